Context: an optimization exercise on an open-source flow, tuned for small area. The choices shown serve that exercise and are no tape-out recipe. At most, simulation tests tie the RTL to the original design; equivalence was not proved. Runs are listed by start time; runs that overlapped did not see each other's results, and the first one shown may already differ from the original design. The series may have gaps, and a smaller design here may also do less where the tests do not look. No functional check of the RTL was part of runs 1, 6 to 8 and 17. No activity file was given, so power comes from the tool's default toggle rates.

`flow/design.v`:
```
`timescale 1ns / 1ps
module full_adder(
    input x,
    input y,
    input c_in,
    output s,
    output c_out
    );
    assign s = x ^ y ^ c_in;
    assign c_out = (x & y) + (c_in & (x ^ y));
endmodule 
`timescale 1ns / 1ps
module adder_subtracter32(
    input [31:0] x,       
    input [31:0] y,       
    input c_in,          
    output reg [31:0] r,      
    output v             
    );
    wire [31:0] s;      
    wire [31:0] c_out;
    wire positive_v, negative_v;
    full_adder add0(
        .x(x[0]),
        .y(y[0] ^ c_in),     
        .c_in(c_in),
        .s(s[0]),
        .c_out(c_out[0]));
    full_adder add1(
        .x(x[1]),
        .y(y[1] ^ c_in),
        .c_in(c_out[0]),
        .s(s[1]),
        .c_out(c_out[1]));
    full_adder add2(
        .x(x[2]),
        .y(y[2] ^ c_in),
        .c_in(c_out[1]),
        .s(s[2]),
        .c_out(c_out[2]));
    full_adder add3(
        .x(x[3]),
        .y(y[3] ^ c_in),
        .c_in(c_out[2]),
        .s(s[3]),
        .c_out(c_out[3]));
    full_adder add4(
        .x(x[4]),
        .y(y[4] ^ c_in),
        .c_in(c_out[3]),
        .s(s[4]),
        .c_out(c_out[4]));
    full_adder add5(
        .x(x[5]),
        .y(y[5] ^ c_in),
        .c_in(c_out[4]),
        .s(s[5]),
        .c_out(c_out[5]));
    full_adder add6(
        .x(x[6]),
        .y(y[6] ^ c_in),
        .c_in(c_out[5]),
        .s(s[6]),
        .c_out(c_out[6]));
    full_adder add7(
        .x(x[7]),
        .y(y[7] ^ c_in),
        .c_in(c_out[6]),
        .s(s[7]),
        .c_out(c_out[7]));
    full_adder add8(
        .x(x[8]),
        .y(y[8] ^ c_in),
        .c_in(c_out[7]),
        .s(s[8]),
        .c_out(c_out[8])); 
    full_adder add9(
        .x(x[9]),
        .y(y[9] ^ c_in),
        .c_in(c_out[8]),
        .s(s[9]),
        .c_out(c_out[9]));
    full_adder add10(
        .x(x[10]),
        .y(y[10] ^ c_in),
        .c_in(c_out[9]),
        .s(s[10]),
        .c_out(c_out[10]));
    full_adder add11(
        .x(x[11]),
        .y(y[11] ^ c_in),
        .c_in(c_out[10]),
        .s(s[11]),
        .c_out(c_out[11]));
    full_adder add12(
        .x(x[12]),
        .y(y[12] ^ c_in),
        .c_in(c_out[11]),
        .s(s[12]),
        .c_out(c_out[12]));
    full_adder add13(
        .x(x[13]),
        .y(y[13] ^ c_in),
        .c_in(c_out[12]),
        .s(s[13]),
        .c_out(c_out[13]));
    full_adder add14(
        .x(x[14]),
        .y(y[14] ^ c_in),
        .c_in(c_out[13]),
        .s(s[14]),
        .c_out(c_out[14]));
    full_adder add15(
        .x(x[15]),
        .y(y[15] ^ c_in),
        .c_in(c_out[14]),
        .s(s[15]),
        .c_out(c_out[15]));
    full_adder add16(
        .x(x[16]),
        .y(y[16] ^ c_in),     
        .c_in(c_out[15]),
        .s(s[16]),
        .c_out(c_out[16]));
    full_adder add17(
        .x(x[17]),
        .y(y[17] ^ c_in),
        .c_in(c_out[16]),
        .s(s[17]),
        .c_out(c_out[17]));
    full_adder add18(
        .x(x[18]),
        .y(y[18] ^ c_in),
        .c_in(c_out[17]),
        .s(s[18]),
        .c_out(c_out[18]));
    full_adder add19(
        .x(x[19]),
        .y(y[19] ^ c_in),
        .c_in(c_out[18]),
        .s(s[19]),
        .c_out(c_out[19]));
    full_adder add20(
        .x(x[20]),
        .y(y[20] ^ c_in),
        .c_in(c_out[19]),
        .s(s[20]),
        .c_out(c_out[20]));
    full_adder add21(
        .x(x[21]),
        .y(y[21] ^ c_in),
        .c_in(c_out[20]),
        .s(s[21]),
        .c_out(c_out[21]));
    full_adder add22(
        .x(x[22]),
        .y(y[22] ^ c_in),
        .c_in(c_out[21]),
        .s(s[22]),
        .c_out(c_out[22]));
    full_adder add23(
        .x(x[23]),
        .y(y[23] ^ c_in),
        .c_in(c_out[22]),
        .s(s[23]),
        .c_out(c_out[23]));
    full_adder add24(
        .x(x[24]),
        .y(y[24] ^ c_in),
        .c_in(c_out[23]),
        .s(s[24]),
        .c_out(c_out[24])); 
    full_adder add25(
        .x(x[25]),
        .y(y[25] ^ c_in),
        .c_in(c_out[24]),
        .s(s[25]),
        .c_out(c_out[25]));
    full_adder add26(
        .x(x[26]),
        .y(y[26] ^ c_in),
        .c_in(c_out[25]),
        .s(s[26]),
        .c_out(c_out[26]));
    full_adder add27(
        .x(x[27]),
        .y(y[27] ^ c_in),
        .c_in(c_out[26]),
        .s(s[27]),
        .c_out(c_out[27]));
    full_adder add28(
        .x(x[28]),
        .y(y[28] ^ c_in),
        .c_in(c_out[27]),
        .s(s[28]),
        .c_out(c_out[28]));
    full_adder add29(
        .x(x[29]),
        .y(y[29] ^ c_in),
        .c_in(c_out[28]),
        .s(s[29]),
        .c_out(c_out[29]));
    full_adder add30(
        .x(x[30]),
        .y(y[30] ^ c_in),
        .c_in(c_out[29]),
        .s(s[30]),
        .c_out(c_out[30]));
    full_adder add31(
        .x(x[31]),
        .y(y[31] ^ c_in),
        .c_in(c_out[30]),
        .s(s[31]),
        .c_out(c_out[31]));
    assign v = c_out[31] ^ c_out[30];  
    assign positive_v = ~x[31] && ((!y[31] && !c_in) || (!y[31] && !c_in)) && v;  
    assign negative_v = x[31] && (y[31] ^ c_in) && v;   
    always @* begin
        if (negative_v) begin  
            r <= 32'h80000000;  
        end 
        else if (positive_v)  begin
            r <= 32'h7FFFFFFF;  
        end
        else begin  
            r <= s;
        end
    end  
endmodule
module mux2 (
	d0,
	d1,
	s,
	y
);
	parameter WIDTH = 32;
	input wire [WIDTH - 1:0] d0;
	input wire [WIDTH - 1:0] d1;
	input wire s;
	output wire [WIDTH - 1:0] y;
	assign y = (s ? d1 : d0);
endmodule
`timescale 1ns / 1ps
module shift_right #(
    parameter SHIFT_NUM = 7,  
    parameter WIDTH = 32
)(
    input signed [WIDTH-1:0] data_in,
    output signed [WIDTH-1:0] data_out
);
wire signed [WIDTH-1:0] bias;
wire [WIDTH-1:0] shift_mask = (1 << SHIFT_NUM) - 1;
assign bias = (data_in < 0) ? shift_mask : 0;
assign data_out = (data_in + bias) >>> SHIFT_NUM;
endmodule
`timescale 1ns / 1ps
module mux2_0 (
    input  wire [31:0] d0,
    input  wire [31:0] d1,
    input  wire        s,
    output wire [31:0] y
);
mux2 #(.WIDTH(32)) inst (
    .d0(d0),
    .d1(d1),
    .s(s),
    .y(y)
);
endmodule
module adder_subtracter32_ip (
    input  wire [31:0] x,
    input  wire [31:0] y,
    input  wire        c_in,
    output wire [31:0] r,
    output wire        v
);
adder_subtracter32 inst (
    .x(x),
    .y(y),
    .c_in(c_in),
    .r(r),
    .v(v)
);
endmodule
module shift_right_fractional_len (
    input  wire [31:0] data_in,
    output wire [31:0] data_out
);
shift_right #(.SHIFT_NUM(8), .WIDTH(32)) inst (
    .data_in(data_in),
    .data_out(data_out)
);
endmodule
module multiplier (
    input  wire        CLK,
    input  wire [31:0] A,
    input  wire [9:0]  B,
    output wire [31:0] P
);
reg [31:0] a_r;
reg [9:0]  b_r;
reg [31:0] p1;
reg [31:0] p2;
reg [31:0] p3;
always @(posedge CLK) begin
    a_r <= A;
    b_r <= B;
    p1  <= $signed(a_r) * $signed(b_r);
    p2  <= p1;
    p3  <= p2;
end
assign P = p3;
endmodule
`timescale 1ns / 1ps
module butterfly_full(
    input clk,
    input rstn,
    input CE,
    input [31:0] x0_re_i,
    input [31:0] x0_im_i,
    input [31:0] x1_re_i,
    input [31:0] x1_im_i,
    input [9:0] w_re_i,
    input [9:0] w_im_i,
    output reg [31:0] X0_re_o,
    output reg [31:0] X0_im_o,
    output reg [31:0] X1_re_o,
    output reg [31:0] X1_im_o
    );
    reg [31:0] x1_re_x_w_re_r;
    reg [31:0] x1_im_x_w_im_r;
    reg [31:0] x1_re_x_w_im_r;
    reg [31:0] x1_im_x_w_re_r;
    wire [31:0] z_re;
    wire [31:0] z_im;
    reg [31:0] z_re_add_r;
    reg [31:0] z_im_add_r;
    wire [31:0] z_re_shifted;
    wire [31:0] z_im_shifted;
    reg [31:0] x0_re_r;
    reg [31:0] x0_im_r;
    reg [31:0] x1_re_r;
    reg [31:0] x1_im_r;
    wire [31:0] x1_re;
    wire [31:0] x1_im;
    wire [31:0] w_re;
    wire [31:0] w_im;
    wire [31:0] X0_re;
    wire [31:0] X0_im;
    wire [31:0] X1_re;
    wire [31:0] X1_im;
    wire [31:0] x1_re_x_w_re_m;
    wire [31:0] x1_im_x_w_im_m;
    wire [31:0] x1_im_x_w_re_m;
    wire [31:0] x1_re_x_w_im_m;
    wire [31:0] x1_re_x_w_re;
    wire [31:0] x1_im_x_w_im;
    wire [31:0] x1_re_x_w_im;
    wire [31:0] x1_im_x_w_re;
wire X0_re_add_v;
wire X0_im_add_v;
wire X1_re_sub_v;
wire X1_im_sub_v;
wire z_re_sub_v;
wire z_im_add_v;
always @(posedge clk or negedge rstn) begin
  if(!rstn) begin
    x0_re_r <= 32'd0;
    x0_im_r <= 32'd0;
    x1_re_r <= 32'd0;
    x1_im_r <= 32'd0;
    x1_re_x_w_re_r <= 32'd0;
    x1_re_x_w_im_r <= 32'd0;
    x1_im_x_w_im_r <= 32'd0;   
    x1_im_x_w_re_r <= 32'd0;
    z_re_add_r <= 32'd0;
    z_im_add_r <= 32'd0;
  end
  else begin
    x0_re_r <= x0_re_i;
    x0_im_r <= x0_im_i;
    x1_re_r <= x1_re_i;
    x1_im_r <= x1_im_i;
    x1_re_x_w_re_r <= x1_re_x_w_re;
    x1_re_x_w_im_r <= x1_re_x_w_im;
    x1_im_x_w_im_r <= x1_im_x_w_im;   
    x1_im_x_w_re_r <= x1_im_x_w_re;
    z_re_add_r <= z_re;
    z_im_add_r <= z_im;
  end
end    
always @(posedge clk or negedge rstn) begin
  if(!rstn) begin
    X0_re_o <= 32'd0;
    X0_im_o <= 32'd0;
    X1_re_o <= 32'd0;
    X1_im_o <= 32'd0;  
  end
  else if(CE) begin
    X0_re_o <= X0_re;
    X0_im_o <= X0_im;
    X1_re_o <= X1_re;
    X1_im_o <= X1_im;
  end
end
adder_subtracter32_ip X0_re_add(
  .x(x0_re_r),      
  .y(z_re_shifted),            
  .c_in(1'b0),                 
  .v(X0_re_add_v), 
  .r(X0_re)         
);
adder_subtracter32_ip X0_im_add(
  .x(x0_im_r),      
  .y(z_im_shifted),         
  .c_in(1'b0),   
  .v(X0_im_add_v), 
  .r(X0_im)        
);
adder_subtracter32_ip X1_re_sub(
  .x(x0_re_r),    
  .y(z_re_shifted),        
  .c_in(1'b1),        
  .v(X1_re_sub_v), 
  .r(X1_re)       
);
adder_subtracter32_ip X1_im_sub(
  .x(x0_im_r),    
  .y(z_im_shifted),             
  .c_in(1'b1),            
  .v(X1_im_sub_v),
  .r(X1_im)       
);
shift_right_fractional_len shift_z_re (
    .data_in(z_re_add_r),
    .data_out(z_re_shifted)
);
shift_right_fractional_len shift_z_im (
    .data_in(z_im_add_r),
    .data_out(z_im_shifted)
);
adder_subtracter32_ip z_re_sub(
  .x(x1_re_x_w_re_r),     
  .y(x1_im_x_w_im_r),
  .c_in(1'b1),   
  .v(z_re_sub_v), 
  .r(z_re)         
);
adder_subtracter32_ip z_im_add(
  .x(x1_re_x_w_im_r),   
  .y(x1_im_x_w_re_r),          
  .c_in(1'b0),    
  .v(z_im_add_v), 
  .r(z_im)       
);
mux2_0 x1_re_mux (  
  .d0(x1_re_r),  
  .d1(~x1_re_r + 1'b1),
  .s(x1_re_r[31]),
  .y(x1_re)
);
mux2_0 x1_im_mux (  
  .d0(x1_im_r),  
  .d1(~x1_im_r + 1'b1),
  .s(x1_im_r[31]),
  .y(x1_im)
);
mux2_0 w_re_mux (  
  .d0(w_re_i),  
  .d1(~w_re_i + 1'b1),
  .s(w_re_i[9]),
  .y(w_re)
);
mux2_0 w_im_mux (  
  .d0(w_im_i),  
  .d1(~w_im_i + 1'b1),
  .s(w_im_i[9]),
  .y(w_im)
);
multiplier x1_re_w_re_mul(
  .CLK(clk),  
  .A(x1_re),     
  .B(w_re),     
  .P(x1_re_x_w_re_m)    
); 
multiplier x1_im_w_im_mul(
  .CLK(clk), 
  .A(x1_im),   
  .B(w_im),       
  .P(x1_im_x_w_im_m)      
);
multiplier x1_re_w_im_mul(
  .CLK(clk), 
  .A(x1_re),    
  .B(w_im),      
  .P(x1_re_x_w_im_m)    
); 
multiplier x1_im_w_re_mul(
  .CLK(clk),  
  .A(x1_im),     
  .B(w_re),     
  .P(x1_im_x_w_re_m)   
);
mux2_0 x1_re_w_re_mux ( 
  .d0(x1_re_x_w_re_m),  
  .d1(~x1_re_x_w_re_m + 1'b1),
  .s(x1_re_r[31] ^ w_re_i[9]),
  .y(x1_re_x_w_re)
);
mux2_0 x1_im_w_im_mux ( 
  .d0(x1_im_x_w_im_m),  
  .d1(~x1_im_x_w_im_m + 1'b1),
  .s(x1_im_r[31] ^ w_im_i[9]),
  .y(x1_im_x_w_im)
);
mux2_0 x1_re_w_im_mux ( 
  .d0(x1_re_x_w_im_m),  
  .d1(~x1_re_x_w_im_m + 1'b1),
  .s(x1_re_r[31] ^ w_im_i[9]),
  .y(x1_re_x_w_im)
);
mux2_0 x1_im_w_re ( 
  .d0(x1_im_x_w_re_m),  
  .d1(~x1_im_x_w_re_m + 1'b1),
  .s(x1_im_r[31] ^ w_re_i[9]),
  .y(x1_im_x_w_re)
);
endmodule
```
`flow/run.sh`:
```
#!/bin/bash
# synth_recipe.tcl (not shown) runs the flow's synth.tcl, then flattens the netlist and writes it again
# the make line also repeats each setting of config.mk as NAME=value (left out here)
make -C /OpenROAD-flow-scripts/flow DESIGN_CONFIG=/design/flow/config.mk WORK_HOME=/design/flow/orfs CLKGATE_MAP_FILE= SYNTH_SCRIPT=/design/flow/synth_recipe.tcl finish
```
`flow/config.mk`:
```
export PLATFORM = sky130hd
export DESIGN_NAME = butterfly_full
export DESIGN_NICKNAME = butterfly_full
export VERILOG_FILES = /design/flow/design.v
export SDC_FILE = /design/flow/constraint.sdc
export NUM_CORES = 4
export LEC_CHECK = 0
export CAP_MARGIN = 20
export CORE_MARGIN = 2
export CORE_UTILIZATION = 40
export PLACE_DENSITY = 0.6
export SLEW_MARGIN = 20
```
`flow/constraint.sdc`:
```
create_clock -name core_clock -period 16.0 [get_ports {clk}]
set_input_delay 3.2000 -clock core_clock [delete_from_list [all_inputs] [get_ports {clk}]]
set_output_delay 3.2000 -clock core_clock [all_outputs]
set_load 0.01 [all_outputs]
```
==> impl_summary.log, run 1 <==
INFO  metric outcome = timing/DRC/antenna clean
INFO  metric clkTransAtPathRegs = 60 ps
INFO  metric final_hold_viol_count = 0
INFO  metric nFillCells = 15319
INFO  metric drt_drc_violations_left = 0
INFO  metric synth.mux.area_fraction = 0.0495%
INFO  metric critical_path_buf_inv_count = 5
INFO  metric die_y = 409 um
INFO  metric tritoncts.num_buffers = 98
INFO  metric synthesis.area_per_instance = 10.5 um^2
INFO  metric antenna_violations_before_repair = 11
INFO  metric synthFlopType = sky130_fd_sc_hd__dfxtp_1
INFO  metric placed_wire_length_estimate = 118000 um
INFO  metric clock_skew = 27.1 ps
INFO  metric syn_nets = 7739
INFO  metric synth_top_family_by_area = adder cells
INFO  metric ctsRootBufferMaster = sky130_fd_sc_hd__clkbuf_16
INFO  metric start_util = 40.3%
INFO  metric util_after_layout = 45.4%
INFO  metric coreArea = 163000 um^2
INFO  metric crit_path_top_cell_by_count = sky130_fd_sc_hd__fa_1
INFO  metric first_pass_grt_wire_length = 252000 um
INFO  metric layout.nets = 7887
INFO  metric timing.critical_path.max_delay_family = adder cells
INFO  metric firstDrtPassIters = 7
INFO  metric die_w = 409 um
INFO  metric route.detailed.wl_per_inst = 17.9 um
INFO  metric clock_insertion_delay_at_the_later_pin_of_the_skew_report = 740 ps
INFO  metric crit_slowest_cell = sky130_fd_sc_hd__dfrtp_2
INFO  metric yosys_synthesis_warning_count = 11
INFO  metric ys_seq_area_share = 31.3%
INFO  metric layout-drive-gt1-share = 4.38%
INFO  metric crit_path_max_incr_delay = 500 ps
INFO  metric clock_tree_from_tritoncts = built
INFO  metric vias_per_cell = 4.94
INFO  metric drtIter0Drc = 2449
INFO  metric global_route.usage.total = 19.0%
INFO  metric num_vias = 42869
INFO  metric fin_max_slew_vios = 0
INFO  metric ant_nets = 0
INFO  metric async_reset_ff_share = 48.9%
INFO  metric post-place-ws = 331 ps
INFO  metric globalRoute.totalOverflow = 0
INFO  metric synth-simple-area-share = 12.7%
INFO  metric path_class = flip-flop to flip-flop
INFO  metric worst_hold_margin = 317 ps
INFO  metric placement_row_count = 148
INFO  metric grt_pass1_vias = 46129
INFO  metric clock_sink_count = 916
INFO  metric htree_levels = 3
INFO  metric final_period_minus_worst_setup_slack = 15420 ps
INFO  metric area_growth_syn_to_layout = 12.6%
INFO  metric max_clock_freq = 64.9 MHz
INFO  metric worst_hold_path_type = flip-flop to flip-flop
INFO  metric synth-edff-count = 0
INFO  metric number_of_buffers_inserted_by_hold_repair_at_cts = 0
INFO  metric endpoint_kind = flip-flop
INFO  metric syn_area = 65700 um^2
INFO  metric synth.ff_latch_count = 916
INFO  metric ios = 279
INFO  metric synth_compound_gate_area_share = 6.41%
INFO  metric yosys.area.top_type = sky130_fd_sc_hd__fa_1
INFO  metric post_synth_inst_count = 6274
INFO  metric maxCapViolCount = 0
INFO  metric finalSetupViolations = 0
INFO  metric yosys.area.top_type_share = 30.0%
INFO  metric yosys_cell_types = 74
INFO  metric yosysMostFrequentCell = sky130_fd_sc_hd__inv_1
INFO  metric setup.worst_path.start_class = flip-flop
INFO  metric cp_data_required_time = 16570 ps
INFO  metric grt_setup_unrepaired = false
INFO  metric synth.cells.most_frequent = sky130_fd_sc_hd__inv_1, sky130_fd_sc_hd__fa_1, sky130_fd_sc_hd__nand2_1, sky130_fd_sc_hd__and2_1, sky130_fd_sc_hd__dfxtp_1
INFO  metric routed_wirelength = 155000 um
INFO  metric arrival = 15990 ps
INFO  metric design.die.area = 167000 um^2
INFO  metric layout_worst_path_cycle_share = 96.4%
INFO  metric setup_total_negative_slack = 0 ps
INFO  metric post_synth_main_area_contributors = sky130_fd_sc_hd__fa_1, sky130_fd_sc_hd__dfrtp_1, sky130_fd_sc_hd__dfxtp_1
INFO  metric maximum_number_of_pins_on_one_net_before_global_route_repair = 161
INFO  metric post_synth_fa_ha_maj_area_fraction = 36.3%
INFO  metric number_of_input_and_output_port_buffers_inserted = 278
INFO  metric worst_margin_slew = 1260 ps
INFO  metric max_transition_margin = 14.9%
INFO  metric synth-xor-area-share = 5.91%
INFO  metric ctsLongestPathBuffers = 3
INFO  metric place_congestion = 0.880
INFO  metric setup_ws = 580 ps
INFO  metric worst-path-max-fanout = 30
logic make-up after synthesis:
| kind of cell | count (synthesis) |
|---|---|
| AO/OA/AOI/OAI | 666 |
| XOR/XNOR | 443 |
| adder cells (fa/ha/maj) | 1314 |
| buffers and inverters | 1283 |
| flip-flops | 916 |
| multiplexers | 3 |
| AND/OR/NAND/NOR | 1649 |
cell type report:
class	instances	area (um^2)	share of cell area, %
Multi-Input combinational cell	4075	40300	54.5
Clock inverter	53	556	0.751
Clock buffer	128	2780	3.76
Antenna cell	2	5.00	0.00677
Inverter	990	3720	5.02
Sequential cell	916	20600	27.9
Tap cell	2175	2720	3.68
Timing Repair Buffer	341	3280	4.43
what timing repair did:
item,4_1_cts,5_1_grt
gates resized for setup,0,9
buffers inserted,0,0
setup endpoints to repair,0,62
layer usage:
metal / vias up / track usage (%) / part of all wire (%)
li1: 19581 / - / -
met1: 21970 / 26.1 / 45
met2: 1098 / 30.7 / 46
met3: 218 / 3.79 / 6.4
met4: 2 / 4.53 / 2.1
met5: - / 0 / 0.0084
placed cells by master, fill, tap and decap left out, drive strengths merged, types with 107 or more instances in the layout:
master and instances:
nand2 673, clkbuf 128, dfrtp 448, dfxtp 468, xnor2 300, nand2b 107, clkdlybuf4s50 276, fa 985
xor2 143, nor2 152, o21ai 178, inv 1009, a21oi 148, and2 480, ha 329
per-stage QoR:
| step | std cells | area [um^2] |
|---|---|---|
| floorplan | 6274 | 65700 |
| global placement | 8497 | 70600 |
| detailed placement | 8497 | 70600 |
| CTS | 8678 | 73900 |
| global route | 8678 | 73900 |
| finish | 8680 | 74000 |
final timing paths:
kind                                                 end  slack [ps]  depth (start not counted)                          start
max in group asynchronous       z_re_add_r[31]$_DFF_PN0_       10410                          4                           rstn
min in group asynchronous           x1_re_r[8]$_DFF_PN0_        2500                          1                           rstn
setup reg to reg                 X0_re_o[12]$_DFFE_PN0P_         580                         47       z_re_add_r[31]$_DFF_PN0_
setup / recovery                 X0_re_o[12]$_DFFE_PN0P_         580                         47       z_re_add_r[31]$_DFF_PN0_
hold / removal             x1_re_w_re_mul.p2[26]$_DFF_P_         320                          0  x1_re_w_re_mul.p1[26]$_DFF_P_
hold reg to reg            x1_re_w_re_mul.p2[26]$_DFF_P_         320                          0  x1_re_w_re_mul.p1[26]$_DFF_P_
Power of run 1 is not shown: default switching activity piles up to over one toggle a cycle in this logic, so the estimate is an artifact.
==> run 2: changes to the inputs <==
==> flow/design.v (replaced) <==
`timescale 1ns / 1ps
module butterfly_full(
    input clk,
    input rstn,
    input CE,
    input [31:0] x0_re_i,
    input [31:0] x0_im_i,
    input [31:0] x1_re_i,
    input [31:0] x1_im_i,
    input [9:0] w_re_i,
    input [9:0] w_im_i,
    output reg [31:0] X0_re_o,
    output reg [31:0] X0_im_o,
    output reg [31:0] X1_re_o,
    output reg [31:0] X1_im_o
    );
function automatic [33:0] rca32;    
    input [31:0] a;
    input [31:0] b;
    input        cin;
    integer i;
    reg c;
    reg [31:0] s;
    reg c31;
    begin
        c = cin;
        c31 = 1'b0;
        for (i = 0; i < 32; i = i + 1) begin
            s[i] = a[i] ^ b[i] ^ c;
            if (i == 31) c31 = c;
            c = (a[i] & b[i]) | (c & (a[i] ^ b[i]));
        end
        rca32 = {c31, c, s};
    end
endfunction
reg [1:0] ph;
always @(posedge clk or negedge rstn) begin
    if (!rstn) ph <= 2'd0;
    else       ph <= ph + 2'd1;
end
wire [31:0] mx = ph[0] ? x1_im_i : x1_re_i;
wire [9:0]  mw = (ph[0] ^ ph[1]) ? w_im_i : w_re_i;
wire        flip = (ph == 2'd1);           
wire        w_m512 = (mw == 10'h200);      
wire [10:0] wb = {mw, 1'b0};
reg  [4:0]  b_neg, b_one, b_two;
integer k;
always @* begin
    for (k = 0; k < 5; k = k + 1) begin
        b_one[k] = wb[2*k+1] ^ wb[2*k];
        b_two[k] = (wb[2*k+2] & ~wb[2*k+1] & ~wb[2*k]) | (~wb[2*k+2] & wb[2*k+1] & wb[2*k]);
        b_neg[k] = wb[2*k+2];
    end
    b_neg[4] = wb[10] & ~w_m512;
    b_neg = b_neg ^ {5{flip}};
end
reg [31:0] row [0:4];
reg [31:0] corr;
integer j;
always @* begin
    corr = 32'd0;
    for (k = 0; k < 5; k = k + 1) begin
        row[k] = 32'd0;
        for (j = 2*k; j < 32; j = j + 1)
            row[k][j] = ((b_one[k] & mx[j-2*k]) | (b_two[k] & ((j-2*k) > 0 ? mx[j-2*k-1] : 1'b0))) ^ b_neg[k];
        corr[2*k] = b_neg[k];
    end
end
wire [31:0] s1 = row[0] ^ row[1] ^ row[2];
wire [31:0] c1 = ((row[0] & row[1]) | (row[2] & (row[0] ^ row[1]))) << 1;
wire [31:0] s2 = row[3] ^ row[4] ^ corr;
wire [31:0] c2 = ((row[3] & row[4]) | (corr & (row[3] ^ row[4]))) << 1;
wire [31:0] s3 = s1 ^ c1 ^ s2;
wire [31:0] c3 = ((s1 & c1) | (s2 & (s1 ^ c1))) << 1;
wire [31:0] s4 = s3 ^ c3 ^ c2;
wire [31:0] c4 = ((s3 & c3) | (c2 & (s3 ^ c3))) << 1;
wire [33:0] mres = rca32(s4, c4, 1'b0);
wire [31:0] prod = mres[31:0];
reg [31:0] pa, pb;    
always @(posedge clk) begin
    pa <= prod;
    pb <= pa;
end
wire        zim  = ~ph[1];
wire [33:0] zres = rca32(pb, pa, 1'b0);
wire [31:0] zr   = zres[31:0];
wire        ii_nonneg = pa[31] & (|pa[30:0]);
wire        sat_neg = pb[31] & pa[31] & ~zr[31] & (zim | ii_nonneg);
wire        sat_pos = zim & ~pb[31] & ~pa[31] & zr[31];
wire        sat = sat_neg | sat_pos;
wire [23:0] zq = sat ? {~zr[31], {23{zr[31]}}} : zr[31:8];
wire        zrnd = zr[31] & (|zr[7:0]) & ~sat_pos;
reg [23:0] zs_re, zs_im;
reg        rn_re, rn_im;
always @(posedge clk) begin
    if (ph == 2'd2) begin
        zs_re <= zq;
        rn_re <= zrnd;
    end
    if (ph == 2'd0) begin
        zs_im <= zq;
        rn_im <= zrnd;
    end
end
wire [31:0] zre32 = {{8{zs_re[23]}}, zs_re};
wire [31:0] zim32 = {{8{zs_im[23]}}, zs_im};
wire [33:0] a0r = rca32(x0_re_i,  zre32,  rn_re);
wire [33:0] a0i = rca32(x0_im_i,  zim32,  rn_im);
wire [33:0] a1r = rca32(x0_re_i, ~zre32, ~rn_re);
wire [33:0] a1i = rca32(x0_im_i, ~zim32, ~rn_im);
wire v0r = a0r[33] ^ a0r[32];
wire v0i = a0i[33] ^ a0i[32];
wire v1r = (a1r[33] ^ a1r[32]) & x0_re_i[31];
wire v1i = (a1i[33] ^ a1i[32]) & x0_im_i[31];
wire [31:0] X0_re = v0r ? {x0_re_i[31], {31{~x0_re_i[31]}}} : a0r[31:0];
wire [31:0] X0_im = v0i ? {x0_im_i[31], {31{~x0_im_i[31]}}} : a0i[31:0];
wire [31:0] X1_re = v1r ? 32'h80000000 : a1r[31:0];
wire [31:0] X1_im = v1i ? 32'h80000000 : a1i[31:0];
always @(posedge clk or negedge rstn) begin
    if (!rstn) begin
        X0_re_o <= 32'd0;
        X0_im_o <= 32'd0;
        X1_re_o <= 32'd0;
        X1_im_o <= 32'd0;
    end
    else if (CE) begin
        X0_re_o <= X0_re;
        X0_im_o <= X0_im;
        X1_re_o <= X1_re;
        X1_im_o <= X1_im;
    end
end
endmodule
--- a/flow/config.mk
+++ b/flow/config.mk
@@ -5,6 +5,7 @@
 export SDC_FILE = /design/flow/constraint.sdc
 export NUM_CORES = 4
 export LEC_CHECK = 0
+export ABC_AREA = 1
 export CAP_MARGIN = 20
 export CORE_MARGIN = 2
 export CORE_UTILIZATION = 40
==> impl_summary.log, run 2 <==
INFO  metric synth.mux.area_fraction = 1.16%
INFO  metric power.density = 167 nW/um^2
INFO  metric ctsRootBufferMaster = sky130_fd_sc_hd__clkbuf_16
INFO  metric crit_path_top_cell_by_count = sky130_fd_sc_hd__fa_2
INFO  metric synthesis.area_per_instance = 10.2 um^2
INFO  metric final_cells = 2717
INFO  metric synth_top_family_by_area = adder cells
INFO  metric grt_pass1_vias = 14315
INFO  metric number_of_buffers_inserted_by_hold_repair_at_cts = 0
INFO  metric drtIter0Drc = 1023
INFO  metric drt_drc_violations_left = 0
INFO  metric syn_area = 18100 um^2
INFO  metric number_of_input_and_output_port_buffers_inserted = 278
INFO  metric yosys.area.top_type_share = 29.1%
INFO  metric post_synth_main_area_contributors = sky130_fd_sc_hd__fa_1, sky130_fd_sc_hd__dfrtp_1, sky130_fd_sc_hd__edfxtp_1
INFO  metric synthFlopType = sky130_fd_sc_hd__dfrtp_1
INFO  metric yosys_cell_types = 44
INFO  metric crit_start = x0_im_i[0]
INFO  metric fin_max_slew_vios = 0
INFO  metric final_period_minus_worst_setup_slack = 15610 ps
INFO  metric synth.ff_latch_count = 244
INFO  metric synth_compound_gate_area_share = 8.08%
INFO  metric max_clock_freq = 64.0 MHz
INFO  metric ff2ff_path_depth = 39
INFO  metric crit_slowest_cell = sky130_fd_sc_hd__fa_2
INFO  metric postLayoutCellArea = 23600 um^2
INFO  metric async_reset_ff_share = 53.3%
INFO  metric worst_hold_path_type = flip-flop to flip-flop
INFO  metric most_used_cells_in_the_layout_excluding_fill_and_tap_cells = sky130_fd_sc_hd__nand2_1, sky130_fd_sc_hd__clkdlybuf4s50_1, sky130_fd_sc_hd__inv_1
INFO  metric maxCapViolCount = 0
INFO  metric globalRoute.totalOverflow = 0
INFO  metric placed_wire_length_estimate = 37200 um
INFO  metric start_util = 40.7%
INFO  metric nFillCells = 3903
INFO  metric reg2reg_setup_slack = 1750 ps
INFO  metric post_synth_inst_count = 1778
INFO  metric clkTransAtPathRegs = 60 ps
INFO  metric worst_margin_slew = 1090 ps
INFO  metric routed_wirelength = 48300 um
INFO  metric synth-xor-area-share = 7.02%
INFO  metric global_route.usage.total = 20.7%
INFO  metric outcome = timing/DRC/antenna clean
INFO  metric sequential_cell_area = 6040 um^2
INFO  metric antenna_violations_before_repair = 2
INFO  metric die_y = 217 um
INFO  metric num_vias = 13605
INFO  metric yosysMostFrequentCell = sky130_fd_sc_hd__nand2_1
INFO  metric endpoint_kind = flip-flop
INFO  metric ys_seq_area_share = 33.4%
INFO  metric placed_cell_area = 22100 um^2
INFO  metric final_hold_viol_count = 0
INFO  metric layout-drive-gt1-share = 15.4%
INFO  metric arrival = 16030 ps
INFO  metric place_congestion = 0.843
INFO  metric yosys.area.top_type = sky130_fd_sc_hd__fa_1
INFO  metric numPlacedInstances = 2655
INFO  metric layout_commonest_cell = sky130_fd_sc_hd__nand2_1
INFO  metric die_w = 217 um
INFO  metric area_growth_syn_to_layout = 30.7%
INFO  metric end_of_the_worst_register_to_register_path = zs_im[22]$_DFFE_PN_
INFO  metric crit_path_max_incr_delay = 390 ps
INFO  metric vias_per_cell = 5.01
INFO  metric synth.cells.most_frequent = sky130_fd_sc_hd__nand2_1, sky130_fd_sc_hd__fa_1, sky130_fd_sc_hd__inv_1, sky130_fd_sc_hd__xor2_1, sky130_fd_sc_hd__dfrtp_1
INFO  metric timing.rr.start = pa[0]$_DFF_P_
INFO  metric finalSetupViolations = 0
INFO  metric clock_tree_from_tritoncts = built
INFO  metric ctsLongestPathBuffers = 3
INFO  metric design.die.area = 47000 um^2
INFO  metric tritoncts.num_buffers = 26
INFO  metric coreArea = 44400 um^2
INFO  metric synth-edff-count = 50
INFO  metric ant_nets = 0
INFO  metric path_class = input port to flip-flop
INFO  metric layout.nets = 2560
INFO  metric vdd_drop_max = 87.1 uV
INFO  metric placement_row_count = 77
INFO  metric synth-simple-area-share = 11.7%
INFO  metric clock_sink_count = 244
INFO  metric cp_data_required_time = 16420 ps
INFO  metric max_transition_margin = 27.1%
INFO  metric util_after_layout = 53.2%
INFO  metric ios = 279
INFO  metric maximum_number_of_pins_on_one_net_before_global_route_repair = 101
INFO  metric syn_nets = 2234
INFO  metric worst-path-max-fanout = 7
INFO  metric first_pass_grt_wire_length = 77500 um
INFO  metric route.detailed.wl_per_inst = 17.8 um
INFO  metric multi_input_area = 11400 um^2
INFO  metric layout_worst_path_cycle_share = 97.6%
INFO  metric firstDrtPassIters = 5
INFO  metric clock_skew = 18.9 ps
INFO  metric leakage = 10.4 nW
INFO  metric clock_insertion_delay_at_the_later_pin_of_the_skew_report = 540 ps
INFO  metric setup.worst_path.start_class = input port
INFO  metric critical_path.endpoint = X0_im_o[20]$_DFFE_PN0P_
INFO  metric htree_levels = 1
INFO  metric yosys_synthesis_warning_count = 2
INFO  metric post_synth_fa_ha_maj_area_fraction = 32.0%
==> run 2: repair_timing <==
| action | CTS | global route |
|---|---|---|
| pin swaps | 24 | 53 |
| setup endpoints to repair | 129 | 127 |
| endpoints found under the hold margin | 0 | 0 |
| resized for setup | 55 | 81 |
| buffers inserted | 1 | 8 |
| cloned | 3 | 2 |
==> run 2: kinds of logic (layout without fill, tap and decap cells) <==
logic type / Yosys count / count (layout)
simple gates: 522 / 522
other cells: 0 / 1
xor+xnor: 142 / 142
fa+ha+maj: 305 / 305
buf+inv: 290 / 636
compound gates: 254 / 254
flops: 244 / 244
mux: 21 / 21
==> run 2: per-stage QoR <==
stage | TNS, ps | power [W] | hold slack [ps] | worst slack [ps]
6_report | 0 | 0.00396 | 387 | 385
5_1_grt | -2.37 | 0.00435 | 396 | -2.37
4_1_cts | 0 | 0.00396 | 390 | 12.0
3_5_place_dp | -131990 | 0.00326 | 377 | -1150
3_3_place_gp | -108830 | 0.00323 | 360 | -959
2_1_floorplan | -1690 | 0.00244 | 352 | -27.7
==> run 2: worst min-delay path by stage <==
stage | startpoint | end | slack, ps | cells past startpoint
floorplan | pa[29]$_DFF_P_ | pb[29]$_DFF_P_ | 350 | 0
global placement | pa[29]$_DFF_P_ | pb[29]$_DFF_P_ | 360 | 0
detailed placement | pa[0]$_DFF_P_ | pb[0]$_DFF_P_ | 380 | 0
CTS | pa[29]$_DFF_P_ | pb[29]$_DFF_P_ | 390 | 0
global route | pa[29]$_DFF_P_ | pb[29]$_DFF_P_ | 400 | 0
finish | pa[29]$_DFF_P_ | pb[29]$_DFF_P_ | 390 | 0
==> run 2: area by class of cell <==
type | instances | share of cell area [%]
clock buffer | 33 | 3.13
antenna | 1 | 0.0106
inverter | 206 | 3.28
clock inverter | 15 | 0.868
sequential | 244 | 25.5
multi-input combinational | 1244 | 48.0
timing repair buffer | 382 | 16.0
tap | 592 | 3.13
==> run 2: per-layer routing <==
layer | global-route usage [%] | share of wire, % | vias up
li1 | - | - | 6334
met1 | 28.1 | 44 | 6748
met2 | 35.6 | 49 | 462
met3 | 2.54 | 5.8 | 59
met4 | 4.91 | 2.1 | 2
met5 | 0 | 0.027 | -
==> run 2: where the power goes <==
part	switching (W)	internal [W]	total (W)	leakage (nW)
Combinational	0.00120	0.00100	0.00220	7.42
Clock	0.000247	0.000407	0.000654	0.463
Sequential	0.000154	0.000946	0.00110	2.57
==> run 2: worst max-delay path: cells and delay by family <==
kind / cells / cell delay (ps)
AO/OA/AOI/OAI: 1 / 60
adder cells (fa/ha/maj): 32 / 11540
buffers and inverters: 6 / 880
AND/OR/NAND/NOR: 4 / 350
==> run 3: changes to the inputs <==
--- a/flow/config.mk
+++ b/flow/config.mk
@@ -5,7 +5,6 @@
 export SDC_FILE = /design/flow/constraint.sdc
 export NUM_CORES = 4
 export LEC_CHECK = 0
-export ABC_AREA = 1
 export CAP_MARGIN = 20
 export CORE_MARGIN = 2
 export CORE_UTILIZATION = 40
==> impl_summary.log, run 3 <==
INFO  metric multi_input_area = 11400 um^2
INFO  metric layout-drive-gt1-share = 15.5%
INFO  metric power.net_switching = 0.00157 W
INFO  metric ys_seq_area_share = 32.8%
INFO  metric power = 0.00393 W
INFO  metric p_int = 0.00236 W
INFO  metric timing.hold.worst_path_depth = 0
INFO  metric timing.rr.start = ph[1]$_DFF_PN0_
INFO  metric clkPwrFrac = 14.7%
INFO  metric post_synth_main_area_contributors = sky130_fd_sc_hd__fa_1, sky130_fd_sc_hd__dfrtp_1, sky130_fd_sc_hd__edfxtp_1
INFO  metric nFillCells = 4031
INFO  metric ant_nets = 0
INFO  metric placement_row_count = 78
INFO  metric grt_pass1_vias = 13803
INFO  metric worst-path-max-fanout = 4
INFO  metric maxCapViolCount = 0
INFO  metric synthesis.area_per_instance = 11.1 um^2
INFO  metric synth.ff_latch_count = 244
INFO  metric final_period_minus_worst_setup_slack = 15720 ps
INFO  metric yosysMostFrequentCell = sky130_fd_sc_hd__inv_1
INFO  metric start_util = 40.5%
INFO  metric hold_path_startpoint = pa[29]$_DFF_P_
INFO  metric yosys.area.top_type = sky130_fd_sc_hd__fa_1
INFO  metric synth-edff-count = 50
INFO  metric route.detailed.wl_per_inst = 18.7 um
INFO  metric synth.cells.most_frequent = sky130_fd_sc_hd__inv_1, sky130_fd_sc_hd__fa_1, sky130_fd_sc_hd__o21ai_0, sky130_fd_sc_hd__dfrtp_1, sky130_fd_sc_hd__xnor2_1
INFO  metric ctsLongestPathBuffers = 3
INFO  metric coreArea = 45400 um^2
INFO  metric yosys.area.top_type_share = 28.6%
INFO  metric max_transition_margin = 33.6%
INFO  metric async_reset_ff_share = 53.3%
INFO  metric number_of_input_and_output_port_buffers_inserted = 278
INFO  metric clock_insertion_delay_at_the_later_pin_of_the_skew_report = 530 ps
INFO  metric firstDrtPassIters = 5
INFO  metric end_of_the_worst_register_to_register_path = pa[31]$_DFF_P_
INFO  metric die_y = 218 um
INFO  metric power.density = 167 nW/um^2
INFO  metric global_route.usage.total = 20.4%
INFO  metric globalRoute.totalOverflow = 0
INFO  metric finalSetupViolations = 0
INFO  metric share_seq_of_total_power = 28.3%
INFO  metric worst_hold_margin = 374 ps
INFO  metric layout_commonest_cell = sky130_fd_sc_hd__inv_1
INFO  metric ctsRootBufferMaster = sky130_fd_sc_hd__clkbuf_16
INFO  metric crit_slowest_cell = sky130_fd_sc_hd__fa_1
INFO  metric crit_path_top_cell_by_count = sky130_fd_sc_hd__fa_2
INFO  metric most_used_cells_in_the_layout_excluding_fill_and_tap_cells = sky130_fd_sc_hd__inv_1, sky130_fd_sc_hd__clkdlybuf4s50_1, sky130_fd_sc_hd__fa_1
INFO  metric sequential_cell_area = 6040 um^2
INFO  metric grt_setup_unrepaired = true
INFO  metric swShare = 39.9%
INFO  metric ios = 279
INFO  metric clock_skew = 11.1 ps
INFO  metric antenna_violations_before_repair = 3
INFO  metric cp_data_required_time = 16390 ps
INFO  metric drt_drc_violations_left = 0
INFO  metric maximum_number_of_pins_on_one_net_before_global_route_repair = 112
INFO  metric tritoncts.num_buffers = 25
INFO  metric arrival = 16110 ps
INFO  metric leakage = 9.74 nW
INFO  metric worst_hold_path_type = flip-flop to flip-flop
INFO  metric syn_area = 18400 um^2
INFO  metric layout_worst_path_cycle_share = 98.3%
INFO  metric drtIter0Drc = 799
INFO  metric num_vias = 12913
INFO  metric clock_tree_from_tritoncts = built
INFO  metric vdd_drop_max = 86.6 uV
INFO  metric area_growth_syn_to_layout = 28.0%
INFO  metric outcome = timing/DRC/antenna clean
INFO  metric max_clock_freq = 63.6 MHz
INFO  metric reg2reg_setup_slack = 1950 ps
INFO  metric routed_wirelength = 48100 um
INFO  metric yosys_cell_types = 45
INFO  metric setup.worst_path.start_class = input port
INFO  metric clkTransAtPathRegs = 60 ps
INFO  metric worst_margin_slew = 996 ps
INFO  metric vias_per_cell = 5.02
INFO  metric design.die.area = 47700 um^2
INFO  metric fin_max_slew_vios = 0
INFO  metric placed_wire_length_estimate = 37200 um
INFO  metric path_class = input port to flip-flop
INFO  metric die_w = 218 um
INFO  metric ff2ff_path_depth = 48
INFO  metric syn_nets = 2111
INFO  metric layout.nets = 2407
INFO  metric final_hold_viol_count = 0
INFO  metric htree_levels = 1
INFO  metric hold-path-endpoint = pb[29]$_DFF_P_
INFO  metric power.share.combinational = 57.1%
INFO  metric crit_path_max_incr_delay = 530 ps
INFO  metric util_after_layout = 51.9%
INFO  metric endpoint_kind = flip-flop
INFO  metric clock_sink_count = 244
INFO  metric post_synth_inst_count = 1655
INFO  metric first_pass_grt_wire_length = 76600 um
INFO  metric yosys_synthesis_warning_count = 2
INFO  metric place_congestion = 0.832
INFO  metric synthFlopType = sky130_fd_sc_hd__dfrtp_1
==> run 3: routing by layer <==
| metal | track usage (%) | vias up | wire length, um |
|---|---|---|---|
| met5 | 0 | - | 23 |
| met1 | 27.6 | 6423 | 20600 |
| li1 | - | 5968 | - |
| met4 | 5.12 | 4 | 890 |
| met2 | 34.9 | 458 | 23700 |
| met3 | 2.49 | 60 | 2970 |
==> run 3: power groups by stage <==
stage / combinational [W] / sequential (W) / clock, W
after floorplan: 0.00137 / 0.00111 / 0
after global placement: 0.00213 / 0.00112 / 0
after detailed placement: 0.00218 / 0.00113 / 0
after CTS: 0.00223 / 0.00112 / 0.000593
after global routing: 0.00256 / 0.00114 / 0.000616
final: 0.00224 / 0.00111 / 0.000578
==> run 3: what timing repair did <==
| item | 4_1_cts | 5_1_grt |
|---|---|---|
| buffers inserted | 4 | 0 |
| cloned | 3 | 1 |
| hold buffers | 0 | 0 |
| pin swaps | 11 | 12 |
| endpoints found under the setup margin | 128 | 127 |
| gates resized for setup | 55 | 57 |
==> run 3: metrics by stage <==
step | setup slack, ps | area (um^2) | cells | TNS, ps
final | 279 | 23600 | 2570 | 0
after global routing | -105 | 23500 | 2569 | -112
after CTS | 5.67 | 23400 | 2568 | 0
after detailed placement | -1260 | 22300 | 2516 | -144740
after global placement | -1040 | 22300 | 2516 | -121960
after floorplan | 5.01 | 18600 | 1655 | 0
==> run 3: cell type report <==
cell class / count / share of cell area [%]
diodes: 1 / 0.0106
clock buffers: 33 / 2.91
clock inverters: 12 / 0.542
inverters: 272 / 4.34
multi-input cells: 1048 / 48.6
flip-flops and latches: 244 / 25.6
well taps: 600 / 3.19
repair buffers: 360 / 14.8
==> run 3: cells by family (layout without fill, tap and decap cells) <==
kind of cell	Yosys count	in the layout	share of synthesized area, %
other cells	0	1	0
buf+inv	363	677	7.54
compound gates	370	370	12.7
simple gates	130	130	2.99
flops	244	244	32.8
fa+ha+maj	305	305	31.5
mux	52	52	3.18
xor+xnor	191	191	9.34
==> run 3: worst max path at each step <==
stage	cells after the start	slack, ps	from	end
2_1_floorplan	39	5	x0_im_i[0]	X0_im_o[17]$_DFFE_PN0P_
3_3_place_gp	40	-1040	x0_im_i[0]	X0_im_o[11]$_DFFE_PN0P_
3_5_place_dp	40	-1260	x0_im_i[0]	X1_im_o[20]$_DFFE_PN0P_
4_1_cts	46	6	w_re_i[2]	pa[31]$_DFF_P_
5_1_grt	46	-100	w_im_i[3]	pa[31]$_DFF_P_
6_report	45	280	w_re_i[0]	pa[31]$_DFF_P_
==> run 3: worst max-delay path, delay by kind of cell <==
kind | cells | cell delay (ps)
simple gates | 1 | 190
fa+ha+maj | 30 | 10520
buf+inv | 6 | 720
xor+xnor | 6 | 1080
compound gates | 1 | 70
mux | 1 | 320
==> run 4: changes to the inputs <==
==> flow/flow/run.sh (new file) <==
#!/bin/bash
# The standard layout, with the smallest buffer cell for the port buffers.
set -euo pipefail
bash standard.sh BUFFER_PORTS_ARGS="-buffer_cell sky130_fd_sc_hd__buf_1" finish > standard_flow.log 2>&1
==> flow/standard.sh (new file) <==
#!/bin/bash
# synth_recipe.tcl (not shown) runs the flow's synth.tcl, then flattens the netlist and writes it again
# the make line also repeats each setting of config.mk as NAME=value (left out here)
make -C /OpenROAD-flow-scripts/flow DESIGN_CONFIG=/design/flow/config.mk WORK_HOME=/design/flow/orfs CLKGATE_MAP_FILE= SYNTH_SCRIPT=/design/flow/synth_recipe.tcl "${@:-finish}"
removed: flow/run.sh
==> impl_summary.log, run 4 <==
INFO  metric layout-drive-gt1-share = 14.7%
INFO  metric post_synth_inst_count = 1655
INFO  metric critical_path_buf_inv_count = 5
INFO  metric num_vias = 12893
INFO  metric timing.critical_path.max_delay_family = adder cells
INFO  metric synthesis.area_per_instance = 11.1 um^2
INFO  metric ctsLongestPathBuffers = 3
INFO  metric start_util = 40.5%
INFO  metric layout.nets = 2402
INFO  metric util_after_layout = 48.0%
INFO  metric synthFlopType = sky130_fd_sc_hd__dfrtp_1
INFO  metric reg2reg_setup_slack = 1980 ps
INFO  metric yosys_synthesis_warning_count = 2
INFO  metric worst-path-max-fanout = 4
INFO  metric syn_area = 18400 um^2
INFO  metric end_of_the_worst_register_to_register_path = pa[31]$_DFF_P_
INFO  metric synth.ff_latch_count = 244
INFO  metric design.die.area = 47700 um^2
INFO  metric fin_max_slew_vios = 0
INFO  metric tritoncts.num_buffers = 24
INFO  metric ff2ff_path_depth = 47
INFO  metric clock_skew = 9.27 ps
INFO  metric numPlacedInstances = 2514
INFO  metric ctsRootBufferMaster = sky130_fd_sc_hd__clkbuf_16
INFO  metric yosys.area.top_type_share = 28.6%
INFO  metric clock_tree_from_tritoncts = built
INFO  metric critical_path.endpoint = X1_re_o[31]$_DFFE_PN0P_
INFO  metric antenna_violations_before_repair = 2
INFO  metric worst_hold_path_type = flip-flop to flip-flop
INFO  metric maximum_number_of_pins_on_one_net_before_global_route_repair = 104
INFO  metric firstDrtPassIters = 5
INFO  metric final_period_minus_worst_setup_slack = 15670 ps
INFO  metric postLayoutCellArea = 21800 um^2
INFO  metric layout_worst_path_cycle_share = 98.0%
INFO  metric die_w = 218 um
INFO  metric final_cells = 2564
INFO  metric outcome = timing/DRC/antenna clean
INFO  metric worst_margin_slew = 931 ps
INFO  metric worst-path-stages = 40
INFO  metric ios = 279
INFO  metric first_pass_grt_wire_length = 74000 um
INFO  metric number_of_input_and_output_port_buffers_inserted = 278
INFO  metric cp_data_required_time = 16420 ps
INFO  metric maxCapViolCount = 0
INFO  metric placed_cell_area = 20600 um^2
INFO  metric area_growth_syn_to_layout = 18.3%
INFO  metric vias_per_cell = 5.03
INFO  metric crit_slowest_cell = sky130_fd_sc_hd__fa_1
INFO  metric globalRoute.totalOverflow = 0
INFO  metric synth.cells.most_frequent = sky130_fd_sc_hd__inv_1, sky130_fd_sc_hd__fa_1, sky130_fd_sc_hd__o21ai_0, sky130_fd_sc_hd__dfrtp_1, sky130_fd_sc_hd__xnor2_1
INFO  metric path_class = input port to flip-flop
INFO  metric global_route.usage.total = 19.6%
INFO  metric ys_seq_area_share = 32.8%
INFO  metric post_synth_main_area_contributors = sky130_fd_sc_hd__fa_1, sky130_fd_sc_hd__dfrtp_1, sky130_fd_sc_hd__edfxtp_1
INFO  metric routed_wirelength = 46100 um
INFO  metric placed_wire_length_estimate = 36000 um
INFO  metric crit_path_top_cell_by_count = sky130_fd_sc_hd__fa_1
INFO  metric num_antenna_cells = 0
INFO  metric layout_commonest_cell = sky130_fd_sc_hd__buf_1
INFO  metric die_y = 218 um
INFO  metric clock_sink_count = 244
INFO  metric power = 0.00386 W
INFO  metric yosysMostFrequentCell = sky130_fd_sc_hd__inv_1
INFO  metric max_clock_freq = 63.8 MHz
INFO  metric yosys.area.top_type = sky130_fd_sc_hd__fa_1
INFO  metric max_transition_margin = 37.9%
INFO  metric synth-edff-count = 50
INFO  metric drt_drc_violations_left = 0
INFO  metric crit_start = x0_re_i[0]
INFO  metric final_hold_viol_count = 0
INFO  metric route.detailed.wl_per_inst = 18.0 um
INFO  metric place_congestion = 0.845
INFO  metric coreArea = 45400 um^2
INFO  metric syn_nets = 2111
INFO  metric most_used_cells_in_the_layout_excluding_fill_and_tap_cells = sky130_fd_sc_hd__buf_1, sky130_fd_sc_hd__inv_1, sky130_fd_sc_hd__fa_1
INFO  metric placement_row_count = 78
INFO  metric endpoint_kind = flip-flop
INFO  metric finalSetupViolations = 0
INFO  metric clock_insertion_delay_at_the_later_pin_of_the_skew_report = 530 ps
INFO  metric arrival = 16090 ps
INFO  metric drtIter0Drc = 869
INFO  metric setup.worst_path.start_class = input port
INFO  metric htree_levels = 1
INFO  metric timing.rr.start = ph[1]$_DFF_PN0_
INFO  metric vdd_drop_max = 85.8 uV
INFO  metric grt_pass1_vias = 13436
INFO  metric leakage = 8.97 nW
INFO  metric power.density = 177 nW/um^2
INFO  metric worst_hold_margin = 383 ps
INFO  metric yosys_cell_types = 45
INFO  metric ant_nets = 0
INFO  metric clkTransAtPathRegs = 70 ps
INFO  metric crit_path_max_incr_delay = 410 ps
INFO  metric async_reset_ff_share = 53.3%
[run 4: cell counts after synthesis]
No cell type changed its count.
[run 4: worst min-delay path by stage]
stage | startpoint | endpoint | slack [ps] | cells past startpoint
after floorplan | pa[29]$_DFF_P_ | pb[29]$_DFF_P_ | 350 | 0
after global placement | pa[0]$_DFF_P_ | pb[0]$_DFF_P_ | 370 | 0
after detailed placement | pa[17]$_DFF_P_ | pb[17]$_DFF_P_ | 380 | 0
after CTS | pa[29]$_DFF_P_ | pb[29]$_DFF_P_ | 390 | 0
after global routing | pa[29]$_DFF_P_ | pb[29]$_DFF_P_ | 400 | 0
final | pa[29]$_DFF_P_ | pb[29]$_DFF_P_ | 380 | 0
[run 4: what timing repair did]
action                     CTS  global route
gates resized for setup     36            58
setup endpoints to repair  126           127
hold buffers                 0             0
pin swaps                    8            13
gates cloned                 2             2
setup buffers                1             1
[run 4: metal layers]
metal,global-route usage (%),routed length [um],up-vias
met4,4.04,792,4
met3,2.14,2810,46
li1,-,-,5953
met5,0,24,-
met2,33.4,22300,446
met1,27.0,20200,6444
[run 4: power breakdown]
group          internal [W]  switching [W]  total [W]
Combinational      0.000971        0.00117    0.00214
Clock              0.000351       0.000248   0.000599
Sequential         0.000949       0.000164    0.00111
Total               0.00227        0.00159    0.00386
[run 4: cell type report]
type | instances | area, um^2
Fill cell | 4169 | 23600
Multi-Input combinational cell | 1048 | 11400
Sequential cell | 244 | 6040
Timing Repair Buffer | 356 | 1720
Inverter | 272 | 1020
Clock buffer | 35 | 800
Tap cell | 600 | 751
Clock inverter | 9 | 63.8
[run 4: kinds of logic (layout without fill, tap and decap cells)]
family / Yosys count / in the layout / synth area share (%)
AOI/OAI and AO/OA: 370 / 370 / 12.7
and+or+nand+nor: 130 / 130 / 2.99
DFF: 244 / 244 / 32.8
xor gates and xnor gates: 191 / 191 / 9.34
adders and majority gates: 305 / 305 / 31.5
muxes: 52 / 52 / 3.18
buffers and inverters: 363 / 672 / 7.54
[run 4: stage by stage]
stage | setup slack (ps) | setup TNS, ps
after global routing | -11.6 | -20.8
after global placement | -706 | -73650
after detailed placement | -880 | -96110
final | 326 | 0
after CTS | 2.02 | 0
after floorplan | 5.01 | 0
==> run 5: changes to the inputs <==
--- a/flow/config.mk
+++ b/flow/config.mk
@@ -7,6 +7,7 @@
 export LEC_CHECK = 0
 export CAP_MARGIN = 20
 export CORE_MARGIN = 2
-export CORE_UTILIZATION = 40
-export PLACE_DENSITY = 0.6
+export CORE_UTILIZATION = 60
+export CTS_BUF_LIST = sky130_fd_sc_hd__clkbuf_8
+export PLACE_DENSITY = 0.75
 export SLEW_MARGIN = 20
==> impl_summary.log, run 5 <==
INFO  metric vdd_drop_max = 104 uV
INFO  metric synth.cells.most_frequent = sky130_fd_sc_hd__inv_1, sky130_fd_sc_hd__fa_1, sky130_fd_sc_hd__o21ai_0, sky130_fd_sc_hd__dfrtp_1, sky130_fd_sc_hd__xnor2_1
INFO  metric synth-edff-count = 50
INFO  metric final_hold_viol_count = 0
INFO  metric global_route.usage.total = 28.2%
INFO  metric crit_path_top_cell_by_count = sky130_fd_sc_hd__fa_2
INFO  metric route.detailed.wl_per_inst = 18.5 um
INFO  metric setup.worst_path.start_class = input port
INFO  metric tritoncts.num_buffers = 39
INFO  metric yosys.area.top_type = sky130_fd_sc_hd__fa_1
INFO  metric fin_max_slew_vios = 0
INFO  metric antenna_violations_before_repair = 2
INFO  metric cp_data_required_time = 16340 ps
INFO  metric htree_levels = 2
INFO  metric endpoint_kind = flip-flop
INFO  metric async_reset_ff_share = 53.3%
INFO  metric placed_wire_length_estimate = 33900 um
INFO  metric ctsLongestPathBuffers = 3
INFO  metric max_transition_margin = 33.8%
INFO  metric outcome = timing/DRC/antenna clean
INFO  metric first_pass_grt_wire_length = 70500 um
INFO  metric syn_nets = 2111
INFO  metric clkTransAtPathRegs = 60 ps
INFO  metric synthFlopType = sky130_fd_sc_hd__dfrtp_1
INFO  metric ctsRootBufferMaster = sky130_fd_sc_hd__clkbuf_8
INFO  metric yosys_cell_types = 45
INFO  metric layout.nets = 2419
INFO  metric ys_seq_area_share = 32.8%
INFO  metric coreArea = 30400 um^2
INFO  metric power.density = 175 nW/um^2
INFO  metric drt_drc_violations_left = 0
INFO  metric die_y = 179 um
INFO  metric die_w = 179 um
INFO  metric layout-drive-gt1-share = 15.3%
INFO  metric maxCapViolCount = 0
INFO  metric placement_row_count = 64
INFO  metric grt_pass1_vias = 13652
INFO  metric numPlacedInstances = 2312
INFO  metric power = 0.00374 W
INFO  metric worst_margin_slew = 992 ps
INFO  metric clock_sink_count = 244
INFO  metric ios = 279
INFO  metric start_util = 60.5%
INFO  metric final_cells = 2387
INFO  metric clock_insertion_delay_at_the_later_pin_of_the_skew_report = 530 ps
INFO  metric final_period_minus_worst_setup_slack = 15750 ps
INFO  metric firstDrtPassIters = 5
INFO  metric design.die.area = 32100 um^2
INFO  metric number_of_buffers_inserted_by_hold_repair_at_cts = 0
INFO  metric leakage = 8.99 nW
INFO  metric synthesis.area_per_instance = 11.1 um^2
INFO  metric finalSetupViolations = 0
INFO  metric worst-path-max-fanout = 3
INFO  metric yosysMostFrequentCell = sky130_fd_sc_hd__inv_1
INFO  metric clock_skew = 51.1 ps
INFO  metric layout_commonest_cell = sky130_fd_sc_hd__inv_1
INFO  metric layout_worst_path_cycle_share = 98.4%
INFO  metric path_class = input port to flip-flop
INFO  metric clock_tree_from_tritoncts = built
INFO  metric worst_hold_path_type = flip-flop to flip-flop
INFO  metric arrival = 16090 ps
INFO  metric max_clock_freq = 63.5 MHz
INFO  metric routed_wirelength = 44100 um
INFO  metric nFillCells = 2164
INFO  metric synth.ff_latch_count = 244
INFO  metric vias_per_cell = 5.59
INFO  metric area_growth_syn_to_layout = 16.3%
INFO  metric place_congestion = 0.886
INFO  metric post_synth_main_area_contributors = sky130_fd_sc_hd__fa_1, sky130_fd_sc_hd__dfrtp_1, sky130_fd_sc_hd__edfxtp_1
INFO  metric crit_path_max_incr_delay = 510 ps
INFO  metric num_vias = 13347
INFO  metric ant_nets = 0
INFO  metric most_used_cells_in_the_layout_excluding_fill_and_tap_cells = sky130_fd_sc_hd__inv_1, sky130_fd_sc_hd__buf_1, sky130_fd_sc_hd__fa_1
INFO  metric crit_slowest_cell = sky130_fd_sc_hd__fa_1
INFO  metric syn_area = 18400 um^2
INFO  metric drtIter0Drc = 1061
INFO  metric post_synth_inst_count = 1655
INFO  metric globalRoute.totalOverflow = 0
INFO  metric maximum_number_of_pins_on_one_net_before_global_route_repair = 99
INFO  metric number_of_input_and_output_port_buffers_inserted = 278
INFO  metric yosys_synthesis_warning_count = 2
INFO  metric yosys.area.top_type_share = 28.6%
[run 5: area by class of cell]
| class | count | area, um^2 | area share (%) |
|---|---|---|---|
| antenna | 1 | 2.50 | 0.0117 |
| clock buffer | 49 | 674 | 3.15 |
| clock inverter | 19 | 111 | 0.520 |
| inverter | 272 | 1020 | 4.77 |
| multi-input combinational | 1048 | 11400 | 53.1 |
| sequential | 244 | 6040 | 28.2 |
| tap | 396 | 495 | 2.31 |
| timing repair buffer | 358 | 1700 | 7.95 |
[run 5: stage by stage]
step	hold slack, ps	setup WS (ps)	instance area (um^2)	setup TNS (ps)	util [%]
finish	381	250	21400	0	70.4
global route	383	-38.4	21400	-110	70.4
CTS	379	5.76	21200	0	69.8
floorplan	351	5.01	18600	0	-
detailed placement	376	-852	20300	-91290	66.8
global placement	372	-566	20300	-62680	66.8
[run 5: cell families after synthesis]
logic type,Yosys count,synth area share [%]
and+or+nand+nor,130,2.99
adders and majority gates,305,31.5
buffers and inverters,363,7.54
muxes,52,3.18
AOI/OAI and AO/OA,370,12.7
DFF,244,32.8
xor gates and xnor gates,191,9.34
[run 5: worst max-delay path: cells and delay by family]
kind | cells | cell delay, ps
adder cells (fa/ha/maj) | 30 | 10520
XOR/XNOR | 7 | 1400
buffers and inverters | 7 | 540
multiplexers | 1 | 280
AO/OA/AOI/OAI | 1 | 180
[run 5: repair_timing]
action,in CTS,in global routing
gates cloned,2,0
endpoints found under the hold margin,0,0
setup endpoints to repair,124,127
gates resized for setup,35,49
buffers inserted,2,2
pin swaps,4,17
[run 5: per-layer routing]
layer  wire length, um  track usage [%]
met1             17500             37.0
met2             21800             47.7
met3              3030             4.01
met4              1690             10.7
met5                16                0
[run 5: power breakdown]
| part | switching [W] | leakage [nW] | internal (W) | total (W) |
|---|---|---|---|---|
| logic | 0.00116 | 5.97 | 0.000937 | 0.00210 |
| registers | 0.000162 | 2.57 | 0.000949 | 0.00111 |
| clock network | 0.000238 | 0.448 | 0.000292 | 0.000530 |
| total | 0.00156 | 8.99 | 0.00218 | 0.00374 |
[run 5: worst paths after layout]
path                                      start                 endpoint  cells after the start  slack (ps)
worst max-delay path                  w_im_i[2]           pa[31]$_DFF_P_                     46         250
worst min-delay path              pa[0]$_DFF_P_            pb[0]$_DFF_P_                      0         380
worst max register to register  ph[1]$_DFF_PN0_           pa[31]$_DFF_P_                     48        1800
worst min register to register    pa[0]$_DFF_P_            pb[0]$_DFF_P_                      0         380
max in group asynchronous                  rstn  X1_re_o[13]$_DFFE_PN0P_                      2       11720
min in group asynchronous                  rstn  X1_im_o[26]$_DFFE_PN0P_                      1        2850
==> run 6: changes to the inputs <==
--- a/flow/design.v
+++ b/flow/design.v
@@ -54,28 +54,282 @@
     b_neg[4] = wb[10] & ~w_m512;
     b_neg = b_neg ^ {5{flip}};
 end
-reg [31:0] row [0:4];
-reg [31:0] corr;
-integer j;
-always @* begin
-    corr = 32'd0;
-    for (k = 0; k < 5; k = k + 1) begin
-        row[k] = 32'd0;
-        for (j = 2*k; j < 32; j = j + 1)
-            row[k][j] = ((b_one[k] & mx[j-2*k]) | (b_two[k] & ((j-2*k) > 0 ? mx[j-2*k-1] : 1'b0))) ^ b_neg[k];
-        corr[2*k] = b_neg[k];
-    end
-end
-wire [31:0] s1 = row[0] ^ row[1] ^ row[2];
-wire [31:0] c1 = ((row[0] & row[1]) | (row[2] & (row[0] ^ row[1]))) << 1;
-wire [31:0] s2 = row[3] ^ row[4] ^ corr;
-wire [31:0] c2 = ((row[3] & row[4]) | (corr & (row[3] ^ row[4]))) << 1;
-wire [31:0] s3 = s1 ^ c1 ^ s2;
-wire [31:0] c3 = ((s1 & c1) | (s2 & (s1 ^ c1))) << 1;
-wire [31:0] s4 = s3 ^ c3 ^ c2;
-wire [31:0] c4 = ((s3 & c3) | (c2 & (s3 ^ c3))) << 1;
-wire [33:0] mres = rca32(s4, c4, 1'b0);
-wire [31:0] prod = mres[31:0];
+wire [31:0] mx1 = {mx[30:0], 1'b0};
+wire [31:0] pp0 = ((mx & {32{b_one[0]}}) | (mx1 & {32{b_two[0]}})) ^ {32{b_neg[0]}};
+wire [31:0] pp1 = (((mx & {32{b_one[1]}}) | (mx1 & {32{b_two[1]}})) ^ {32{b_neg[1]}}) << 2;
+wire [31:0] pp2 = (((mx & {32{b_one[2]}}) | (mx1 & {32{b_two[2]}})) ^ {32{b_neg[2]}}) << 4;
+wire [31:0] pp3 = (((mx & {32{b_one[3]}}) | (mx1 & {32{b_two[3]}})) ^ {32{b_neg[3]}}) << 6;
+wire [31:0] pp4 = (((mx & {32{b_one[4]}}) | (mx1 & {32{b_two[4]}})) ^ {32{b_neg[4]}}) << 8;
+wire [4:0] lsb = b_one & {5{mx[0]}};
+wire [4:0] crb = b_neg & ~lsb;
+wire lsb0 = lsb[0], lsb1 = lsb[1], lsb2 = lsb[2], lsb3 = lsb[3], lsb4 = lsb[4];
+wire cr0 = crb[0], cr1 = crb[1], cr2 = crb[2], cr3 = crb[3], cr4 = crb[4];
+wire mt_s0 = pp0[1] ^ cr0;
+wire mt_c0 = pp0[1] & cr0;
+wire mt_s1 = lsb1 ^ pp0[2] ^ mt_c0;
+wire mt_c1 = (lsb1 & pp0[2]) | (mt_c0 & (lsb1 ^ pp0[2]));
+wire mt_s2 = pp0[3] ^ pp1[3] ^ cr1;
+wire mt_c2 = (pp0[3] & pp1[3]) | (cr1 & (pp0[3] ^ pp1[3]));
+wire mt_s3 = mt_s2 ^ mt_c1;
+wire mt_c3 = mt_s2 & mt_c1;
+wire mt_s4 = lsb2 ^ pp0[4] ^ pp1[4];
+wire mt_c4 = (lsb2 & pp0[4]) | (pp1[4] & (lsb2 ^ pp0[4]));
+wire mt_s5 = mt_s4 ^ mt_c2 ^ mt_c3;
+wire mt_c5 = (mt_s4 & mt_c2) | (mt_c3 & (mt_s4 ^ mt_c2));
+wire mt_s6 = pp0[5] ^ pp1[5] ^ pp2[5];
+wire mt_c6 = (pp0[5] & pp1[5]) | (pp2[5] & (pp0[5] ^ pp1[5]));
+wire mt_s7 = cr2 ^ mt_c4 ^ mt_s6;
+wire mt_c7 = (cr2 & mt_c4) | (mt_s6 & (cr2 ^ mt_c4));
+wire mt_s8 = mt_s7 ^ mt_c5;
+wire mt_c8 = mt_s7 & mt_c5;
+wire mt_s9 = lsb3 ^ pp0[6] ^ pp1[6];
+wire mt_c9 = (lsb3 & pp0[6]) | (pp1[6] & (lsb3 ^ pp0[6]));
+wire mt_s10 = pp2[6] ^ mt_c6 ^ mt_s9;
+wire mt_c10 = (pp2[6] & mt_c6) | (mt_s9 & (pp2[6] ^ mt_c6));
+wire mt_s11 = mt_c7 ^ mt_s10 ^ mt_c8;
+wire mt_c11 = (mt_c7 & mt_s10) | (mt_c8 & (mt_c7 ^ mt_s10));
+wire mt_s12 = pp0[7] ^ pp1[7] ^ pp2[7];
+wire mt_c12 = (pp0[7] & pp1[7]) | (pp2[7] & (pp0[7] ^ pp1[7]));
+wire mt_s13 = pp3[7] ^ cr3 ^ mt_c9;
+wire mt_c13 = (pp3[7] & cr3) | (mt_c9 & (pp3[7] ^ cr3));
+wire mt_s14 = mt_s12 ^ mt_c10 ^ mt_s13;
+wire mt_c14 = (mt_s12 & mt_c10) | (mt_s13 & (mt_s12 ^ mt_c10));
+wire mt_s15 = mt_s14 ^ mt_c11;
+wire mt_c15 = mt_s14 & mt_c11;
+wire mt_s16 = lsb4 ^ pp0[8] ^ pp1[8];
+wire mt_c16 = (lsb4 & pp0[8]) | (pp1[8] & (lsb4 ^ pp0[8]));
+wire mt_s17 = pp2[8] ^ pp3[8] ^ mt_c12;
+wire mt_c17 = (pp2[8] & pp3[8]) | (mt_c12 & (pp2[8] ^ pp3[8]));
+wire mt_s18 = mt_s16 ^ mt_c13 ^ mt_s17;
+wire mt_c18 = (mt_s16 & mt_c13) | (mt_s17 & (mt_s16 ^ mt_c13));
+wire mt_s19 = mt_c14 ^ mt_s18 ^ mt_c15;
+wire mt_c19 = (mt_c14 & mt_s18) | (mt_c15 & (mt_c14 ^ mt_s18));
+wire mt_s20 = pp0[9] ^ pp1[9] ^ pp2[9];
+wire mt_c20 = (pp0[9] & pp1[9]) | (pp2[9] & (pp0[9] ^ pp1[9]));
+wire mt_s21 = pp3[9] ^ pp4[9] ^ cr4;
+wire mt_c21 = (pp3[9] & pp4[9]) | (cr4 & (pp3[9] ^ pp4[9]));
+wire mt_s22 = mt_c16 ^ mt_s20 ^ mt_s21;
+wire mt_c22 = (mt_c16 & mt_s20) | (mt_s21 & (mt_c16 ^ mt_s20));
+wire mt_s23 = mt_c17 ^ mt_s22 ^ mt_c18;
+wire mt_c23 = (mt_c17 & mt_s22) | (mt_c18 & (mt_c17 ^ mt_s22));
+wire mt_s24 = mt_s23 ^ mt_c19;
+wire mt_c24 = mt_s23 & mt_c19;
+wire mt_s25 = pp0[10] ^ pp1[10] ^ pp2[10];
+wire mt_c25 = (pp0[10] & pp1[10]) | (pp2[10] & (pp0[10] ^ pp1[10]));
+wire mt_s26 = pp3[10] ^ pp4[10] ^ mt_c20;
+wire mt_c26 = (pp3[10] & pp4[10]) | (mt_c20 & (pp3[10] ^ pp4[10]));
+wire mt_s27 = mt_s25 ^ mt_c21 ^ mt_s26;
+wire mt_c27 = (mt_s25 & mt_c21) | (mt_s26 & (mt_s25 ^ mt_c21));
+wire mt_s28 = mt_c22 ^ mt_s27 ^ mt_c23;
+wire mt_c28 = (mt_c22 & mt_s27) | (mt_c23 & (mt_c22 ^ mt_s27));
+wire mt_s29 = mt_s28 ^ mt_c24;
+wire mt_c29 = mt_s28 & mt_c24;
+wire mt_s30 = pp0[11] ^ pp1[11] ^ pp2[11];
+wire mt_c30 = (pp0[11] & pp1[11]) | (pp2[11] & (pp0[11] ^ pp1[11]));
+wire mt_s31 = pp3[11] ^ pp4[11] ^ mt_c25;
+wire mt_c31 = (pp3[11] & pp4[11]) | (mt_c25 & (pp3[11] ^ pp4[11]));
+wire mt_s32 = mt_s30 ^ mt_c26 ^ mt_s31;
+wire mt_c32 = (mt_s30 & mt_c26) | (mt_s31 & (mt_s30 ^ mt_c26));
+wire mt_s33 = mt_c27 ^ mt_s32 ^ mt_c28;
+wire mt_c33 = (mt_c27 & mt_s32) | (mt_c28 & (mt_c27 ^ mt_s32));
+wire mt_s34 = mt_s33 ^ mt_c29;
+wire mt_c34 = mt_s33 & mt_c29;
+wire mt_s35 = pp0[12] ^ pp1[12] ^ pp2[12];
+wire mt_c35 = (pp0[12] & pp1[12]) | (pp2[12] & (pp0[12] ^ pp1[12]));
+wire mt_s36 = pp3[12] ^ pp4[12] ^ mt_c30;
+wire mt_c36 = (pp3[12] & pp4[12]) | (mt_c30 & (pp3[12] ^ pp4[12]));
+wire mt_s37 = mt_s35 ^ mt_c31 ^ mt_s36;
+wire mt_c37 = (mt_s35 & mt_c31) | (mt_s36 & (mt_s35 ^ mt_c31));
+wire mt_s38 = mt_c32 ^ mt_s37 ^ mt_c33;
+wire mt_c38 = (mt_c32 & mt_s37) | (mt_c33 & (mt_c32 ^ mt_s37));
+wire mt_s39 = mt_s38 ^ mt_c34;
+wire mt_c39 = mt_s38 & mt_c34;
+wire mt_s40 = pp0[13] ^ pp1[13] ^ pp2[13];
+wire mt_c40 = (pp0[13] & pp1[13]) | (pp2[13] & (pp0[13] ^ pp1[13]));
+wire mt_s41 = pp3[13] ^ pp4[13] ^ mt_c35;
+wire mt_c41 = (pp3[13] & pp4[13]) | (mt_c35 & (pp3[13] ^ pp4[13]));
+wire mt_s42 = mt_s40 ^ mt_c36 ^ mt_s41;
+wire mt_c42 = (mt_s40 & mt_c36) | (mt_s41 & (mt_s40 ^ mt_c36));
+wire mt_s43 = mt_c37 ^ mt_s42 ^ mt_c38;
+wire mt_c43 = (mt_c37 & mt_s42) | (mt_c38 & (mt_c37 ^ mt_s42));
+wire mt_s44 = mt_s43 ^ mt_c39;
+wire mt_c44 = mt_s43 & mt_c39;
+wire mt_s45 = pp0[14] ^ pp1[14] ^ pp2[14];
+wire mt_c45 = (pp0[14] & pp1[14]) | (pp2[14] & (pp0[14] ^ pp1[14]));
+wire mt_s46 = pp3[14] ^ pp4[14] ^ mt_c40;
+wire mt_c46 = (pp3[14] & pp4[14]) | (mt_c40 & (pp3[14] ^ pp4[14]));
+wire mt_s47 = mt_s45 ^ mt_c41 ^ mt_s46;
+wire mt_c47 = (mt_s45 & mt_c41) | (mt_s46 & (mt_s45 ^ mt_c41));
+wire mt_s48 = mt_c42 ^ mt_s47 ^ mt_c43;
+wire mt_c48 = (mt_c42 & mt_s47) | (mt_c43 & (mt_c42 ^ mt_s47));
+wire mt_s49 = mt_s48 ^ mt_c44;
+wire mt_c49 = mt_s48 & mt_c44;
+wire mt_s50 = pp0[15] ^ pp1[15] ^ pp2[15];
+wire mt_c50 = (pp0[15] & pp1[15]) | (pp2[15] & (pp0[15] ^ pp1[15]));
+wire mt_s51 = pp3[15] ^ pp4[15] ^ mt_c45;
+wire mt_c51 = (pp3[15] & pp4[15]) | (mt_c45 & (pp3[15] ^ pp4[15]));
+wire mt_s52 = mt_s50 ^ mt_c46 ^ mt_s51;
+wire mt_c52 = (mt_s50 & mt_c46) | (mt_s51 & (mt_s50 ^ mt_c46));
+wire mt_s53 = mt_c47 ^ mt_s52 ^ mt_c48;
+wire mt_c53 = (mt_c47 & mt_s52) | (mt_c48 & (mt_c47 ^ mt_s52));
+wire mt_s54 = mt_s53 ^ mt_c49;
+wire mt_c54 = mt_s53 & mt_c49;
+wire mt_s55 = pp0[16] ^ pp1[16] ^ pp2[16];
+wire mt_c55 = (pp0[16] & pp1[16]) | (pp2[16] & (pp0[16] ^ pp1[16]));
+wire mt_s56 = pp3[16] ^ pp4[16] ^ mt_c50;
+wire mt_c56 = (pp3[16] & pp4[16]) | (mt_c50 & (pp3[16] ^ pp4[16]));
+wire mt_s57 = mt_s55 ^ mt_c51 ^ mt_s56;
+wire mt_c57 = (mt_s55 & mt_c51) | (mt_s56 & (mt_s55 ^ mt_c51));
+wire mt_s58 = mt_c52 ^ mt_s57 ^ mt_c53;
+wire mt_c58 = (mt_c52 & mt_s57) | (mt_c53 & (mt_c52 ^ mt_s57));
+wire mt_s59 = mt_s58 ^ mt_c54;
+wire mt_c59 = mt_s58 & mt_c54;
+wire mt_s60 = pp0[17] ^ pp1[17] ^ pp2[17];
+wire mt_c60 = (pp0[17] & pp1[17]) | (pp2[17] & (pp0[17] ^ pp1[17]));
+wire mt_s61 = pp3[17] ^ pp4[17] ^ mt_c55;
+wire mt_c61 = (pp3[17] & pp4[17]) | (mt_c55 & (pp3[17] ^ pp4[17]));
+wire mt_s62 = mt_s60 ^ mt_c56 ^ mt_s61;
+wire mt_c62 = (mt_s60 & mt_c56) | (mt_s61 & (mt_s60 ^ mt_c56));
+wire mt_s63 = mt_c57 ^ mt_s62 ^ mt_c58;
+wire mt_c63 = (mt_c57 & mt_s62) | (mt_c58 & (mt_c57 ^ mt_s62));
+wire mt_s64 = mt_c59 ^ mt_s63;
+wire mt_c64 = mt_c59 & mt_s63;
+wire mt_s65 = pp0[18] ^ pp1[18] ^ pp2[18];
+wire mt_c65 = (pp0[18] & pp1[18]) | (pp2[18] & (pp0[18] ^ pp1[18]));
+wire mt_s66 = pp3[18] ^ pp4[18] ^ mt_c60;
+wire mt_c66 = (pp3[18] & pp4[18]) | (mt_c60 & (pp3[18] ^ pp4[18]));
+wire mt_s67 = mt_s65 ^ mt_c61 ^ mt_s66;
+wire mt_c67 = (mt_s65 & mt_c61) | (mt_s66 & (mt_s65 ^ mt_c61));
+wire mt_s68 = mt_c62 ^ mt_s67 ^ mt_c63;
+wire mt_c68 = (mt_c62 & mt_s67) | (mt_c63 & (mt_c62 ^ mt_s67));
+wire mt_s69 = mt_c64 ^ mt_s68;
+wire mt_c69 = mt_c64 & mt_s68;
+wire mt_s70 = pp0[19] ^ pp1[19] ^ pp2[19];
+wire mt_c70 = (pp0[19] & pp1[19]) | (pp2[19] & (pp0[19] ^ pp1[19]));
+wire mt_s71 = pp3[19] ^ pp4[19] ^ mt_c65;
+wire mt_c71 = (pp3[19] & pp4[19]) | (mt_c65 & (pp3[19] ^ pp4[19]));
+wire mt_s72 = mt_s70 ^ mt_c66 ^ mt_s71;
+wire mt_c72 = (mt_s70 & mt_c66) | (mt_s71 & (mt_s70 ^ mt_c66));
+wire mt_s73 = mt_c67 ^ mt_s72 ^ mt_c68;
+wire mt_c73 = (mt_c67 & mt_s72) | (mt_c68 & (mt_c67 ^ mt_s72));
+wire mt_s74 = mt_c69 ^ mt_s73;
+wire mt_c74 = mt_c69 & mt_s73;
+wire mt_s75 = pp0[20] ^ pp1[20] ^ pp2[20];
+wire mt_c75 = (pp0[20] & pp1[20]) | (pp2[20] & (pp0[20] ^ pp1[20]));
+wire mt_s76 = pp3[20] ^ pp4[20] ^ mt_c70;
+wire mt_c76 = (pp3[20] & pp4[20]) | (mt_c70 & (pp3[20] ^ pp4[20]));
+wire mt_s77 = mt_s75 ^ mt_c71 ^ mt_s76;
+wire mt_c77 = (mt_s75 & mt_c71) | (mt_s76 & (mt_s75 ^ mt_c71));
+wire mt_s78 = mt_c72 ^ mt_s77 ^ mt_c73;
+wire mt_c78 = (mt_c72 & mt_s77) | (mt_c73 & (mt_c72 ^ mt_s77));
+wire mt_s79 = mt_c74 ^ mt_s78;
+wire mt_c79 = mt_c74 & mt_s78;
+wire mt_s80 = pp0[21] ^ pp1[21] ^ pp2[21];
+wire mt_c80 = (pp0[21] & pp1[21]) | (pp2[21] & (pp0[21] ^ pp1[21]));
+wire mt_s81 = pp3[21] ^ pp4[21] ^ mt_c75;
+wire mt_c81 = (pp3[21] & pp4[21]) | (mt_c75 & (pp3[21] ^ pp4[21]));
+wire mt_s82 = mt_s80 ^ mt_c76 ^ mt_s81;
+wire mt_c82 = (mt_s80 & mt_c76) | (mt_s81 & (mt_s80 ^ mt_c76));
+wire mt_s83 = mt_c77 ^ mt_s82 ^ mt_c78;
+wire mt_c83 = (mt_c77 & mt_s82) | (mt_c78 & (mt_c77 ^ mt_s82));
+wire mt_s84 = mt_c79 ^ mt_s83;
+wire mt_c84 = mt_c79 & mt_s83;
+wire mt_s85 = pp0[22] ^ pp1[22] ^ pp2[22];
+wire mt_c85 = (pp0[22] & pp1[22]) | (pp2[22] & (pp0[22] ^ pp1[22]));
+wire mt_s86 = pp3[22] ^ pp4[22] ^ mt_c80;
+wire mt_c86 = (pp3[22] & pp4[22]) | (mt_c80 & (pp3[22] ^ pp4[22]));
+wire mt_s87 = mt_s85 ^ mt_c81 ^ mt_s86;
+wire mt_c87 = (mt_s85 & mt_c81) | (mt_s86 & (mt_s85 ^ mt_c81));
+wire mt_s88 = mt_c82 ^ mt_s87 ^ mt_c83;
+wire mt_c88 = (mt_c82 & mt_s87) | (mt_c83 & (mt_c82 ^ mt_s87));
+wire mt_s89 = mt_c84 ^ mt_s88;
+wire mt_c89 = mt_c84 & mt_s88;
+wire mt_s90 = pp0[23] ^ pp1[23] ^ pp2[23];
+wire mt_c90 = (pp0[23] & pp1[23]) | (pp2[23] & (pp0[23] ^ pp1[23]));
+wire mt_s91 = pp3[23] ^ pp4[23] ^ mt_c85;
+wire mt_c91 = (pp3[23] & pp4[23]) | (mt_c85 & (pp3[23] ^ pp4[23]));
+wire mt_s92 = mt_s90 ^ mt_c86 ^ mt_s91;
+wire mt_c92 = (mt_s90 & mt_c86) | (mt_s91 & (mt_s90 ^ mt_c86));
+wire mt_s93 = mt_c87 ^ mt_s92 ^ mt_c88;
+wire mt_c93 = (mt_c87 & mt_s92) | (mt_c88 & (mt_c87 ^ mt_s92));
+wire mt_s94 = mt_c89 ^ mt_s93;
+wire mt_c94 = mt_c89 & mt_s93;
+wire mt_s95 = pp0[24] ^ pp1[24] ^ pp2[24];
+wire mt_c95 = (pp0[24] & pp1[24]) | (pp2[24] & (pp0[24] ^ pp1[24]));
+wire mt_s96 = pp3[24] ^ pp4[24] ^ mt_c90;
+wire mt_c96 = (pp3[24] & pp4[24]) | (mt_c90 & (pp3[24] ^ pp4[24]));
+wire mt_s97 = mt_s95 ^ mt_c91 ^ mt_s96;
+wire mt_c97 = (mt_s95 & mt_c91) | (mt_s96 & (mt_s95 ^ mt_c91));
+wire mt_s98 = mt_c92 ^ mt_s97 ^ mt_c93;
+wire mt_c98 = (mt_c92 & mt_s97) | (mt_c93 & (mt_c92 ^ mt_s97));
+wire mt_s99 = mt_c94 ^ mt_s98;
+wire mt_c99 = mt_c94 & mt_s98;
+wire mt_s100 = pp0[25] ^ pp1[25] ^ pp2[25];
+wire mt_c100 = (pp0[25] & pp1[25]) | (pp2[25] & (pp0[25] ^ pp1[25]));
+wire mt_s101 = pp3[25] ^ pp4[25] ^ mt_c95;
+wire mt_c101 = (pp3[25] & pp4[25]) | (mt_c95 & (pp3[25] ^ pp4[25]));
+wire mt_s102 = mt_s100 ^ mt_c96 ^ mt_s101;
+wire mt_c102 = (mt_s100 & mt_c96) | (mt_s101 & (mt_s100 ^ mt_c96));
+wire mt_s103 = mt_c97 ^ mt_s102 ^ mt_c98;
+wire mt_c103 = (mt_c97 & mt_s102) | (mt_c98 & (mt_c97 ^ mt_s102));
+wire mt_s104 = mt_c99 ^ mt_s103;
+wire mt_c104 = mt_c99 & mt_s103;
+wire mt_s105 = pp0[26] ^ pp1[26] ^ pp2[26];
+wire mt_c105 = (pp0[26] & pp1[26]) | (pp2[26] & (pp0[26] ^ pp1[26]));
+wire mt_s106 = pp3[26] ^ pp4[26] ^ mt_c100;
+wire mt_c106 = (pp3[26] & pp4[26]) | (mt_c100 & (pp3[26] ^ pp4[26]));
+wire mt_s107 = mt_s105 ^ mt_c101 ^ mt_s106;
+wire mt_c107 = (mt_s105 & mt_c101) | (mt_s106 & (mt_s105 ^ mt_c101));
+wire mt_s108 = mt_c102 ^ mt_s107 ^ mt_c103;
+wire mt_c108 = (mt_c102 & mt_s107) | (mt_c103 & (mt_c102 ^ mt_s107));
+wire mt_s109 = mt_c104 ^ mt_s108;
+wire mt_c109 = mt_c104 & mt_s108;
+wire mt_s110 = pp0[27] ^ pp1[27] ^ pp2[27];
+wire mt_c110 = (pp0[27] & pp1[27]) | (pp2[27] & (pp0[27] ^ pp1[27]));
+wire mt_s111 = pp3[27] ^ pp4[27] ^ mt_c105;
+wire mt_c111 = (pp3[27] & pp4[27]) | (mt_c105 & (pp3[27] ^ pp4[27]));
+wire mt_s112 = mt_s110 ^ mt_c106 ^ mt_s111;
+wire mt_c112 = (mt_s110 & mt_c106) | (mt_s111 & (mt_s110 ^ mt_c106));
+wire mt_s113 = mt_c107 ^ mt_s112 ^ mt_c108;
+wire mt_c113 = (mt_c107 & mt_s112) | (mt_c108 & (mt_c107 ^ mt_s112));
+wire mt_s114 = mt_c109 ^ mt_s113;
+wire mt_c114 = mt_c109 & mt_s113;
+wire mt_s115 = pp0[28] ^ pp1[28] ^ pp2[28];
+wire mt_c115 = (pp0[28] & pp1[28]) | (pp2[28] & (pp0[28] ^ pp1[28]));
+wire mt_s116 = pp3[28] ^ pp4[28] ^ mt_c110;
+wire mt_c116 = (pp3[28] & pp4[28]) | (mt_c110 & (pp3[28] ^ pp4[28]));
+wire mt_s117 = mt_s115 ^ mt_c111 ^ mt_s116;
+wire mt_c117 = (mt_s115 & mt_c111) | (mt_s116 & (mt_s115 ^ mt_c111));
+wire mt_s118 = mt_c112 ^ mt_s117 ^ mt_c113;
+wire mt_c118 = (mt_c112 & mt_s117) | (mt_c113 & (mt_c112 ^ mt_s117));
+wire mt_s119 = mt_c114 ^ mt_s118;
+wire mt_c119 = mt_c114 & mt_s118;
+wire mt_s120 = pp0[29] ^ pp1[29] ^ pp2[29];
+wire mt_c120 = (pp0[29] & pp1[29]) | (pp2[29] & (pp0[29] ^ pp1[29]));
+wire mt_s121 = pp3[29] ^ pp4[29] ^ mt_c115;
+wire mt_c121 = (pp3[29] & pp4[29]) | (mt_c115 & (pp3[29] ^ pp4[29]));
+wire mt_s122 = mt_s120 ^ mt_c116 ^ mt_s121;
+wire mt_c122 = (mt_s120 & mt_c116) | (mt_s121 & (mt_s120 ^ mt_c116));
+wire mt_s123 = mt_c117 ^ mt_s122 ^ mt_c118;
+wire mt_c123 = (mt_c117 & mt_s122) | (mt_c118 & (mt_c117 ^ mt_s122));
+wire mt_s124 = mt_c119 ^ mt_s123;
+wire mt_c124 = mt_c119 & mt_s123;
+wire mt_s125 = pp0[30] ^ pp1[30] ^ pp2[30];
+wire mt_c125 = (pp0[30] & pp1[30]) | (pp2[30] & (pp0[30] ^ pp1[30]));
+wire mt_s126 = pp3[30] ^ pp4[30] ^ mt_c120;
+wire mt_c126 = (pp3[30] & pp4[30]) | (mt_c120 & (pp3[30] ^ pp4[30]));
+wire mt_s127 = mt_s125 ^ mt_c121 ^ mt_s126;
+wire mt_c127 = (mt_s125 & mt_c121) | (mt_s126 & (mt_s125 ^ mt_c121));
+wire mt_s128 = mt_c122 ^ mt_s127 ^ mt_c123;
+wire mt_c128 = (mt_c122 & mt_s127) | (mt_c123 & (mt_c122 ^ mt_s127));
+wire mt_s129 = mt_c124 ^ mt_s128;
+wire mt_c129 = mt_c124 & mt_s128;
+wire mt_s130 = pp0[31] ^ pp1[31] ^ pp2[31];
+wire mt_s131 = pp3[31] ^ pp4[31] ^ mt_c125;
+wire mt_s132 = mt_s130 ^ mt_c126 ^ mt_s131;
+wire mt_s133 = mt_c127 ^ mt_s132 ^ mt_c128;
+wire mt_s134 = mt_c129 ^ mt_s133;
+wire [31:0] prod = {mt_s134, mt_s129, mt_s124, mt_s119, mt_s114, mt_s109, mt_s104, mt_s99, mt_s94, mt_s89, mt_s84, mt_s79, mt_s74, mt_s69, mt_s64, mt_s59, mt_s54, mt_s49, mt_s44, mt_s39, mt_s34, mt_s29, mt_s24, mt_s19, mt_s15, mt_s11, mt_s8, mt_s5, mt_s3, mt_s1, mt_s0, lsb0};
 reg [31:0] pa, pb;    
 always @(posedge clk) begin
     pa <= prod;
@@ -106,8 +360,10 @@
 wire [31:0] zim32 = {{8{zs_im[23]}}, zs_im};
 wire [33:0] a0r = rca32(x0_re_i,  zre32,  rn_re);
 wire [33:0] a0i = rca32(x0_im_i,  zim32,  rn_im);
-wire [33:0] a1r = rca32(x0_re_i, ~zre32, ~rn_re);
-wire [33:0] a1i = rca32(x0_im_i, ~zim32, ~rn_im);
+wire [33:0] a1r_n = rca32(~x0_re_i, zre32, rn_re);
+wire [33:0] a1i_n = rca32(~x0_im_i, zim32, rn_im);
+wire [33:0] a1r = {a1r_n[33:32], ~a1r_n[31:0]};
+wire [33:0] a1i = {a1i_n[33:32], ~a1i_n[31:0]};
 wire v0r = a0r[33] ^ a0r[32];
 wire v0i = a0i[33] ^ a0i[32];
 wire v1r = (a1r[33] ^ a1r[32]) & x0_re_i[31];
--- a/flow/config.mk
+++ b/flow/config.mk
@@ -8,6 +8,8 @@
 export CAP_MARGIN = 20
 export CORE_MARGIN = 2
 export CORE_UTILIZATION = 60
-export CTS_BUF_LIST = sky130_fd_sc_hd__clkbuf_8
+export CTS_BUF_LIST = sky130_fd_sc_hd__clkbuf_16
+export CTS_CLUSTER_DIAMETER = 80
+export CTS_CLUSTER_SIZE = 25
 export PLACE_DENSITY = 0.75
 export SLEW_MARGIN = 20
==> impl_summary.log, run 6 <==
INFO  metric syn_area = 18200 um^2
INFO  metric power.net_switching = 0.00148 W
INFO  metric globalRoute.totalOverflow = 0
INFO  metric clkTransAtPathRegs = 100 ps
INFO  metric worst-path-max-fanout = 14
INFO  metric post_synth_fa_ha_maj_area_fraction = 31.1%
INFO  metric yosysMostFrequentCell = sky130_fd_sc_hd__fa_1
INFO  metric vdd_drop_max = 85.9 uV
INFO  metric clkPwrFrac = 9.9%
INFO  metric worst_margin_slew = 1020 ps
INFO  metric max_transition_margin = 32.2%
INFO  metric clock_sink_count = 244
INFO  metric start_util = 61.1%
INFO  metric layout-drive-gt1-share = 14.4%
INFO  metric global_route.usage.total = 28.6%
INFO  metric routed_wirelength = 44600 um
INFO  metric crit_path_max_incr_delay = 440 ps
INFO  metric power.share.combinational = 58.8%
INFO  metric setup.worst_path.start_class = input port
INFO  metric tritoncts.num_buffers = 13
INFO  metric worst_hold_path_type = flip-flop to flip-flop
INFO  metric share_seq_of_total_power = 31.3%
INFO  metric coreArea = 29800 um^2
INFO  metric endpoint_kind = flip-flop
INFO  metric outcome = timing/DRC/antenna clean
INFO  metric final_hold_viol_count = 0
INFO  metric drtIter0Drc = 1083
INFO  metric p_int = 0.00200 W
INFO  metric ios = 279
INFO  metric clock_tree_from_tritoncts = built
INFO  metric crit_slowest_cell = sky130_fd_sc_hd__fa_1
INFO  metric area_growth_syn_to_layout = 15.5%
INFO  metric synth.cells.most_frequent = sky130_fd_sc_hd__fa_1, sky130_fd_sc_hd__inv_1, sky130_fd_sc_hd__o21ai_0, sky130_fd_sc_hd__dfrtp_1, sky130_fd_sc_hd__xor2_1
INFO  metric first_pass_grt_wire_length = 71200 um
INFO  metric synth.mux.area_fraction = 3.15%
INFO  metric worst_hold_margin = 381 ps
INFO  metric setup_ws = 279 ps
INFO  metric ant_nets = 0
INFO  metric synth.ff_latch_count = 244
INFO  metric post_synth_inst_count = 1622
INFO  metric num_antenna_cells = 0
INFO  metric power = 0.00348 W
INFO  metric timing.critical_path.max_delay_family = adder cells
INFO  metric clock_skew = 20.1 ps
INFO  metric postLayoutCellArea = 21000 um^2
INFO  metric synth-xor-area-share = 9.18%
INFO  metric most_used_cells_in_the_layout_excluding_fill_and_tap_cells = sky130_fd_sc_hd__buf_1, sky130_fd_sc_hd__inv_1, sky130_fd_sc_hd__fa_1
INFO  metric placed_wire_length_estimate = 34700 um
INFO  metric syn_nets = 2068
INFO  metric synth-edff-count = 50
INFO  metric power.density = 166 nW/um^2
INFO  metric firstDrtPassIters = 7
INFO  metric arrival = 16060 ps
INFO  metric swShare = 42.5%
INFO  metric critical_path_buf_inv_count = 4
INFO  metric vias_per_cell = 5.67
INFO  metric synthesis.area_per_instance = 11.2 um^2
INFO  metric synth_top_family_by_area = adder cells
INFO  metric design.die.area = 31800 um^2
INFO  metric drt_drc_violations_left = 0
INFO  metric ys_seq_area_share = 33.1%
INFO  metric die_y = 178 um
INFO  metric ctsLongestPathBuffers = 3
INFO  metric yosys.area.top_type = sky130_fd_sc_hd__fa_1
INFO  metric die_w = 178 um
INFO  metric number_of_buffers_inserted_by_hold_repair_at_cts = 0
INFO  metric layout_commonest_cell = sky130_fd_sc_hd__buf_1
INFO  metric cp_data_required_time = 16340 ps
INFO  metric leakage = 8.65 nW
INFO  metric fin_max_slew_vios = 0
INFO  metric post-place-ws = -989 ps
INFO  metric grt_pass1_vias = 13630
INFO  metric final_period_minus_worst_setup_slack = 15720 ps
INFO  metric number_of_input_and_output_port_buffers_inserted = 278
INFO  metric place_congestion = 0.914
INFO  metric placed_cell_area = 20400 um^2
INFO  metric finalSetupViolations = 0
INFO  metric path_class = input port to flip-flop
INFO  metric yosys_synthesis_warning_count = 1
INFO  metric route.detailed.wl_per_inst = 19.2 um
INFO  metric layout_worst_path_cycle_share = 98.3%
INFO  metric ctsRootBufferMaster = sky130_fd_sc_hd__clkbuf_16
INFO  metric clock_insertion_delay_at_the_later_pin_of_the_skew_report = 480 ps
INFO  metric maximum_number_of_pins_on_one_net_before_global_route_repair = 117
INFO  metric placement_row_count = 63
INFO  metric layout.nets = 2369
INFO  metric setup_total_negative_slack = 0 ps
INFO  metric maxCapViolCount = 0
INFO  metric synth-simple-area-share = 3.18%
INFO  metric yosys.area.top_type_share = 29.0%
INFO  metric yosys_cell_types = 46
INFO  metric max_clock_freq = 63.6 MHz
INFO  metric antenna_violations_before_repair = 1
INFO  metric htree_levels = 1
INFO  metric crit_path_top_cell_by_count = sky130_fd_sc_hd__fa_2
INFO  metric async_reset_ff_share = 53.3%
INFO  metric synth_compound_gate_area_share = 13.2%
INFO  metric num_vias = 13154
INFO  metric post_synth_main_area_contributors = sky130_fd_sc_hd__fa_1, sky130_fd_sc_hd__dfrtp_1, sky130_fd_sc_hd__edfxtp_1
INFO  metric synthFlopType = sky130_fd_sc_hd__dfrtp_1
INFO  metric nFillCells = 2204
[run 6: cell count changes after synthesis, sizes merged, moves of 5 or more]
| cell | delta |
|---|---|
| xnor2 | -31 |
| o21ai | +20 |
| xor2 | +26 |
| a21oi | -10 |
| o22ai | -10 |
| o211ai | +8 |
| inv | -32 |
| ha | -11 |
| and2 | +5 |
| nand2 | -6 |
[run 6: layout make-up]
cell class                      instances  area (um^2)  share of cell area [%]
Clock inverter                          8         40.0                   0.190
Multi-Input combinational cell       1045        11300                    53.9
Inverter                              240          901                    4.28
Sequential cell                       244         6040                    28.7
Timing Repair Buffer                  379         1910                    9.08
Tap cell                              390          488                    2.32
Clock buffer                           13          325                    1.55
[run 6: cells by family (layout without fill, tap and decap cells)]
family                     count (synthesis)  after routing
AOI/OAI and AO/OA                        381            381
xor gates and xnor gates                 186            186
adders and majority gates                295            295
buffers and inverters                    334            640
DFF                                      244            244
muxes                                     50             50
and+or+nand+nor                          132            133
[run 6: routing by layer]
metal / vias up / part of all wire, % / global-route usage, %
met2: 537 / 52 / 51.2
met5: - / 0.020 / 0
met4: 2 / 2.8 / 7.79
li1: 5898 / - / -
met3: 82 / 6.1 / 2.66
met1: 6635 / 39 / 37.3
[run 6: final timing paths]
check	startpoint	end	slack [ps]	cells past startpoint
setup reg to reg	ph[1]$_DFF_PN0_	pa[31]$_DFF_P_	1790	40
hold reg to reg	pa[29]$_DFF_P_	pb[29]$_DFF_P_	380	0
max in group asynchronous	rstn	X0_re_o[1]$_DFFE_PN0P_	11820	2
min in group asynchronous	rstn	X1_im_o[25]$_DFFE_PN0P_	2830	1
hold / removal	pa[29]$_DFF_P_	pb[29]$_DFF_P_	380	0
setup / recovery	x0_re_i[0]	X0_re_o[4]$_DFFE_PN0P_	280	40
[run 6: per-stage QoR]
| stage | cells | util, % |
|---|---|---|
| floorplan | 1622 | - |
| global placement | 2290 | 68.4 |
| detailed placement | 2290 | 68.4 |
| CTS | 2318 | 70.1 |
| global route | 2319 | 70.6 |
| finish | 2319 | 70.6 |
[run 6: what timing repair did]
action | in CTS | in global routing
setup buffers | 6 | 2
endpoints found under the setup margin | 121 | 127
pin swaps | 5 | 15
cloned | 1 | 0
gates resized for setup | 29 | 54
[run 6: power groups by stage]
stage               Combinational (W)  Sequential [W]  Clock (W)
floorplan                     0.00136         0.00110          0
global placement              0.00191         0.00110          0
global route                  0.00237         0.00112   0.000374
finish                        0.00205         0.00109   0.000346
detailed placement            0.00200         0.00111          0
CTS                           0.00204         0.00109   0.000350
==> run 7: changes to the inputs <==
--- a/flow/config.mk
+++ b/flow/config.mk
@@ -8,8 +8,8 @@
 export CAP_MARGIN = 20
 export CORE_MARGIN = 2
 export CORE_UTILIZATION = 60
-export CTS_BUF_LIST = sky130_fd_sc_hd__clkbuf_16
-export CTS_CLUSTER_DIAMETER = 80
-export CTS_CLUSTER_SIZE = 25
+export CTS_BUF_LIST = sky130_fd_sc_hd__clkbuf_8
+export CTS_CLUSTER_DIAMETER = 60
+export CTS_CLUSTER_SIZE = 16
 export PLACE_DENSITY = 0.75
 export SLEW_MARGIN = 20
==> impl_summary.log, run 7 <==
INFO  metric final_period_minus_worst_setup_slack = 15700 ps
INFO  metric power = 0.00346 W
INFO  metric route.detailed.wl_per_inst = 18.9 um
INFO  metric synth.ff_latch_count = 244
INFO  metric numPlacedInstances = 2290
INFO  metric async_reset_ff_share = 53.3%
INFO  metric arrival = 16080 ps
INFO  metric reg2reg_setup_slack = 1790 ps
INFO  metric firstDrtPassIters = 5
INFO  metric synth.cells.most_frequent = sky130_fd_sc_hd__fa_1, sky130_fd_sc_hd__inv_1, sky130_fd_sc_hd__o21ai_0, sky130_fd_sc_hd__dfrtp_1, sky130_fd_sc_hd__xor2_1
INFO  metric placed_cell_area = 20400 um^2
INFO  metric syn_area = 18200 um^2
INFO  metric clock_sink_count = 244
INFO  metric yosysMostFrequentCell = sky130_fd_sc_hd__fa_1
INFO  metric timing.hold.worst_path_depth = 0
INFO  metric yosys_cell_types = 46
INFO  metric swShare = 42.8%
INFO  metric synth-edff-count = 50
INFO  metric outcome = timing/DRC/antenna clean
INFO  metric power.density = 165 nW/um^2
INFO  metric number_of_input_and_output_port_buffers_inserted = 278
INFO  metric place_congestion = 0.914
INFO  metric hold-path-endpoint = pb[18]$_DFF_P_
INFO  metric start_util = 61.1%
INFO  metric hold_path_startpoint = pa[18]$_DFF_P_
INFO  metric end_of_the_worst_register_to_register_path = pa[31]$_DFF_P_
INFO  metric grt_pass1_vias = 13607
INFO  metric clock_tree_from_tritoncts = built
INFO  metric yosys.area.top_type_share = 29.0%
INFO  metric number_of_buffers_inserted_by_hold_repair_at_cts = 0
INFO  metric path_class = input port to flip-flop
INFO  metric globalRoute.totalOverflow = 0
INFO  metric p_int = 0.00198 W
INFO  metric timing.rr.start = ph[1]$_DFF_PN0_
INFO  metric ios = 279
INFO  metric die_y = 178 um
INFO  metric clock_skew = 24.4 ps
INFO  metric ff2ff_path_depth = 40
INFO  metric area_growth_syn_to_layout = 15.4%
INFO  metric share_seq_of_total_power = 31.5%
INFO  metric crit_slowest_cell = sky130_fd_sc_hd__fa_2
INFO  metric maximum_number_of_pins_on_one_net_before_global_route_repair = 117
INFO  metric post_synth_inst_count = 1622
INFO  metric clkPwrFrac = 9.7%
INFO  metric clkTransAtPathRegs = 110 ps
INFO  metric power.net_switching = 0.00148 W
INFO  metric num_vias = 13175
INFO  metric yosys.area.top_type = sky130_fd_sc_hd__fa_1
INFO  metric antenna_violations_before_repair = 1
INFO  metric util_after_layout = 70.5%
INFO  metric ys_seq_area_share = 33.1%
INFO  metric coreArea = 29800 um^2
INFO  metric leakage = 8.66 nW
INFO  metric power.share.combinational = 58.8%
INFO  metric synthesis.area_per_instance = 11.2 um^2
INFO  metric synthFlopType = sky130_fd_sc_hd__dfrtp_1
INFO  metric drt_drc_violations_left = 0
INFO  metric drtIter0Drc = 965
INFO  metric endpoint_kind = flip-flop
INFO  metric global_route.usage.total = 28.4%
INFO  metric crit_path_top_cell_by_count = sky130_fd_sc_hd__fa_2
INFO  metric routed_wirelength = 44000 um
INFO  metric most_used_cells_in_the_layout_excluding_fill_and_tap_cells = sky130_fd_sc_hd__buf_1, sky130_fd_sc_hd__inv_1, sky130_fd_sc_hd__fa_1
INFO  metric syn_nets = 2068
INFO  metric die_w = 178 um
INFO  metric placement_row_count = 63
INFO  metric layout-drive-gt1-share = 14.5%
INFO  metric ant_nets = 0
INFO  metric crit_path_max_incr_delay = 450 ps
INFO  metric finalSetupViolations = 0
INFO  metric post_synth_main_area_contributors = sky130_fd_sc_hd__fa_1, sky130_fd_sc_hd__dfrtp_1, sky130_fd_sc_hd__edfxtp_1
INFO  metric vdd_drop_max = 75.7 uV
INFO  metric max_transition_margin = 32.5%
INFO  metric cp_data_required_time = 16380 ps
INFO  metric grt_setup_unrepaired = false
INFO  metric clock_insertion_delay_at_the_later_pin_of_the_skew_report = 540 ps
INFO  metric ctsRootBufferMaster = sky130_fd_sc_hd__clkbuf_8
INFO  metric placed_wire_length_estimate = 34700 um
INFO  metric num_antenna_cells = 0
INFO  metric maxCapViolCount = 0
INFO  metric ctsLongestPathBuffers = 3
INFO  metric htree_levels = 1
INFO  metric worst_margin_slew = 1010 ps
INFO  metric design.die.area = 31800 um^2
INFO  metric worst_hold_path_type = flip-flop to flip-flop
INFO  metric setup.worst_path.start_class = input port
INFO  metric yosys_synthesis_warning_count = 1
INFO  metric layout_worst_path_cycle_share = 98.1%
INFO  metric postLayoutCellArea = 21000 um^2
INFO  metric tritoncts.num_buffers = 19
INFO  metric nFillCells = 2210
INFO  metric max_clock_freq = 63.7 MHz
INFO  metric first_pass_grt_wire_length = 70800 um
INFO  metric layout.nets = 2372
INFO  metric timing.critical_path.max_delay_family = adder cells
INFO  metric fin_max_slew_vios = 0
INFO  metric vias_per_cell = 5.66
INFO  metric layout_commonest_cell = sky130_fd_sc_hd__buf_1
INFO  metric critical_path_buf_inv_count = 5
INFO  metric worst-path-max-fanout = 20
INFO  metric final_cells = 2327
INFO  metric final_hold_viol_count = 0
## run 7: cell counts after synthesis
No cell type changed its count.
## run 7: cell type report
type / instances / area, um^2 / area share (%)
clock inverters: 12 / 76.3 / 0.363
inverters: 240 / 901 / 4.29
repair buffers: 376 / 1890 / 8.97
multi-input cells: 1045 / 11400 / 54.0
clock buffers: 20 / 275 / 1.31
flip-flops and latches: 244 / 6040 / 28.7
well taps: 390 / 488 / 2.32
## run 7: worst register-to-register path: cells and delay by family, from the launching register on
| family | cells | cell delay, ps |
|---|---|---|
| and+or+nand+nor | 1 | 240 |
| buffers and inverters | 3 | 200 |
| DFF | 1 | 410 |
| AOI/OAI and AO/OA | 1 | 320 |
| muxes | 1 | 420 |
| xor gates and xnor gates | 8 | 1580 |
| adders and majority gates | 26 | 10890 |
## run 7: kinds of logic (layout without fill, tap and decap cells)
group | Yosys count | after routing | synth area share (%)
muxes | 50 | 50 | 3.15
xor gates and xnor gates | 186 | 186 | 9.18
buffers and inverters | 334 | 648 | 7.02
DFF | 244 | 244 | 33.1
adders and majority gates | 295 | 295 | 31.1
and+or+nand+nor | 132 | 133 | 3.18
AOI/OAI and AO/OA | 381 | 381 | 13.2
## run 7: per-layer routing
layer	wire [um]	vias up	share of wire [%]	GRT usage (%)
li1	-	5914	-	-
met1	17500	6669	40	36.9
met2	22600	518	51	50.7
met3	2770	72	6.3	3.50
met4	1090	2	2.5	7.28
met5	11	-	0.025	0
## run 7: worst max-delay path by stage
stage	from	endpoint	depth (start not counted)
2_1_floorplan	w_re_i[3]	pa[31]$_DFF_P_	39
3_3_place_gp	x0_im_i[0]	X0_im_o[0]$_DFFE_PN0P_	40
3_5_place_dp	x0_im_i[0]	X1_im_o[3]$_DFFE_PN0P_	43
4_1_cts	x0_re_i[0]	X0_re_o[21]$_DFFE_PN0P_	40
5_1_grt	x0_im_i[0]	X0_im_o[22]$_DFFE_PN0P_	40
6_report	x0_re_i[0]	X0_re_o[9]$_DFFE_PN0P_	40
## run 7: power groups by stage
stage	Combinational [W]	Sequential [W]	Clock (W)
floorplan	0.00136	0.00110	0
global placement	0.00191	0.00110	0
detailed placement	0.00200	0.00111	0
CTS	0.00204	0.00109	0.000339
global route	0.00236	0.00112	0.000365
finish	0.00204	0.00109	0.000334
## run 7: stage by stage
stage          setup WS, ps  hold WS [ps]  TNS (ps)
2_1_floorplan         -9.10           351     -9.10
3_3_place_gp           -768           375    -76410
3_5_place_dp           -989           372    -97760
4_1_cts                9.82           381         0
5_1_grt                22.4           387         0
6_report                299           375         0
## run 7: repair_timing
action | 4_1_cts | 5_1_grt
setup endpoints to repair | 120 | 127
gates resized for setup | 23 | 55
pin swaps | 4 | 11
buffers inserted | 3 | 1
gates cloned | 1 | 0
==> run 8: changes to the inputs <==
--- a/flow/design.v
+++ b/flow/design.v
@@ -330,20 +330,27 @@
 wire mt_s133 = mt_c127 ^ mt_s132 ^ mt_c128;
 wire mt_s134 = mt_c129 ^ mt_s133;
 wire [31:0] prod = {mt_s134, mt_s129, mt_s124, mt_s119, mt_s114, mt_s109, mt_s104, mt_s99, mt_s94, mt_s89, mt_s84, mt_s79, mt_s74, mt_s69, mt_s64, mt_s59, mt_s54, mt_s49, mt_s44, mt_s39, mt_s34, mt_s29, mt_s24, mt_s19, mt_s15, mt_s11, mt_s8, mt_s5, mt_s3, mt_s1, mt_s0, lsb0};
-reg [31:0] pa, pb;    
+reg [31:0] pa;
+reg [23:0] pb_hi;
+reg        zlo_c, zlo_nz;
+wire [33:0] zlo_r = rca32({24'd0, pa[7:0]}, {24'd0, prod[7:0]}, 1'b0);
+wire [8:0] zlo = zlo_r[8:0];
 always @(posedge clk) begin
-    pa <= prod;
-    pb <= pa;
+    pa     <= prod;
+    pb_hi  <= pa[31:8];
+    zlo_c  <= zlo[8];
+    zlo_nz <= |zlo[7:0];
 end
 wire        zim  = ~ph[1];
-wire [33:0] zres = rca32(pb, pa, 1'b0);
-wire [31:0] zr   = zres[31:0];
+wire [23:0] zr;                       
+wire [33:0] zr_r = rca32({8'd0, pb_hi}, {8'd0, pa[31:8]}, zlo_c);
+assign zr = zr_r[23:0];
 wire        ii_nonneg = pa[31] & (|pa[30:0]);
-wire        sat_neg = pb[31] & pa[31] & ~zr[31] & (zim | ii_nonneg);
-wire        sat_pos = zim & ~pb[31] & ~pa[31] & zr[31];
+wire        sat_neg = pb_hi[23] & pa[31] & ~zr[23] & (zim | ii_nonneg);
+wire        sat_pos = zim & ~pb_hi[23] & ~pa[31] & zr[23];
 wire        sat = sat_neg | sat_pos;
-wire [23:0] zq = sat ? {~zr[31], {23{zr[31]}}} : zr[31:8];
-wire        zrnd = zr[31] & (|zr[7:0]) & ~sat_pos;
+wire [23:0] zq = sat ? {~zr[23], {23{zr[23]}}} : zr;
+wire        zrnd = zr[23] & zlo_nz & ~sat_pos;
 reg [23:0] zs_re, zs_im;
 reg        rn_re, rn_im;
 always @(posedge clk) begin
==> impl_summary.log, run 8 <==
INFO  metric cp_data_required_time = 16350 ps
INFO  metric final_period_minus_worst_setup_slack = 15630 ps
INFO  metric final_hold_viol_count = 0
INFO  metric globalRoute.totalOverflow = 0
INFO  metric drtIter0Drc = 1001
INFO  metric routed_wirelength = 42600 um
INFO  metric clock_sink_count = 238
INFO  metric crit_path_top_cell_by_count = sky130_fd_sc_hd__fa_2
INFO  metric firstDrtPassIters = 5
INFO  metric ctsLongestPathBuffers = 3
INFO  metric synth.ff_latch_count = 238
INFO  metric max_transition_margin = 28.3%
INFO  metric ctsRootBufferMaster = sky130_fd_sc_hd__clkbuf_8
INFO  metric timing.hold.worst_path_depth = 0
INFO  metric coreArea = 29600 um^2
INFO  metric final_cells = 2354
INFO  metric nFillCells = 2162
INFO  metric fin_max_slew_vios = 0
INFO  metric hold-path-endpoint = pb_hi[4]$_DFF_P_
INFO  metric tritoncts.num_buffers = 18
INFO  metric finalSetupViolations = 0
INFO  metric leakage = 8.69 nW
INFO  metric worst_margin_slew = 1070 ps
INFO  metric clock_insertion_delay_at_the_later_pin_of_the_skew_report = 540 ps
INFO  metric place_congestion = 0.888
INFO  metric timing.rr.start = ph[0]$_DFF_PN0_
INFO  metric route.detailed.wl_per_inst = 18.1 um
INFO  metric number_of_buffers_inserted_by_hold_repair_at_cts = 0
INFO  metric synth.cells.most_frequent = sky130_fd_sc_hd__fa_1, sky130_fd_sc_hd__inv_1, sky130_fd_sc_hd__o21ai_0, sky130_fd_sc_hd__dfrtp_1, sky130_fd_sc_hd__nand2_1
INFO  metric ios = 279
INFO  metric critical_path_buf_inv_count = 6
INFO  metric async_reset_ff_share = 54.6%
INFO  metric endpoint_kind = flip-flop
INFO  metric synthesis.area_per_instance = 11.0 um^2
INFO  metric yosys.area.top_type = sky130_fd_sc_hd__fa_1
INFO  metric clock_tree_from_tritoncts = built
INFO  metric layout.nets = 2399
INFO  metric synthFlopType = sky130_fd_sc_hd__dfrtp_1
INFO  metric vdd_drop_max = 84.6 uV
INFO  metric clkTransAtPathRegs = 110 ps
INFO  metric yosys.area.top_type_share = 29.2%
INFO  metric design.die.area = 31500 um^2
INFO  metric die_y = 178 um
INFO  metric placed_wire_length_estimate = 33500 um
INFO  metric layout_worst_path_cycle_share = 97.7%
INFO  metric numPlacedInstances = 2317
INFO  metric antenna_violations_before_repair = 0
INFO  metric setup.worst_path.start_class = input port
INFO  metric global_route.usage.total = 27.6%
INFO  metric area_growth_syn_to_layout = 14.8%
INFO  metric drt_drc_violations_left = 0
INFO  metric grt_pass1_vias = 13539
INFO  metric maxCapViolCount = 0
INFO  metric layout-drive-gt1-share = 13.4%
INFO  metric most_used_cells_in_the_layout_excluding_fill_and_tap_cells = sky130_fd_sc_hd__buf_1, sky130_fd_sc_hd__inv_1, sky130_fd_sc_hd__fa_1
INFO  metric ff2ff_path_depth = 40
INFO  metric clock_skew = 27.9 ps
INFO  metric crit_slowest_cell = sky130_fd_sc_hd__fa_1
INFO  metric placed_cell_area = 20200 um^2
INFO  metric placement_row_count = 63
INFO  metric worst_hold_path_type = flip-flop to flip-flop
INFO  metric timing.critical_path.max_delay_family = adder cells
INFO  metric ant_nets = 0
INFO  metric arrival = 15990 ps
INFO  metric yosys_synthesis_warning_count = 1
INFO  metric crit_path_max_incr_delay = 430 ps
INFO  metric path_class = input port to flip-flop
INFO  metric die_w = 178 um
INFO  metric first_pass_grt_wire_length = 68600 um
INFO  metric num_vias = 13099
INFO  metric end_of_the_worst_register_to_register_path = pa[31]$_DFF_P_
INFO  metric power.density = 165 nW/um^2
INFO  metric number_of_input_and_output_port_buffers_inserted = 278
INFO  metric yosys_cell_types = 46
INFO  metric layout_commonest_cell = sky130_fd_sc_hd__buf_1
INFO  metric max_clock_freq = 64.0 MHz
INFO  metric vias_per_cell = 5.56
INFO  metric reg2reg_setup_slack = 1940 ps
INFO  metric worst-path-max-fanout = 6
INFO  metric outcome = timing/DRC/antenna clean
INFO  metric htree_levels = 1
INFO  metric hold_path_startpoint = pa[12]$_DFF_P_
INFO  metric syn_nets = 2085
INFO  metric yosysMostFrequentCell = sky130_fd_sc_hd__fa_1
INFO  metric syn_area = 18100 um^2
INFO  metric post_synth_inst_count = 1639
INFO  metric maximum_number_of_pins_on_one_net_before_global_route_repair = 121
INFO  metric ys_seq_area_share = 32.7%
INFO  metric post_synth_main_area_contributors = sky130_fd_sc_hd__fa_1, sky130_fd_sc_hd__dfrtp_1, sky130_fd_sc_hd__edfxtp_1
INFO  metric synth-edff-count = 50
INFO  metric start_util = 61.0%
INFO  metric postLayoutCellArea = 20700 um^2
## run 8: cell types whose count changed in the layout (fill, tap and decap cells not counted), sizes merged, moves of 4 or more
cell,delta
nor3,+4
nand2,+49
o21ai,-18
dfxtp,-6
buf,+8
a21oi,+40
xnor2,+10
nor2,+15
o211ai,-21
xor2,-9
o21a,-21
inv,-19
## run 8: layout make-up
cell class	instances	area [um^2]	area share (%)
Clock inverter	10	37.5	0.181
Tap cell	390	488	2.35
Clock buffer	20	275	1.33
Timing Repair Buffer	383	1880	9.08
Antenna cell	1	2.50	0.0121
Inverter	221	830	4.00
Multi-Input combinational cell	1091	11300	54.5
Sequential cell	238	5920	28.5
## run 8: worst reg2reg max path, delay by kind of cell (launching register included)
family / cells / cell delay (ps)
AO/OA/AOI/OAI: 2 / 320
multiplexers: 1 / 440
flip-flops: 1 / 400
adder cells (fa/ha/maj): 27 / 11140
AND/OR/NAND/NOR: 1 / 140
XOR/XNOR: 7 / 1320
buffers and inverters: 2 / 160
## run 8: timing repair
action                     CTS  global route
resized for setup           15            43
setup buffers                3             1
setup endpoints to repair  105           127
pin swaps                    4             8
cloned                       2             0
## run 8: kinds of logic after synthesis
family	count (synthesis)	share of synthesized area, %
AO/OA/AOI/OAI	357	12.0
buffers and inverters	312	6.63
adder cells (fa/ha/maj)	295	31.4
flip-flops	238	32.7
AND/OR/NAND/NOR	200	4.74
XOR/XNOR	187	9.42
multiplexers	50	3.07
## run 8: worst max path at each step
stage,depth (start not counted),end,startpoint
2_1_floorplan,43,X1_im_o[20]$_DFFE_PN0P_,x0_im_i[0]
3_3_place_gp,40,X0_re_o[16]$_DFFE_PN0P_,x0_re_i[0]
3_5_place_dp,43,X1_im_o[14]$_DFFE_PN0P_,x0_im_i[0]
4_1_cts,40,X0_re_o[26]$_DFFE_PN0P_,x0_re_i[0]
5_1_grt,43,X1_im_o[14]$_DFFE_PN0P_,x0_im_i[0]
6_report,42,X0_im_o[7]$_DFFE_PN0P_,x0_im_i[0]
## run 8: power by group
group	internal [W]	switching [W]	leakage (nW)	total [W]
clock	0.000115	0.000192	0.197	0.000308
sequential	0.000918	0.000150	2.51	0.00107
combinational	0.000871	0.00119	5.98	0.00206
## run 8: per-stage QoR
step / hold WS, ps / setup WS, ps / total power [W] / util [%] / TNS [ps]
final: 381 / 367 / 0.00343 / 70.0 / 0
after global routing: 398 / -10.1 / 0.00380 / 70.0 / -10.1
after CTS: 392 / 8.32 / 0.00343 / 69.6 / 0
after detailed placement: 379 / -708 / 0.00307 / 68.2 / -73320
after global placement: 376 / -491 / 0.00297 / 68.2 / -50070
after floorplan: 351 / 3.94 / 0.00239 / - / 0
## run 8: routing by layer
layer | up-vias | wire [um] | GRT usage [%]
met1 | 6507 | 17100 | 35.7
met4 | 0 | 1300 | 8.95
met5 | - | 0 | 0
li1 | 5967 | - | -
met2 | 537 | 21600 | 48.9
met3 | 88 | 2550 | 2.91
==> run 9: changes to the inputs <==
--- a/flow/design.v
+++ b/flow/design.v
@@ -363,22 +363,46 @@
         rn_im <= zrnd;
     end
 end
-wire [31:0] zre32 = {{8{zs_re[23]}}, zs_re};
-wire [31:0] zim32 = {{8{zs_im[23]}}, zs_im};
-wire [33:0] a0r = rca32(x0_re_i,  zre32,  rn_re);
-wire [33:0] a0i = rca32(x0_im_i,  zim32,  rn_im);
-wire [33:0] a1r_n = rca32(~x0_re_i, zre32, rn_re);
-wire [33:0] a1i_n = rca32(~x0_im_i, zim32, rn_im);
-wire [33:0] a1r = {a1r_n[33:32], ~a1r_n[31:0]};
-wire [33:0] a1i = {a1i_n[33:32], ~a1i_n[31:0]};
-wire v0r = a0r[33] ^ a0r[32];
-wire v0i = a0i[33] ^ a0i[32];
-wire v1r = (a1r[33] ^ a1r[32]) & x0_re_i[31];
-wire v1i = (a1i[33] ^ a1i[32]) & x0_im_i[31];
-wire [31:0] X0_re = v0r ? {x0_re_i[31], {31{~x0_re_i[31]}}} : a0r[31:0];
-wire [31:0] X0_im = v0i ? {x0_im_i[31], {31{~x0_im_i[31]}}} : a0i[31:0];
-wire [31:0] X1_re = v1r ? 32'h80000000 : a1r[31:0];
-wire [31:0] X1_im = v1i ? 32'h80000000 : a1i[31:0];
+function automatic [32:0] add_sx;
+    input [31:0] x;
+    input [22:0] y;
+    input        ys;
+    input        cin;
+    reg [33:0] lo;
+    reg        c23, all1, all0, c;
+    reg [31:0] r;
+    integer i;
+    begin
+        lo = rca32({9'd0, x[22:0]}, {9'd0, y}, cin);
+        c23 = lo[23];
+        r = lo[31:0];
+        all1 = 1'b1;
+        all0 = 1'b1;
+        for (i = 23; i < 32; i = i + 1) begin
+            c = ys ? (c23 | ~all0) : (c23 & all1);
+            r[i] = x[i] ^ ys ^ c;
+            all1 = all1 & x[i];
+            all0 = all0 & ~x[i];
+        end
+        add_sx = {c23, r};
+    end
+endfunction
+wire [32:0] a0r = add_sx(x0_re_i,  zs_re[22:0],  zs_re[23],  rn_re);
+wire [32:0] a0i = add_sx(x0_im_i,  zs_im[22:0],  zs_im[23],  rn_im);
+wire [32:0] a1r = add_sx(x0_re_i, ~zs_re[22:0], ~zs_re[23], ~rn_re);
+wire [32:0] a1i = add_sx(x0_im_i, ~zs_im[22:0], ~zs_im[23], ~rn_im);
+wire re_hi1 = &x0_re_i[30:23], re_hi0 = ~|x0_re_i[30:23];
+wire im_hi1 = &x0_im_i[30:23], im_hi0 = ~|x0_im_i[30:23];
+wire p0r = ~zs_re[23] & ~x0_re_i[31] & re_hi1 &  a0r[32];
+wire n0r =  zs_re[23] &  x0_re_i[31] & re_hi0 & ~a0r[32];
+wire p0i = ~zs_im[23] & ~x0_im_i[31] & im_hi1 &  a0i[32];
+wire n0i =  zs_im[23] &  x0_im_i[31] & im_hi0 & ~a0i[32];
+wire n1r = ~zs_re[23] & x0_re_i[31] & re_hi0 & ~a1r[32];
+wire n1i = ~zs_im[23] & x0_im_i[31] & im_hi0 & ~a1i[32];
+wire [31:0] X0_re = p0r ? 32'h7fffffff : n0r ? 32'h80000000 : a0r[31:0];
+wire [31:0] X0_im = p0i ? 32'h7fffffff : n0i ? 32'h80000000 : a0i[31:0];
+wire [31:0] X1_re = n1r ? 32'h80000000 : a1r[31:0];
+wire [31:0] X1_im = n1i ? 32'h80000000 : a1i[31:0];
 always @(posedge clk or negedge rstn) begin
     if (!rstn) begin
         X0_re_o <= 32'd0;
==> impl_summary.log, run 9 <==
INFO  metric maximum_number_of_pins_on_one_net_before_global_route_repair = 84
INFO  metric num_vias = 13458
INFO  metric first_pass_grt_wire_length = 70400 um
INFO  metric layout.nets = 2378
INFO  metric clkTransAtPathRegs = 100 ps
INFO  metric yosys.area.top_type = sky130_fd_sc_hd__fa_1
INFO  metric firstDrtPassIters = 6
INFO  metric coreArea = 30300 um^2
INFO  metric yosysMostFrequentCell = sky130_fd_sc_hd__fa_1
INFO  metric placed_cell_area = 19800 um^2
INFO  metric route.detailed.wl_per_inst = 18.7 um
INFO  metric post-place-ws = -41.2 ps
INFO  metric max_transition_margin = 36.8%
INFO  metric start_util = 60.4%
INFO  metric cp_data_required_time = 16390 ps
INFO  metric tritoncts.num_buffers = 18
INFO  metric number_of_buffers_inserted_by_hold_repair_at_cts = 0
INFO  metric yosys_cell_types = 64
INFO  metric design.die.area = 32000 um^2
INFO  metric worst-path-max-fanout = 5
INFO  metric drt_drc_violations_left = 0
INFO  metric ctsRootBufferMaster = sky130_fd_sc_hd__clkbuf_8
INFO  metric power.density = 157 nW/um^2
INFO  metric layout-drive-gt1-share = 6.33%
INFO  metric final_period_minus_worst_setup_slack = 15530 ps
INFO  metric clock_skew = 21.9 ps
INFO  metric die_w = 179 um
INFO  metric leakage = 8.53 nW
INFO  metric setup_ws = 465 ps
INFO  metric syn_nets = 2134
INFO  metric ios = 279
INFO  metric power = 0.00318 W
INFO  metric grt_setup_unrepaired = false
INFO  metric ant_nets = 0
INFO  metric setup_total_negative_slack = 0 ps
INFO  metric crit_slowest_cell = sky130_fd_sc_hd__fa_1
INFO  metric htree_levels = 1
INFO  metric synth.ff_latch_count = 238
INFO  metric placement_row_count = 64
INFO  metric drtIter0Drc = 1115
INFO  metric setup.worst_path.start_class = input port
INFO  metric synth.cells.most_frequent = sky130_fd_sc_hd__fa_1, sky130_fd_sc_hd__inv_1, sky130_fd_sc_hd__dfrtp_1, sky130_fd_sc_hd__xor2_1, sky130_fd_sc_hd__nand2_1
INFO  metric vias_per_cell = 5.67
INFO  metric ctsLongestPathBuffers = 3
INFO  metric number_of_input_and_output_port_buffers_inserted = 278
INFO  metric crit_path_top_cell_by_count = sky130_fd_sc_hd__fa_1
INFO  metric place_congestion = 0.947
INFO  metric globalRoute.totalOverflow = 0
INFO  metric path_class = input port to flip-flop
INFO  metric finalSetupViolations = 0
INFO  metric numPlacedInstances = 2336
INFO  metric synth-edff-count = 50
INFO  metric layout_commonest_cell = sky130_fd_sc_hd__buf_1
INFO  metric worst_margin_slew = 947 ps
INFO  metric nFillCells = 2432
INFO  metric post_synth_inst_count = 1718
INFO  metric sequential_cell_area = 5920 um^2
INFO  metric crit_path_max_incr_delay = 490 ps
INFO  metric maxCapViolCount = 0
INFO  metric post_synth_main_area_contributors = sky130_fd_sc_hd__fa_1, sky130_fd_sc_hd__dfrtp_1, sky130_fd_sc_hd__edfxtp_1
INFO  metric vdd_drop_max = 98.1 uV
INFO  metric endpoint_kind = flip-flop
INFO  metric outcome = timing/DRC/antenna clean
INFO  metric most_used_cells_in_the_layout_excluding_fill_and_tap_cells = sky130_fd_sc_hd__buf_1, sky130_fd_sc_hd__inv_1, sky130_fd_sc_hd__fa_1
INFO  metric syn_area = 18300 um^2
INFO  metric global_route.usage.total = 28.1%
INFO  metric worst_hold_path_type = flip-flop to flip-flop
INFO  metric clock_sink_count = 238
INFO  metric clock_tree_from_tritoncts = built
INFO  metric grt_pass1_vias = 13589
INFO  metric routed_wirelength = 44400 um
INFO  metric ys_seq_area_share = 32.3%
INFO  metric fin_max_slew_vios = 0
INFO  metric multi_input_area = 11200 um^2
INFO  metric max_clock_freq = 64.4 MHz
INFO  metric yosys.area.top_type_share = 24.9%
INFO  metric postLayoutCellArea = 20200 um^2
INFO  metric area_growth_syn_to_layout = 10.1%
INFO  metric arrival = 15920 ps
INFO  metric final_cells = 2372
INFO  metric die_y = 179 um
INFO  metric antenna_violations_before_repair = 3
INFO  metric clock_insertion_delay_at_the_later_pin_of_the_skew_report = 520 ps
INFO  metric yosys_synthesis_warning_count = 1
INFO  metric final_hold_viol_count = 0
INFO  metric async_reset_ff_share = 54.6%
INFO  metric synthesis.area_per_instance = 10.7 um^2
INFO  metric synthFlopType = sky130_fd_sc_hd__dfrtp_1
INFO  metric placed_wire_length_estimate = 34600 um
INFO  metric layout_worst_path_cycle_share = 97.1%
run 9: area by class of cell:
| type | instances | share of cell area [%] |
|---|---|---|
| antenna | 2 | 0.0248 |
| multi-input combinational | 1156 | 55.5 |
| tap | 396 | 2.45 |
| inverter | 221 | 4.11 |
| sequential | 238 | 29.3 |
| clock buffer | 19 | 1.29 |
| timing repair buffer | 327 | 7.11 |
| clock inverter | 13 | 0.242 |
run 9: worst max-delay path: cells and delay by family:
| family | cells | cell delay [ps] |
|---|---|---|
| xor+xnor | 8 | 1700 |
| buf+inv | 2 | 160 |
| fa+ha+maj | 25 | 10040 |
| simple gates | 1 | 280 |
| compound gates | 1 | 220 |
| mux | 1 | 320 |
run 9: metal layers:
| metal | wire [um] | GRT usage (%) | vias to the layer above |
|---|---|---|---|
| met2 | 22100 | 48.6 | 597 |
| met5 | 13 | 0 | - |
| met4 | 1560 | 9.82 | 2 |
| met1 | 17700 | 36.9 | 6603 |
| met3 | 3080 | 3.10 | 107 |
| li1 | - | - | 6149 |
run 9: report_power, final:
group          switching, W  internal [W]
registers          0.000114      0.000905
logic               0.00108      0.000772
clock network      0.000190      0.000111
total               0.00139       0.00179
run 9: cells by family after synthesis:
kind of cell    synth area share (%)
compound gates                  12.6
xor+xnor                        10.8
fa+ha+maj                       27.4
buf+inv                         7.04
flops                           32.3
mux                             3.12
simple gates                    6.82
run 9: path summary, 6_finish.rpt:
| kind | from | endpoint | slack (ps) | cells past startpoint |
|---|---|---|---|---|
| min in group asynchronous | rstn | X0_re_o[25]$_DFFE_PN0P_ | 2750 | 1 |
| max | w_im_i[1] | pa[31]$_DFF_P_ | 470 | 38 |
| max in group asynchronous | rstn | ph[0]$_DFF_PN0_ | 12060 | 2 |
| max reg2reg | ph[1]$_DFF_PN0_ | pa[31]$_DFF_P_ | 1900 | 40 |
| min | pa[8]$_DFF_P_ | pb_hi[0]$_DFF_P_ | 380 | 0 |
| min reg2reg | pa[8]$_DFF_P_ | pb_hi[0]$_DFF_P_ | 380 | 0 |
run 9: through the flow:
step | hold WS, ps | utilization (%)
final | 384 | 66.6
after global routing | 394 | 66.5
after CTS | 386 | 66.4
after detailed placement | 376 | 65.3
after global placement | 369 | 65.3
after floorplan | 351 | -
run 9: what timing repair did:
action | CTS | global route
resized for setup | 0 | 2
buffers inserted | 0 | 2
setup endpoints to repair | 0 | 1
hold endpoints to repair | 0 | 0
==> run 10: changes to the inputs <==
--- a/flow/config.mk
+++ b/flow/config.mk
@@ -5,11 +5,11 @@
 export SDC_FILE = /design/flow/constraint.sdc
 export NUM_CORES = 4
 export LEC_CHECK = 0
-export CAP_MARGIN = 20
+export CAP_MARGIN = 0
 export CORE_MARGIN = 2
 export CORE_UTILIZATION = 60
 export CTS_BUF_LIST = sky130_fd_sc_hd__clkbuf_8
 export CTS_CLUSTER_DIAMETER = 60
 export CTS_CLUSTER_SIZE = 16
 export PLACE_DENSITY = 0.75
-export SLEW_MARGIN = 20
+export SLEW_MARGIN = 0
==> impl_summary.log, run 10 <==
INFO  metric placed_cell_area = 19800 um^2
INFO  metric final_hold_viol_count = 0
INFO  metric ys_seq_area_share = 32.3%
INFO  metric finalSetupViolations = 0
INFO  metric synth-xor-area-share = 10.8%
INFO  metric maxCapViolCount = 0
INFO  metric topRoutingLayerUsed = met5
INFO  metric path_class = input port to flip-flop
INFO  metric numPlacedInstances = 2336
INFO  metric post_synth_main_area_contributors = sky130_fd_sc_hd__fa_1, sky130_fd_sc_hd__dfrtp_1, sky130_fd_sc_hd__edfxtp_1
INFO  metric wirelength_met1 = 18100 um
INFO  metric design.die.area = 32000 um^2
INFO  metric coreArea = 30300 um^2
INFO  metric firstDrtPassIters = 6
INFO  metric ant_nets = 0
INFO  metric maximum_number_of_pins_on_one_net_before_global_route_repair = 84
INFO  metric yosys_cell_types = 64
INFO  metric layout_worst_path_cycle_share = 97.2%
INFO  metric place_congestion = 0.947
INFO  metric die_w = 179 um
INFO  metric vdd_drop_max = 98.4 uV
INFO  metric final_period_minus_worst_setup_slack = 15540 ps
INFO  metric worst-path-max-fanout = 4
INFO  metric first_pass_grt_wire_length = 70400 um
INFO  metric placement_row_count = 64
INFO  metric synth.cells.most_frequent = sky130_fd_sc_hd__fa_1, sky130_fd_sc_hd__inv_1, sky130_fd_sc_hd__dfrtp_1, sky130_fd_sc_hd__xor2_1, sky130_fd_sc_hd__nand2_1
INFO  metric most_used_cells_in_the_layout_excluding_fill_and_tap_cells = sky130_fd_sc_hd__buf_1, sky130_fd_sc_hd__inv_1, sky130_fd_sc_hd__fa_1
INFO  metric route.detailed.wl_per_inst = 18.8 um
INFO  metric yosys_synthesis_warning_count = 1
INFO  metric drtIter0Drc = 1157
INFO  metric yosys.area.top_type_share = 24.9%
INFO  metric power.density = 158 nW/um^2
INFO  metric max_clock_freq = 64.3 MHz
INFO  metric synth.ff_latch_count = 238
INFO  metric syn_nets = 2134
INFO  metric endpoint_kind = flip-flop
INFO  metric leakage = 8.52 nW
INFO  metric antenna_violations_before_repair = 3
INFO  metric synth_top_family_by_area = adder cells
INFO  metric layout.nets = 2378
INFO  metric clkTransAtPathRegs = 100 ps
INFO  metric yosysMostFrequentCell = sky130_fd_sc_hd__fa_1
INFO  metric vias_per_cell = 5.69
INFO  metric die_y = 179 um
INFO  metric crit_path_top_cell_by_count = sky130_fd_sc_hd__fa_1
INFO  metric route.met2.wl = 22100 um
INFO  metric postLayoutCellArea = 20200 um^2
INFO  metric start_util = 60.4%
INFO  metric setup.worst_path.start_class = input port
INFO  metric synth-simple-area-share = 6.82%
INFO  metric routed_wirelength = 44700 um
INFO  metric fin_max_slew_vios = 0
INFO  metric max_transition_margin = 19.6%
INFO  metric synth_compound_gate_area_share = 12.6%
INFO  metric clock_skew = 21.9 ps
INFO  metric final_cells = 2372
INFO  metric global_route.usage.total = 28.1%
INFO  metric clock_sink_count = 238
INFO  metric placed_wire_length_estimate = 34600 um
INFO  metric drt_drc_violations_left = 0
INFO  metric ios = 279
INFO  metric worst_margin_slew = 1200 ps
INFO  metric arrival = 15940 ps
INFO  metric grt_setup_unrepaired = false
INFO  metric layout_commonest_cell = sky130_fd_sc_hd__buf_1
INFO  metric worst_hold_path_type = flip-flop to flip-flop
INFO  metric clock_insertion_delay_at_the_later_pin_of_the_skew_report = 520 ps
INFO  metric synth-edff-count = 50
INFO  metric synthFlopType = sky130_fd_sc_hd__dfrtp_1
INFO  metric async_reset_ff_share = 54.6%
INFO  metric ctsLongestPathBuffers = 3
INFO  metric number_of_input_and_output_port_buffers_inserted = 278
INFO  metric setup_ws = 455 ps
INFO  metric post-place-ws = -41.2 ps
INFO  metric layout-drive-gt1-share = 6.23%
INFO  metric ctsRootBufferMaster = sky130_fd_sc_hd__clkbuf_8
INFO  metric syn_area = 18300 um^2
INFO  metric yosys.area.top_type = sky130_fd_sc_hd__fa_1
INFO  metric htree_levels = 1
INFO  metric outcome = timing/DRC/antenna clean
INFO  metric grt_pass1_vias = 13589
INFO  metric post_synth_inst_count = 1718
INFO  metric crit_path_max_incr_delay = 490 ps
INFO  metric clock_tree_from_tritoncts = built
INFO  metric tritoncts.num_buffers = 18
INFO  metric cp_data_required_time = 16390 ps
INFO  metric globalRoute.totalOverflow = 0
INFO  metric met3WireLength = 2940 um
INFO  metric synth.mux.area_fraction = 3.12%
INFO  metric num_vias = 13504
INFO  metric synthesis.area_per_instance = 10.7 um^2
INFO  metric area_growth_syn_to_layout = 10.0%
INFO  metric post_synth_fa_ha_maj_area_fraction = 27.4%
INFO  metric crit_slowest_cell = sky130_fd_sc_hd__fa_1
-- run 10: through the flow --
step / hold slack (ps) / TNS [ps] / utilization [%] / power, W
6_report: 387 / 0 / 66.5 / 0.00318
3_3_place_gp: 369 / 0 / 65.3 / 0.00280
5_1_grt: 394 / 0 / 66.5 / 0.00351
3_5_place_dp: 376 / -41.2 / 65.3 / 0.00289
2_1_floorplan: 351 / 0 / - / 0.00228
4_1_cts: 386 / 0 / 66.4 / 0.00320
-- run 10: path summary, 6_finish.rpt --
path / start / slack [ps] / cells past startpoint / to
min reg2reg: pa[8]$_DFF_P_ / 390 / 0 / pb_hi[0]$_DFF_P_
min: pa[8]$_DFF_P_ / 390 / 0 / pb_hi[0]$_DFF_P_
max in group asynchronous: rstn / 11720 / 2 / X0_im_o[11]$_DFFE_PN0P_
min in group asynchronous: rstn / 2740 / 1 / X0_re_o[25]$_DFFE_PN0P_
max: w_im_i[4] / 460 / 39 / pa[31]$_DFF_P_
max reg2reg: ph[1]$_DFF_PN0_ / 1600 / 40 / pa[31]$_DFF_P_
-- run 10: logic make-up after synthesis --
group / count (synthesis)
AOI/OAI and AO/OA: 344
xor gates and xnor gates: 219
adders and majority gates: 265
buffers and inverters: 324
DFF: 238
muxes: 51
and+or+nand+nor: 277
-- run 10: power by group --
part | internal (W) | switching, W | leakage [nW] | total, W
clock network | 0.000111 | 0.000191 | 0.202 | 0.000302
logic | 0.000772 | 0.00109 | 5.87 | 0.00186
registers | 0.000905 | 0.000114 | 2.45 | 0.00102
total | 0.00179 | 0.00139 | 8.52 | 0.00318
-- run 10: critical path, delay by kind of cell --
family	cells	cell delay [ps]
AOI/OAI and AO/OA	2	270
buffers and inverters	2	120
adders and majority gates	26	10440
muxes	1	320
xor gates and xnor gates	7	1430
and+or+nand+nor	1	160
-- run 10: cell type report --
type	count	area (um^2)
Timing Repair Buffer	327	1420
Fill cell	2434	10200
Antenna cell	2	5.00
Multi-Input combinational cell	1156	11200
Tap cell	396	495
Inverter	221	830
Sequential cell	238	5920
Clock inverter	13	48.8
Clock buffer	19	262
-- run 10: what timing repair did --
action	CTS	global route
gates resized for setup	0	3
buffers inserted	0	1
hold buffers	0	0
setup endpoints to repair	0	1
-- run 10: routing by layer --
metal	GRT usage, %	vias up
li1	-	6152
met4	9.82	2
met3	3.10	101
met2	48.6	585
met1	36.9	6664
met5	0	-
==> run 11: changes to the inputs <==
--- a/flow/config.mk
+++ b/flow/config.mk
@@ -5,11 +5,13 @@
 export SDC_FILE = /design/flow/constraint.sdc
 export NUM_CORES = 4
 export LEC_CHECK = 0
-export CAP_MARGIN = 0
+export CAP_MARGIN = 20
 export CORE_MARGIN = 2
 export CORE_UTILIZATION = 60
 export CTS_BUF_LIST = sky130_fd_sc_hd__clkbuf_8
 export CTS_CLUSTER_DIAMETER = 60
 export CTS_CLUSTER_SIZE = 16
+export GPL_ROUTABILITY_DRIVEN = 0
+export GPL_TIMING_DRIVEN = 0
 export PLACE_DENSITY = 0.75
-export SLEW_MARGIN = 0
+export SLEW_MARGIN = 20
==> impl_summary.log, run 11 <==
INFO  metric outcome = timing/DRC/antenna clean
INFO  metric clock_insertion_delay_at_the_later_pin_of_the_skew_report = 530 ps
INFO  metric layout.nets = 2434
INFO  metric number_of_input_and_output_port_buffers_inserted = 269
INFO  metric worst_hold_margin = 372 ps
INFO  metric arrival = 15920 ps
INFO  metric placement_row_count = 64
INFO  metric clkPwrFrac = 9.4%
INFO  metric start_util = 60.4%
INFO  metric worst_hold_path_type = flip-flop to flip-flop
INFO  metric share_seq_of_total_power = 31.6%
INFO  metric vias_per_cell = 5.71
INFO  metric clkTransAtPathRegs = 100 ps
INFO  metric cp_data_required_time = 16370 ps
INFO  metric critical_path.endpoint = pa[31]$_DFF_P_
INFO  metric timing.rr.start = ph[0]$_DFF_PN0_
INFO  metric max_clock_freq = 64.3 MHz
INFO  metric placed_cell_area = 19900 um^2
INFO  metric crit_start = w_im_i[5]
INFO  metric leakage = 8.62 nW
INFO  metric layout_commonest_cell = sky130_fd_sc_hd__buf_1
INFO  metric most_used_cells_in_the_layout_excluding_fill_and_tap_cells = sky130_fd_sc_hd__buf_1, sky130_fd_sc_hd__inv_1, sky130_fd_sc_hd__fa_1
INFO  metric number_of_buffers_inserted_by_hold_repair_at_cts = 0
INFO  metric ff2ff_path_depth = 48
INFO  metric ctsRootBufferMaster = sky130_fd_sc_hd__clkbuf_8
INFO  metric route.detailed.wl_per_inst = 19.0 um
INFO  metric die_y = 179 um
INFO  metric nFillCells = 2429
INFO  metric synth-edff-count = 50
INFO  metric power.share.combinational = 59.0%
INFO  metric globalRoute.totalOverflow = 0
INFO  metric post-place-ws = -1490 ps
INFO  metric yosysMostFrequentCell = sky130_fd_sc_hd__fa_1
INFO  metric area_growth_syn_to_layout = 11.8%
INFO  metric layout_worst_path_cycle_share = 97.2%
INFO  metric synthesis.area_per_instance = 10.7 um^2
INFO  metric power.net_switching = 0.00141 W
INFO  metric crit_path_max_incr_delay = 510 ps
INFO  metric maxCapViolCount = 0
INFO  metric yosys.area.top_type = sky130_fd_sc_hd__fa_1
INFO  metric ant_nets = 0
INFO  metric syn_nets = 2134
INFO  metric firstDrtPassIters = 6
INFO  metric syn_area = 18300 um^2
INFO  metric swShare = 44.0%
INFO  metric drtIter0Drc = 1102
INFO  metric antenna_violations_before_repair = 1
INFO  metric timing.critical_path.max_delay_family = adder cells
INFO  metric drt_drc_violations_left = 0
INFO  metric postLayoutCellArea = 20500 um^2
INFO  metric power.density = 156 nW/um^2
INFO  metric numPlacedInstances = 2387
INFO  metric setup.worst_path.start_class = input port
INFO  metric setup_ws = 448 ps
INFO  metric tritoncts.num_buffers = 18
INFO  metric yosys.area.top_type_share = 24.9%
INFO  metric first_pass_grt_wire_length = 72800 um
INFO  metric sequential_cell_area = 5920 um^2
INFO  metric power = 0.00320 W
INFO  metric fin_max_slew_vios = 0
INFO  metric synthFlopType = sky130_fd_sc_hd__dfrtp_1
INFO  metric async_reset_ff_share = 54.6%
INFO  metric critical_path_buf_inv_count = 3
INFO  metric placed_wire_length_estimate = 36900 um
INFO  metric final_hold_viol_count = 0
INFO  metric max_transition_margin = 46.2%
INFO  metric worst-path-stages = 38
INFO  metric num_vias = 13868
INFO  metric yosys_synthesis_warning_count = 1
INFO  metric layout-drive-gt1-share = 6.50%
INFO  metric clock_skew = 19.1 ps
INFO  metric finalSetupViolations = 0
INFO  metric coreArea = 30300 um^2
INFO  metric worst_margin_slew = 807 ps
INFO  metric multi_input_area = 11300 um^2
INFO  metric grt_pass1_vias = 14247
INFO  metric htree_levels = 1
INFO  metric crit_path_top_cell_by_count = sky130_fd_sc_hd__fa_1
INFO  metric ios = 279
INFO  metric design.die.area = 32000 um^2
INFO  metric clock_tree_from_tritoncts = built
INFO  metric post_synth_main_area_contributors = sky130_fd_sc_hd__fa_1, sky130_fd_sc_hd__dfrtp_1, sky130_fd_sc_hd__edfxtp_1
INFO  metric path_class = input port to flip-flop
INFO  metric clock_sink_count = 238
INFO  metric final_cells = 2427
INFO  metric synth.cells.most_frequent = sky130_fd_sc_hd__fa_1, sky130_fd_sc_hd__inv_1, sky130_fd_sc_hd__dfrtp_1, sky130_fd_sc_hd__xor2_1, sky130_fd_sc_hd__nand2_1
INFO  metric die_w = 179 um
INFO  metric end_of_the_worst_register_to_register_path = pa[31]$_DFF_P_
INFO  metric routed_wirelength = 46100 um
INFO  metric endpoint_kind = flip-flop
INFO  metric vdd_drop_max = 98.7 uV
INFO  metric crit_slowest_cell = sky130_fd_sc_hd__fa_1
INFO  metric worst-path-max-fanout = 10
INFO  metric maximum_number_of_pins_on_one_net_before_global_route_repair = 33
INFO  metric p_int = 0.00179 W
INFO  metric synth.ff_latch_count = 238
INFO  metric reg2reg_setup_slack = 960 ps
INFO  metric yosys_cell_types = 64
INFO  metric ys_seq_area_share = 32.3%
INFO  metric final_period_minus_worst_setup_slack = 15550 ps
INFO  metric post_synth_inst_count = 1718
INFO  metric ctsLongestPathBuffers = 3
INFO  metric global_route.usage.total = 29.0%
-- run 11: changes by cell type in the layout (fill, tap and decap cells not counted), sizes merged --
cell	delta
buf	-9
clkinv	-1
clkbuf	+65
clkdlybuf4s15	-1
diode	-1
inv	+1
mux2i	+1
-- run 11: final cells by class --
type	instances	share of cell area (%)
multi-input combinational	1157	55.0
buffer	101	2.48
antenna	1	0.0122
clock buffer	19	1.28
inverter	221	4.05
tap	396	2.42
clock inverter	13	0.238
timing repair buffer	281	5.65
sequential	238	28.9
-- run 11: timing repair --
action,4_1_cts,5_1_grt
setup endpoints to repair,1,1
setup buffers,6,2
gates cloned,1,0
pin swaps,3,4
gates resized for setup,23,30
-- run 11: worst min-delay path by stage --
stage | startpoint | to | slack (ps) | cells after the start
final | pa[8]$_DFF_P_ | pb_hi[0]$_DFF_P_ | 370 | 0
after global placement | pa[8]$_DFF_P_ | pb_hi[0]$_DFF_P_ | 360 | 0
after floorplan | pa[8]$_DFF_P_ | pb_hi[0]$_DFF_P_ | 350 | 0
after global routing | pa[8]$_DFF_P_ | pb_hi[0]$_DFF_P_ | 390 | 0
after CTS | pa[8]$_DFF_P_ | pb_hi[0]$_DFF_P_ | 380 | 0
after detailed placement | pa[8]$_DFF_P_ | pb_hi[0]$_DFF_P_ | 370 | 0
-- run 11: kinds of logic (layout without fill, tap and decap cells) --
| logic type | Yosys count | count (layout) | share of synthesized area (%) |
|---|---|---|---|
| AND/OR/NAND/NOR | 277 | 277 | 6.82 |
| multiplexers | 51 | 52 | 3.12 |
| adder cells (fa/ha/maj) | 265 | 265 | 27.4 |
| AO/OA/AOI/OAI | 344 | 344 | 12.6 |
| XOR/XNOR | 219 | 219 | 10.8 |
| buffers and inverters | 324 | 635 | 7.04 |
| other | 0 | 1 | 0 |
| flip-flops | 238 | 238 | 32.3 |
-- run 11: routing by layer --
| metal | global-route usage [%] | vias to the layer above | wire length, um |
|---|---|---|---|
| met5 | 0 | - | 0 |
| met4 | 10.8 | 0 | 1730 |
| met3 | 2.57 | 117 | 3000 |
| met2 | 51.2 | 614 | 23400 |
| met1 | 37.4 | 6862 | 17900 |
| li1 | - | 6275 | - |
-- run 11: metrics by stage --
stage	util (%)	TNS (ps)
final	67.6	0
after global routing	67.6	-19.7
after CTS	67.2	0
after detailed placement	65.7	-1570
after global placement	65.4	-1390
after floorplan	-	0
-- run 11: power groups by stage --
stage	clock, W	combinational, W	sequential, W
floorplan	0	0.00125	0.00103
global placement	0	0.00180	0.00102
detailed placement	0	0.00188	0.00103
CTS	0.000309	0.00190	0.00101
global route	0.000329	0.00217	0.00103
finish	0.000301	0.00189	0.00101
==> run 12: changes to the inputs <==
--- a/flow/config.mk
+++ b/flow/config.mk
@@ -7,11 +7,9 @@
 export LEC_CHECK = 0
 export CAP_MARGIN = 20
 export CORE_MARGIN = 2
-export CORE_UTILIZATION = 60
+export CORE_UTILIZATION = 72
 export CTS_BUF_LIST = sky130_fd_sc_hd__clkbuf_8
 export CTS_CLUSTER_DIAMETER = 60
 export CTS_CLUSTER_SIZE = 16
-export GPL_ROUTABILITY_DRIVEN = 0
-export GPL_TIMING_DRIVEN = 0
-export PLACE_DENSITY = 0.75
+export PLACE_DENSITY = 0.86
 export SLEW_MARGIN = 20
==> impl_summary.log, run 12 <==
INFO  metric outcome = timing/DRC/antenna clean
INFO  metric synth_compound_gate_area_share = 12.6%
INFO  metric power.share.combinational = 57.9%
INFO  metric maxCapViolCount = 0
INFO  metric share_seq_of_total_power = 31.3%
INFO  metric start_util = 73.0%
INFO  metric most_used_cells_in_the_layout_excluding_fill_and_tap_cells = sky130_fd_sc_hd__buf_1, sky130_fd_sc_hd__fa_1, sky130_fd_sc_hd__inv_1
INFO  metric timing.critical_path.max_delay_family = adder cells
INFO  metric synth-simple-area-share = 6.82%
INFO  metric number_of_buffers_inserted_by_hold_repair_at_cts = 0
INFO  metric ant_nets = 0
INFO  metric synth.mux.area_fraction = 3.12%
INFO  metric setup_ws = 477 ps
INFO  metric max_transition_margin = 32.6%
INFO  metric endpoint_kind = flip-flop
INFO  metric timing.rr.start = ph[1]$_DFF_PN0_
INFO  metric power.net_switching = 0.00144 W
INFO  metric clock_skew = 20.6 ps
INFO  metric final_period_minus_worst_setup_slack = 15520 ps
INFO  metric ys_seq_area_share = 32.3%
INFO  metric fin_max_slew_vios = 0
INFO  metric routed_wirelength = 44800 um
INFO  metric placed_wire_length_estimate = 34800 um
INFO  metric path_class = input port to flip-flop
INFO  metric number_of_input_and_output_port_buffers_inserted = 278
INFO  metric first_pass_grt_wire_length = 71000 um
INFO  metric reg2reg_setup_slack = 1870 ps
INFO  metric vdd_drop_max = 111 uV
INFO  metric synth-edff-count = 50
INFO  metric critical_path_buf_inv_count = 2
INFO  metric die_y = 164 um
INFO  metric crit_start = w_re_i[1]
INFO  metric synthesis.area_per_instance = 10.7 um^2
INFO  metric layout.nets = 2367
INFO  metric worst_hold_margin = 389 ps
INFO  metric post_synth_main_area_contributors = sky130_fd_sc_hd__fa_1, sky130_fd_sc_hd__dfrtp_1, sky130_fd_sc_hd__edfxtp_1
INFO  metric clkTransAtPathRegs = 100 ps
INFO  metric ff2ff_path_depth = 40
INFO  metric grt_pass1_vias = 13979
INFO  metric numPlacedInstances = 2258
INFO  metric setup_total_negative_slack = 0 ps
INFO  metric yosys_cell_types = 64
INFO  metric clkPwrFrac = 10.7%
INFO  metric finalSetupViolations = 0
INFO  metric drt_drc_violations_left = 0
INFO  metric post_synth_fa_ha_maj_area_fraction = 27.4%
INFO  metric maximum_number_of_pins_on_one_net_before_global_route_repair = 82
INFO  metric setup.worst_path.start_class = input port
INFO  metric power.density = 163 nW/um^2
INFO  metric max_clock_freq = 64.4 MHz
INFO  metric crit_path_max_incr_delay = 490 ps
INFO  metric crit_path_top_cell_by_count = sky130_fd_sc_hd__fa_1
INFO  metric cts.repair.resized = 0
INFO  metric ctsRootBufferMaster = sky130_fd_sc_hd__clkbuf_8
INFO  metric globalRoute.totalOverflow = 0
INFO  metric worst-path-max-fanout = 4
INFO  metric synth.ff_latch_count = 238
INFO  metric global_route.usage.total = 33.9%
INFO  metric util_after_layout = 80.0%
INFO  metric hold_path_startpoint = pa[8]$_DFF_P_
INFO  metric worst_margin_slew = 1010 ps
INFO  metric die_w = 164 um
INFO  metric yosys.area.top_type_share = 24.9%
INFO  metric placement_row_count = 58
INFO  metric layout_worst_path_cycle_share = 97.0%
INFO  metric synthFlopType = sky130_fd_sc_hd__dfrtp_1
INFO  metric post_synth_inst_count = 1718
INFO  metric p_int = 0.00183 W
INFO  metric synth-xor-area-share = 10.8%
INFO  metric htree_levels = 1
INFO  metric design.die.area = 26800 um^2
INFO  metric cp_data_required_time = 16410 ps
INFO  metric antenna_violations_before_repair = 2
INFO  metric place_congestion = 0.939
INFO  metric layout_commonest_cell = sky130_fd_sc_hd__buf_1
INFO  metric end_of_the_worst_register_to_register_path = pa[31]$_DFF_P_
INFO  metric clock_insertion_delay_at_the_later_pin_of_the_skew_report = 540 ps
INFO  metric grt_setup_unrepaired = false
INFO  metric synth_top_family_by_area = adder cells
INFO  metric route.detailed.wl_per_inst = 19.5 um
INFO  metric worst_hold_path_type = flip-flop to flip-flop
INFO  metric yosys_synthesis_warning_count = 1
INFO  metric vias_per_cell = 6.03
INFO  metric yosys.area.top_type = sky130_fd_sc_hd__fa_1
INFO  metric tritoncts.num_buffers = 21
INFO  metric crit_slowest_cell = sky130_fd_sc_hd__fa_1
INFO  metric leakage = 8.48 nW
INFO  metric area_growth_syn_to_layout = 9.54%
INFO  metric yosysMostFrequentCell = sky130_fd_sc_hd__fa_1
INFO  metric cts.repair_timing.setup_buffer_count = 0
INFO  metric layout-drive-gt1-share = 6.16%
INFO  metric syn_area = 18300 um^2
INFO  metric hold-path-endpoint = pb_hi[0]$_DFF_P_
INFO  metric async_reset_ff_share = 54.6%
INFO  metric clock_sink_count = 238
INFO  metric firstDrtPassIters = 7
INFO  metric ios = 279
INFO  metric synth.cells.most_frequent = sky130_fd_sc_hd__fa_1, sky130_fd_sc_hd__inv_1, sky130_fd_sc_hd__dfrtp_1, sky130_fd_sc_hd__xor2_1, sky130_fd_sc_hd__nand2_1
INFO  metric nFillCells = 1539
INFO  metric clock_tree_from_tritoncts = built
INFO  metric final_hold_viol_count = 0
INFO  metric drtIter0Drc = 1485
INFO  metric ctsLongestPathBuffers = 3
INFO  metric timing.hold.worst_path_depth = 0
INFO  metric arrival = 15930 ps
INFO  metric swShare = 44.0%
INFO  metric coreArea = 25100 um^2
INFO  metric num_vias = 13851
INFO  metric syn_nets = 2134
INFO  metric final_cells = 2296
INFO  metric post-place-ws = -46.1 ps
## run 12: cell types whose count changed in the layout (fill, tap and decap cells not counted), moves of 7 or more
cell                       previous run  this run
sky130_fd_sc_hd__clkbuf_1            62         0
sky130_fd_sc_hd__inv_1              233       226
sky130_fd_sc_hd__buf_6               10         2
sky130_fd_sc_hd__buf_2               17         0
sky130_fd_sc_hd__buf_4               11        33
## run 12: layout make-up
class                      count  area, um^2  area share (%)
antenna                        2        5.00          0.0249
clock buffer                  23         317            1.58
clock inverter                13        82.6           0.411
inverter                     221         830            4.13
multi-input combinational   1156       11200            55.8
sequential                   238        5920            29.4
tap                          330         413            2.06
timing repair buffer         313        1320            6.58
## run 12: layer usage
metal	track usage [%]	vias up	wire length, um
met5	0	-	0
met4	13.5	0	1940
met3	3.05	135	3160
met2	60.5	714	23300
met1	42.9	6873	16500
li1	-	6129	-
## run 12: worst max-delay path by stage
| stage | endpoint | slack [ps] | cells after the start |
|---|---|---|---|
| after floorplan | pa[31]$_DFF_P_ | 140 | 39 |
| after global placement | pa[31]$_DFF_P_ | 170 | 39 |
| after detailed placement | pa[31]$_DFF_P_ | -50 | 39 |
| after CTS | pa[31]$_DFF_P_ | 500 | 39 |
| after global routing | pa[31]$_DFF_P_ | 40 | 39 |
| final | pa[31]$_DFF_P_ | 480 | 39 |
## run 12: worst register-to-register path, delay by kind of cell (launching register included)
family | cells | cell delay [ps]
xor+xnor | 7 | 1460
simple gates | 1 | 110
compound gates | 2 | 380
flops | 1 | 390
mux | 1 | 390
fa+ha+maj | 27 | 11130
buf+inv | 2 | 140
## run 12: cells by family after synthesis
logic type               Yosys count
adder cells (fa/ha/maj)          265
XOR/XNOR                         219
multiplexers                      51
AO/OA/AOI/OAI                    344
buffers and inverters            324
flip-flops                       238
AND/OR/NAND/NOR                  277
## run 12: power by group through the flow
stage	clock network [W]	registers, W	logic (W)
5_1_grt	0.000375	0.00105	0.00215
6_report	0.000352	0.00103	0.00190
3_5_place_dp	0	0.00104	0.00187
4_1_cts	0.000355	0.00103	0.00190
2_1_floorplan	0	0.00103	0.00125
3_3_place_gp	0	0.00103	0.00173
## run 12: through the flow
step	cell area (um^2)	total power, W
floorplan	18300	0.00228
global placement	19700	0.00276
detailed placement	19700	0.00291
CTS	20100	0.00328
global route	20100	0.00357
finish	20100	0.00328
==> run 13: changes to the inputs <==
==> flow/config.mk (replaced) <==
export PLATFORM = sky130hd
export DESIGN_NAME = butterfly_full
export DESIGN_NICKNAME = butterfly_full
export VERILOG_FILES = /design/flow/design.v
export SDC_FILE = /design/flow/constraint.sdc
export NUM_CORES = 4
export LEC_CHECK = 0
export CAP_MARGIN = 20
export CORE_MARGIN = 2
export CORE_UTILIZATION = 60
export CTS_BUF_LIST = sky130_fd_sc_hd__clkbuf_4
export CTS_CLUSTER_DIAMETER = 40
export CTS_CLUSTER_SIZE = 10
export PLACE_DENSITY = 0.75
export SLEW_MARGIN = 20
==> impl_summary.log, run 13 <==
INFO  metric clock_skew = 38.7 ps
INFO  metric max_clock_freq = 64.9 MHz
INFO  metric yosys.area.top_type_share = 24.9%
INFO  metric yosys_synthesis_warning_count = 1
INFO  metric globalRoute.totalOverflow = 0
INFO  metric ios = 279
INFO  metric coreArea = 30300 um^2
INFO  metric num_vias = 13520
INFO  metric timing.rr.start = ph[1]$_DFF_PN0_
INFO  metric vdd_drop_max = 102 uV
INFO  metric power = 0.00326 W
INFO  metric sequential_cell_area = 5920 um^2
INFO  metric firstDrtPassIters = 5
INFO  metric synthFlopType = sky130_fd_sc_hd__dfrtp_1
INFO  metric syn_area = 18300 um^2
INFO  metric crit_start = w_re_i[1]
INFO  metric crit_slowest_cell = sky130_fd_sc_hd__fa_1
INFO  metric crit_path_max_incr_delay = 490 ps
INFO  metric synth.mux.area_fraction = 3.12%
INFO  metric area_growth_syn_to_layout = 10.8%
INFO  metric synth_compound_gate_area_share = 12.6%
INFO  metric worst_hold_path_type = flip-flop to flip-flop
INFO  metric worst_margin_slew = 977 ps
INFO  metric finalSetupViolations = 0
INFO  metric leakage = 8.60 nW
INFO  metric async_reset_ff_share = 54.6%
INFO  metric reg2reg_setup_slack = 1850 ps
INFO  metric yosys_cell_types = 64
INFO  metric crit_path_top_cell_by_count = sky130_fd_sc_hd__fa_1
INFO  metric yosys.area.top_type = sky130_fd_sc_hd__fa_1
INFO  metric grt_setup_unrepaired = false
INFO  metric tritoncts.num_buffers = 31
INFO  metric final_period_minus_worst_setup_slack = 15410 ps
INFO  metric design.die.area = 32000 um^2
INFO  metric cp_data_required_time = 16550 ps
INFO  metric synth.cells.most_frequent = sky130_fd_sc_hd__fa_1, sky130_fd_sc_hd__inv_1, sky130_fd_sc_hd__dfrtp_1, sky130_fd_sc_hd__xor2_1, sky130_fd_sc_hd__nand2_1
INFO  metric synthesis.area_per_instance = 10.7 um^2
INFO  metric syn_nets = 2134
INFO  metric layout_commonest_cell = sky130_fd_sc_hd__buf_1
INFO  metric post_synth_main_area_contributors = sky130_fd_sc_hd__fa_1, sky130_fd_sc_hd__dfrtp_1, sky130_fd_sc_hd__edfxtp_1
INFO  metric hold_path_startpoint = pa[8]$_DFF_P_
INFO  metric worst_hold_margin = 365 ps
INFO  metric critical_path_buf_inv_count = 2
INFO  metric synth_top_family_by_area = adder cells
INFO  metric layout.nets = 2389
INFO  metric placed_wire_length_estimate = 34600 um
INFO  metric global_route.usage.total = 28.3%
INFO  metric drt_drc_violations_left = 0
INFO  metric drtIter0Drc = 1179
INFO  metric cts.repair.resized = 0
INFO  metric multi_input_area = 11200 um^2
INFO  metric route.detailed.wl_per_inst = 18.6 um
INFO  metric vias_per_cell = 5.65
INFO  metric fin_max_slew_vios = 0
INFO  metric synth-xor-area-share = 10.8%
INFO  metric setup_total_negative_slack = 0 ps
INFO  metric placement_row_count = 64
INFO  metric synth-simple-area-share = 6.82%
INFO  metric clkTransAtPathRegs = 110 ps
INFO  metric start_util = 60.4%
INFO  metric endpoint_kind = flip-flop
INFO  metric nFillCells = 2404
INFO  metric number_of_input_and_output_port_buffers_inserted = 278
INFO  metric timing.critical_path.max_delay_family = adder cells
INFO  metric final_hold_viol_count = 0
INFO  metric place_congestion = 0.947
INFO  metric util_after_layout = 67.0%
INFO  metric die_w = 179 um
INFO  metric grt_pass1_vias = 13695
INFO  metric htree_levels = 1
INFO  metric yosysMostFrequentCell = sky130_fd_sc_hd__fa_1
INFO  metric post-place-ws = -41.2 ps
INFO  metric setup_ws = 588 ps
INFO  metric number_of_buffers_inserted_by_hold_repair_at_cts = 0
INFO  metric antenna_violations_before_repair = 3
INFO  metric first_pass_grt_wire_length = 70800 um
INFO  metric ctsRootBufferMaster = sky130_fd_sc_hd__clkbuf_4
INFO  metric most_used_cells_in_the_layout_excluding_fill_and_tap_cells = sky130_fd_sc_hd__buf_1, sky130_fd_sc_hd__fa_1, sky130_fd_sc_hd__inv_1
INFO  metric maximum_number_of_pins_on_one_net_before_global_route_repair = 84
INFO  metric arrival = 15960 ps
INFO  metric path_class = input port to flip-flop
INFO  metric worst-path-max-fanout = 5
INFO  metric maxCapViolCount = 0
INFO  metric outcome = timing/DRC/antenna clean
INFO  metric synth-edff-count = 50
INFO  metric post_synth_inst_count = 1718
INFO  metric ctsLongestPathBuffers = 3
INFO  metric post_synth_fa_ha_maj_area_fraction = 27.4%
INFO  metric setup.worst_path.start_class = input port
INFO  metric clock_insertion_delay_at_the_later_pin_of_the_skew_report = 700 ps
INFO  metric layout_worst_path_cycle_share = 96.3%
INFO  metric clock_sink_count = 238
INFO  metric max_transition_margin = 34.9%
INFO  metric routed_wirelength = 44600 um
INFO  metric die_y = 179 um
INFO  metric layout-drive-gt1-share = 7.81%
INFO  metric ys_seq_area_share = 32.3%
INFO  metric clock_tree_from_tritoncts = built
INFO  metric ant_nets = 0
INFO  metric synth.ff_latch_count = 238
INFO  metric cts.repair_timing.setup_buffer_count = 0
INFO  metric power.density = 161 nW/um^2
run 13: metrics by stage:
step           instances  area (um^2)
6_report            2395        20300
3_3_place_gp        2336        19800
5_1_grt             2395        20300
3_5_place_dp        2336        19800
4_1_cts             2393        20300
2_1_floorplan       1718        18300
run 13: logic make-up (layout without fill, tap and decap cells):
| kind of cell | after synthesis | in the layout |
|---|---|---|
| xor+xnor | 219 | 219 |
| buf+inv | 324 | 603 |
| other cells | 0 | 2 |
| compound gates | 344 | 344 |
| simple gates | 277 | 277 |
| fa+ha+maj | 265 | 265 |
| mux | 51 | 51 |
| flops | 238 | 238 |
run 13: path summary, 6_finish.rpt:
path,end,cells after the start
min in group asynchronous,X0_re_o[31]$_DFFE_PN0P_,1
hold / removal,pb_hi[0]$_DFF_P_,0
max in group asynchronous,ph[1]$_DFF_PN0_,2
setup reg to reg,pa[31]$_DFF_P_,41
hold reg to reg,pb_hi[0]$_DFF_P_,0
setup / recovery,pa[31]$_DFF_P_,39
run 13: layout make-up:
cell class,count,area share [%]
diodes,2,0.0246
clock buffers,44,1.63
well taps,396,2.44
clock inverters,13,0.671
flip-flops and latches,238,29.1
inverters,221,4.08
repair buffers,325,6.93
multi-input cells,1156,55.1
run 13: power breakdown:
part | total [W] | switching, W | internal (W)
clock network | 0.000390 | 0.000212 | 0.000178
logic | 0.00186 | 0.00109 | 0.000770
registers | 0.00102 | 0.000113 | 0.000905
run 13: routing by layer:
metal / share of wire (%) / global-route usage, % / vias up
met4: 3.3 / 9.96 / 2
li1: - / - / 6184
met5: 0.029 / 0 / -
met3: 6.8 / 3.33 / 103
met1: 40 / 37.2 / 6633
met2: 50 / 48.7 / 598
run 13: worst register-to-register path: cells and delay by family (launching register included):
kind                     cells  cell delay (ps)
XOR/XNOR                     7             1440
adder cells (fa/ha/maj)     27            11190
AO/OA/AOI/OAI                2              280
multiplexers                 1              270
AND/OR/NAND/NOR              1               90
buffers and inverters        3              360
flip-flops                   1              390
==> run 14: changes to the inputs <==
==> flow/config.mk (replaced) <==
export PLATFORM = sky130hd
export DESIGN_NAME = butterfly_full
export DESIGN_NICKNAME = butterfly_full
export VERILOG_FILES = /design/flow/design.v
export SDC_FILE = /design/flow/constraint.sdc
export NUM_CORES = 4
export LEC_CHECK = 0
export ABC_AREA = 1
export CAP_MARGIN = 20
export CORE_MARGIN = 2
export CORE_UTILIZATION = 72
export CTS_BUF_LIST = sky130_fd_sc_hd__clkbuf_8
export CTS_CLUSTER_DIAMETER = 60
export CTS_CLUSTER_SIZE = 16
export PLACE_DENSITY = 0.86
export SLEW_MARGIN = 20
==> impl_summary.log, run 14 <==
INFO  metric endpoint_kind = flip-flop
INFO  metric grt.met1_usage = 47.6%
INFO  metric cts.repair.resized = 0
INFO  metric grtUsageMet2 = 69.3%
INFO  metric drt_drc_violations_left = 0
INFO  metric routed_wirelength = 49600 um
INFO  metric placement_row_count = 57
INFO  metric global_route.usage.total = 38.9%
INFO  metric tritoncts.num_buffers = 19
INFO  metric syn_nets = 2198
INFO  metric crit_path_max_incr_delay = 490 ps
INFO  metric final_period_minus_worst_setup_slack = 15250 ps
INFO  metric synth.cells.most_frequent = sky130_fd_sc_hd__nand2_1, sky130_fd_sc_hd__inv_1, sky130_fd_sc_hd__fa_1, sky130_fd_sc_hd__xor2_1, sky130_fd_sc_hd__o22ai_1
INFO  metric sequential_cell_area = 5920 um^2
INFO  metric yosysMostFrequentCell = sky130_fd_sc_hd__nand2_1
INFO  metric synthFlopType = sky130_fd_sc_hd__dfrtp_1
INFO  metric postLayoutCellArea = 19700 um^2
INFO  metric timing.rr.start = ph[0]$_DFF_PN0_
INFO  metric layout_commonest_cell = sky130_fd_sc_hd__buf_1
INFO  metric die_w = 162 um
INFO  metric synthesis.area_per_instance = 10.0 um^2
INFO  metric first_pass_grt_wire_length = 79200 um
INFO  metric vdd_drop_max = 95.1 uV
INFO  metric clkTransAtPathRegs = 120 ps
INFO  metric grt_setup_unrepaired = false
INFO  metric end_of_the_worst_register_to_register_path = pa[31]$_DFF_P_
INFO  metric final_hold_viol_count = 0
INFO  metric clock_tree_from_tritoncts = built
INFO  metric yosys_synthesis_warning_count = 1
INFO  metric cp_data_required_time = 16430 ps
INFO  metric drtIter0Drc = 1575
INFO  metric worst-path-max-fanout = 4
INFO  metric maxCapViolCount = 0
INFO  metric outcome = timing/DRC/antenna clean
INFO  metric ys_seq_area_share = 33.1%
INFO  metric layout_worst_path_cycle_share = 95.3%
INFO  metric clock_sink_count = 238
INFO  metric power.density = 171 nW/um^2
INFO  metric coreArea = 24300 um^2
INFO  metric maximum_number_of_pins_on_one_net_before_global_route_repair = 84
INFO  metric path_class = input port to flip-flop
INFO  metric ant_nets = 0
INFO  metric placed_cell_area = 19400 um^2
INFO  metric htree_levels = 1
INFO  metric die_y = 162 um
INFO  metric most_used_cells_in_the_layout_excluding_fill_and_tap_cells = sky130_fd_sc_hd__buf_1, sky130_fd_sc_hd__nand2_1, sky130_fd_sc_hd__inv_1
INFO  metric setup_total_negative_slack = 0 ps
INFO  metric worst_margin_slew = 1130 ps
INFO  metric finalSetupViolations = 0
INFO  metric hold_path_startpoint = pa[13]$_DFF_P_
INFO  metric leakage = 9.23 nW
INFO  metric async_reset_ff_share = 54.6%
INFO  metric vias_per_cell = 6.10
INFO  metric max_transition_margin = 24.6%
INFO  metric yosys.area.top_type_share = 25.5%
INFO  metric antenna_violations_before_repair = 1
INFO  metric ios = 279
INFO  metric fin_max_slew_vios = 0
INFO  metric route.detailed.wl_per_inst = 20.8 um
INFO  metric nFillCells = 1478
INFO  metric ff2ff_path_depth = 43
INFO  metric globalRoute.totalOverflow = 0
INFO  metric clock_insertion_delay_at_the_later_pin_of_the_skew_report = 550 ps
INFO  metric globalRouteMet3Util = 5.80%
INFO  metric hold-path-endpoint = pb_hi[5]$_DFF_P_
INFO  metric ctsRootBufferMaster = sky130_fd_sc_hd__clkbuf_8
INFO  metric placed_wire_length_estimate = 37200 um
INFO  metric max_clock_freq = 65.6 MHz
INFO  metric multi_input_area = 10700 um^2
INFO  metric number_of_buffers_inserted_by_hold_repair_at_cts = 0
INFO  metric crit_path_top_cell_by_count = sky130_fd_sc_hd__fa_1
INFO  metric arrival = 15680 ps
INFO  metric synth.ff_latch_count = 238
INFO  metric clock_skew = 27.2 ps
INFO  metric setup.worst_path.start_class = input port
INFO  metric util_after_layout = 81.0%
INFO  metric timing.hold.worst_path_depth = 0
INFO  metric cts.repair_timing.setup_buffer_count = 0
INFO  metric post_synth_main_area_contributors = sky130_fd_sc_hd__fa_1, sky130_fd_sc_hd__dfrtp_1, sky130_fd_sc_hd__edfxtp_1
INFO  metric number_of_input_and_output_port_buffers_inserted = 278
INFO  metric num_vias = 14577
INFO  metric place_congestion = 0.950
INFO  metric crit_slowest_cell = sky130_fd_sc_hd__fa_1
INFO  metric post_synth_inst_count = 1782
INFO  metric area_growth_syn_to_layout = 10.2%
INFO  metric grt_pass1_vias = 15158
INFO  metric yosys.area.top_type = sky130_fd_sc_hd__fa_1
INFO  metric yosys_cell_types = 46
INFO  metric layout-drive-gt1-share = 6.34%
INFO  metric start_util = 73.5%
INFO  metric worst_hold_path_type = flip-flop to flip-flop
INFO  metric grt-busiest-layer = met2
INFO  metric ctsLongestPathBuffers = 3
INFO  metric design.die.area = 26100 um^2
INFO  metric synth-edff-count = 50
INFO  metric reg2reg_setup_slack = 2080 ps
INFO  metric firstDrtPassIters = 5
INFO  metric syn_area = 17900 um^2
INFO  metric layout.nets = 2469
-- run 14: final cells by class --
| cell class | instances | share of cell area [%] |
|---|---|---|
| Multi-Input combinational cell | 1218 | 54.1 |
| Clock inverter | 15 | 0.368 |
| Tap cell | 324 | 2.06 |
| Timing Repair Buffer | 333 | 7.44 |
| Sequential cell | 238 | 30.0 |
| Antenna cell | 1 | 0.0127 |
| Clock buffer | 19 | 1.33 |
| Inverter | 243 | 4.64 |
-- run 14: how the worst max path moves through the flow --
stage | from | end | slack [ps] | depth (start not counted)
2_1_floorplan | w_re_i[3] | pa[31]$_DFF_P_ | 660 | 41
3_3_place_gp | w_im_i[1] | pa[31]$_DFF_P_ | 420 | 43
3_5_place_dp | w_im_i[1] | pa[31]$_DFF_P_ | 300 | 43
4_1_cts | w_re_i[3] | pa[31]$_DFF_P_ | 840 | 41
5_1_grt | w_re_i[3] | pa[31]$_DFF_P_ | 260 | 41
6_report | w_im_i[1] | pa[31]$_DFF_P_ | 750 | 43
-- run 14: layer usage --
layer	vias up	share of wire, %
li1	6308	-
met1	7149	35
met2	923	52
met3	197	8.6
met4	0	4.5
met5	-	0
-- run 14: per-stage QoR --
step	hold slack (ps)	instances	setup WS (ps)	power, W
after CTS	389	2390	842	0.00335
after floorplan	351	1782	663	0.00233
after detailed placement	381	2356	302	0.00300
final	375	2391	750	0.00337
after global routing	397	2391	263	0.00366
after global placement	365	2356	421	0.00282
-- run 14: critical path, delay by kind of cell --
family | cells | cell delay, ps
fa+ha+maj | 26 | 10450
xor+xnor | 5 | 1000
simple gates | 7 | 640
buf+inv | 4 | 240
compound gates | 1 | 110
-- run 14: logic make-up after synthesis --
kind of cell	synth area share (%)
mux	1.29
buf+inv	7.30
simple gates	10.3
compound gates	11.0
xor+xnor	8.87
fa+ha+maj	28.1
flops	33.1
-- run 14: report_power, final --
| part | internal (W) | total [W] | leakage, nW | switching [W] |
|---|---|---|---|---|
| clock network | 0.000115 | 0.000320 | 0.211 | 0.000205 |
| logic | 0.000812 | 0.00201 | 6.57 | 0.00120 |
| registers | 0.000909 | 0.00104 | 2.45 | 0.000133 |
==> run 15: changes to the inputs <==
--- a/flow/config.mk
+++ b/flow/config.mk
@@ -8,9 +8,9 @@
 export ABC_AREA = 1
 export CAP_MARGIN = 20
 export CORE_MARGIN = 2
-export CORE_UTILIZATION = 72
+export CORE_UTILIZATION = 80
 export CTS_BUF_LIST = sky130_fd_sc_hd__clkbuf_8
 export CTS_CLUSTER_DIAMETER = 60
 export CTS_CLUSTER_SIZE = 16
-export PLACE_DENSITY = 0.86
+export PLACE_DENSITY = 0.92
 export SLEW_MARGIN = 20
==> impl_summary.log, run 15 <==
INFO  metric async_reset_ff_share = 54.6%
INFO  metric post-place-ws = 181 ps
INFO  metric outcome = did not finish
INFO  metric ios = 279
INFO  metric haltStage = global routing (5_1_grt)
INFO  metric number_of_buffers_inserted_by_hold_repair_at_cts = 0
INFO  metric die_y = 154 um
INFO  metric grt_pass1_vias = 19003
INFO  metric first_pass_grt_wire_length = 114000 um
INFO  metric synthesis.area_per_instance = 10.0 um^2
INFO  metric syn_nets = 2198
INFO  metric synth.cells.most_frequent = sky130_fd_sc_hd__nand2_1, sky130_fd_sc_hd__inv_1, sky130_fd_sc_hd__fa_1, sky130_fd_sc_hd__xor2_1, sky130_fd_sc_hd__o22ai_1
INFO  metric post_synth_main_area_contributors = sky130_fd_sc_hd__fa_1, sky130_fd_sc_hd__dfrtp_1, sky130_fd_sc_hd__edfxtp_1
INFO  metric cts.repair.resized = 0
INFO  metric placement_row_count = 54
INFO  metric error_that_ended_the_run = [ERROR GRT-0116] Global routing finished with congestion. Check the congestion regions in the DRC Viewer.
INFO  metric synth.ff_latch_count = 238
INFO  metric cts.repair_timing.setup_buffer_count = 0
INFO  metric synthFlopType = sky130_fd_sc_hd__dfrtp_1
INFO  metric die_w = 154 um
INFO  metric syn_area = 17900 um^2
INFO  metric synth-edff-count = 50
INFO  metric yosysMostFrequentCell = sky130_fd_sc_hd__nand2_1
INFO  metric yosys.area.top_type_share = 25.5%
INFO  metric ys_seq_area_share = 33.1%
INFO  metric ctsRootBufferMaster = sky130_fd_sc_hd__clkbuf_8
INFO  metric htree_levels = 1
INFO  metric clock_sink_count = 238
INFO  metric placed_wire_length_estimate = 41700 um
INFO  metric start_util = 81.7%
INFO  metric ctsLongestPathBuffers = 3
INFO  metric yosys.area.top_type = sky130_fd_sc_hd__fa_1
INFO  metric maximum_number_of_pins_on_one_net_before_global_route_repair = 70
INFO  metric place_congestion = 1.01
INFO  metric global_route.usage.total = 66.5%
INFO  metric post_synth_inst_count = 1782
INFO  metric yosys_cell_types = 46
INFO  metric globalRoute.totalOverflow = 8
INFO  metric tritoncts.num_buffers = 18
INFO  metric number_of_input_and_output_port_buffers_inserted = 278
INFO  metric yosys_synthesis_warning_count = 1
-- run 15: cell counts after synthesis --
No cell type changed its count.
-- run 15: kinds of logic after synthesis --
logic type               Yosys count  synth area share (%)
XOR/XNOR                         176                  8.87
buffers and inverters            326                  7.30
multiplexers                      23                  1.29
AO/OA/AOI/OAI                    317                  11.0
flip-flops                       238                  33.1
AND/OR/NAND/NOR                  437                  10.3
adder cells (fa/ha/maj)          265                  28.1
-- run 15: stage by stage --
| step | hold WS [ps] | cells | area [um^2] |
|---|---|---|---|
| CTS | 409 | 2337 | 19600 |
| detailed placement | 384 | 2305 | 19300 |
| global placement | 372 | 2305 | 19300 |
| floorplan | 351 | 1782 | 17900 |
-- run 15: routing by layer --
metal,global-route usage [%],overflow
met4,59.2,3
met1,66.8,0
met2,87.4,1
met5,18.4,0
met3,49.4,4
-- run 15: worst max path at each step --
stage               from              to  slack (ps)  depth (start not counted)
2_1_floorplan  w_re_i[3]  pa[31]$_DFF_P_         660                         41
3_3_place_gp   w_im_i[1]  pa[31]$_DFF_P_         460                         43
4_1_cts        w_im_i[1]  pa[31]$_DFF_P_         590                         43
3_5_place_dp   w_im_i[1]  pa[31]$_DFF_P_         180                         43
==> run 16: changes to the inputs <==
--- a/flow/config.mk
+++ b/flow/config.mk
@@ -8,9 +8,9 @@
 export ABC_AREA = 1
 export CAP_MARGIN = 20
 export CORE_MARGIN = 2
-export CORE_UTILIZATION = 80
+export CORE_UTILIZATION = 60
 export CTS_BUF_LIST = sky130_fd_sc_hd__clkbuf_8
 export CTS_CLUSTER_DIAMETER = 60
 export CTS_CLUSTER_SIZE = 16
-export PLACE_DENSITY = 0.92
+export PLACE_DENSITY = 0.75
 export SLEW_MARGIN = 20
==> impl_summary.log, run 16 <==
INFO  metric async_reset_ff_share = 54.6%
INFO  metric path_class = input port to flip-flop
INFO  metric syn_area = 17900 um^2
INFO  metric drt_drc_violations_left = 0
INFO  metric firstDrtPassIters = 7
INFO  metric route.detailed.wl_per_inst = 18.0 um
INFO  metric layout-drive-gt1-share = 6.25%
INFO  metric worst_margin_slew = 958 ps
INFO  metric synth.cells.most_frequent = sky130_fd_sc_hd__nand2_1, sky130_fd_sc_hd__inv_1, sky130_fd_sc_hd__fa_1, sky130_fd_sc_hd__xor2_1, sky130_fd_sc_hd__o22ai_1
INFO  metric outcome = timing/DRC/antenna clean
INFO  metric design.die.area = 31200 um^2
INFO  metric final_hold_viol_count = 0
INFO  metric vias_per_cell = 5.55
INFO  metric final_period_minus_worst_setup_slack = 15280 ps
INFO  metric layout.nets = 2468
INFO  metric layout_worst_path_cycle_share = 95.5%
INFO  metric max_clock_freq = 65.5 MHz
INFO  metric globalRoute.totalOverflow = 0
INFO  metric die_y = 177 um
INFO  metric finalSetupViolations = 0
INFO  metric yosysMostFrequentCell = sky130_fd_sc_hd__nand2_1
INFO  metric crit_path_top_cell_by_count = sky130_fd_sc_hd__fa_1
INFO  metric reg2reg_setup_slack = 2100 ps
INFO  metric multi_input_area = 10700 um^2
INFO  metric global_route.usage.total = 28.8%
INFO  metric first_pass_grt_wire_length = 71600 um
INFO  metric synthFlopType = sky130_fd_sc_hd__dfrtp_1
INFO  metric postLayoutCellArea = 19800 um^2
INFO  metric routed_wirelength = 44200 um
INFO  metric post_synth_inst_count = 1782
INFO  metric max_transition_margin = 34.3%
INFO  metric post-place-ws = 219 ps
INFO  metric ant_nets = 0
INFO  metric clkTransAtPathRegs = 90 ps
INFO  metric start_util = 60.7%
INFO  metric setup.worst_path.start_class = input port
INFO  metric sequential_cell_area = 5920 um^2
INFO  metric syn_nets = 2198
INFO  metric crit_slowest_cell = sky130_fd_sc_hd__fa_1
INFO  metric ys_seq_area_share = 33.1%
INFO  metric placed_cell_area = 19400 um^2
INFO  metric ios = 279
INFO  metric grt_pass1_vias = 13826
INFO  metric cts.repair_timing.setup_buffer_count = 0
INFO  metric most_used_cells_in_the_layout_excluding_fill_and_tap_cells = sky130_fd_sc_hd__buf_1, sky130_fd_sc_hd__nand2_1, sky130_fd_sc_hd__inv_1
INFO  metric yosys_synthesis_warning_count = 1
INFO  metric cp_data_required_time = 16420 ps
INFO  metric arrival = 15690 ps
INFO  metric synth-edff-count = 50
INFO  metric nFillCells = 2424
INFO  metric antenna_violations_before_repair = 1
INFO  metric number_of_buffers_inserted_by_hold_repair_at_cts = 0
INFO  metric vdd_drop_max = 85.2 uV
INFO  metric setup_total_negative_slack = 0 ps
INFO  metric yosys_cell_types = 46
INFO  metric area_growth_syn_to_layout = 10.6%
INFO  metric maxCapViolCount = 0
INFO  metric worst_hold_path_type = flip-flop to flip-flop
INFO  metric grt_setup_unrepaired = false
INFO  metric synthesis.area_per_instance = 10.0 um^2
INFO  metric clock_sink_count = 238
INFO  metric ctsRootBufferMaster = sky130_fd_sc_hd__clkbuf_8
INFO  metric post_synth_main_area_contributors = sky130_fd_sc_hd__fa_1, sky130_fd_sc_hd__dfrtp_1, sky130_fd_sc_hd__edfxtp_1
INFO  metric ctsLongestPathBuffers = 3
INFO  metric placement_row_count = 63
INFO  metric place_congestion = 0.930
INFO  metric num_vias = 13633
INFO  metric worst-path-max-fanout = 4
INFO  metric htree_levels = 1
INFO  metric clock_skew = 35.8 ps
INFO  metric power.density = 160 nW/um^2
INFO  metric cts.repair.resized = 0
INFO  metric yosys.area.top_type = sky130_fd_sc_hd__fa_1
INFO  metric clock_tree_from_tritoncts = built
INFO  metric die_w = 177 um
INFO  metric setup_ws = 725 ps
INFO  metric number_of_input_and_output_port_buffers_inserted = 278
INFO  metric coreArea = 29500 um^2
INFO  metric tritoncts.num_buffers = 18
INFO  metric clock_insertion_delay_at_the_later_pin_of_the_skew_report = 540 ps
INFO  metric layout_commonest_cell = sky130_fd_sc_hd__buf_1
INFO  metric endpoint_kind = flip-flop
INFO  metric yosys.area.top_type_share = 25.5%
INFO  metric drtIter0Drc = 1007
INFO  metric placed_wire_length_estimate = 34800 um
INFO  metric fin_max_slew_vios = 0
INFO  metric synth.ff_latch_count = 238
INFO  metric leakage = 9.23 nW
INFO  metric crit_path_max_incr_delay = 480 ps
INFO  metric maximum_number_of_pins_on_one_net_before_global_route_repair = 75
run 16: cell counts after synthesis:
Identical to the previous run, type by type.
run 16: where the power goes:
part           total [W]  switching (W)  leakage [nW]  internal (W)
registers        0.00102       0.000115          2.45      0.000908
clock network   0.000302       0.000190         0.205      0.000112
logic            0.00185        0.00108          6.58      0.000769
run 16: area by class of cell:
type                       count  area share (%)
multi-input combinational   1218            53.9
sequential                   238            29.9
timing repair buffer         333            7.43
inverter                     243            4.63
tap                          390            2.47
clock buffer                  19            1.32
clock inverter                13           0.272
antenna                        1          0.0127
run 16: kinds of logic after synthesis:
kind of cell / share of synthesized area [%]
and+or+nand+nor: 10.3
xor gates and xnor gates: 8.87
adders and majority gates: 28.1
AOI/OAI and AO/OA: 11.0
muxes: 1.29
DFF: 33.1
buffers and inverters: 7.30
run 16: final timing paths:
path / startpoint / end / cells past startpoint
min reg2reg: pa[26]$_DFF_P_ / pb_hi[18]$_DFF_P_ / 0
min in group asynchronous: rstn / X0_im_o[24]$_DFFE_PN0P_ / 1
max reg2reg: ph[1]$_DFF_PN0_ / pa[31]$_DFF_P_ / 43
max in group asynchronous: rstn / X1_re_o[10]$_DFFE_PN0P_ / 2
max: w_im_i[1] / pa[31]$_DFF_P_ / 42
min: pa[26]$_DFF_P_ / pb_hi[18]$_DFF_P_ / 0
run 16: stage by stage:
step,util [%],instances,power (W),hold slack (ps)
6_report,67.1,2455,0.00317,371
5_1_grt,67.1,2454,0.00352,381
3_5_place_dp,65.9,2421,0.00290,373
4_1_cts,67.0,2453,0.00320,375
2_1_floorplan,-,1782,0.00233,351
3_3_place_gp,65.9,2421,0.00282,381
run 16: worst max-delay path, delay by kind of cell:
family	cells	cell delay, ps
adder cells (fa/ha/maj)	26	10390
AND/OR/NAND/NOR	6	550
buffers and inverters	3	200
XOR/XNOR	5	930
AO/OA/AOI/OAI	2	370
run 16: layer usage:
metal	share of wire, %	vias to the layer above	global-route usage, %	wire length [um]
met2	50	538	50.4	21900
li1	-	6305	-	-
met3	6.5	74	3.31	2870
met4	2.1	0	6.23	932
met1	42	6716	39.1	18500
met5	0	-	0	0
==> run 17: changes to the inputs <==
--- a/flow/design.v
+++ b/flow/design.v
@@ -368,29 +368,20 @@
     input [22:0] y;
     input        ys;
     input        cin;
+    reg [33:0] r;
     reg [33:0] lo;
-    reg        c23, all1, all0, c;
-    reg [31:0] r;
-    integer i;
     begin
+        r  = rca32(x, {{9{ys}}, y}, cin);
         lo = rca32({9'd0, x[22:0]}, {9'd0, y}, cin);
-        c23 = lo[23];
-        r = lo[31:0];
-        all1 = 1'b1;
-        all0 = 1'b1;
-        for (i = 23; i < 32; i = i + 1) begin
-            c = ys ? (c23 | ~all0) : (c23 & all1);
-            r[i] = x[i] ^ ys ^ c;
-            all1 = all1 & x[i];
-            all0 = all0 & ~x[i];
-        end
-        add_sx = {c23, r};
+        add_sx = {lo[23], r[31:0]};
     end
 endfunction
 wire [32:0] a0r = add_sx(x0_re_i,  zs_re[22:0],  zs_re[23],  rn_re);
 wire [32:0] a0i = add_sx(x0_im_i,  zs_im[22:0],  zs_im[23],  rn_im);
-wire [32:0] a1r = add_sx(x0_re_i, ~zs_re[22:0], ~zs_re[23], ~rn_re);
-wire [32:0] a1i = add_sx(x0_im_i, ~zs_im[22:0], ~zs_im[23], ~rn_im);
+wire [32:0] a1r_n = add_sx(~x0_re_i, zs_re[22:0], zs_re[23], rn_re);
+wire [32:0] a1i_n = add_sx(~x0_im_i, zs_im[22:0], zs_im[23], rn_im);
+wire [32:0] a1r = {~a1r_n[32], ~a1r_n[31:0]};
+wire [32:0] a1i = {~a1i_n[32], ~a1i_n[31:0]};
 wire re_hi1 = &x0_re_i[30:23], re_hi0 = ~|x0_re_i[30:23];
 wire im_hi1 = &x0_im_i[30:23], im_hi0 = ~|x0_im_i[30:23];
 wire p0r = ~zs_re[23] & ~x0_re_i[31] & re_hi1 &  a0r[32];
==> impl_summary.log, run 17 <==
INFO  metric layout_worst_path_cycle_share = 96.6%
INFO  metric cts.repair_timing.setup_buffer_count = 0
INFO  metric coreArea = 29600 um^2
INFO  metric design.die.area = 31500 um^2
INFO  metric fin_max_slew_vios = 0
INFO  metric p_int = 0.00177 W
INFO  metric htree_levels = 1
INFO  metric area_growth_syn_to_layout = 10.0%
INFO  metric finalSetupViolations = 0
INFO  metric firstDrtPassIters = 6
INFO  metric timing.hold.worst_path_depth = 0
INFO  metric layout.nets = 2498
INFO  metric post_synth_inst_count = 1793
INFO  metric endpoint_kind = flip-flop
INFO  metric max_transition_margin = 22.9%
INFO  metric maxCapViolCount = 0
INFO  metric place_congestion = 0.942
INFO  metric ys_seq_area_share = 32.8%
INFO  metric maximum_number_of_pins_on_one_net_before_global_route_repair = 95
INFO  metric route.detailed.wl_per_inst = 17.1 um
INFO  metric die_y = 177 um
INFO  metric crit_slowest_cell = sky130_fd_sc_hd__fa_1
INFO  metric nFillCells = 2355
INFO  metric setup_ws = 550 ps
INFO  metric clock_sink_count = 238
INFO  metric syn_nets = 2239
INFO  metric yosys.area.top_type = sky130_fd_sc_hd__fa_1
INFO  metric swShare = 44.3%
INFO  metric drt_drc_violations_left = 0
INFO  metric ctsLongestPathBuffers = 3
INFO  metric synth-edff-count = 50
INFO  metric clock_skew = 22.0 ps
INFO  metric post_synth_main_area_contributors = sky130_fd_sc_hd__fa_1, sky130_fd_sc_hd__dfrtp_1, sky130_fd_sc_hd__edfxtp_1
INFO  metric num_antenna_cells = 0
INFO  metric max_clock_freq = 64.7 MHz
INFO  metric timing.critical_path.max_delay_family = adder cells
INFO  metric layout_commonest_cell = sky130_fd_sc_hd__nand2_1
INFO  metric cts.repair.resized = 0
INFO  metric tritoncts.num_buffers = 18
INFO  metric first_pass_grt_wire_length = 68600 um
INFO  metric yosys.area.top_type_share = 28.6%
INFO  metric clkPwrFrac = 9.5%
INFO  metric hold_path_startpoint = pa[8]$_DFF_P_
INFO  metric number_of_buffers_inserted_by_hold_repair_at_cts = 0
INFO  metric power.net_switching = 0.00141 W
INFO  metric number_of_input_and_output_port_buffers_inserted = 278
INFO  metric drtIter0Drc = 1126
INFO  metric start_util = 60.9%
INFO  metric crit_path_top_cell_by_count = sky130_fd_sc_hd__fa_1
INFO  metric antenna_violations_before_repair = 1
INFO  metric end_of_the_worst_register_to_register_path = pa[31]$_DFF_P_
INFO  metric synth.ff_latch_count = 238
INFO  metric async_reset_ff_share = 54.6%
INFO  metric num_vias = 13581
INFO  metric worst-path-stages = 34
INFO  metric final_hold_viol_count = 0
INFO  metric path_class = input port to flip-flop
INFO  metric globalRoute.totalOverflow = 0
INFO  metric layout-drive-gt1-share = 5.52%
INFO  metric ios = 279
INFO  metric routed_wirelength = 42000 um
INFO  metric syn_area = 18100 um^2
INFO  metric crit_path_max_incr_delay = 450 ps
INFO  metric vdd_drop_max = 80.6 uV
INFO  metric placed_wire_length_estimate = 32800 um
INFO  metric die_w = 177 um
INFO  metric yosysMostFrequentCell = sky130_fd_sc_hd__nand2_1
INFO  metric final_period_minus_worst_setup_slack = 15450 ps
INFO  metric critical_path_buf_inv_count = 2
INFO  metric leakage = 9.23 nW
INFO  metric placement_row_count = 63
INFO  metric worst_margin_slew = 1120 ps
INFO  metric cp_data_required_time = 16410 ps
INFO  metric yosys_synthesis_warning_count = 1
INFO  metric global_route.usage.total = 27.2%
INFO  metric most_used_cells_in_the_layout_excluding_fill_and_tap_cells = sky130_fd_sc_hd__nand2_1, sky130_fd_sc_hd__buf_1, sky130_fd_sc_hd__inv_1
INFO  metric synthFlopType = sky130_fd_sc_hd__dfrtp_1
INFO  metric ant_nets = 0
INFO  metric power.density = 160 nW/um^2
INFO  metric timing.rr.start = ph[0]$_DFF_PN0_
INFO  metric hold-path-endpoint = pb_hi[0]$_DFF_P_
INFO  metric synth.cells.most_frequent = sky130_fd_sc_hd__nand2_1, sky130_fd_sc_hd__fa_1, sky130_fd_sc_hd__inv_1, sky130_fd_sc_hd__xor2_1
INFO  metric synthesis.area_per_instance = 10.1 um^2
INFO  metric worst_hold_path_type = flip-flop to flip-flop
INFO  metric clock_insertion_delay_at_the_later_pin_of_the_skew_report = 530 ps
INFO  metric power.share.combinational = 58.5%
INFO  metric yosys_cell_types = 41
INFO  metric post-place-ws = 26.7 ps
INFO  metric grt_setup_unrepaired = false
INFO  metric worst-path-max-fanout = 2
INFO  metric setup.worst_path.start_class = input port
INFO  metric grt_pass1_vias = 14019
INFO  metric arrival = 15860 ps
INFO  metric vias_per_cell = 5.53
INFO  metric clkTransAtPathRegs = 100 ps
INFO  metric clock_tree_from_tritoncts = built
INFO  metric share_seq_of_total_power = 32.0%
INFO  metric ff2ff_path_depth = 50
INFO  metric setup_total_negative_slack = 0 ps
INFO  metric ctsRootBufferMaster = sky130_fd_sc_hd__clkbuf_8
INFO  metric reg2reg_setup_slack = 1960 ps
INFO  metric outcome = timing/DRC/antenna clean
## run 17: worst max-delay path by stage
stage	from	endpoint	slack (ps)
finish	x0_re_i[0]	X1_re_o[30]$_DFFE_PN0P_	550
global route	x0_re_i[0]	X1_re_o[30]$_DFFE_PN0P_	110
detailed placement	x0_im_i[0]	X0_im_o[30]$_DFFE_PN0P_	30
floorplan	x0_im_i[0]	X1_im_o[30]$_DFFE_PN0P_	800
CTS	x0_im_i[0]	X0_im_o[30]$_DFFE_PN0P_	580
global placement	x0_im_i[0]	X0_im_o[30]$_DFFE_PN0P_	250
## run 17: per-stage QoR
step / area, um^2 / hold slack [ps] / total power (W) / instances / util (%)
after floorplan: 18100 / 351 / 0.00231 / 1793 / -
after global placement: 19500 / 362 / 0.00281 / 2422 / 65.9
after detailed placement: 19500 / 367 / 0.00291 / 2422 / 65.9
after CTS: 19900 / 357 / 0.00322 / 2454 / 67.0
after global routing: 19900 / 362 / 0.00355 / 2454 / 67.0
final: 19900 / 360 / 0.00318 / 2454 / 67.0
## run 17: power by group through the flow
stage,clock [W],combinational [W],sequential [W]
3_3_place_gp,0,0.00178,0.00102
3_5_place_dp,0,0.00187,0.00103
2_1_floorplan,0,0.00127,0.00104
5_1_grt,0.000333,0.00218,0.00104
4_1_cts,0.000313,0.00188,0.00102
6_report,0.000303,0.00186,0.00102
## run 17: layout make-up
cell class | count | area [um^2] | area share, %
clock buffer | 20 | 275 | 1.39
clock inverter | 12 | 45.0 | 0.227
inverter | 264 | 991 | 4.99
multi-input combinational | 1205 | 10700 | 54.1
sequential | 238 | 5920 | 29.8
tap | 390 | 488 | 2.46
timing repair buffer | 325 | 1400 | 7.07
## run 17: per-layer routing
metal | part of all wire [%] | routed length [um] | GRT usage, %
met5 | 0 | 0 | 0
met3 | 7.4 | 3090 | 2.74
met4 | 3.4 | 1420 | 10.4
met2 | 49 | 20800 | 46.7
met1 | 40 | 16700 | 36.0
## run 17: cells by family (layout without fill, tap and decap cells)
group / count (synthesis) / after routing / synth area share (%)
compound gates: 307 / 307 / 9.91
xor+xnor: 137 / 137 / 6.75
fa+ha+maj: 295 / 295 / 31.2
buf+inv: 350 / 621 / 7.82
flops: 238 / 238 / 32.8
mux: 23 / 23 / 1.27
simple gates: 443 / 443 / 10.3

afterwards: timing with drivers on the ports:
No port has a modelled driver above. Below, the same layouts with a new extraction and two added sets of constraints.
Step 1: set_driving_cell puts a clkbuf_16 on clk and a buf_2 on each other input, an assumption about the parent block.
Step 2 times the ports against the registers' clock, not the clock port: input delays grow and output delays shrink by t, the midpoint of the rising clock arrivals with the driver on.
a / b / c = ideal ports / drivers / drivers and shift; a / b = the first two.
run | t, ns | setup WS [ns] | worst setup path after step 2 | worst register clock-pin slew, ns | pins driven straight from the clock port
run 1 | 0.803 | 0.580 / 0.580 / 0.580 | register to register | 0.07 / 0.07 | 1
run 2 | 0.582 | 0.385 / 0.411 / -0.171 | input to register | 0.06 / 0.06 | 1
run 3 | 0.575 | 0.279 / 0.293 / -0.281 | input to register | 0.07 / 0.07 | 1
run 4 | 0.573 | 0.326 / 0.353 / -0.220 | input to register | 0.07 / 0.07 | 1
run 5 | 0.549 | 0.250 / 0.272 / -0.277 | input to register | 0.07 / 0.07 | 1
run 6 | 0.520 | 0.279 / 0.301 / -0.218 | input to register | 0.11 / 0.11 | 1
run 7 | 0.565 | 0.299 / 0.317 / -0.248 | input to register | 0.11 / 0.11 | 1
run 8 | 0.565 | 0.367 / 0.379 / -0.186 | input to register | 0.11 / 0.11 | 1
run 9 | 0.555 | 0.465 / 0.485 / -0.070 | input to register | 0.11 / 0.11 | 1
run 10 | 0.555 | 0.455 / 0.470 / -0.085 | input to register | 0.11 / 0.11 | 1
run 11 | 0.559 | 0.448 / 0.473 / -0.086 | input to register | 0.11 / 0.11 | 1
run 12 | 0.566 | 0.477 / 0.494 / -0.072 | input to register | 0.11 / 0.11 | 1
run 13 | 0.718 | 0.588 / 0.604 / -0.115 | input to register | 0.12 / 0.12 | 1
run 14 | 0.577 | 0.750 / 0.757 / 0.181 | input to register | 0.12 / 0.12 | 1
run 16 | 0.570 | 0.725 / 0.742 / 0.172 | input to register | 0.11 / 0.11 | 1
run 17 | 0.555 | 0.550 / 0.571 / 0.016 | input to register | 0.11 / 0.11 | 1
Met with ideal ports but missed after step 2: setup timing in 12 of these runs. The setup slack of run 13, which loses most, moves by +0.016 ns with the drivers and by -0.703 ns with both steps.
